This design comes from an exercise in tuning for a short achievable clock period and few clock cycles on the open sky130 flow, not from production work. Only simulation tests tie the RTL to the original design; equivalence was not proved. Runs are listed by start time; runs that overlapped did not see each other's results, and the first one shown may already differ from the original design. Not every run is shown, and edits may drop behaviour that the tests do not exercise. Power and IR drop assume default switching activity.

--- flow/config.mk ---
export PLATFORM = sky130hd
export DESIGN_NAME = mips_cpu
export DESIGN_NICKNAME = mips_cpu
export VERILOG_FILES = /design/flow/design.v
export SDC_FILE = /design/flow/constraint.sdc
export NUM_CORES = 4
export LEC_CHECK = 0
export CAP_MARGIN = 20
export CORE_MARGIN = 2
export CORE_UTILIZATION = 45
export PLACE_DENSITY = 0.6
export SLEW_MARGIN = 20
--- flow/constraint.sdc ---
create_clock -name core_clock -period 10.0 [get_ports {clk}]
set_input_delay 2.0000 -clock core_clock [delete_from_list [all_inputs] [get_ports {clk}]]
set_output_delay 2.0000 -clock core_clock [all_outputs]
set_load 0.01 [all_outputs]
--- flow/design.v ---
`timescale 1ns / 1ps
module Alu(
  X, Y, S,
  Equal, Result
  );
  input [31:0] X, Y;
  input [3:0] S;
  output Equal;
  output reg [31:0] Result;
  assign  Equal = (X == Y) ? 1 : 0;
  always @ ( X or Y or S ) begin
    case (S)
    0 : Result = X << Y[4:0];
    1 : Result = $signed(X) >>> Y[4:0];
    2 : Result = X >> Y[4:0];
    3 : Result = 0; 
    4 : Result = 0; 
    5 : Result = X + Y;
    6 : Result = X - Y;
    7 : Result = X & Y;
    8 : Result = X | Y;
    9 : Result = X ^ Y;
    10 : Result = ~(X | Y);
    11 : Result = (($signed(X) < $signed(Y)) ? 1 : 0);
    12 : Result = (($unsigned(X) < $unsigned(Y)) ? 1 : 0);
    default : Result = 0;
    endcase
  end
endmodule
`timescale 1ns / 1ps
module AluSrc_mux(
R2, extend, shift_num,
AluSrc, shift, ComBranch, syscall,
Y
    );
    input [31:0] R2, extend, shift_num;
    input AluSrc, shift, ComBranch, syscall;
    output [31:0] Y;
    wire [31:0] a, b, c;
    assign a = (AluSrc) ? extend : R2;
    assign b = (shift) ? shift_num : a;
    assign c = (ComBranch) ? 0 : b;
    assign Y = (syscall) ? 10 : c;
endmodule
`timescale 1ns / 1ps
module branch_decoder(
beq, Equal, bne, true, ComBranch,
Branch
    );
    input beq, Equal, bne, true, ComBranch;
    output Branch;
    assign Branch = ((beq & Equal) | (~Equal & bne) | (~Equal & true & ComBranch));
endmodule
`timescale 1ns / 1ps
module control_unit_instruction_spliter(
	instruction,
	op, rs, rt, rd, shamt, func
);
	input [31:0] instruction;
	output [5:0] op;
	output [4:0] rs;
	output [4:0] rt;
	output [4:0] rd;
	output [4:0] shamt;
	output [5:0] func;
	assign op = instruction[31:26];
	assign rs = instruction[25:21];
	assign rt = instruction[20:16];
	assign rd = instruction[15:11];
	assign shamt = instruction[10:6];
	assign func = instruction[5:0];
endmodule
module Itype_decoder(
	op,
	_addi, _addiu, _andi, _ori, _xori, _lui, _lw, _sw, _beq, _bne, _slti, _sltiu
);
	input [5:0] op;
	output _addi, _addiu, _andi, _ori, _xori, _lui, _lw, _sw, _beq, _bne, _slti, _sltiu;
	assign _addi = ~op[5] & ~op[4] & op[3] & ~op[2] & ~op[1] & ~op[0];
	assign _addiu = ~op[5] & ~op[4] & op[3] & ~op[2] & ~op[1] & op[0];
	assign _andi = ~op[5] & ~op[4] & op[3] & op[2] & ~op[1] & ~op[0];
	assign _ori = ~op[5] & ~op[4] & op[3] & op[2] & ~op[1] & op[0];
	assign _xori = ~op[5] & ~op[4] & op[3] & op[2] & op[1] & ~op[0];
	assign _lui = ~op[5] & ~op[4] & op[3] & op[2] & op[1] & op[0];
	assign _lw = op[5] & ~op[4] & ~op[3] & ~op[2] & op[1] & op[0];
	assign _sw = op[5] & ~op[4] & op[3] & ~op[2] & op[1] & op[0];
	assign _beq = ~op[5] & ~op[4] & ~op[3] & op[2] & ~op[1] & ~op[0];
	assign _bne = ~op[5] & ~op[4] & ~op[3] & op[2] & ~op[1] & op[0];
	assign _slti = ~op[5] & ~op[4] & op[3] & ~op[2] & op[1] & ~op[0];
	assign _sltiu = ~op[5] & ~op[4] & op[3] & ~op[2] & op[1] & op[0];
endmodule
module Rtype_decoder(
	func, opiszero,
	_add, _addu, _sub, _subu, _and, _or, _xor, _nor, _slt, _sltu,
	_sll, _srl, _sra, _sllv, _srlv, _srav, _jr, _syscall
);
	input [5:0] func;
	input opiszero;
	output _add, _addu, _sub, _subu, _and, _or, _xor, _nor, _slt, _sltu, _sll, _srl;
	output _sra, _sllv, _srlv, _srav, _jr, _syscall;
	assign _add = func[5] & ~func[4] & ~func[3] & ~func[2] & ~func[1] & ~func[0] & opiszero;
	assign _addu = func[5] & ~func[4] & ~func[3] & ~func[2] & ~func[1] & func[0] & opiszero;
	assign _sub = func[5] & ~func[4] & ~func[3] & ~func[2] & func[1] & ~func[0] & opiszero;
	assign _subu = func[5] & ~func[4] & ~func[3] & ~func[2] & func[1] & func[0] & opiszero;
	assign _and = func[5] & ~func[4] & ~func[3] & func[2] & ~func[1] & ~func[0] & opiszero;
	assign _or = func[5] & ~func[4] & ~func[3] & func[2] & ~func[1] & func[0] & opiszero;
	assign _xor = func[5] & ~func[4] & ~func[3] & func[2] & func[1] & ~func[0] & opiszero;
	assign _nor = func[5] & ~func[4] & ~func[3] & func[2] & func[1] & func[0] & opiszero;
	assign _slt = func[5] & ~func[4] & func[3] & ~func[2] & func[1] & ~func[0] & opiszero;
	assign _sltu = func[5] & ~func[4] & func[3] & ~func[2] & func[1] & func[0] & opiszero;
	assign _sll = ~func[5] & ~func[4] & ~func[3] & ~func[2] & ~func[1] & ~func[0] & opiszero;
	assign _srl = ~func[5] & ~func[4] & ~func[3] & ~func[2] & func[1] & ~func[0] & opiszero;
	assign _sra = ~func[5] & ~func[4] & ~func[3] & ~func[2] & func[1] & func[0] & opiszero;
	assign _sllv = ~func[5] & ~func[4] & ~func[3] & func[2] & ~func[1] & ~func[0] & opiszero;
	assign _srlv = ~func[5] & ~func[4] & ~func[3] & func[2] & func[1] & ~func[0] & opiszero;
	assign _srav = ~func[5] & ~func[4] & ~func[3] & func[2] & func[1] & func[0] & opiszero;
	assign _jr = ~func[5] & ~func[4] & func[3] & ~func[2] & ~func[1] & ~func[0] & opiszero;
	assign _syscall = ~func[5] & ~func[4] & func[3] & func[2] & ~func[1] & ~func[0] & opiszero;
endmodule
module Jtype_decoder(
	op,
	j, jal
);
	input [5:0] op;
	output j, jal;
	assign j = ~op[5] & ~op[4] & ~op[3] & ~op[2] & op[1] & ~op[0];
	assign jal = ~op[5] & ~op[4] & ~op[3] & ~op[2] & op[1] & op[0];
endmodule
module control_unit(
	instruction,
	isCop, isCopread, jump, J_type, beq, bne, I_type, AluSrc,  R_type, RegDst,
    MemWrite, MemRead, MemtoReg, RegWrite, shift, syscall, Unsigned, jr, jal,
    isHalf, bltz, AluOp, _or
);
	input [31:0] instruction;
	output isCop, isCopread, jump, J_type, beq, bne, I_type, AluSrc,  R_type, RegDst,
	       MemWrite, MemRead, MemtoReg, RegWrite, shift, syscall, Unsigned, jr, jal,
	       isHalf, bltz, _or;
	output reg [3:0] AluOp;
	wire [5:0] op;
	wire [4:0] rs;
	wire [4:0] rt;
	wire [4:0] rd;
	wire [4:0] shamt;
	wire [5:0] func;
	wire _addi, _addiu, _andi, _ori, _xori, _lui, _lw, _sw, _beq, _bne, _slti, _sltiu;
	wire _j, _jal;
	wire _add, _addu, _sub, _subu, _and, _or, _xor, _nor, _slt, _sltu, _sll, _srl,
		_sra, _sllv, _srlv, _srav, _jr, _syscall;
	control_unit_instruction_spliter split(instruction, op, rs, rt, rd, shamt, func);
	Itype_decoder i_decode(op,
		_addi, _addiu, _andi, _ori, _xori, _lui, _lw, _sw, _beq, _bne, _slti, _sltiu);
	wire opiszero, shamt_is_0;
	assign opiszero = (op == 6'h0) ? 1 : 0;
	Jtype_decoder j_decode(op, _j, _jal);
	Rtype_decoder R_decode(func, opiszero,
		_add, _addu, _sub, _subu, _and, _or, _xor, _nor, _slt, _sltu, _sll, _srl,
		_sra, _sllv, _srlv, _srav, _jr, _syscall);
	assign shamt_is_0 = (shamt == 5'h0) ? 1 : 0;
	wire lh, lw, bltz, rs_is0, rt_is0, com_branch, isLoad;
	assign lh = (op == 6'b100001) ? 1 : 0;
	assign isLoad = _lw | lh;
	assign rs_is0 = (rs == 5'h0) ? 1 : 0;
	assign rt_is0 = (rt == 5'h0) ? 1 : 0;
	assign isCopread = rs_is0;
	assign isCop = (op == 6'b010000) ? 1 : 0;
	assign com_branch = (op == 6'b000001) ? 1 : 0;
	assign bltz = rt_is0 & com_branch;
	assign J_type = _j | _jal;
	assign jump = J_type;
	assign beq = _beq;
	assign bne = _bne;
	assign I_type = (~opiszero & ~_jal & ~_j);
	assign R_type = opiszero;
	assign RegDst = opiszero;
	assign MemWrite = _sw;
	assign MemRead = isLoad;
	assign MemtoReg = isLoad;
	assign AluSrc = (I_type & ~_beq & ~_bne);
	wire isAdd, isAnd, isSub, isOr, isXor, COM;
	assign isAdd = (_lw | _addu | _addiu | _addi | _add | _sw);
	assign isAnd = (_and | _andi);
	assign isSub = (_sub | _subu);
	assign COM = (_slt | bltz | _slti);
	assign isOr = (_ori | _or);
	assign isXor = (_xori | _xori);
	assign RegWrite = (_addi | _jal | _addiu | _andi | _ori | isLoad | _xori | _slti | (isCop & isCopread) | (opiszero & ~_jr & ~_syscall));
	assign shift = (_sll | _srl | _sra);
	assign syscall = _syscall;
	assign Unsigned = (_addiu | _addu | _subu | _sltu);
	assign jr = _jr;
	assign jal = _jal;
	assign isHalf = lh;
	always @ (*) begin
			if (_sra) begin
				AluOp = 4'h1;
			end
			else if (_srl) begin
				AluOp = 4'h2;
			end
			else if (isAdd) begin
				AluOp = 4'h5;
			end
			else if (isSub) begin
				AluOp = 4'h6;
			end
			else if (isAnd) begin
				AluOp = 4'h7;
			end
			else if (isOr) begin
				AluOp = 4'h8;
			end
			else if (isXor) begin
				AluOp = 4'h9;
			end
			else if (_nor) begin
				AluOp = 4'ha;
			end
			else if (COM) begin
				AluOp = 4'hb;
			end
			else if (_sltu) begin
				AluOp = 4'hc;
			end
			else
			    AluOp = 0;
	end
endmodule
`timescale 1ns / 1ps
module dst_mux(
  seq_dst, branch_dst, jump_dst, jr_dst,
  branch, jump, jr,
  PC_dst
    );
    input [31:0] seq_dst, branch_dst, jump_dst, jr_dst;
    input branch, jump, jr;
    output [31:0] PC_dst;
    wire [31:0] a, b;
    assign a = (branch) ? branch_dst : seq_dst;
    assign b = (jump) ? jump_dst : a;
    assign PC_dst = (jr) ? jr_dst : b;
endmodule
`timescale 1ns / 1ps
module mutex2_width32(
    sel,
    data0,
    data1,
    dataout
    );
    input sel;
    input [31:0] data0, data1;
    output [31:0] dataout;
    assign dataout = sel ? data1 : data0;
endmodule
module mutex4_width32(
    sel,
    data0, data1,
    data2, data3,
    dataout
    );
    input [1:0] sel;
    input [31:0] data0, data1, data2, data3;
    output [31:0] dataout;
    wire [31:0] dataout0, dataout1;
    mutex2_width32 mux0(sel[0], data0, data1, dataout0);
    mutex2_width32 mux1(sel[0], data2, data3, dataout1);
    assign dataout = sel[1] ? dataout1 : dataout0;
endmodule
module mutex8_width32(
    sel,
    data0, data1, data2, data3,
    data4, data5, data6, data7,
    dataout
    );
    input [2:0] sel;
    input [31:0] data0, data1, data2, data3;
    input [31:0] data4, data5, data6, data7;
    output [31:0] dataout;
    wire [31:0] dataout0, dataout1;
    mutex4_width32 mux0(sel[1:0], data0, data1, data2, data3, dataout0);
    mutex4_width32 mux1(sel[1:0], data4, data5, data6, data7, dataout1);
    assign dataout = sel[2] ? dataout1 : dataout0;
endmodule
module mutex16_width32(
    sel,
    data0, data1, data2, data3, data4, data5, data6, data7,
    data8, data9, data10, data11, data12, data13, data14, data15,
    dataout
    );
    input [3:0] sel;
    input [31:0] data0, data1, data2, data3, data4, data5, data6, data7;
    input [31:0] data8, data9, data10, data11, data12, data13, data14, data15;
    output [31:0] dataout;
    wire [31:0] dataout0, dataout1;
    mutex8_width32 mux0(sel[2:0], data0, data1, data2, data3, data4, data5, data6, data7, dataout0);
    mutex8_width32 mux1(sel[2:0], data8, data9, data10, data11, data12, data13, data14, data15, dataout1);
    assign dataout = sel[3] ? dataout1 : dataout0;
endmodule
module mutex32_width32(
    sel,
    data0, data1, data2, data3, data4, data5, data6, data7, data8, data9, data10, data11, data12, data13, data14, data15,
    data16, data17, data18, data19, data20, data21, data22, data23, data24, data25, data26, data27, data28, data29, data30, data31,
    dataout
    );
    input [4:0] sel;
    input [31:0] data0, data1, data2, data3, data4, data5, data6, data7, data8, data9, data10, data11, data12, data13, data14, data15;
    input [31:0] data16, data17, data18, data19, data20, data21, data22, data23, data24, data25, data26, data27, data28, data29, data30, data31;
    output [31:0] dataout;
    wire [31:0] dataout0, dataout1;
    mutex16_width32 mux0(sel[3:0], data0, data1, data2, data3, data4, data5, data6, data7, data8, data9, data10, data11, data12, data13, data14, data15, dataout0);
    mutex16_width32 mux1(sel[3:0], data16, data17, data18, data19, data20, data21, data22, data23, data24, data25, data26, data27, data28, data29, data30, data31, dataout1);
    assign dataout = sel[4] ? dataout1 : dataout0;
endmodule
module _regforMain (
  clk, ennable, reset, Din,
  dataout
  );
  input clk, ennable, reset;
  input [31:0] Din;
  output [31:0] dataout;
  reg [31:0] data;
  assign dataout = data;
  always @ ( posedge clk ) begin
    if (reset) begin
      data <= 0;
    end
    else if (ennable) begin
      data <= Din;
    end
  end
endmodule 
`timescale 1ns / 1ps
module _regforRegfile (
  clk, ennable, reset, Din,
  dataout
  );
  input clk, ennable, reset;
  input [31:0] Din;
  output [31:0] dataout;
  reg [31:0] data;
  assign dataout = data;
  always @ ( posedge clk ) begin
    if (reset) begin
      data <= 0;
    end
    else if (ennable) begin
      data <= Din;
    end
  end
endmodule 
module RegFile (
  R1_no, R2_no, RW_no, Din, WE, clk, reset,
  val_s0, val_s3, val_s2, val_ra, R1_val, R2_val
  );
  input [4:0] R1_no;
  input [4:0] R2_no;
  input [4:0] RW_no;
  input [31:0] Din;
  input WE, clk, reset;
  output [31:0] val_s0;
  output [31:0] val_s3;
  output [31:0] val_s2;
  output [31:0] val_ra;
  output [31:0] R1_val;
  output [31:0] R2_val;
  wire [31:0] R1_stored, R2_stored;
  assign R1_val = (WE && (RW_no == R1_no) && (R1_no != 0)) ? Din : R1_stored;
  assign R2_val = (WE && (RW_no == R2_no) && (R2_no != 0)) ? Din : R2_stored;
  wire [31:0] _reg0, _reg1, _reg2, _reg3, _reg4, _reg5, _reg6, _reg7,
       _reg8, _reg9, _reg10, _reg11, _reg12, _reg13, _reg14, _reg15,
       _reg16, _reg17, _reg18, _reg19, _reg20, _reg21, _reg22, _reg23,
       _reg24, _reg25, _reg26, _reg27, _reg28, _reg29, _reg30, _reg31;
  wire [31:0] we_n;
  assign we_n[0] = 0;
  assign we_n[1] = (RW_no == 1) ? (WE & 1) : 0;
  assign we_n[2] = (RW_no == 2) ? (WE & 1) : 0;
  assign we_n[3] = (RW_no == 3) ? (WE & 1) : 0;
  assign we_n[4] = (RW_no == 4) ? (WE & 1) : 0;
  assign we_n[5] = (RW_no == 5) ? (WE & 1) : 0;
  assign we_n[6] = (RW_no == 6) ? (WE & 1) : 0;
  assign we_n[7] = (RW_no == 7) ? (WE & 1) : 0;
  assign we_n[8] = (RW_no == 8) ? (WE & 1) : 0;
  assign we_n[9] = (RW_no == 9) ? (WE & 1) : 0;
  assign we_n[10] = (RW_no == 10) ? (WE & 1) : 0;
  assign we_n[11] = (RW_no == 11) ? (WE & 1) : 0;
  assign we_n[12] = (RW_no == 12) ? (WE & 1) : 0;
  assign we_n[13] = (RW_no == 13) ? (WE & 1) : 0;
  assign we_n[14] = (RW_no == 14) ? (WE & 1) : 0;
  assign we_n[15] = (RW_no == 15) ? (WE & 1) : 0;
  assign we_n[16] = (RW_no == 16) ? (WE & 1) : 0;
  assign we_n[17] = (RW_no == 17) ? (WE & 1) : 0;
  assign we_n[18] = (RW_no == 18) ? (WE & 1) : 0;
  assign we_n[19] = (RW_no == 19) ? (WE & 1) : 0;
  assign we_n[20] = (RW_no == 20) ? (WE & 1) : 0;
  assign we_n[21] = (RW_no == 21) ? (WE & 1) : 0;
  assign we_n[22] = (RW_no == 22) ? (WE & 1) : 0;
  assign we_n[23] = (RW_no == 23) ? (WE & 1) : 0;
  assign we_n[24] = (RW_no == 24) ? (WE & 1) : 0;
  assign we_n[25] = (RW_no == 25) ? (WE & 1) : 0;
  assign we_n[26] = (RW_no == 26) ? (WE & 1) : 0;
  assign we_n[27] = (RW_no == 27) ? (WE & 1) : 0;
  assign we_n[28] = (RW_no == 28) ? (WE & 1) : 0;
  assign we_n[29] = (RW_no == 29) ? (WE & 1) : 0;
  assign we_n[30] = (RW_no == 30) ? (WE & 1) : 0;
  assign we_n[31] = (RW_no == 31) ? (WE & 1) : 0;
  _regforRegfile r0(clk, we_n[0], reset, 0, _reg0);
  _regforRegfile r1(clk, we_n[1], reset, Din, _reg1);
  _regforRegfile r2(clk, we_n[2], reset, Din, _reg2);
  _regforRegfile r3(clk, we_n[3], reset, Din, _reg3);
  _regforRegfile r4(clk, we_n[4], reset, Din, _reg4);
  _regforRegfile r5(clk, we_n[5], reset, Din, _reg5);
  _regforRegfile r6(clk, we_n[6], reset, Din, _reg6);
  _regforRegfile r7(clk, we_n[7], reset, Din, _reg7);
  _regforRegfile r8(clk, we_n[8], reset, Din, _reg8);
  _regforRegfile r9(clk, we_n[9], reset, Din, _reg9);
  _regforRegfile r10(clk, we_n[10], reset, Din, _reg10);
  _regforRegfile r11(clk, we_n[11], reset, Din, _reg11);
  _regforRegfile r12(clk, we_n[12], reset, Din, _reg12);
  _regforRegfile r13(clk, we_n[13], reset, Din, _reg13);
  _regforRegfile r14(clk, we_n[14], reset, Din, _reg14);
  _regforRegfile r15(clk, we_n[15], reset, Din, _reg15);
  _regforRegfile r16(clk, we_n[16], reset, Din, _reg16);
  _regforRegfile r17(clk, we_n[17], reset, Din, _reg17);
  _regforRegfile r18(clk, we_n[18], reset, Din, _reg18);
  _regforRegfile r19(clk, we_n[19], reset, Din, _reg19);
  _regforRegfile r20(clk, we_n[20], reset, Din, _reg20);
  _regforRegfile r21(clk, we_n[21], reset, Din, _reg21);
  _regforRegfile r22(clk, we_n[22], reset, Din, _reg22);
  _regforRegfile r23(clk, we_n[23], reset, Din, _reg23);
  _regforRegfile r24(clk, we_n[24], reset, Din, _reg24);
  _regforRegfile r25(clk, we_n[25], reset, Din, _reg25);
  _regforRegfile r26(clk, we_n[26], reset, Din, _reg26);
  _regforRegfile r27(clk, we_n[27], reset, Din, _reg27);
  _regforRegfile r28(clk, we_n[28], reset, Din, _reg28);
  _regforRegfile r29(clk, we_n[29], reset, Din, _reg29);
  _regforRegfile r30(clk, we_n[30], reset, Din, _reg30);
  _regforRegfile r31(clk, we_n[31], reset, Din, _reg31);
  assign val_s0 = _reg16;
  assign val_s3 = _reg19;
  assign val_s2 = _reg18;
  assign val_ra = _reg31;
  mutex32_width32 choose_r1(R1_no,
    _reg0, _reg1, _reg2, _reg3, _reg4, _reg5, _reg6, _reg7,
    _reg8, _reg9, _reg10, _reg11, _reg12, _reg13, _reg14, _reg15,
    _reg16, _reg17, _reg18, _reg19, _reg20, _reg21, _reg22, _reg23,
    _reg24, _reg25, _reg26, _reg27, _reg28, _reg29, _reg30, _reg31,
    R1_stored);
    mutex32_width32 choose_r2(R2_no,
      _reg0, _reg1, _reg2, _reg3, _reg4, _reg5, _reg6, _reg7,
      _reg8, _reg9, _reg10, _reg11, _reg12, _reg13, _reg14, _reg15,
      _reg16, _reg17, _reg18, _reg19, _reg20, _reg21, _reg22, _reg23,
      _reg24, _reg25, _reg26, _reg27, _reg28, _reg29, _reg30, _reg31,
      R2_stored);
endmodule  
`timescale 1ns / 1ps
module IF_ID(
  reset, clk, PCdst, insert_nop,
  IRin, PC_add_4in, PCin,
  IRout, PC_add_4out, PCout
    );
    input reset;
    input clk, PCdst, insert_nop;
    input [31:0] IRin, PC_add_4in, PCin;
    wire [31:0] D_IR, D_PC_add_4, D_PC;
    output [31:0] IRout, PC_add_4out, PCout;
    assign D_IR = (PCdst) ? 0 : IRin;
    assign D_PC_add_4 = (PCdst) ? 0 : PC_add_4in;
    assign D_PC = (PCdst) ? 0 : PCin;
    _regforMain IR(clk, ~insert_nop, reset, D_IR, IRout);
    _regforMain PC_add_4(clk, ~insert_nop, reset, D_PC_add_4, PC_add_4out);
    _regforMain PC(clk, ~insert_nop, reset, D_PC, PCout);
endmodule
`timescale 1ns / 1ps
module ID_EX(
reset, clk, isNop, PC_dst, load_use, halt,
sig_in, PC_jmp_in, PC_add_4_in, R1_in, R2_in, shift_num_in, extend_in, IR_in, PC_in,
RD_in, src_reg_num_in,
sig_out, PC_jmp_out, PC_add_4_out, R1_out, R2_out, shift_num_out, extend_out, IR_out, PC_out,
RD_out, src_reg_num_out
    );
    input reset;
    input clk, isNop, PC_dst, load_use, halt;
    input [31:0] sig_in, PC_jmp_in, PC_add_4_in, R1_in, R2_in, shift_num_in, extend_in, IR_in, PC_in;
    input [4:0] RD_in;
    input [9:0] src_reg_num_in;
    output [31:0] sig_out, PC_jmp_out, PC_add_4_out, R1_out, R2_out, shift_num_out, extend_out, IR_out, PC_out;
    output [4:0] RD_out;
    output [9:0] src_reg_num_out;
    reg [4:0] RD;
    reg [9:0] src_reg_num;
    wire insert_nop;
    assign insert_nop = (PC_dst | load_use | halt);
    wire [31:0] D_sig, D_PC_jmp, D_PC_add_4, D_R1, D_R2, D_shift_num, D_extend, D_IR, D_PC, D_sig2;
    assign D_sig = (insert_nop) ? 0 : sig_in;
    assign D_PC_jmp = (insert_nop) ? 0 : PC_jmp_in;
    assign D_PC_add_4 = (insert_nop) ? 0 : PC_add_4_in;
    assign D_R1 = (insert_nop) ? 0 : R1_in;
    assign D_R2 = (insert_nop) ? 0 : R2_in;
    assign D_shift_num = (insert_nop) ? 0 : shift_num_in;
    assign D_extend = (insert_nop) ? 0 : extend_in;
    assign D_IR = (insert_nop) ? 0 : IR_in;
    assign D_PC = (insert_nop) ? 0 : PC_in;
    assign D_sig2 = (isNop) ? 0 : D_sig;
    _regforMain sig(clk, 1, reset, D_sig, sig_out);
    _regforMain PC_jmp(clk, 1, reset, D_PC_jmp, PC_jmp_out);
    _regforMain PC_add_4(clk, 1, reset, D_PC_add_4, PC_add_4_out);
    _regforMain R1(clk, 1, reset, D_R1, R1_out);
    _regforMain R2(clk, 1, reset, D_R2, R2_out);
    _regforMain shift_num(clk, 1, reset, D_shift_num, shift_num_out);
    _regforMain extend(clk, 1, reset, D_extend, extend_out);
    _regforMain IR(clk, 1, reset, D_IR, IR_out);
    _regforMain PC(clk, 1, reset, D_PC, PC_out);
    always @ ( posedge clk ) begin
      if(insert_nop | reset) begin
        RD <= 0;
        src_reg_num <= 0;
      end
      else begin
        RD <= RD_in;
        src_reg_num <= src_reg_num_in;
      end
    end
    assign src_reg_num_out = src_reg_num;
    assign RD_out = RD;
endmodule
`timescale 1ns / 1ps
module EX_MEM(
reset, clk,
sig_in, AluOut_in, R2_out_in, IR_in, PC_in,
RDdst_in, halt_in,
sig_out, AluOut_out, R2_out_out, IR_out, PC_out,
RDdst_out, halt_out
    );
    input reset;
    input clk, halt_in;
    input [31:0] sig_in, AluOut_in, R2_out_in, IR_in, PC_in;
    input [4:0] RDdst_in;
    reg [4:0] RDdst;
    reg halt;
    output [31:0] sig_out, AluOut_out, R2_out_out, IR_out, PC_out;
    output [4:0] RDdst_out;
    output halt_out;
    _regforMain sig(clk, 1, reset, sig_in, sig_out);
    _regforMain AluOut(clk, 1, reset, AluOut_in, AluOut_out);
    _regforMain R2_out(clk, 1, reset, R2_out_in, R2_out_out);
    _regforMain IR(clk, 1, reset, IR_in, IR_out);
    _regforMain PC(clk, 1, reset, PC_in, PC_out);
    always @ ( posedge clk ) begin
      if(reset) begin
      RDdst <= 0;
      halt <= 0;
      end
      else begin
      RDdst <= RDdst_in;
      halt <= halt_in;
      end
    end
    assign RDdst_out = RDdst;
    assign halt_out = halt;
endmodule
`timescale 1ns / 1ps
module MEM_WB(
reset, clk,
read_data_in, sig_in, AluOut_in, IR_in, PC_in,
RDdst_in, halt_in,
read_data_out, sig_out, AluOut_out, IR_out, PC_out,
RDdst_out, halt_out
    );
    input reset;
    input clk, halt_in;
    input [31:0] read_data_in, sig_in, AluOut_in, IR_in, PC_in;
    input [4:0] RDdst_in;
    output halt_out;
    output [31:0] read_data_out, sig_out, AluOut_out, IR_out, PC_out;
    output [4:0] RDdst_out;
    reg [4:0] RDdst;
    reg halt;
    _regforMain read_data(clk, 1, reset, read_data_in, read_data_out);
    _regforMain sig(clk, 1, reset, sig_in, sig_out);
    _regforMain AluOut(clk, 1, reset, AluOut_in, AluOut_out);
    _regforMain IR(clk, 1, reset, IR_in, IR_out);
    _regforMain PC(clk, 1, reset, PC_in, PC_out);
    always @ ( posedge clk ) begin
      if(reset) begin
      RDdst <= 0;
      halt <= 0;
      end
      else begin
      RDdst <= RDdst_in;
      halt <= halt_in;
      end
    end
    assign RDdst_out = RDdst;
    assign halt_out = halt;
endmodule
`timescale 1ns / 1ps
module mips_cpu(
  clk, reset,
  imem_addr, imem_rdata,
  dmem_addr, dmem_wdata, dmem_we, dmem_rdata,
  print_valid, print_data, halted
    );
    input clk;
    input reset;
    output [9:0] imem_addr;
    input [31:0] imem_rdata;
    output [9:0] dmem_addr;
    output [31:0] dmem_wdata;
    output dmem_we;
    input [31:0] dmem_rdata;
    output print_valid;
    output [31:0] print_data;
    output halted;
    wire PC_enable, load_use;
    wire _or;
    reg halt_end;
    wire Branch;
    wire [31:0] instruction, IRout_if_id, IR_out_id_ex, IR_out_ex_mem, IR_out_mem_wb, Branch_dst, PC_in, PC_out;
    assign PC_enable = ~(halt_end | load_use);
    wire PCdst;
    assign PC_in = (PCdst) ? Branch_dst : (PC_out + 4);
    _regforMain PC(clk, PC_enable, reset, PC_in, PC_out);
    assign imem_addr = PC_out[11:2];
    assign instruction = imem_rdata;
    wire [31:0] PC_add_4out_if_id, PC_out_if_id;
    IF_ID if_id(
      reset, clk, PCdst, load_use,
      instruction, PC_out + 4, PC_out,
      IRout_if_id, PC_add_4out_if_id, PC_out_if_id
      );
    wire [31:0] PC_jmp_id, PC_add_4out_id;
    assign PC_jmp_id = {PC_add_4out_if_id[31:28], IRout_if_id[25:0], 2'h0};
    assign PC_add_4out_id = PC_add_4out_if_id;
    wire isCop, rs_is_zero, Jump, J, beq, bne, I, ALUSrc,  R, RegDst,
      MemWrite, MemRead, MemtoReg, RegWrite, Shift, syscall, Unsigned, Jr, Jal,
      HalfWord, ComBranch;
    wire [3:0] ALUOp;
    control_unit c_u(
      IRout_if_id,
    	isCop, rs_is_zero, Jump, J, beq, bne, I, ALUSrc,  R, RegDst,
        MemWrite, MemRead, MemtoReg, RegWrite, Shift, syscall, Unsigned, Jr, Jal,
        HalfWord, ComBranch, ALUOp, _or
      );
    wire [4:0] rs_temp_id, rs;
    assign rs_temp_id = (syscall) ? 2 : IRout_if_id[25:21];
    assign rs = (Jr) ? 5'h1f : rs_temp_id;
    wire [4:0] rt;
    assign rt = (syscall) ? 4 : IRout_if_id[20:16];
    wire [4:0] rw_temp_id, Write_num;
    assign rw_temp_id = (RegDst) ? IRout_if_id[15:11] : IRout_if_id[20:16];
    assign Write_num = (Jal) ? 5'h1f : rw_temp_id;
    wire [1:0] selno;
    assign selno = IRout_if_id[12:11];
    wire [31:0] shift_num_id, unsigned_extend_id, signed_extend_id, extend_id;
    assign shift_num_id = {{27{1'b0}}, IRout_if_id[10:6]};
    assign unsigned_extend_id = {{16{1'b0}}, IRout_if_id[15:0]};
    assign signed_extend_id = {{16{IRout_if_id[15]}}, IRout_if_id[15:0]};
    assign extend_id = (Unsigned) ? unsigned_extend_id : signed_extend_id;
    wire [31:0] val_s0, val_s3, val_s2, val_ra, R1_val, R2_val;
    wire [31:0] DataToReg;
    wire [4:0] WB_RegWrite_num;
    wire WB_RegWrite;
    RegFile reg_file(
      rs, rt, WB_RegWrite_num, DataToReg, WB_RegWrite, clk, reset,
      val_s0, val_s3, val_s2, val_ra, R1_val, R2_val
      );
    wire if_id_isNop;
    assign if_id_isNop = (IRout_if_id == 0) ? 1 : 0;
    wire [31:0] id_sig;
    assign id_sig[31:30] = 0;
    assign id_sig[29] = RegWrite;
    assign id_sig[28] = Jal;
    assign id_sig[27:23] = rs;
    assign id_sig[22:21] = selno;
    assign id_sig[20] = R;
    assign id_sig[19] = I;
    assign id_sig[18] = J;
    assign id_sig[17] = rs_is_zero;
    assign id_sig[16] = HalfWord;
    assign id_sig[15] = isCop;
    assign id_sig[14] = MemRead;
    assign id_sig[13] = MemWrite;
    assign id_sig[12] = MemtoReg;
    assign id_sig[11] = syscall;
    assign id_sig[10:7] = ALUOp;
    assign id_sig[6] = ALUSrc;
    assign id_sig[5] = Shift;
    assign id_sig[4] = Jr;
    assign id_sig[3] = Jump;
    assign id_sig[2] = ComBranch;
    assign id_sig[1] = bne;
    assign id_sig[0] = beq;
    wire [31:0] sig_out_id_ex, PC_jmp_out_id_ex, PC_add_4_out_id_ex, R1_out_id_ex;
    wire [31:0] R2_out_id_ex, shift_num_out_id_ex, extend_out_id_ex, PC_out_id_ex;
    wire [4:0] RD_out_id_ex;
    wire [9:0] src_reg_num_out_id_ex;
    ID_EX id_ex(
      reset, clk, if_id_isNop, PCdst, load_use, halt_end,
      id_sig, PC_jmp_id, PC_add_4out_id, R1_val, R2_val, shift_num_id, extend_id, IRout_if_id, PC_out_if_id,
      Write_num, {rt, rs},
      sig_out_id_ex, PC_jmp_out_id_ex, PC_add_4_out_id_ex, R1_out_id_ex, R2_out_id_ex, shift_num_out_id_ex, extend_out_id_ex, IR_out_id_ex, PC_out_id_ex,
      RD_out_id_ex, src_reg_num_out_id_ex
      );
    wire [31:0] EX_rs_val, EX_rt_val;
    assign EX_rs_val = R1_out_id_ex;
    assign EX_rt_val = R2_out_id_ex;
    wire EX_beq, EX_bne, EX_ComBranch, EX_Jump, EX_Jr, EX_Shift, EX_ALUSrc, EX_syscall,
      EX_MemWrite, EX_MemRead, EX_isCop, EX_rs_iszero, EX_J, EX_I, EX_R, EX_RegWrite;
    wire [1:0] EX_selno;
    wire [3:0] EX_ALUOp;
    wire [4:0] EX_rs, EX_rt;
    assign EX_rs = src_reg_num_out_id_ex[4:0];
    assign EX_rt = src_reg_num_out_id_ex[9:5];
    assign EX_selno = sig_out_id_ex[22:21];
    assign EX_ALUOp = sig_out_id_ex[10:7];
    assign EX_beq = sig_out_id_ex[0];
    assign EX_bne = sig_out_id_ex[1];
    assign EX_ComBranch = sig_out_id_ex[2];
    assign EX_Jump = sig_out_id_ex[3];
    assign EX_Jr = sig_out_id_ex[4];
    assign EX_Shift = sig_out_id_ex[5];
    assign EX_ALUSrc = sig_out_id_ex[6];
    assign EX_syscall = sig_out_id_ex[11];
    assign EX_MemWrite = sig_out_id_ex[13];
    assign EX_MemRead = sig_out_id_ex[14];
    assign EX_isCop = sig_out_id_ex[15];
    assign EX_rs_iszero = sig_out_id_ex[17];
    assign EX_J = sig_out_id_ex[18];
    assign EX_I = sig_out_id_ex[19];
    assign EX_R = sig_out_id_ex[20];
    assign EX_RegWrite = sig_out_id_ex[29];
    wire [31:0] branch_dst;
    assign branch_dst = (extend_out_id_ex << 2) + PC_add_4_out_id_ex;
    wire [31:0] data2rs, data2rt;
    dst_mux d_m(
      PC_add_4_out_id_ex, branch_dst, PC_jmp_out_id_ex, data2rs,
      Branch, EX_Jump, EX_Jr,
      Branch_dst
      );
    wire [31:0] _Y, _X;
    assign _X = (EX_Shift) ? data2rt : data2rs;
    AluSrc_mux a_m(
      data2rt, extend_out_id_ex, shift_num_out_id_ex,
      EX_ALUSrc, EX_Shift, EX_ComBranch, EX_syscall,
      _Y
      );
    wire Equal, true;
    wire [31:0] EX_alures;
    assign true = EX_alures[0];
    Alu _alu(
        _X, _Y, EX_ALUOp,
        Equal, EX_alures
      );
    branch_decoder b_dec(
        EX_beq, Equal, EX_bne, true, EX_ComBranch,
        Branch
      );
    wire EX_halt;
    assign EX_halt = Equal & EX_syscall;
    wire [31:0] sig_out_ex_mem, AluOut_out_ex_mem, R2_out_out_ex_mem, PC_out_ex_mem;
    wire [4:0] RDdst_out_ex_mem;
    wire halt_out_ex_mem;
    EX_MEM ex_mem(
      reset, clk,
      sig_out_id_ex, EX_alures, data2rt, IR_out_id_ex, PC_out_id_ex,
      RD_out_id_ex, EX_halt,
      sig_out_ex_mem, AluOut_out_ex_mem, R2_out_out_ex_mem, IR_out_ex_mem, PC_out_ex_mem,
      RDdst_out_ex_mem, halt_out_ex_mem
      );
    wire MEM_MemWrite, MEM_MemRead, MEM_RegWrite;
    assign MEM_MemWrite = sig_out_ex_mem[13];
    assign MEM_MemRead = sig_out_ex_mem[14];
    assign MEM_RegWrite = sig_out_ex_mem[29];
    wire [31:0] data_from_ram;
    assign dmem_addr = AluOut_out_ex_mem[11:2];
    assign dmem_wdata = R2_out_out_ex_mem;
    assign dmem_we = MEM_MemWrite;
    assign data_from_ram = dmem_rdata;
    wire [31:0] read_data_out_mem_wb, sig_out_mem_wb, AluOut_out_mem_wb, PC_out_mem_wb;
    wire [4:0] RDdst_out_mem_wb;
    wire halt_out_mem_wb;
    MEM_WB mem_wb(
      reset, clk,
      data_from_ram, sig_out_ex_mem, AluOut_out_ex_mem, IR_out_ex_mem, PC_out_ex_mem,
      RDdst_out_ex_mem, halt_out_ex_mem,
      read_data_out_mem_wb, sig_out_mem_wb, AluOut_out_mem_wb, IR_out_mem_wb, PC_out_mem_wb,
      RDdst_out_mem_wb, halt_out_mem_wb
      );
    assign WB_RegWrite_num = RDdst_out_mem_wb;
    wire WB_Jal, WB_HalfWord, WB_MemtoReg;
    assign WB_RegWrite = sig_out_mem_wb[29];
    assign WB_Jal = sig_out_mem_wb[28];
    assign WB_HalfWord = sig_out_mem_wb[16];
    assign WB_MemtoReg = sig_out_mem_wb[12];
    wire [31:0] WB_data_from_Ram, WB_data_from_Ram_half;
    assign WB_data_from_Ram_half = {{16{read_data_out_mem_wb[15]}}, read_data_out_mem_wb[15:0]};
    assign WB_data_from_Ram = (WB_HalfWord) ?  WB_data_from_Ram_half : read_data_out_mem_wb;
    wire [31:0] WB_val_MemtoReg;
    assign WB_val_MemtoReg = (WB_MemtoReg) ? WB_data_from_Ram : AluOut_out_mem_wb;
    assign DataToReg = (WB_Jal) ? (PC_out_mem_wb + 4) : WB_val_MemtoReg;
    always @ ( posedge clk) begin
    if(reset)
      halt_end <= 0;
    else
      halt_end <= halt_end | halt_out_mem_wb;
    end
    assign halted = halt_end;
    wire rt_equ_EX_RegWrite, rs_equ_EX_RegWrite;
    wire load_usecheck_rs_rt, load_usecheck_rs, load_usecheck_rt;
    assign rt_equ_EX_RegWrite = (rt == RD_out_id_ex) ? 1 : 0;
    assign rs_equ_EX_RegWrite = (rs == RD_out_id_ex) ? 1 : 0;
    assign load_usecheck_rs = rs_equ_EX_RegWrite & EX_RegWrite;
    assign load_usecheck_rt = rt_equ_EX_RegWrite & EX_RegWrite;
    assign load_usecheck_rs_rt = load_usecheck_rs | load_usecheck_rt;
    wire id_ex_isNop = (IR_out_id_ex == 0) ? 1 : 0;
    wire load_use_relative;
    assign load_use_relative =
      (((MemWrite | MemRead | beq | bne | R) & load_usecheck_rs_rt)
      | ((I | syscall) & load_usecheck_rs)) & ~id_ex_isNop;
    assign PCdst = EX_Jr | Branch | EX_Jump;
    wire rt_Mem_relative, rs_Mem_relative, rt_Wb_relative, rs_Wb_relative;
    assign rt_Mem_relative = (EX_rt == RDdst_out_ex_mem) ? (MEM_RegWrite) : 0;
    assign rs_Mem_relative = (EX_rs == RDdst_out_ex_mem) ? (MEM_RegWrite) : 0;
    assign rt_Wb_relative = (EX_rt == RDdst_out_mem_wb) ? (WB_RegWrite) : 0;
    assign rs_Wb_relative = (EX_rs == RDdst_out_mem_wb) ? (WB_RegWrite) : 0;
    wire check_rs, check_rt, check_rs_rt;
    assign check_rs = rs_Mem_relative | rs_Wb_relative;
    assign check_rt = rt_Mem_relative | rt_Wb_relative;
    assign check_rs_rt = check_rs | check_rt;
    wire data_relative;
    wire check_2Reg, check_1Reg;
    assign check_2Reg = (EX_MemWrite | EX_MemRead | EX_beq | EX_bne | EX_R) & check_rs_rt;
    assign check_1Reg = (EX_I | EX_syscall) & check_rs;
    assign data_relative =  (check_2Reg | check_1Reg) & ~id_ex_isNop;
    assign load_use = EX_MemRead & load_use_relative;
    wire rt_Mem, rt_Wb, rs_Mem, rs_Wb;
    assign rt_Mem = data_relative & rt_Mem_relative;
    assign rt_Wb = data_relative & rt_Wb_relative;
    assign rs_Mem = data_relative & rs_Mem_relative;
    assign rs_Wb = data_relative & rs_Wb_relative;
    wire [31:0] data_from_mem, data_from_wb;
    assign data_from_mem = AluOut_out_ex_mem;
    assign data_from_wb = DataToReg;
    wire [31:0] rs_temp, rt_temp;
    assign rs_temp = (rs_Wb) ? data_from_wb : R1_out_id_ex;
    assign rt_temp = (rt_Wb) ? data_from_wb : R2_out_id_ex;
    assign data2rs = (rs_Mem) ? data_from_mem : rs_temp;
    assign data2rt = (rt_Mem) ? data_from_mem : rt_temp;
    reg [31:0] seg_num;
    reg print_valid_r;
    always @ ( posedge clk) begin
      if(EX_syscall)
        seg_num <= data2rt;
    end
    always @ ( posedge clk) begin
      if(reset)
        print_valid_r <= 0;
      else
        print_valid_r <= EX_syscall;
    end
    assign print_valid = print_valid_r;
    assign print_data = seg_num;
endmodule
--- flow/run.sh ---
#!/bin/bash
# synth_recipe.tcl (not shown) runs the flow's synth.tcl, then flattens the netlist and writes it again
# the make line also repeats each setting of config.mk as NAME=value (left out here)
make -C /OpenROAD-flow-scripts/flow DESIGN_CONFIG=/design/flow/config.mk WORK_HOME=/design/flow/orfs CLKGATE_MAP_FILE= SYNTH_SCRIPT=/design/flow/synth_recipe.tcl finish
==> impl_results.md, run 1 <==
- Run status: timing/DRC/antenna clean
- Synth Warn #: 27
- CTS clk-pin slew, worst paths: 0.06 ns
- Largest family of logic cells by synthesized area: simple AND/OR/NAND/NOR gates
- Synth top area share: 0.361
- Post_cts resized: 0
- Mean Syn Cell Area: 7.63 um^2
- Fillers: roughly 18000
- Root Driver: clkbuf_16
- Async S/R FF share, synth: 0
- Nets: 10806
- Area occupied by multi-input gates: 49300 um^2
- Grt ovf: 0
- Port buffer count: between 150 and 200
- Crit end category: flip-flop
- Post CTS Setup Buffer Count: 0
- Simple-gate area share of the yosys netlist: 0.236
- Routed Antenna Nets: 0
- CP max FO: 50
- Xor-xnor portion of the synthesized cell area: 0.0112
- Mux contribution to synthesized area: 0.0940
- Residual DRC: 0
- Main flop type after synthesis: dfxtp_1
- Worst-Margin Slew: 1.31 ns
- Post-DP HPWL: 241000 um
- Starting DRT DRC Count: around 12000
- TNS Setup: 0 ns
- Cell family with most CP delay: compound AO/OA/AOI/OAI gates
- Initial Utilization: 0.452
- Skew-Pair Late Insertion Delay: between 0.8 and 0.9 ns
- Final setup vio count: 0
- Pre-antenna DRT Iters: 7
- Syn Inst Count: 11093
- Vias per cell: 6.38
- Hold_buf cts: 0
- First-pass GRT wire length: between 500000 and 600000 um
- Cell repeated most along the worst path: a31oi_1
- Mapped Area: 84600 um^2
- CTS tree: built
- Unrepaired setup endpoints after global routing: no
- Pleak: 33.4 nW
- Die X-Extent: approximately 440 um
- Max Slew Vio Count: 0
- Die Y: 438 um
- Vias in the first global route: 77886
- Syn_nets: 11296
- Fin. Hold Viols: 0
- Critical Path AT: 9.53 ns
- Routed vias: approximately 85000
- FF+latch count, synth: about 1600
- Largest net degree at the start of global routing: 200
- Routed WL: 380000 um
- Top-count cell post-synth: nand2_1
- Clock Skew: 0.0538 ns
- Final min period: ~8.7 ns
- # H-tree levels: 4
- I/O Pins: 153
- Post-synth cell types: 104
- Sequential share of the synthesized area: 0.373
- Area contributors post-synth: dfxtp_1 36%, nand2_1 8.7%, a21oi_1 8.3%
- MaxCap Viol Count: 0
- Final period util: 0.874
- Critical Path Max Stage Delay: 0.71 ns
- CTS max path bufs: 3
- Setup CP Type: reg2reg
- GR Util All Layers: 0.383
- Relative slew slack: 0.128
- DIE AREA: 191000 um^2
- Post-DR wirelength/cell: 28.7 um
- Max Clk Rate: ~110 MHz
- Area Overhead vs Synth: 10.9%
- Class of the worst hold path: reg2reg
- Post-synth EDFFs: 32
- Area fraction in compound gates after synthesis: 0.212
- Share of layout cells above drive strength 1: 0.0939
- CTS sink cnt: 1558
- CP Data Required Time: 10.78 ns
- PwrDens: 170 nW/um^2
- Register area: 31500 um^2
- Slowest stage cell, crit path: nor2_1
- Core ar.: 187000 um^2
- Initial antenna violation count: 13
- Yosys top cell by area: dfxtp_1
- Hold WS: between 0.4 and 0.5 ns
- Post-synthesis adder-cell area fraction: 0.0205
- Num CTS Buffers: between 150 and 200
- Worst path buffer plus inverter count: 3
- GPL Wtd Cong: 0.974
- Top cells by count, synth: 1971 x nand2_1, 1681 x nor2_1, 1526 x dfxtp_1
- Rows: 159
- Worst Setup Start Kind: flip-flop
- Peak supply drop: 0.142 mV
==> final timing paths <==
kind	start	end	slack, ns	depth (start not counted)
setup / recovery	mem_wb.RDdst[3]	ex_mem.AluOut.data[30]	1.26	26
hold / removal	id_ex.PC.data[16]	ex_mem.PC.data[16]	0.43	1
setup reg to reg	mem_wb.RDdst[3]	ex_mem.AluOut.data[30]	1.26	26
hold reg to reg	id_ex.PC.data[16]	ex_mem.PC.data[16]	0.43	1
==> routing by layer <==
| layer | routed length (um) | vias to the layer above | part of all wire | track usage |
|---|---|---|---|---|
| met3 | 38800 | 1135 | 0.10 | 0.0714 |
| li1 | - | 37523 | - | - |
| met5 | 78 | - | 0.00021 | 0 |
| met2 | 163000 | 5225 | 0.43 | 0.578 |
| met4 | 28500 | 10 | 0.075 | 0.246 |
| met1 | 150000 | 40699 | 0.39 | 0.503 |
==> cells by family after synthesis <==
kind of cell,count (synthesis)
simple gates,4706
xor+xnor,108
flops,1558
buf+inv,1173
compound gates,2911
fa+ha+maj,137
mux,500
==> per-stage QoR <==
stage | instances | total power, mW | area (um^2) | utilization | worst slack (ns)
floorplan | 11093 | 8.05 | 84600 | - | 3.05
global placement | 12918 | 9.14 | 87700 | 0.469 | 1.73
detailed placement | 12919 | 9.13 | 87700 | 0.469 | 1.51
CTS | 13248 | 15.9 | 93800 | 0.501 | 1.48
global route | 13248 | 16.4 | 93800 | 0.501 | 0.771
finish | 13250 | 16.0 | 93800 | 0.501 | 1.26
==> placed cells by master (no fill, tap or decap), types with 66 or more instances in the layout <==
cell             synthesis  final
dfxtp_1               1526   1519
buf_4                   20    205
a21oi_1               1403   1393
o211ai_1                69     69
a211oi_1               308    307
clkdlybuf4s50_1          0    151
a311oi_1                81     81
nand2_1               1971   1930
a22oi_1                 89     89
o21ai_0                299    299
and2_1                 130    129
and3_1                  74     74
nor2b_1                276    274
mux2i_1                188    188
inv_1                  124    122
nand3_1                274    273
a2bb2oi_1               66     66
clkbuf_16                0    178
mux4_2                 225    225
ha_1                   134    134
nor3_1                  83     80
mux2_2                  83     83
nor2_1                1681   1644
a31oi_1                191    190
==> final cells by class <==
type | count | area share
multi-input combinational | 8362 | 0.525
sequential | 1558 | 0.336
clock buffer | 254 | 0.0552
timing repair buffer | 371 | 0.0356
tap | 2495 | 0.0333
clock inverter | 75 | 0.00964
inverter | 133 | 0.00532
antenna | 2 | 0.0000533
==> where the power goes <==
part / switching (mW) / internal (mW) / leakage (nW) / total, mW
Sequential: 0.158 / 6.34 / 12.7 / 6.50
Combinational: 1.89 / 0.722 / 17.8 / 2.61
Clock: 2.92 / 3.94 / 2.99 / 6.86
Total: 4.97 / 11.0 / 33.4 / 16.0
==> worst register-to-register path, stage by stage, from the launching register on <==
cell and delay, ns:
dfxtp_1 0.65, xnor2_1 0.22, nand4_1 0.21, nor2_1 0.71
nand2_1 0.60, o22a_1 0.34, o22ai_1 0.47, inv_1 0.19
a21oi_4 0.21, buf_4 0.53, inv_2 0.41, ha_1 0.38
a21oi_1 0.24, o21ai_0 0.15, o311ai_0 0.59, nand3_1 0.24
a31oi_1 0.42, o41ai_1 0.24, or4_1 0.51, a31oi_1 0.28
nor4_1 0.12, nor2_1 0.24, nor3_1 0.08, nor3_1 0.24
xnor2_1 0.14, nand2_1 0.07, a31oi_1 0.18
Testbench counts, summed over its fixed seeds: cycles 202,138.
==> run 2, diff against run 1 <==
==> flow/design.v (replaced) <==
`timescale 1ns / 1ps
module mips_cpu(
  clk, reset,
  imem_addr, imem_rdata,
  dmem_addr, dmem_wdata, dmem_we, dmem_rdata,
  print_valid, print_data, halted
    );
    input clk;
    input reset;
    output [9:0] imem_addr;
    input [31:0] imem_rdata;
    output [9:0] dmem_addr;
    output [31:0] dmem_wdata;
    output dmem_we;
    input [31:0] dmem_rdata;
    output print_valid;
    output [31:0] print_data;
    output halted;
    reg  [9:0]  fa;          
    reg         fix_v;       
    reg  [31:0] fix_pc;
    reg  [31:0] ra_pred;     
    reg         d_v;
    reg  [31:0] d_ir;
    reg  [31:0] d_pc;
    reg         d_isJ, d_isJr, d_pt;
    reg  [31:0] d_jrt;
    reg  [4:0]  d_rA, d_rB;
    reg         e_v;
    reg  [31:0] e_A, e_B, e_SD;
    reg         e_fwdA, e_fwdB, e_fwdSD;
    reg  [4:0]  e_rd;
    reg         e_wr, e_isLoad, e_isLh, e_isStore, e_isSys, e_isJal;
    reg         e_isBeq, e_isBne, e_isBltz, e_isJr, e_pt;
    reg  [31:0] e_btgt, e_pc4, e_jrt;
    reg         e_opAdd, e_opSub, e_opAnd, e_opOr, e_opXor, e_opNor;
    reg         e_opSlt, e_opSltu, e_opSll, e_opSrl, e_opSra;
    reg  [31:0] m_res, m_SD;
    reg  [4:0]  m_rd;
    reg         m_wr, m_isLoad, m_isLh, m_isStore;
    reg         halt_r;
    reg         pv_r;
    reg  [31:0] pd_r;
    reg  [31:0] rf [1:31];
    wire [31:0] ldata = m_isLh ? {{16{dmem_rdata[15]}}, dmem_rdata[15:0]} : dmem_rdata;
    wire [31:0] wb_data = m_isLoad ? ldata : m_res;
    assign dmem_addr  = m_res[11:2];
    assign dmem_wdata = m_SD;
    assign dmem_we    = m_isStore & ~halt_r;
    integer i;
    always @(posedge clk) begin
      if (reset) begin
        for (i = 1; i < 32; i = i + 1) rf[i] <= 32'd0;
      end else if (m_wr) begin
        rf[m_rd] <= wb_data;
      end
    end
    wire [31:0] A  = e_fwdA  ? m_res : e_A;
    wire [31:0] B  = e_fwdB  ? m_res : e_B;
    wire [31:0] SD = e_fwdSD ? m_res : e_SD;
    wire [31:0] sum  = A + B;
    wire [32:0] dif  = {1'b0, A} - {1'b0, B};
    wire        sltu = dif[32];
    wire        slt  = (A[31] ^ B[31]) ? A[31] : dif[31];
    wire [31:0] shl  = A << B[4:0];
    wire [31:0] shr  = A >> B[4:0];
    wire [31:0] sra  = $signed(A) >>> B[4:0];
    wire [31:0] res =
        ({32{e_opAdd}}  & sum)
      | ({32{e_opSub}}  & dif[31:0])
      | ({32{e_opAnd}}  & (A & B))
      | ({32{e_opOr}}   & (A | B))
      | ({32{e_opXor}}  & (A ^ B))
      | ({32{e_opNor}}  & ~(A | B))
      | {31'd0, (e_opSlt & slt) | (e_opSltu & sltu)}
      | ({32{e_opSll}}  & shl)
      | ({32{e_opSrl}}  & shr)
      | ({32{e_opSra}}  & sra);
    wire eq    = (A == B);
    wire taken = (e_isBeq & eq) | (e_isBne & ~eq) | (e_isBltz & A[31]);
    wire mis_br = (e_isBeq | e_isBne | e_isBltz) & (taken ^ e_pt);
    wire mis_jr = e_isJr & (A != e_jrt);
    wire redirect = e_v & (mis_br | mis_jr);
    wire [31:0] rtgt = e_isJr ? A : (taken ? e_btgt : e_pc4);
    wire halting = e_v & e_isSys & (A == 32'd10);
    always @(posedge clk) begin
      if (reset) begin
        halt_r <= 1'b0;
        pv_r   <= 1'b0;
      end else begin
        if (halting) halt_r <= 1'b1;
        pv_r <= e_v & e_isSys & ~halt_r;
      end
      if (e_v & e_isSys) pd_r <= SD;
    end
    assign halted = halt_r;
    assign print_valid = pv_r;
    assign print_data = pd_r;
    always @(posedge clk) begin
      if (reset) ra_pred <= 32'd0;
      else if (e_v & e_isJal) ra_pred <= e_A;
    end
    always @(posedge clk) begin
      if (reset) begin
        m_wr <= 1'b0;
        m_isLoad <= 1'b0;
        m_isStore <= 1'b0;
      end else begin
        m_wr <= e_v & e_wr;
        m_isLoad <= e_v & e_isLoad;
        m_isStore <= e_v & e_isStore;
      end
      m_res <= res;
      m_SD <= SD;
      m_rd <= e_rd;
      m_isLh <= e_isLh;
    end
    wire [5:0] op = d_ir[31:26];
    wire [4:0] rs = d_ir[25:21];
    wire [4:0] rt = d_ir[20:16];
    wire [4:0] rd = d_ir[15:11];
    wire [4:0] sh = d_ir[10:6];
    wire [5:0] fn = d_ir[5:0];
    wire [15:0] imm = d_ir[15:0];
    wire isR    = (op == 6'h00);
    wire r_sll  = isR & (fn == 6'h00);
    wire r_srl  = isR & (fn == 6'h02);
    wire r_sra  = isR & (fn == 6'h03);
    wire r_jr   = isR & (fn == 6'h08);
    wire r_sys  = isR & (fn == 6'h0c);
    wire r_add  = isR & ((fn == 6'h20) | (fn == 6'h21));
    wire r_sub  = isR & ((fn == 6'h22) | (fn == 6'h23));
    wire r_and  = isR & (fn == 6'h24);
    wire r_or   = isR & (fn == 6'h25);
    wire r_xor  = isR & (fn == 6'h26);
    wire r_nor  = isR & (fn == 6'h27);
    wire r_slt  = isR & (fn == 6'h2a);
    wire r_sltu = isR & (fn == 6'h2b);
    wire r_shi  = r_sll | r_srl | r_sra;
    wire r_other = isR & ~(r_shi | r_jr | r_sys | r_add | r_sub | r_and | r_or
                           | r_xor | r_nor | r_slt | r_sltu);    
    wire i_addi  = (op == 6'h08);
    wire i_addiu = (op == 6'h09);
    wire i_slti  = (op == 6'h0a);
    wire i_andi  = (op == 6'h0c);
    wire i_ori   = (op == 6'h0d);
    wire i_xori  = (op == 6'h0e);
    wire i_lw    = (op == 6'h23);
    wire i_lh    = (op == 6'h21);
    wire i_sw    = (op == 6'h2b);
    wire i_beq   = (op == 6'h04);
    wire i_bne   = (op == 6'h05);
    wire i_bltz  = (op == 6'h01) & (rt == 5'd0);
    wire i_jal   = (op == 6'h03);
    wire wr_rd = isR & ~r_jr & ~r_sys;
    wire wr_rt = i_addi | i_addiu | i_slti | i_andi | i_ori | i_xori | i_lw | i_lh;
    wire [4:0] dst = i_jal ? 5'd31 : (wr_rd ? rd : rt);
    wire d_wr = (wr_rd | wr_rt | i_jal) & (dst != 5'd0);
    wire usesA  = isR | i_addi | i_addiu | i_slti | i_andi | i_ori | i_xori
                | i_lw | i_lh | i_sw | i_beq | i_bne | i_bltz;
    wire usesB  = (isR & ~r_shi & ~r_jr & ~r_sys) | i_beq | i_bne;
    wire usesSD = i_sw | r_sys;
    wire useImm = ~usesB;
    wire [31:0] sext = {{16{imm[15]}}, imm};
    wire [31:0] immv = r_shi ? {27'd0, sh} : i_addiu ? {16'd0, imm} : i_jal ? 32'd0 : sext;
    wire [31:0] rfA = (d_rA == 5'd0) ? 32'd0 : rf[d_rA];
    wire [31:0] rfB = (d_rB == 5'd0) ? 32'd0 : rf[d_rB];
    wire hitA = m_wr & (m_rd == d_rA);
    wire hitB = m_wr & (m_rd == d_rB);
    wire [31:0] d_pc4 = d_pc + 32'd4;
    wire [31:0] valA = hitA ? wb_data : (i_jal ? d_pc4 : rfA);
    wire [31:0] valB = hitB ? wb_data : rfB;
    wire mA = e_v & e_wr & (e_rd == d_rA);
    wire mB = e_v & e_wr & (e_rd == d_rB);
    wire stall = d_v & e_isLoad & ((usesA & mA) | ((usesB | usesSD) & mB));
    wire [31:0] d_btgt = d_pc4 + {sext[29:0], 2'b00};
    wire [31:0] d_jtgt = {d_pc4[31:28], d_ir[25:0], 2'b00};
    always @(posedge clk) begin
      if (reset | redirect | stall | ~d_v) e_v <= 1'b0;
      else e_v <= 1'b1;
      e_A <= valA;
      e_B <= useImm ? immv : valB;
      e_SD <= valB;
      e_fwdA <= mA & ~i_jal;
      e_fwdB <= mB & ~useImm;
      e_fwdSD <= mB;
      e_rd <= dst;
      e_wr <= d_wr;
      e_isLoad <= i_lw | i_lh;
      e_isLh <= i_lh;
      e_isStore <= i_sw;
      e_isSys <= r_sys;
      e_isJal <= i_jal;
      e_isBeq <= i_beq;
      e_isBne <= i_bne;
      e_isBltz <= i_bltz;
      e_isJr <= r_jr;
      e_pt <= d_pt;
      e_btgt <= d_btgt;
      e_pc4 <= d_pc4;
      e_jrt <= d_jrt;
      e_opAdd <= r_add | i_addi | i_addiu | i_lw | i_sw;
      e_opSub <= r_sub;
      e_opAnd <= r_and | i_andi;
      e_opOr  <= r_or | i_ori | i_jal;
      e_opXor <= i_xori;
      e_opNor <= r_nor;
      e_opSlt <= r_slt | i_slti;
      e_opSltu <= r_sltu;
      e_opSll <= r_sll | r_xor | r_other | i_lh;    
      e_opSrl <= r_srl;
      e_opSra <= r_sra;
    end
    wire [31:0] fi = imem_rdata;
    wire [5:0]  f_op = fi[31:26];
    wire        f_isR  = (f_op == 6'h00);
    wire        f_isJ  = (f_op == 6'h02) | (f_op == 6'h03);
    wire        f_isJr = f_isR & (fi[5:0] == 6'h08);
    wire        f_sys  = f_isR & (fi[5:0] == 6'h0c);
    wire        f_shi  = f_isR & ((fi[5:0] == 6'h00) | (fi[5:0] == 6'h02) | (fi[5:0] == 6'h03));
    wire        f_isBr = (f_op == 6'h04) | (f_op == 6'h05) | ((f_op == 6'h01) & (fi[20:16] == 5'd0));
    wire        f_pt   = f_isBr & (fi[15] | (f_op == 6'h05));
    wire [4:0]  f_rA = f_isJr ? 5'd31 : f_sys ? 5'd2 : f_shi ? fi[20:16] :
                       (f_op == 6'h03) ? 5'd0 : fi[25:21];
    wire [4:0]  f_rB = f_sys ? 5'd4 : fi[20:16];
    wire [9:0]  fa1 = fa + 10'd1;
    wire [9:0]  fpred = f_isJ ? fi[9:0] : f_isJr ? ra_pred[11:2] :
                        f_pt ? (fa1 + fi[9:0]) : fa1;
    wire [31:0] d_tgt = d_isJ ? d_jtgt : d_isJr ? d_jrt : d_btgt;
    wire [31:0] pcF = fix_v ? fix_pc : ((d_isJ | d_isJr | d_pt) ? d_tgt : d_pc4);
    always @(posedge clk) begin
      if (reset) begin
        fa <= 10'd0;
        fix_v <= 1'b1;
        fix_pc <= 32'd0;
        d_v <= 1'b0;
      end else if (redirect) begin
        fa <= rtgt[11:2];
        fix_v <= 1'b1;
        fix_pc <= rtgt;
        d_v <= 1'b0;
      end else if (~stall) begin
        fa <= fpred;
        fix_v <= 1'b0;
        d_v <= 1'b1;
      end
      if (~stall) begin
        d_ir <= fi;
        d_pc <= pcF;
        d_isJ <= f_isJ;
        d_isJr <= f_isJr;
        d_pt <= f_pt;
        d_jrt <= ra_pred;
        d_rA <= f_rA;
        d_rB <= f_rB;
      end
    end
    assign imem_addr = fa;
endmodule
--- a/flow/config.mk
+++ b/flow/config.mk
@@ -6,7 +6,9 @@
 export NUM_CORES = 4
 export LEC_CHECK = 0
+export ABC_CLOCK_PERIOD_IN_PS = 4000
 export CAP_MARGIN = 20
 export CORE_MARGIN = 2
 export CORE_UTILIZATION = 45
 export PLACE_DENSITY = 0.6
+export SETUP_SLACK_MARGIN = 5
 export SLEW_MARGIN = 20
==> run 2 against run 1 <==
  * Clock power fell by 9.9%
  * Cell count decreased by 28%
  * Largest cell class is now sequential cells
  * Critical path depth down 10
  * Register-to-register slack improved by 3.8 ns
  * Non-clock buffer count is 11 higher
==> impl_results.md, run 2 <==
- Synth top area share: 0.426 (was 0.361)
- Post-route cell area: 92700 um^2 (was 93800 um^2)
- Sequential share of the synthesized area: 0.518 (was 0.373)
- Clock Skew: 0.0499 ns (was 0.0538 ns)
- GPL Wtd Cong: 1.07 (was 0.974)
- Top cells by count, synth: 1286 x nor2_1, 1165 x edfxtp_1, 474 x clkbuf_1 (was 1971 x nand2_1, 1681 x nor2_1, 1526 x dfxtp_1)
- CTS tree: built (unchanged)
- Relative slew slack: 0.234 (was 0.128)
- Placement Cell Area: 86300 um^2 (was 87700 um^2)
- Mapped Area: 82100 um^2 (was 84600 um^2)
- Hold path startpoint: e_isLh (was id_ex.PC.data[16])
- Post-synth EDFFs: 1165 (was 32)
- Async S/R FF share, synth: 0 (unchanged)
- Worst Setup Start Kind: flip-flop (unchanged)
- Vias in the first global route: 61207 (was 77886)
- Area Overhead vs Synth: 13.0% (was 10.9%)
- Pleak: 33.5 nW (was 33.4 nW)
- Largest reg by FF count: rf
- Most frequent cells in the layout: 1284 x nor2_1, 1165 x edfxtp_1, 451 x mux4_2 (was 1930 x nand2_1, 1644 x nor2_1, 1519 x dfxtp_1)
- Slowest stage cell, crit path: a2111oi_2 (was nor2_1)
- Port buffer count: 152 (unchanged)
- Fin. Hold Viols: 0 (unchanged)
- First-pass GRT wire length: 466000 um (was 548000 um)
- Worst-Margin Slew: 1.14 ns (was 1.31 ns)
- Pre-antenna DRT Iters: 7 (unchanged)
- Run status: timing/DRC/antenna clean (unchanged)
- Leading cell type in the layout, fill and taps excluded: nor2_1 (was nand2_1)
- Worst reg2reg endpoint: m_res[29] (was ex_mem.AluOut.data[30])
- Nets: 7214 (was 10806)
- Skew-Pair Late Insertion Delay: 0.83 ns (was 0.89 ns)
- Routed vias: 62899 (was 84592)
- Area occupied by multi-input gates: 37500 um^2 (was 49300 um^2)
- Post-DP HPWL: 221000 um (was 241000 um)
- Crit end category: flip-flop (unchanged)
- Routed WL: 334000 um (was 380000 um)
- Root Driver: clkbuf_16 (unchanged)
- Initial antenna violation count: 15 (was 13)
- Synth Warn #: 1 (was 27)
- Setup CP Type: reg2reg (unchanged)
- TNS Setup: 0 ns (unchanged)
- Max FFs per register: 1024
- Post-synth cell types: 94 (was 104)
- Register area: 42600 um^2 (was 31500 um^2)
- Critical Path Max Stage Delay: 0.50 ns (was 0.71 ns)
- FF+latch count, synth: 1542 (was 1558)
- Initial Utilization: 0.454 (was 0.452)
- Critical Path, Cell by Cell: buf_12 -> mux2i_4 -> buf_12 -> inv_1 -> buf_4 -> ha_1 -> a2111oi_0 -> o21ai_1 -> a21oi_2 -> o311ai_2 -> a31o_2 -> and3_1 -> a2111oi_2 -> o21bai_1 -> xnor2_1 -> a221o_1
- DIE AREA: 186000 um^2 (was 191000 um^2)
- # H-tree levels: 4 (unchanged)
- Worst R2R Setup Slack: 5.07 ns (was 1.26 ns)
- Share of layout cells above drive strength 1: 0.175 (was 0.0939)
- CP max FO: 26 (was 50)
- Die Y: 431 um (was 438 um)
- Vias per cell: 6.61 (was 6.38)
- Fillers: 15770 (was 18097)
- CTS max path bufs: 3 (unchanged)
- Hold Path Sink: m_isLh (was ex_mem.PC.data[16])
- Post-DR wirelength/cell: 35.2 um (was 28.7 um)
- Routed Antenna Nets: 0 (unchanged)
- Max Slew Vio Count: 0 (unchanged)
- Main flop type after synthesis: edfxtp_1 (was dfxtp_1)
- Peak supply drop: 0.162 mV (was 0.142 mV)
- Area contributors post-synth: edfxtp_1 43%, mux4_2 12%, dfxtp_1 9.2% (was dfxtp_1 36%, nand2_1 8.7%, a21oi_1 8.3%)
- Unrepaired setup endpoints after global routing: yes (was no)
- Residual DRC: 0 (unchanged)
- Final period util: 0.493 (was 0.874)
- Critical Path AT: 5.60 ns (was 9.53 ns)
- I/O Pins: 153 (unchanged)
- Die X-Extent: 431 um (was 438 um)
- Final min period: 4.93 ns (was 8.74 ns)
- MaxCap Viol Count: 0 (unchanged)
- FF-to-FF path depth: 16 (was 26)
- Core ar.: 181000 um^2 (was 187000 um^2)
- Final setup vio count: 0 (unchanged)
- Top-count cell post-synth: nor2_1 (was nand2_1)
- CP Data Required Time: 10.67 ns (was 10.78 ns)
- Class of the worst hold path: reg2reg (unchanged)
- Max Clk Rate: 203 MHz (was 114 MHz)
- Worst r2r src: e_fwdB (was mem_wb.RDdst[3])
- CTS sink cnt: 1542 (was 1558)
- Syn_nets: 7274 (was 11296)
- Num CTS Buffers: 169 (was 177)
- Mean Syn Cell Area: 11.6 um^2 (was 7.63 um^2)
- Grt ovf: 0 (unchanged)
- Yosys top cell by area: edfxtp_1 (was dfxtp_1)
- Largest net degree at the start of global routing: 109 (was 200)
- PwrDens: 179 nW/um^2 (was 170 nW/um^2)
- Rows: 156 (was 159)
- Starting DRT DRC Count: 8899 (was 11531)
- Syn Inst Count: 7057 (was 11093)
- Cell repeated most along the worst path: buf_12 (was a31oi_1)
- CTS clk-pin slew, worst paths: 0.06 ns (about the same)
- Worst Hold Depth: 0 (was 1)
- GR Util All Layers: 0.354 (was 0.383)
==> run 2: changes by cell type in the layout (fill, tap and decap cells not counted), moves of 116 or more <==
cell	previous run	this run
nand2_1	1930	400
dfxtp_1	1519	364
edfxtp_1	32	1165
a21oi_1	1393	428
nor2_1	1644	1284
a211oi_1	307	37
nor2b_1	274	17
mux2i_1	188	420
mux4_2	225	451
nand3_1	273	51
a31oi_1	190	20
and2_1	129	13
==> run 2: area by class of cell <==
| type | count | area share |
|---|---|---|
| tap | 2370 | 0.0320 |
| antenna | 5 | 0.000135 |
| multi-input combinational | 4721 | 0.404 |
| clock buffer | 221 | 0.0497 |
| clock inverter | 89 | 0.00850 |
| inverter | 181 | 0.00742 |
| timing repair buffer | 382 | 0.0389 |
| sequential | 1542 | 0.459 |
==> run 2: layer usage <==
metal	up-vias	GRT usage	wire length [um]	part of all wire
li1	26239	-	-	-
met1	31749	0.438	120000	0.36
met2	3936	0.557	154000	0.46
met3	963	0.0756	33300	0.10
met4	12	0.239	26800	0.080
met5	-	0	78	0.00023
==> run 2: logic make-up after synthesis <==
logic type,Yosys count,synth area share
fa+ha+maj,151,0.0235
xor+xnor,130,0.0139
simple gates,2078,0.106
mux,1023,0.196
buf+inv,794,0.0381
flops,1542,0.518
compound gates,1339,0.105
==> run 2: how the worst max path moves through the flow <==
stage                     startpoint   endpoint
after detailed placement      e_fwdA      fa[5]
after floorplan               e_fwdB  m_res[31]
after CTS                    d_pc[4]   d_pc[26]
after global placement        e_fwdA      fa[5]
after global routing          e_fwdB  m_res[31]
final                         e_fwdB  m_res[29]
==> run 2: what timing repair did <==
| action | in CTS | in global routing |
|---|---|---|
| pin swaps | 3 | 3 |
| buffers inserted | 17 | 10 |
| gates resized for setup | 71 | 43 |
| endpoints found under the setup margin | 66 | 57 |
| gates cloned | 2 | 4 |
| hold buffers | 0 | 0 |
==> run 2: per-stage QoR <==
step / hold slack [ns] / power, mW / std cells / utilization / setup slack [ns]
5_1_grt: 0.359 / 17.0 / 9506 / 0.512 / 4.92
4_1_cts: 0.346 / 16.5 / 9490 / 0.510 / 4.98
2_1_floorplan: 0.310 / 9.15 / 7057 / - / 5.04
6_report: 0.339 / 16.6 / 9511 / 0.512 / 5.07
3_5_place_dp: 0.317 / 10.4 / 9161 / 0.477 / 3.09
3_3_place_gp: 0.316 / 10.4 / 9160 / 0.477 / 3.25
==> run 2: critical path: cells and delay by family (launching register included) <==
family	cells	cell delay (ns)
simple gates	1	0.22
buf+inv	4	0.73
mux	1	0.38
xor+xnor	1	0.15
compound gates	8	2.50
flops	1	0.42
fa+ha+maj	1	0.34
==> run 2: power breakdown <==
group          total [mW]  leakage, nW  switching, mW  internal, mW
logic                3.03         15.6           2.02          1.01
clock network        6.18         2.64           2.69          3.49
registers            7.41         15.2          0.247          7.16
Testbench counts for the RTL of run 2, summed over its fixed seeds: cycles 168,706.
==> run 3, diff against run 2 <==
--- a/flow/design.v
+++ b/flow/design.v
@@ -29,5 +29,4 @@
     reg         e_v;
     reg  [31:0] e_A, e_B, e_SD;
-    reg         e_fwdA, e_fwdB, e_fwdSD;
     reg  [4:0]  e_rd;
     reg         e_wr, e_isLoad, e_isLh, e_isStore, e_isSys, e_isJal;
@@ -56,7 +55,7 @@
       end
     end
-    wire [31:0] A  = e_fwdA  ? m_res : e_A;
-    wire [31:0] B  = e_fwdB  ? m_res : e_B;
-    wire [31:0] SD = e_fwdSD ? m_res : e_SD;
+    wire [31:0] A  = e_A;
+    wire [31:0] B  = e_B;
+    wire [31:0] SD = e_SD;
     wire [31:0] sum  = A + B;
     wire [32:0] dif  = {1'b0, A} - {1'b0, B};
@@ -168,5 +167,5 @@
     wire hitA = m_wr & (m_rd == d_rA);
     wire hitB = m_wr & (m_rd == d_rB);
-    wire [31:0] d_pc4 = d_pc + 32'd4;
+    wire [31:0] d_pc4 = {d_pc[31:2] + 30'd1, d_pc[1:0]};
     wire [31:0] valA = hitA ? wb_data : (i_jal ? d_pc4 : rfA);
     wire [31:0] valB = hitB ? wb_data : rfB;
@@ -174,15 +173,13 @@
     wire mB = e_v & e_wr & (e_rd == d_rB);
     wire stall = d_v & e_isLoad & ((usesA & mA) | ((usesB | usesSD) & mB));
-    wire [31:0] d_btgt = d_pc4 + {sext[29:0], 2'b00};
+    wire [30:0] btsum = {d_pc[31:2], 1'b1} + {sext[29:0], 1'b1};
+    wire [31:0] d_btgt = {btsum[30:1], d_pc[1:0]};
     wire [31:0] d_jtgt = {d_pc4[31:28], d_ir[25:0], 2'b00};
     always @(posedge clk) begin
       if (reset | redirect | stall | ~d_v) e_v <= 1'b0;
       else e_v <= 1'b1;
-      e_A <= valA;
-      e_B <= useImm ? immv : valB;
-      e_SD <= valB;
-      e_fwdA <= mA & ~i_jal;
-      e_fwdB <= mB & ~useImm;
-      e_fwdSD <= mB;
+      e_A <= (mA & ~i_jal) ? res : valA;
+      e_B <= useImm ? immv : (mB ? res : valB);
+      e_SD <= mB ? res : valB;
       e_rd <= dst;
       e_wr <= d_wr;
==> flow/flow/run.sh (new file) <==
#!/bin/bash
# The standard layout (standard synthesis unchanged), with repair_timing aiming
# for extra setup slack so the layout is pushed below the design's 10 ns period.
set -o pipefail
bash standard.sh SETUP_SLACK_MARGIN=6.5 ABC_CLOCK_PERIOD_IN_PS=3000 finish > flow_make.log 2>&1
==> flow/standard.sh (new file) <==
#!/bin/bash
# synth_recipe.tcl (not shown) runs the flow's synth.tcl, then flattens the netlist and writes it again
# the make line also repeats each setting of config.mk as NAME=value (left out here)
make -C /OpenROAD-flow-scripts/flow DESIGN_CONFIG=/design/flow/config.mk WORK_HOME=/design/flow/orfs CLKGATE_MAP_FILE= SYNTH_SCRIPT=/design/flow/synth_recipe.tcl "${@:-finish}"
--- a/flow/config.mk
+++ b/flow/config.mk
@@ -6,9 +6,7 @@
 export NUM_CORES = 4
 export LEC_CHECK = 0
-export ABC_CLOCK_PERIOD_IN_PS = 4000
 export CAP_MARGIN = 20
 export CORE_MARGIN = 2
 export CORE_UTILIZATION = 45
 export PLACE_DENSITY = 0.6
-export SETUP_SLACK_MARGIN = 5
 export SLEW_MARGIN = 20
removed: flow/run.sh
==> run 3 against run 2 <==
  * Still clean
  * Non-clock buffer count grew 176
  * Largest power group unchanged
  * Largest cell class unchanged
  * Highest routed layer unchanged
  * Critical endpoint is now e_SD[31]
  * Synthesized cell count shrank 1.3%
  * Clock skew shrank 0.014 ns
  * Critical path type unchanged
  * First-iteration DRC count grew 7.3%
==> impl_results.md, run 3 <==
- Syn Inst Count: 6967 (was 7057)
- FF+latch count, synth: 1539 (was 1542)
- Max FFs per register: 1024 (unchanged)
- Clock Power Share: 0.354 (was 0.372)
- Crit end category: flip-flop (unchanged)
- Initial antenna violation count: 18 (was 15)
- Routed WL: 353000 um (was 334000 um)
- Final min period: 4.18 ns (was 4.93 ns)
- Class of the worst hold path: reg2reg (unchanged)
- Synth top area share: 0.424 (was 0.426)
- Root Driver: clkbuf_16 (unchanged)
- Top-count cell post-synth: nor2_1 (unchanged)
- # H-tree levels: 4 (unchanged)
- Sw frac: 0.311 (was 0.299)
- Post-route cell area: 97800 um^2 (was 92700 um^2)
- Share of layout cells above drive strength 1: 0.251 (was 0.175)
- Leading cell type in the layout, fill and taps excluded: nor2_1 (unchanged)
- CP Data Required Time: 10.70 ns (was 10.67 ns)
- P_sw: 5.37 mW (was 4.96 mW)
- Nets: 7304 (was 7214)
- Clock Skew: 0.0362 ns (was 0.0499 ns)
- Peak supply drop: 0.181 mV (was 0.162 mV)
- Post-synth EDFFs: 1165 (unchanged)
- Final period util: 0.418 (was 0.493)
- Vias per cell: 6.84 (was 6.61)
- Placement Cell Area: 86600 um^2 (was 86300 um^2)
- Fin. Hold Viols: 0 (unchanged)
- Power share of the combinational group: 0.217 (was 0.182)
- CP max FO: 3 (was 26)
- Post-DP HPWL: 219000 um (was 221000 um)
- Grt ovf: 0 (unchanged)
- Pleak: 35.9 nW (was 33.5 nW)
- Area occupied by multi-input gates: 39800 um^2 (was 37500 um^2)
- CTS clk-pin slew, worst paths: 0.06 ns (about the same)
- Vias in the first global route: 62013 (was 61207)
- Worst Hold Depth: 0 (unchanged)
- CTS sink cnt: 1539 (was 1542)
- Post-DR wirelength/cell: 36.7 um (was 35.2 um)
- Yosys top cell by area: edfxtp_1 (unchanged)
- Largest family of logic cells by synthesized area: multiplexers (unchanged)
- Syn_nets: 7184 (was 7274)
- Mux contribution to synthesized area: 0.200 (was 0.196)
- Unrepaired setup endpoints after global routing: yes (unchanged)
- Main flop type after synthesis: edfxtp_1 (unchanged)
- Critical Path AT: 4.87 ns (was 5.60 ns)
- Fillers: 15457 (was 15770)
- GR Util All Layers: 0.370 (was 0.354)
- Worst Setup Start Kind: flip-flop (unchanged)
- Area Overhead vs Synth: 18.5% (was 13.0%)
- Mean Syn Cell Area: 11.8 um^2 (was 11.6 um^2)
- GPL Wtd Cong: 0.994 (was 1.07)
- Async S/R FF share, synth: 0 (unchanged)
- MaxCap Viol Count: 0 (unchanged)
- Max Slew Vio Count: 0 (unchanged)
- CTS tree: built (unchanged)
- TNS Setup: 0 ns (unchanged)
- Top cells by count, synth: 1285 x nor2_1, 1165 x edfxtp_1, 537 x mux4_2 (was 1286 x nor2_1, 1165 x edfxtp_1, 474 x clkbuf_1)
- Max Clk Rate: 240 MHz (was 203 MHz)
- Rows: 157 (was 156)
- Register area: 42700 um^2 (was 42600 um^2)
- Finished Layout Cells: 9620 (was 9511)
- Worst-Margin Slew: 1.35 ns (was 1.14 ns)
- Routed Antenna Nets: 0 (unchanged)
- Synth Warn #: 1 (unchanged)
- Area contributors post-synth: edfxtp_1 42%, mux4_2 15%, dfxtp_1 9.1% (was edfxtp_1 43%, mux4_2 12%, dfxtp_1 9.2%)
- Post-synthesis adder-cell area fraction: 0.0233 (was 0.0235)
- Final setup vio count: 0 (unchanged)
- Post-synth cell types: 88 (was 94)
- Skew-Pair Late Insertion Delay: 0.86 ns (was 0.83 ns)
- CTS max path bufs: 3 (unchanged)
- Placed insts: 9018 (was 9161)
- Largest reg by FF count: rf (unchanged)
- Xor-xnor portion of the synthesized cell area: 0.0136 (was 0.0139)
- Core ar.: 183000 um^2 (was 181000 um^2)
- Setup CP Type: reg2reg (unchanged)
- Die X-Extent: 432 um (was 431 um)
- FF-to-FF path depth: 17 (was 16)
- Most frequent cells in the layout: 1262 x nor2_1, 1165 x edfxtp_1, 537 x mux4_2 (was 1284 x nor2_1, 1165 x edfxtp_1, 451 x mux4_2)
- Largest net degree at the start of global routing: 76 (was 109)
- Area fraction in compound gates after synthesis: 0.0990 (was 0.105)
- Reg power frac: 0.429 (was 0.446)
- Relative slew slack: 0.0958 (was 0.234)
- Starting DRT DRC Count: 9545 (was 8899)
- I/O Pins: 153 (unchanged)
- Simple-gate area share of the yosys netlist: 0.109 (was 0.106)
- Mapped Area: 82500 um^2 (was 82100 um^2)
- Sequential share of the synthesized area: 0.515 (was 0.518)
- Routed vias: 65768 (was 62899)
- Die Y: 432 um (was 431 um)
- Num CTS Buffers: 170 (was 169)
- PwrDens: 177 nW/um^2 (was 179 nW/um^2)
- Residual DRC: 0 (unchanged)
- Initial Utilization: 0.452 (was 0.454)
- Port buffer count: 152 (unchanged)
- Run status: timing/DRC/antenna clean (unchanged)
- DIE AREA: 187000 um^2 (was 186000 um^2)
- Pre-antenna DRT Iters: 8 (was 7)
- First-pass GRT wire length: 486000 um (was 466000 um)
- Cell internal pwr: 11.9 mW (was 11.7 mW)
## run 3: cell types whose count changed after synthesis, moves of 52 or more
cell     before  now
a21oi_1     430  329
mux4_2      451  537
o21ai_0     246  165
mux2_2      104   32
mux2i_1     459  400
nor3_1       41   93
## run 3: routing by layer
layer | global-route usage | wire, um | part of all wire
met1 | 0.472 | 126000 | 0.36
met2 | 0.568 | 158000 | 0.45
met3 | 0.0899 | 41700 | 0.12
met4 | 0.233 | 27200 | 0.077
met5 | 0 | 201 | 0.00057
## run 3: stage by stage
| stage | setup slack, ns | hold slack (ns) | power (mW) | utilization |
|---|---|---|---|---|
| floorplan | 6.08 | 0.310 | 9.32 | - |
| global placement | 4.41 | 0.321 | 10.6 | 0.474 |
| detailed placement | 4.39 | 0.322 | 10.6 | 0.474 |
| CTS | 5.92 | 0.347 | 17.0 | 0.527 |
| global route | 5.74 | 0.354 | 17.7 | 0.535 |
| finish | 5.82 | 0.341 | 17.3 | 0.535 |
## run 3: layout make-up
| class | count | area share |
|---|---|---|
| Multi-Input combinational cell | 4608 | 0.407 |
| Sequential cell | 1539 | 0.436 |
| Timing Repair Buffer | 558 | 0.0623 |
| Clock buffer | 219 | 0.0464 |
| Antenna cell | 10 | 0.000256 |
| Clock inverter | 91 | 0.00756 |
| Inverter | 210 | 0.00909 |
| Tap cell | 2385 | 0.0305 |
## run 3: worst max-delay path, stage by stage (launching register included)
cell,delay (ns)
dfxtp_2,0.34
inv_2,0.07
ha_4,0.27
nor3_4,0.20
or4b_4,0.50
or2_4,0.25
o211a_4,0.17
o21ai_2,0.14
a21oi_2,0.06
o21bai_1,0.21
a21oi_2,0.09
fa_2,0.52
o21ai_1,0.05
a221oi_1,0.22
nand4_1,0.19
a211oi_4,0.36
a21boi_4,0.30
a21oi_1,0.08
## run 3: worst paths after layout
kind / endpoint / startpoint / slack [ns]
max: e_SD[31] / e_B[20] / 5.82
min: m_isLh / e_isLh / 0.34
max reg2reg: e_SD[31] / e_B[20] / 5.82
min reg2reg: m_isLh / e_isLh / 0.34
## run 3: timing repair
item	4_1_cts	5_1_grt
endpoints found under the setup margin	2097	842
pin swaps	82	75
gates resized for setup	735	182
setup buffers	170	61
cloned	41	6
hold buffers	0	0
## run 3: logic make-up (layout without fill, tap and decap cells)
group | after synthesis | count (layout)
flops | 1539 | 1539
buf+inv | 847 | 1078
compound gates | 1205 | 1207
other cells | 0 | 10
simple gates | 2127 | 2152
fa+ha+maj | 151 | 151
mux | 970 | 970
xor+xnor | 128 | 128
## run 3: power by group through the flow
stage          registers, mW  clock network, mW  logic [mW]
2_1_floorplan           7.42                  0        1.90
3_3_place_gp            7.57                  0        3.00
3_5_place_dp            7.59                  0        3.00
4_1_cts                 7.40               6.14        3.50
5_1_grt                 7.43               6.37        3.85
6_report                7.41               6.13        3.75
Testbench counts for the RTL of run 3, summed over its fixed seeds: cycles 168,706.
==> run 4, diff against run 3 <==
--- a/flow/design.v
+++ b/flow/design.v
@@ -1,2 +1,21 @@
+module ks_add32(a, b, cin, s, cout);
+  input [31:0] a, b;
+  input cin;
+  output [31:0] s;
+  output cout;
+  wire [31:0] p0 = a ^ b;
+  wire [31:0] g0 = (a & b) | {31'd0, p0[0] & cin};    
+  wire [31:0] g1 = g0 | (p0 & {g0[30:0], 1'b0});
+  wire [31:0] p1 = p0 & {p0[30:0], 1'b0};
+  wire [31:0] g2 = g1 | (p1 & {g1[29:0], 2'b0});
+  wire [31:0] p2 = p1 & {p1[29:0], 2'b0};
+  wire [31:0] g3 = g2 | (p2 & {g2[27:0], 4'b0});
+  wire [31:0] p3 = p2 & {p2[27:0], 4'b0};
+  wire [31:0] g4 = g3 | (p3 & {g3[23:0], 8'b0});
+  wire [31:0] p4 = p3 & {p3[23:0], 8'b0};
+  wire [31:0] c  = g4 | (p4 & {g4[15:0], 16'b0});    
+  assign s = p0 ^ {c[30:0], cin};
+  assign cout = c[31];
+endmodule
 `timescale 1ns / 1ps
 module mips_cpu(
@@ -58,8 +77,10 @@
     wire [31:0] B  = e_B;
     wire [31:0] SD = e_SD;
-    wire [31:0] sum  = A + B;
-    wire [32:0] dif  = {1'b0, A} - {1'b0, B};
-    wire        sltu = dif[32];
-    wire        slt  = (A[31] ^ B[31]) ? A[31] : dif[31];
+    wire [31:0] sum, dif;
+    wire        sum_co, dif_co;
+    ks_add32 u_add(.a(A), .b(B), .cin(1'b0), .s(sum), .cout(sum_co));
+    ks_add32 u_sub(.a(A), .b(~B), .cin(1'b1), .s(dif), .cout(dif_co));
+    wire        sltu = ~dif_co;
+    wire        slt  = A[31] ^ ~B[31] ^ dif_co;
     wire [31:0] shl  = A << B[4:0];
     wire [31:0] shr  = A >> B[4:0];
@@ -67,5 +88,5 @@
     wire [31:0] res =
         ({32{e_opAdd}}  & sum)
-      | ({32{e_opSub}}  & dif[31:0])
+      | ({32{e_opSub}}  & dif)
       | ({32{e_opAnd}}  & (A & B))
       | ({32{e_opOr}}   & (A | B))
@@ -217,5 +238,8 @@
     wire        f_shi  = f_isR & ((fi[5:0] == 6'h00) | (fi[5:0] == 6'h02) | (fi[5:0] == 6'h03));
     wire        f_isBr = (f_op == 6'h04) | (f_op == 6'h05) | ((f_op == 6'h01) & (fi[20:16] == 5'd0));
-    wire        f_pt   = f_isBr & (fi[15] | (f_op == 6'h05));
+    wire        f_same = (fi[25:21] == fi[20:16]);
+    wire        f_pt   = ((f_op == 6'h04) & (f_same | fi[15]))
+                       | ((f_op == 6'h05) & ~f_same)
+                       | ((f_op == 6'h01) & (fi[20:16] == 5'd0) & fi[15] & (fi[25:21] != 5'd0));
     wire [4:0]  f_rA = f_isJr ? 5'd31 : f_sys ? 5'd2 : f_shi ? fi[20:16] :
                        (f_op == 6'h03) ? 5'd0 : fi[25:21];
==> run 4 against run 3 <==
  * Largest cell class unchanged
  * Sequential cell count is the same
  * Die area is 1.1% higher
  * Synthesized cell count rose by 0.92%
  * Non-clock buffer count rose by 56
  * Maximum frequency is 17% higher
  * Final area rose by 1.8%
  * Hold slack got worse by 0.0083 ns
  * Register-to-register slack improved by 0.59 ns
  * Sequential power about the same
==> impl_results.md, run 4 <==
- Max FFs per register: 1024 (unchanged)
- CTS sink cnt: 1539 (unchanged)
- Vias per cell: 6.79 (was 6.84)
- GPL Wtd Cong: 1.01 (was 0.994)
- Critical Path, Cell by Cell: buf_16 -> or2_4 -> buf_16 -> o221ai_1 -> o22ai_1 -> nor3_2 -> o21ai_0 -> o211ai_1 -> o211ai_1 -> o21ai_2 (was inv_2 -> ha_4 -> nor3_4 -> or4b_4 -> or2_4 -> o211a_4 -> o21ai_2 -> a21oi_2 -> o21bai_1 -> a21oi_2 -> fa_2 -> o21ai_1 -> a221oi_1 -> nand4_1 -> a211oi_4 -> a21boi_4 -> a21oi_1)
- Run status: timing/DRC/antenna clean (unchanged)
- Post-synth cell types: 97 (was 88)
- Critical Path Max Stage Delay: 0.62 ns (was 0.52 ns)
- Max Clk Rate: 279 MHz (was 240 MHz)
- Slowest stage cell, crit path: nor3_2 (was fa_2)
- Async S/R FF share, synth: 0 (unchanged)
- Synth top area share: 0.419 (was 0.424)
- Routed vias: 66750 (was 65768)
- Final period util: 0.358 (was 0.418)
- Largest net degree at the start of global routing: 100 (was 76)
- Vias in the first global route: 62870 (was 62013)
- Critical Path AT: 4.26 ns (was 4.87 ns)
- Peak supply drop: 0.139 mV (was 0.181 mV)
- Unrepaired setup endpoints after global routing: yes (unchanged)
- Pre-antenna DRT Iters: 9 (was 8)
- Sequential share of the synthesized area: 0.509 (was 0.515)
- TNS Setup: 0 ns (unchanged)
- Register area: 42600 um^2 (was 42700 um^2)
- Area Overhead vs Synth: 19.4% (was 18.5%)
- Worst Setup Start Kind: flip-flop (unchanged)
- CTS tree: built (unchanged)
- Top cells by count, synth: 1252 x nor2_1, 1165 x edfxtp_1, 549 x mux4_2 (was 1285 x nor2_1, 1165 x edfxtp_1, 537 x mux4_2)
- Yosys top cell by area: edfxtp_1 (unchanged)
- Grt ovf: 0 (unchanged)
- Syn_nets: 7238 (was 7184)
- PwrDens: 177 nW/um^2 (about the same)
- CTS max path bufs: 3 (unchanged)
- Setup CP Type: reg2reg (unchanged)
- Area occupied by multi-input gates: 40500 um^2 (was 39800 um^2)
- Root Driver: clkbuf_16 (unchanged)
- MaxCap Viol Count: 0 (unchanged)
- Initial antenna violation count: 24 (was 18)
- Share of layout cells above drive strength 1: 0.254 (was 0.251)
- Final min period: 3.58 ns (was 4.18 ns)
- Post-DP HPWL: 217000 um (was 219000 um)
- Relative slew slack: 0.174 (was 0.0958)
- Largest reg by FF count: rf (unchanged)
- I/O Pins: 153 (unchanged)
- Die X-Extent: 435 um (was 432 um)
- Final setup vio count: 0 (unchanged)
- Fillers: 15507 (was 15457)
- Die Y: 435 um (was 432 um)
- Post-DR wirelength/cell: 35.5 um (was 36.7 um)
- Top-count cell post-synth: nor2_1 (unchanged)
- Rows: 158 (was 157)
- Syn Inst Count: 7031 (was 6967)
- Nets: 7405 (was 7304)
- CTS clk-pin slew, worst paths: 0.07 ns (was 0.06 ns)
- Max Slew Vio Count: 0 (unchanged)
- Mean Syn Cell Area: 11.9 um^2 (was 11.8 um^2)
- Port buffer count: 152 (unchanged)
- Fin. Hold Viols: 0 (unchanged)
- Area contributors post-synth: edfxtp_1 42%, mux4_2 15%, dfxtp_1 9.0% (was edfxtp_1 42%, mux4_2 15%, dfxtp_1 9.1%)
- Routed WL: 349000 um (was 353000 um)
- Starting DRT DRC Count: 10225 (was 9545)
- Residual DRC: 0 (unchanged)
- Clock Skew: 0.0622 ns (was 0.0362 ns)
- First-pass GRT wire length: 480000 um (was 486000 um)
- Num CTS Buffers: 168 (was 170)
- Core ar.: 185000 um^2 (was 183000 um^2)
- FF+latch count, synth: 1539 (unchanged)
- Class of the worst hold path: reg2reg (unchanged)
- Pleak: 36.7 nW (was 35.9 nW)
- # H-tree levels: 4 (unchanged)
- GR Util All Layers: 0.359 (was 0.370)
- Mapped Area: 83400 um^2 (was 82500 um^2)
- Worst-Margin Slew: 1.24 ns (was 1.35 ns)
- Routed Antenna Nets: 0 (unchanged)
- CP max FO: 73 (was 3)
- Synth Warn #: 1 (unchanged)
- Initial Utilization: 0.451 (was 0.452)
- CP Data Required Time: 10.68 ns (was 10.70 ns)
- Most frequent cells in the layout: 1241 x nor2_1, 1165 x edfxtp_1, 558 x mux4_2 (was 1262 x nor2_1, 1165 x edfxtp_1, 537 x mux4_2)
- Post-synth EDFFs: 1165 (unchanged)
- Main flop type after synthesis: edfxtp_1 (unchanged)
- Skew-Pair Late Insertion Delay: 0.85 ns (was 0.86 ns)
- Leading cell type in the layout, fill and taps excluded: nor2_1 (unchanged)
- DIE AREA: 189000 um^2 (was 187000 um^2)
- Hold WS: 0.333 ns (was 0.341 ns)
- Crit end category: flip-flop (unchanged)
==> run 4: critical path: cells and delay by family, from the launching register on <==
family	cells	cell delay (ns)
buffers and inverters	2	0.47
and+or+nand+nor	2	0.97
DFF	1	0.45
AOI/OAI and AO/OA	6	1.34
==> run 4: metrics by stage <==
| stage | cells | total power [mW] | worst slack [ns] | utilization | cell area [um^2] |
|---|---|---|---|---|---|
| 4_1_cts | 9669 | 17.2 | 6.40 | 0.525 | 97100 |
| 6_report | 9831 | 17.6 | 6.42 | 0.539 | 99600 |
| 3_3_place_gp | 9183 | 10.6 | 4.07 | 0.473 | 87400 |
| 5_1_grt | 9819 | 17.9 | 6.36 | 0.538 | 99500 |
| 3_5_place_dp | 9186 | 10.6 | 4.35 | 0.473 | 87500 |
| 2_1_floorplan | 7031 | 9.33 | 6.15 | - | 83800 |
==> run 4: worst paths after layout <==
check            end  depth (start not counted)    start  slack [ns]
max          e_A[31]                         10  d_rA[1]        6.42
max reg2reg  e_A[31]                         10  d_rA[1]        6.42
min reg2reg   m_isLh                          0   e_isLh        0.33
min           m_isLh                          0   e_isLh        0.33
==> run 4: power by group <==
group | internal [mW] | switching (mW) | leakage (nW)
Clock | 3.49 | 2.79 | 2.65
Sequential | 7.16 | 0.221 | 15.2
Combinational | 1.45 | 2.46 | 18.9
==> run 4: cell families (layout without fill, tap and decap cells) <==
logic type | after synthesis | in the layout | share of synthesized area
other | 0 | 12 | 0
xor gates and xnor gates | 130 | 130 | 0.0137
DFF | 1539 | 1539 | 0.509
and+or+nand+nor | 2172 | 2199 | 0.112
AOI/OAI and AO/OA | 1216 | 1216 | 0.0989
muxes | 969 | 969 | 0.203
buffers and inverters | 864 | 1145 | 0.0426
adders and majority gates | 141 | 141 | 0.0214
==> run 4: routing by layer <==
metal  track usage  vias to the layer above  part of all wire
li1              -                    26956                 -
met1         0.454                    33651              0.35
met2         0.553                     5005              0.45
met3        0.0954                     1128              0.12
met4         0.219                       10             0.076
met5             0                        -           0.00017
==> run 4: final cells by class <==
type,instances,share of cell area
Sequential cell,1539,0.428
Multi-Input combinational cell,4655,0.407
Timing Repair Buffer,614,0.0699
Clock buffer,201,0.0439
Tap cell,2480,0.0312
Clock inverter,110,0.0112
Inverter,220,0.00910
Antenna cell,12,0.000302
==> run 4: repair_timing <==
action | in CTS | in global routing
resized for setup | 670 | 218
hold buffers | 0 | 0
cloned | 42 | 15
pin swaps | 35 | 68
buffers inserted | 130 | 133
setup endpoints to repair | 1376 | 800
Testbench counts for the RTL of run 4, summed over its fixed seeds: cycles 167,082.
==> run 5, diff against run 4 <==
==> flow/flow/run.sh (replaced) <==
#!/bin/bash
# The standard layout (standard synthesis unchanged), with repair_timing aiming
# for extra setup slack so the layout is pushed below the design's 10 ns period.
set -o pipefail
bash standard.sh SETUP_SLACK_MARGIN=7.5 ABC_CLOCK_PERIOD_IN_PS=2000 finish > flow_make.log 2>&1
==> run 5 against run 4 <==
  * The flow now stops in global routing (5_1_grt)
  * Synthesized cell count stayed put
  * Area after synthesis unchanged
==> impl_results.md, run 5 <==
- GR Util All Layers: 0.607
- Largest net degree at the start of global routing: 59
- Mapped Area: 83400 um^2 (unchanged)
- Area contributors post-synth: edfxtp_1 42%, mux4_2 15%, dfxtp_1 9.0% (unchanged)
- Async S/R FF share, synth: 0 (unchanged)
- Syn_nets: 7238 (unchanged)
- Post-DP HPWL: 224000 um (was 217000 um)
- I/O Pins: 153 (unchanged)
- Placement Cell Area: 88700 um^2 (was 87500 um^2)
- Placed insts: 9185 (was 9186)
- CTS sink cnt: 1539 (unchanged)
- Yosys top cell by area: edfxtp_1 (unchanged)
- Mux contribution to synthesized area: 0.203 (unchanged)
- Die Y: 435 um (unchanged)
- Initial Utilization: 0.451 (unchanged)
- Run status: did not finish (was timing/DRC/antenna clean)
- Last stage: global routing (5_1_grt)
- Area fraction in compound gates after synthesis: 0.0989 (unchanged)
- Synth top area share: 0.419 (unchanged)
- Xor-xnor portion of the synthesized cell area: 0.0137 (unchanged)
- Syn Inst Count: 7031 (unchanged)
- Top cells by count, synth: 1252 x nor2_1, 1165 x edfxtp_1, 549 x mux4_2 (unchanged)
- Simple-gate area share of the yosys netlist: 0.112 (unchanged)
- Synth Warn #: 1 (unchanged)
- Num CTS Buffers: 168 (unchanged)
- Sequential share of the synthesized area: 0.509 (unchanged)
- Die X-Extent: 435 um (unchanged)
- Rows: 158 (unchanged)
- Root Driver: clkbuf_16 (unchanged)
- Mean Syn Cell Area: 11.9 um^2 (unchanged)
- Hold_buf cts: 0 (unchanged)
- Post-synth EDFFs: 1165 (unchanged)
- Tool error: [ERROR GRT-0232] Routing congestion too high. Check the congestion heatmap in the GUI.
- Top-count cell post-synth: nor2_1 (unchanged)
- Grt ovf: 3
- FF+latch count, synth: 1539 (unchanged)
- Largest family of logic cells by synthesized area: multiplexers (unchanged)
- Main flop type after synthesis: edfxtp_1 (unchanged)
- CTS max path bufs: 3 (unchanged)
- GPL Wtd Cong: 0.969 (was 1.01)
- # H-tree levels: 4 (unchanged)
- Post-synthesis adder-cell area fraction: 0.0214 (unchanged)
- Port buffer count: 152 (unchanged)
- Post-synth cell types: 97 (unchanged)
run 5: cell counts after synthesis:
Identical to the previous run, type by type.
run 5: power groups by stage:
stage | Clock (mW) | Combinational, mW | Sequential [mW]
2_1_floorplan | 0 | 2.16 | 7.43
3_3_place_gp | 0 | 3.21 | 7.56
3_5_place_dp | 0 | 3.24 | 7.57
4_1_cts | 6.17 | 4.96 | 7.39
run 5: cells by family after synthesis:
kind of cell,count (synthesis)
mux,969
simple gates,2172
flops,1539
fa+ha+maj,141
compound gates,1216
xor+xnor,130
buf+inv,864
run 5: how the worst max path moves through the flow:
| stage | startpoint | to | cells past startpoint |
|---|---|---|---|
| 2_1_floorplan | imem_rdata[22] | fa[6] | 10 |
| 3_3_place_gp | e_A[6] | fix_v | 13 |
| 3_5_place_dp | e_A[6] | fa[6] | 12 |
| 4_1_cts | halt_r | dmem_we | 2 |
run 5: per-stage QoR:
step / worst slack [ns] / hold WS [ns]
floorplan: 6.15 / 0.310
global placement: 4.82 / 0.322
detailed placement: 4.80 / 0.330
CTS: 6.50 / 0.340
run 5: repair_timing:
item	CTS
endpoints found under the setup margin	2509
resized for setup	2677
buffers inserted	831
pin swaps	559
cloned	289
run 5: routing by layer:
layer / track usage / GRT overflow
met1: 0.612 / 0
met2: 0.762 / 0
met3: 0.457 / 0
met4: 0.576 / 3
met5: 0.291 / 0
==> run 6, diff against run 5 <==
--- a/flow/design.v
+++ b/flow/design.v
@@ -66,10 +66,21 @@
     assign dmem_wdata = m_SD;
     assign dmem_we    = m_isStore & ~halt_r;
+    reg  [31:0] w_data;
+    reg  [4:0]  w_rd;
+    reg         w_wr;
+    always @(posedge clk) begin
+      if (reset) w_wr <= 1'b0;
+      else w_wr <= m_wr;
+      w_data <= wb_data;
+      w_rd <= m_rd;
+    end
+    reg rst_q;
+    always @(posedge clk) rst_q <= reset;
     integer i;
     always @(posedge clk) begin
-      if (reset) begin
+      if (rst_q) begin
         for (i = 1; i < 32; i = i + 1) rf[i] <= 32'd0;
-      end else if (m_wr) begin
-        rf[m_rd] <= wb_data;
+      end else if (w_wr) begin
+        rf[w_rd] <= w_data;
       end
     end
@@ -118,6 +129,5 @@
     assign print_data = pd_r;
     always @(posedge clk) begin
-      if (reset) ra_pred <= 32'd0;
-      else if (e_v & e_isJal) ra_pred <= e_A;
+      if (e_v & e_isJal) ra_pred <= e_A;
     end
     always @(posedge clk) begin
@@ -188,7 +198,9 @@
     wire hitA = m_wr & (m_rd == d_rA);
     wire hitB = m_wr & (m_rd == d_rB);
+    wire hwA = w_wr & (w_rd == d_rA);
+    wire hwB = w_wr & (w_rd == d_rB);
     wire [31:0] d_pc4 = {d_pc[31:2] + 30'd1, d_pc[1:0]};
-    wire [31:0] valA = hitA ? wb_data : (i_jal ? d_pc4 : rfA);
-    wire [31:0] valB = hitB ? wb_data : rfB;
+    wire [31:0] valA = hitA ? wb_data : hwA ? w_data : (i_jal ? d_pc4 : rfA);
+    wire [31:0] valB = hitB ? wb_data : hwB ? w_data : rfB;
     wire mA = e_v & e_wr & (e_rd == d_rA);
     wire mB = e_v & e_wr & (e_rd == d_rB);
==> flow/flow/run.sh (replaced) <==
#!/bin/bash
# The standard layout (standard synthesis unchanged), with repair_timing aiming
# for extra setup slack so the layout is pushed below the design's 10 ns period.
set -o pipefail
bash standard.sh SETUP_SLACK_MARGIN=6.5 ABC_CLOCK_PERIOD_IN_PS=3000 finish > flow_make.log 2>&1
==> run 6 against run 5 <==
  * Now clean on timing, DRC and antenna
  * Synthesized cell count fell by 0.82%
  * Area after synthesis rose by 3.3%
==> impl_results.md, run 6 <==
- Final min period: 4.00 ns
- Vias per cell: 6.65
- Die X-Extent: 442 um (was 435 um)
- Routed Antenna Nets: 0
- Num CTS Buffers: 175 (was 168)
- Initial Utilization: 0.453 (was 0.451)
- Post-DR wirelength/cell: about 36 um
- Main flop type after synthesis: edfxtp_1 (unchanged)
- Most frequent cells in the layout: 1197 x edfxtp_1, 1006 x and2_1, 536 x mux4_2
- GR Util All Layers: 0.345
- Crit end category: flip-flop
- Crit. Startpoint: d_ir[0]
- Max Clk Rate: 250 MHz
- Syn_nets: 7180 (was 7238)
- Core ar.: about 190000 um^2
- Critical Path, Cell by Cell: inv_2 -> ha_4 -> inv_2 -> fa_2 -> a211oi_4 -> o21ai_2 -> a221o_1 -> a211o_1 -> o211a_1 -> o311a_4 -> o41ai_4 -> mux2i_1 -> nand2_1
- Yosys top cell by area: edfxtp_1 (unchanged)
- MaxCap Viol Count: 0
- Hold_buf cts: 0 (unchanged)
- PwrDens: 172 nW/um^2
- Synth Warn #: 1 (unchanged)
- Worst slack, placed: 4.78 ns (was 4.80 ns)
- Area Overhead vs Synth: 16.7%
- CTS clk-pin slew, worst paths: ~0.06 ns
- Critical Path AT: between 4 and 5 ns
- Cell family with most CP delay: compound AO/OA/AOI/OAI gates
- Post-synth EDFFs: 1197 (was 1165)
- Synth top area share: 0.417 (was 0.419)
- First-pass GRT wire length: 481000 um
- Fin. Hold Viols: 0
- Run status: timing/DRC/antenna clean (was did not finish)
- Leading cell type in the layout, fill and taps excluded: edfxtp_1
- I/O Pins: 153 (unchanged)
- Async S/R FF share, synth: 0 (unchanged)
- Worst-Margin Slew: 1.16 ns
- Peak supply drop: 0.146 mV
- CP max FO: 2
- CTS tree: built
- Worst setup margin: 6.00 ns
- Grt ovf: 0
- DIE AREA: 195000 um^2
- Worst r2r src: d_ir[0]
- Nets: 7269
- Initial antenna violation count: 19
- Routed WL: 346000 um
- Critical Path Max Stage Delay: 0.49 ns
- Sequential share of the synthesized area: 0.506 (was 0.509)
- Vias in the first global route: ~63000
- Relative slew slack: 0.225
- FF+latch count, synth: 1578 (was 1539)
- Setup CP Type: reg2reg
- Skew-Pair Late Insertion Delay: roughly 0.86 ns
- Top-count cell post-synth: edfxtp_1 (was nor2_1)
- Worst R2R Setup Slack: 6.00 ns
- Die Y: 442 um (was 435 um)
- Power Total: 17.3 mW
- Port buffer count: 152 (unchanged)
- Post-synth cell types: 90 (was 97)
- Worst path buffer plus inverter count: 2
- Mapped Area: 86200 um^2 (was 83400 um^2)
- Post-DP HPWL: 210000 um (was 224000 um)
- TNS Setup: 0 ns
- Rows: 160 (was 158)
- Largest reg by FF count: rf
- # H-tree levels: 4 (unchanged)
- Slowest stage cell, crit path: edfxtp_1
- Worst Setup Start Kind: flip-flop
- CP Data Required Time: 10.61 ns
- Cell repeated most along the worst path: inv_2
- Class of the worst hold path: reg2reg
- Final period util: 0.400
- Mean Syn Cell Area: 12.4 um^2 (was 11.9 um^2)
- GPL Wtd Cong: 0.988 (was 0.969)
- Area contributors post-synth: edfxtp_1 42%, mux4_2 14%, dfxtp_1 8.8% (was edfxtp_1 42%, mux4_2 15%, dfxtp_1 9.0%)
- Hold path startpoint: e_isLh
- Root Driver: clkbuf_16 (unchanged)
- Routed vias: 64661
- Syn Inst Count: 6973 (was 7031)
- CTS max path bufs: 3 (unchanged)
- Max Slew Vio Count: 0
- Final setup vio count: 0
- Starting DRT DRC Count: 8378
- Top cells by count, synth: 1197 x edfxtp_1, 1008 x and2_1, 536 x mux4_2 (was 1252 x nor2_1, 1165 x edfxtp_1, 549 x mux4_2)
- CTS sink cnt: 1578 (was 1539)
- Unrepaired setup endpoints after global routing: yes
- Residual DRC: 0
- Max FFs per register: 1024
- Pre-antenna DRT Iters: 6
- Share of layout cells above drive strength 1: 0.243
- Clock Skew: 0.0731 ns
- Pleak: 37.2 nW
- Largest net degree at the start of global routing: 65
-- run 6: changes by cell type after synthesis, sizes merged, moves of 26 or more --
cell / change
and2: +984
buf: -29
clkbuf: +27
edfxtp: +32
inv: -42
mux2i: +34
mux4: -30
nand2: -140
nand2b: -40
nor2: -950
o221ai: +30
or2: +26
xor2: +40
-- run 6: worst paths after layout --
| path | cells past startpoint | endpoint |
|---|---|---|
| hold / removal | 0 | m_isLh |
| hold reg to reg | 0 | m_isLh |
| setup / recovery | 13 | d_pc[30] |
| setup reg to reg | 13 | d_pc[30] |
-- run 6: final cells by class --
type / count / area [um^2]
flip-flops and latches: 1578 / 43700
diodes: 10 / 25.0
clock inverters: 89 / 767
fillers: 16123 / 89600
repair buffers: 547 / 5680
multi-input cells: 4582 / 41800
inverters: 178 / 701
well taps: 2511 / 3140
clock buffers: 230 / 4780
-- run 6: per-stage QoR --
step / std cells / area [um^2] / hold WS (ns) / util
2_1_floorplan: 6973 / 86600 / 0.310 / -
3_3_place_gp: 9191 / 90400 / 0.315 / 0.475
3_5_place_dp: 9191 / 90400 / 0.317 / 0.475
4_1_cts: 9650 / 98900 / 0.328 / 0.520
5_1_grt: 9716 / 101000 / 0.342 / 0.529
6_report: 9725 / 101000 / 0.326 / 0.529
-- run 6: routing by layer --
metal,routed length (um),up-vias,GRT usage,part of all wire
li1,-,26647,-,-
met1,127000,32933,0.437,0.37
met2,160000,4053,0.550,0.46
met3,36400,1006,0.0816,0.11
met4,21800,22,0.182,0.063
met5,152,-,0,0.00044
-- run 6: cells by family (layout without fill, tap and decap cells) --
logic type / after synthesis / after routing / synth area share
AOI/OAI and AO/OA: 1270 / 1270 / 0.0986
and+or+nand+nor: 2032 / 2039 / 0.129
buffers and inverters: 820 / 1044 / 0.0379
adders and majority gates: 141 / 141 / 0.0207
xor gates and xnor gates: 147 / 147 / 0.0152
DFF: 1578 / 1578 / 0.506
other: 0 / 10 / 0
muxes: 985 / 985 / 0.193
-- run 6: repair_timing --
item	in CTS	in global routing
gates resized for setup	548	283
endpoints found under the hold margin	0	0
pin swaps	46	86
setup endpoints to repair	494	293
cloned	18	7
buffers inserted	122	57
-- run 6: report_power, final --
group | leakage, nW | internal (mW) | switching, mW
combinational | 19.0 | 1.25 | 2.00
sequential | 15.5 | 7.36 | 0.378
clock | 2.70 | 3.52 | 2.83
-- run 6: worst register-to-register path: cells and delay by family, from the launching register on --
family,cells,cell delay (ns)
mux,1,0.24
flops,1,0.49
compound gates,7,2.25
buf+inv,2,0.17
fa+ha+maj,2,0.54
simple gates,1,0.07
Testbench counts for the RTL of run 6, summed over its fixed seeds: cycles 167,082.
==> run 7, diff against run 6 <==
==> flow/flow/run.sh (replaced) <==
#!/bin/bash
# The standard layout (standard synthesis unchanged), with repair_timing aiming
# for extra setup slack so the layout is pushed below the design's 10 ns period.
set -o pipefail
bash standard.sh SETUP_SLACK_MARGIN=7.5 ABC_CLOCK_PERIOD_IN_PS=2000 finish > flow_make.log 2>&1
--- a/flow/config.mk
+++ b/flow/config.mk
@@ -8,5 +8,5 @@
 export CAP_MARGIN = 20
 export CORE_MARGIN = 2
-export CORE_UTILIZATION = 45
-export PLACE_DENSITY = 0.6
+export CORE_UTILIZATION = 35
+export PLACE_DENSITY = 0.5
 export SLEW_MARGIN = 20
==> run 7 against run 6 <==
  * Cell count up 13%
  * Utilization down 6.6 points
  * Final area increased by 13%
  * Critical path depth increased by 2
  * Via count is 6.1% higher
  * Setup slack improved by 0.19 ns
  * Synthesized cell count unchanged
  * Wire length rose by 20%
  * Die area up 28%
  * Sequential power is 0.9% lower
  * Largest cell class is now multi-input combinational cells
==> impl_results.md, run 7 <==
- Vias per cell: 6.24 (was 6.65)
- TNS Setup: 0 ns (unchanged)
- Fillers: 21724 (was 16123)
- Critical Path AT: 4.37 ns (was 4.61 ns)
- Placement Cell Area: 92000 um^2 (was 90400 um^2)
- FF+latch count, synth: 1578 (unchanged)
- Routed vias: 68608 (was 64661)
- Nets: 7816 (was 7269)
- Pre-antenna DRT Iters: 6 (unchanged)
- Worst r2r src: d_ir[0] (unchanged)
- Routed WL: 413000 um (was 346000 um)
- Largest reg by FF count: rf (unchanged)
- Initial antenna violation count: 20 (was 19)
- Largest net degree at the start of global routing: 65 (unchanged)
- Post-synth EDFFs: 1197 (unchanged)
- DIE AREA: 250000 um^2 (was 195000 um^2)
- # H-tree levels: 4 (unchanged)
- Mux contribution to synthesized area: 0.193 (unchanged)
- Max Clk Rate: 263 MHz (was 250 MHz)
- Class of the worst hold path: reg2reg (unchanged)
- Hold Path Sink: m_isLh (unchanged)
- Mapped Area: 86200 um^2 (unchanged)
- Synth Warn #: 1 (unchanged)
- Top-count cell post-synth: edfxtp_1 (unchanged)
- Main flop type after synthesis: edfxtp_1 (unchanged)
- Worst reg2reg endpoint: d_pc[28] (was d_pc[30])
- Worst path buffer plus inverter count: 4 (was 2)
- Worst Hold Depth: 0 (unchanged)
- Syn_nets: 7180 (unchanged)
- Setup CP Type: reg2reg (unchanged)
- Area Overhead vs Synth: 31.9% (was 16.7%)
- Unrepaired setup endpoints after global routing: yes (unchanged)
- GPL Wtd Cong: 0.959 (was 0.988)
- CTS clk-pin slew, worst paths: 0.06 ns (about the same)
- Placed insts: 9881 (was 9191)
- GR Util All Layers: 0.318 (was 0.345)
- Final min period: 3.81 ns (was 4.00 ns)
- Mean Syn Cell Area: 12.4 um^2 (unchanged)
- Worst-Margin Slew: 1.21 ns (was 1.16 ns)
- Post-route cell area: 114000 um^2 (was 101000 um^2)
- CTS tree: built (unchanged)
- Clock Skew: 0.0430 ns (was 0.0731 ns)
- Finished Layout Cells: 10997 (was 9725)
- Yosys top cell by area: edfxtp_1 (unchanged)
- CTS sink cnt: 1578 (unchanged)
- CP max FO: 2 (unchanged)
- Sequential share of the synthesized area: 0.506 (unchanged)
- Fin. Hold Viols: 0 (unchanged)
- Root Driver: clkbuf_16 (unchanged)
- Rows: 182 (was 160)
- Die Y: 500 um (was 442 um)
- Xor-xnor portion of the synthesized cell area: 0.0152 (unchanged)
- Worst Setup Start Kind: flip-flop (unchanged)
- Final period util: 0.381 (was 0.400)
- Max FFs per register: 1024 (unchanged)
- Simple-gate area share of the yosys netlist: 0.129 (unchanged)
- Pleak: 42.4 nW (was 37.2 nW)
- Skew-Pair Late Insertion Delay: 0.87 ns (was 0.86 ns)
- CTS max path bufs: 3 (unchanged)
- Post-synth cell types: 90 (unchanged)
- Slowest stage cell, crit path: a221o_2 (was edfxtp_1)
- CP Data Required Time: 10.57 ns (was 10.61 ns)
- Vias in the first global route: 65955 (was 62833)
- FF-to-FF path depth: 15 (was 13)
- MaxCap Viol Count: 0 (unchanged)
- First-pass GRT wire length: 554000 um (was 481000 um)
- Num CTS Buffers: 180 (was 175)
- Hold path startpoint: e_isLh (unchanged)
- Relative slew slack: 0.191 (was 0.225)
- Leading cell type in the layout, fill and taps excluded: edfxtp_1 (unchanged)
- Die X-Extent: 500 um (was 442 um)
- Async S/R FF share, synth: 0 (unchanged)
- PwrDens: 165 nW/um^2 (was 172 nW/um^2)
- I/O Pins: 153 (unchanged)
- Share of layout cells above drive strength 1: 0.369 (was 0.243)
- Initial Utilization: 0.351 (was 0.453)
- Post-DP HPWL: 223000 um (was 210000 um)
- Routed Antenna Nets: 0 (unchanged)
- Critical Path Max Stage Delay: 0.44 ns (was 0.49 ns)
- Cell family with most CP delay: compound AO/OA/AOI/OAI gates (unchanged)
- Area fraction in compound gates after synthesis: 0.0986 (unchanged)
- Post-DR wirelength/cell: 37.6 um (was 35.6 um)
- Syn Inst Count: 6973 (unchanged)
- Area contributors post-synth: edfxtp_1 42%, mux4_2 14%, dfxtp_1 8.8% (unchanged)
- Starting DRT DRC Count: 9228 (was 8378)
- Residual DRC: 0 (unchanged)
- Port buffer count: 152 (unchanged)
- Run status: timing/DRC/antenna clean (unchanged)
- Largest family of logic cells by synthesized area: multiplexers (unchanged)
- Max Slew Vio Count: 0 (unchanged)
- Final setup vio count: 0 (unchanged)
- Post-synthesis adder-cell area fraction: 0.0207 (unchanged)
- Critical Path, Cell by Cell: buf_8 -> inv_8 -> ha_4 -> inv_2 -> fa_2 -> a211oi_2 -> o21ai_2 -> a221o_2 -> a211o_1 -> o211a_1 -> o311a_4 -> buf_6 -> mux2i_4 -> o21ai_1 -> o21ai_1 (was inv_2 -> ha_4 -> inv_2 -> fa_2 -> a211oi_4 -> o21ai_2 -> a221o_1 -> a211o_1 -> o211a_1 -> o311a_4 -> o41ai_4 -> mux2i_1 -> nand2_1)
- Worst R2R Setup Slack: 6.19 ns (was 6.00 ns)
- Cell repeated most along the worst path: o21ai_1 (was inv_2)
- Core ar.: 245000 um^2 (was 190000 um^2)
- Most frequent cells in the layout: 1197 x edfxtp_1, 1003 x and2_1, 536 x mux4_2 (was 1197 x edfxtp_1, 1006 x and2_1, 536 x mux4_2)
- Grt ovf: 0 (unchanged)
- Peak supply drop: 0.163 mV (was 0.146 mV)
- Top cells by count, synth: 1197 x edfxtp_1, 1008 x and2_1, 536 x mux4_2 (unchanged)
- Crit end category: flip-flop (unchanged)
- Synth top area share: 0.417 (unchanged)
- Hold_buf cts: 0 (unchanged)
-- run 7: cell counts after synthesis --
Identical to the previous run, type by type.
-- run 7: timing repair --
action                      CTS  global route
gates resized for setup    1596           477
gates cloned                112            16
setup endpoints to repair  1643           948
buffers inserted            469           169
pin swaps                   214           225
-- run 7: worst register-to-register path, cell delays in order, from the launching register on --
cell and delay (ns):
edfxtp_1 0.43, buf_8 0.17, inv_8 0.07, ha_4 0.13, inv_2 0.03, fa_2 0.35
a211oi_2 0.25, o21ai_2 0.10, a221o_2 0.44, a211o_1 0.35, o211a_1 0.31, o311a_4 0.35
buf_6 0.13, mux2i_4 0.18, o21ai_1 0.14, o21ai_1 0.10
-- run 7: how the worst max path moves through the flow --
stage | depth (start not counted) | slack (ns) | from | endpoint
floorplan | 11 | 5.89 | imem_rdata[0] | fa[8]
global placement | 11 | 4.64 | imem_rdata[31] | fa[5]
detailed placement | 11 | 4.64 | imem_rdata[31] | fa[5]
CTS | 13 | 6.15 | e_B[17] | fix_pc[7]
global route | 12 | 6.16 | imem_rdata[0] | fa[8]
finish | 15 | 6.19 | d_ir[0] | d_pc[28]
-- run 7: stage by stage --
step	util	worst slack [ns]	hold slack, ns	total power [mW]
detailed placement	0.375	4.64	0.325	10.8
finish	0.463	6.19	0.331	18.8
global placement	0.375	4.64	0.319	10.7
floorplan	-	5.89	0.310	9.52
CTS	0.447	6.15	0.333	18.4
global route	0.463	6.16	0.331	19.2
-- run 7: logic make-up (layout without fill, tap and decap cells) --
logic type      after synthesis  after routing
compound gates             1270           1271
xor+xnor                    147            147
fa+ha+maj                   141            141
buf+inv                     820           1586
flops                      1578           1578
mux                         985            985
other cells                   0             11
simple gates               2032           2058
-- run 7: per-layer routing --
metal  track usage  up-vias  routed length [um]
li1              -    27827                   -
met1         0.406    35397              155000
met2         0.504     4283              188000
met3        0.0695     1093               41500
met4         0.169        8               28000
met5             0        -                  51
-- run 7: power breakdown --
part / switching [mW] / total [mW] / internal (mW)
clock: 2.92 / 6.77 / 3.85
sequential: 0.310 / 7.67 / 7.36
combinational: 2.54 / 4.34 / 1.80
-- run 7: final cells by class --
class / instances / area, um^2 / area share
multi-input combinational: 4602 / 45400 / 0.400
tap: 3220 / 4030 / 0.0354
sequential: 1578 / 43800 / 0.385
timing repair inverter: 3 / 26.3 / 0.000231
timing repair buffer: 1066 / 13700 / 0.121
inverter: 178 / 785 / 0.00690
clock buffer: 247 / 4960 / 0.0436
antenna: 11 / 27.5 / 0.000242
clock inverter: 92 / 958 / 0.00843
==> run 8, diff against run 7 <==
--- a/flow/design.v
+++ b/flow/design.v
@@ -97,15 +97,24 @@
     wire [31:0] shr  = A >> B[4:0];
     wire [31:0] sra  = $signed(A) >>> B[4:0];
-    wire [31:0] res =
-        ({32{e_opAdd}}  & sum)
-      | ({32{e_opSub}}  & dif)
-      | ({32{e_opAnd}}  & (A & B))
-      | ({32{e_opOr}}   & (A | B))
-      | ({32{e_opXor}}  & (A ^ B))
-      | ({32{e_opNor}}  & ~(A | B))
-      | {31'd0, (e_opSlt & slt) | (e_opSltu & sltu)}
-      | ({32{e_opSll}}  & shl)
-      | ({32{e_opSrl}}  & shr)
-      | ({32{e_opSra}}  & sra);
+    function [31:0] pick;
+      input [10:0] sel;    
+      input [31:0] sum, dif, a, b, shl, shr, sra;
+      input slt, sltu;
+      begin
+        pick = ({32{sel[10]}} & sum)
+             | ({32{sel[9]}}  & dif)
+             | ({32{sel[8]}}  & (a & b))
+             | ({32{sel[7]}}  & (a | b))
+             | ({32{sel[6]}}  & (a ^ b))
+             | ({32{sel[5]}}  & ~(a | b))
+             | {31'd0, (sel[4] & slt) | (sel[3] & sltu)}
+             | ({32{sel[2]}}  & shl)
+             | ({32{sel[1]}}  & shr)
+             | ({32{sel[0]}}  & sra);
+      end
+    endfunction
+    wire [10:0] e_ops = {e_opAdd, e_opSub, e_opAnd, e_opOr, e_opXor, e_opNor,
+                         e_opSlt, e_opSltu, e_opSll, e_opSrl, e_opSra};
+    wire [31:0] res = pick(e_ops, sum, dif, A, B, shl, shr, sra, slt, sltu);
     wire eq    = (A == B);
     wire taken = (e_isBeq & eq) | (e_isBne & ~eq) | (e_isBltz & A[31]);
@@ -200,19 +209,29 @@
     wire hwA = w_wr & (w_rd == d_rA);
     wire hwB = w_wr & (w_rd == d_rB);
-    wire [31:0] d_pc4 = {d_pc[31:2] + 30'd1, d_pc[1:0]};
+    wire [31:0] pc4sum;
+    wire        pc4co;
+    ks_add32 u_pc4(.a({2'b00, d_pc[31:2]}), .b(32'd0), .cin(1'b1), .s(pc4sum), .cout(pc4co));
+    wire [31:0] d_pc4 = {pc4sum[29:0], d_pc[1:0]};
     wire [31:0] valA = hitA ? wb_data : hwA ? w_data : (i_jal ? d_pc4 : rfA);
     wire [31:0] valB = hitB ? wb_data : hwB ? w_data : rfB;
     wire mA = e_v & e_wr & (e_rd == d_rA);
     wire mB = e_v & e_wr & (e_rd == d_rB);
+    wire fA = mA & ~i_jal;        
+    wire fB = mB & ~useImm;
     wire stall = d_v & e_isLoad & ((usesA & mA) | ((usesB | usesSD) & mB));
-    wire [30:0] btsum = {d_pc[31:2], 1'b1} + {sext[29:0], 1'b1};
-    wire [31:0] d_btgt = {btsum[30:1], d_pc[1:0]};
+    wire [31:0] btsum;
+    wire        btco;
+    ks_add32 u_bt(.a({2'b00, d_pc[31:2]}), .b({2'b00, sext[29:0]}), .cin(1'b1), .s(btsum), .cout(btco));
+    wire [31:0] d_btgt = {btsum[29:0], d_pc[1:0]};
     wire [31:0] d_jtgt = {d_pc4[31:28], d_ir[25:0], 2'b00};
     always @(posedge clk) begin
       if (reset | redirect | stall | ~d_v) e_v <= 1'b0;
       else e_v <= 1'b1;
-      e_A <= (mA & ~i_jal) ? res : valA;
-      e_B <= useImm ? immv : (mB ? res : valB);
-      e_SD <= mB ? res : valB;
+      e_A  <= pick(e_ops & {11{fA}}, sum, dif, A, B, shl, shr, sra, slt, sltu)
+            | ({32{~fA}} & valA);
+      e_B  <= pick(e_ops & {11{fB}}, sum, dif, A, B, shl, shr, sra, slt, sltu)
+            | ({32{~fB & ~useImm}} & valB) | ({32{useImm}} & immv);
+      e_SD <= pick(e_ops & {11{mB}}, sum, dif, A, B, shl, shr, sra, slt, sltu)
+            | ({32{~mB}} & valB);
       e_rd <= dst;
       e_wr <= d_wr;
@@ -257,7 +276,11 @@
                        (f_op == 6'h03) ? 5'd0 : fi[25:21];
     wire [4:0]  f_rB = f_sys ? 5'd4 : fi[20:16];
-    wire [9:0]  fa1 = fa + 10'd1;
+    wire [31:0] fa1s, fbts;
+    wire        fa1co, fbtco;
+    ks_add32 u_fa1(.a({22'd0, fa}), .b(32'd0), .cin(1'b1), .s(fa1s), .cout(fa1co));
+    ks_add32 u_fbt(.a({22'd0, fa}), .b({22'd0, fi[9:0]}), .cin(1'b1), .s(fbts), .cout(fbtco));
+    wire [9:0]  fa1 = fa1s[9:0];
     wire [9:0]  fpred = f_isJ ? fi[9:0] : f_isJr ? ra_pred[11:2] :
-                        f_pt ? (fa1 + fi[9:0]) : fa1;
+                        f_pt ? fbts[9:0] : fa1;
     wire [31:0] d_tgt = d_isJ ? d_jtgt : d_isJr ? d_jrt : d_btgt;
     wire [31:0] pcF = fix_v ? fix_pc : ((d_isJ | d_isJr | d_pt) ? d_tgt : d_pc4);
@@ -266,10 +289,8 @@
         fa <= 10'd0;
         fix_v <= 1'b1;
-        fix_pc <= 32'd0;
         d_v <= 1'b0;
       end else if (redirect) begin
         fa <= rtgt[11:2];
         fix_v <= 1'b1;
-        fix_pc <= rtgt;
         d_v <= 1'b0;
       end else if (~stall) begin
@@ -278,4 +299,5 @@
         d_v <= 1'b1;
       end
+      fix_pc <= reset ? 32'd0 : rtgt;
       if (~stall) begin
         d_ir <= fi;
==> run 8 against run 7 <==
  * Still clean on timing, DRC and antenna
  * Total power rose by 0.40%
  * Wire length decreased by 1.1%
  * Area after synthesis is 1.0% lower
  * Register-to-register slack better by 0.17 ns
  * Die area fell by 1.0%
  * Non-clock buffer count rose by 38
  * Clock power down 2%
  * Critical path type unchanged
  * Largest cell class unchanged
  * Largest power group unchanged
==> impl_results.md, run 8 <==
- Mapped Area: 85300 um^2 (was 86200 um^2)
- Worst setup margin: 6.36 ns (was 6.19 ns)
- Clock Skew: 0.0654 ns (was 0.0430 ns)
- Final min period: 3.64 ns (was 3.81 ns)
- Initial Utilization: 0.351 (about the same)
- P_sw: 5.82 mW (was 5.77 mW)
- Synth Warn #: 1 (unchanged)
- CTS max path bufs: 3 (unchanged)
- Worst-Margin Slew: 1.14 ns (was 1.21 ns)
- Vias per cell: 6.21 (was 6.24)
- Post-layout util: 0.466 (was 0.463)
- Top cells by count, synth: 1197 x edfxtp_1, 1007 x and2_1, 670 x mux4_2 (was 1197 x edfxtp_1, 1008 x and2_1, 536 x mux4_2)
- Post-synth EDFFs: 1197 (unchanged)
- # H-tree levels: 4 (unchanged)
- I/O Pins: 153 (unchanged)
- Routed vias: 66377 (was 68608)
- Area fraction in compound gates after synthesis: 0.0829 (was 0.0986)
- Initial antenna violation count: 57 (was 20)
- Relative slew slack: 0.237 (was 0.191)
- Crit end category: flip-flop (unchanged)
- Syn_nets: 6835 (was 7180)
- Grt ovf: 0 (unchanged)
- Pleak: 41.8 nW (was 42.4 nW)
- Area Overhead vs Synth: 32.5% (was 31.9%)
- Hold_buf cts: 0 (unchanged)
- Finished Layout Cells: 10686 (was 10997)
- CTS tree: built (unchanged)
- Post-DP HPWL: 221000 um (was 223000 um)
- Reg power frac: 0.409 (about the same)
- Post-synthesis adder-cell area fraction: 0.0210 (was 0.0207)
- GR Util All Layers: 0.319 (was 0.318)
- Cell internal pwr: 13.0 mW (about the same)
- Fin. Hold Viols: 0 (unchanged)
- Root Driver: clkbuf_16 (unchanged)
- TNS Setup: 0 ns (unchanged)
- Core ar.: 243000 um^2 (was 245000 um^2)
- Largest net degree at the start of global routing: 65 (unchanged)
- Peak supply drop: 0.192 mV (was 0.163 mV)
- Sw frac: 0.308 (was 0.307)
- FF+latch count, synth: 1578 (unchanged)
- Largest family of logic cells by synthesized area: multiplexers (unchanged)
- Post-DR wirelength/cell: 38.3 um (was 37.6 um)
- Die Y: 498 um (was 500 um)
- Critical Path AT: 4.40 ns (was 4.37 ns)
- Placed insts: 9561 (was 9881)
- Starting DRT DRC Count: 10014 (was 9228)
- Port buffer count: 152 (unchanged)
- GPL Wtd Cong: 0.947 (was 0.959)
- MaxCap Viol Count: 0 (unchanged)
- Simple-gate area share of the yosys netlist: 0.125 (was 0.129)
- CTS sink cnt: 1578 (unchanged)
- Setup CP Type: reg2reg (unchanged)
- Xor-xnor portion of the synthesized cell area: 0.0175 (was 0.0152)
- Skew-Pair Late Insertion Delay: 0.88 ns (was 0.87 ns)
- Leading cell type in the layout, fill and taps excluded: edfxtp_1 (unchanged)
- CP Data Required Time: 10.76 ns (was 10.57 ns)
- Die X-Extent: 498 um (was 500 um)
- Worst Setup Start Kind: flip-flop (unchanged)
- Nets: 7524 (was 7816)
- CP max FO: 5 (was 2)
- Num CTS Buffers: 180 (unchanged)
- Residual DRC: 0 (unchanged)
- Yosys top cell by area: edfxtp_1 (unchanged)
- PwrDens: 167 nW/um^2 (was 165 nW/um^2)
- Worst slack, placed: 4.70 ns (was 4.64 ns)
- DIE AREA: 248000 um^2 (was 250000 um^2)
- Syn Inst Count: 6628 (was 6973)
- Largest reg by FF count: rf (unchanged)
- Main flop type after synthesis: edfxtp_1 (unchanged)
- Share of layout cells above drive strength 1: 0.397 (was 0.369)
- Mean Syn Cell Area: 12.9 um^2 (was 12.4 um^2)
- Max FFs per register: 1024 (unchanged)
- Power share of the combinational group: 0.239 (was 0.231)
- Routed Antenna Nets: 0 (unchanged)
- Unrepaired setup endpoints after global routing: yes (unchanged)
- Rows: 181 (was 182)
- First-pass GRT wire length: 546000 um (was 554000 um)
- Clock Power Share: 0.352 (was 0.360)
- Vias in the first global route: 63381 (was 65955)
- CTS clk-pin slew, worst paths: 0.06 ns (about the same)
- Top-count cell post-synth: edfxtp_1 (unchanged)
- Power Total: 18.9 mW (was 18.8 mW)
- Final period util: 0.364 (was 0.381)
- Routed WL: 409000 um (was 413000 um)
- Post-synth cell types: 83 (was 90)
- Synth top area share: 0.421 (was 0.417)
- Sequential share of the synthesized area: 0.511 (was 0.506)
- Mux contribution to synthesized area: 0.207 (was 0.193)
- Pre-antenna DRT Iters: 8 (was 6)
- Area contributors post-synth: edfxtp_1 42%, mux4_2 18%, dfxtp_1 8.9% (was edfxtp_1 42%, mux4_2 14%, dfxtp_1 8.8%)
- Async S/R FF share, synth: 0 (unchanged)
- Class of the worst hold path: reg2reg (unchanged)
- Most frequent cells in the layout: 1197 x edfxtp_1, 1003 x and2_1, 670 x mux4_2 (was 1197 x edfxtp_1, 1003 x and2_1, 536 x mux4_2)
- Max Clk Rate: 275 MHz (was 263 MHz)
- Final setup vio count: 0 (unchanged)
- Run status: timing/DRC/antenna clean (unchanged)
- Max Slew Vio Count: 0 (unchanged)
## run 8: changes by cell type after synthesis, sizes merged, moves of 31 or more
cell / delta
nand2: -31
clkbuf: -34
o22ai: -57
nor2: +38
mux2i: -215
nor3: -55
o221ai: -114
nand3: -35
mux4: +134
## run 8: power groups by stage
stage	clock [mW]	sequential (mW)	combinational, mW
floorplan	0	7.69	2.02
global placement	0	7.90	3.04
detailed placement	0	7.91	3.04
CTS	6.68	7.70	4.05
global route	6.97	7.74	4.64
finish	6.64	7.71	4.50
## run 8: kinds of logic after synthesis
| kind of cell | count (synthesis) |
|---|---|
| AO/OA/AOI/OAI | 1077 |
| buffers and inverters | 801 |
| AND/OR/NAND/NOR | 1946 |
| XOR/XNOR | 170 |
| multiplexers | 915 |
| flip-flops | 1578 |
| adder cells (fa/ha/maj) | 141 |
## run 8: final timing paths
check / start / end / slack (ns) / cells after the start
max: e_A[2] / fa[8] / 6.36 / 15
min: e_isLh / m_isLh / 0.34 / 0
max reg2reg: e_A[2] / fa[8] / 6.36 / 15
min reg2reg: e_isLh / m_isLh / 0.34 / 0
## run 8: critical path, stage by stage, from the launching register on
cell and delay [ns]:
dfxtp_2 0.35, buf_12 0.12, clkinvlp_4 0.13, ha_4 0.30
nor4_4 0.37, nand4_1 0.23, nor4_4 0.54, mux2i_1 0.28
nand2_2 0.16, xor2_2 0.21, o31ai_4 0.11, a21boi_4 0.26
buf_6 0.15, clkbuf_16 0.14, a211oi_1 0.04, a211oi_1 0.15
## run 8: what timing repair did
| action | in CTS | in global routing |
|---|---|---|
| setup endpoints to repair | 2483 | 597 |
| pin swaps | 227 | 221 |
| cloned | 99 | 12 |
| setup buffers | 440 | 225 |
| resized for setup | 1733 | 416 |
## run 8: area by class of cell
| cell class | instances | area [um^2] |
|---|---|---|
| diodes | 23 | 57.6 |
| multi-input cells | 4251 | 44100 |
| well taps | 3202 | 4010 |
| clock buffers | 244 | 4920 |
| fillers | 21239 | 130000 |
| clock inverters | 82 | 905 |
| repair inverters | 5 | 56.3 |
| flip-flops and latches | 1578 | 43800 |
| repair buffers | 1104 | 14300 |
| inverters | 197 | 867 |
## run 8: stage by stage
stage / hold WS [ns] / instance area, um^2
3_3_place_gp: 0.325 / 91300
6_report: 0.336 / 113000
5_1_grt: 0.350 / 113000
2_1_floorplan: 0.310 / 87000
3_5_place_dp: 0.328 / 91300
4_1_cts: 0.343 / 109000
## run 8: layer usage
layer  vias up  part of all wire  global-route usage
met5         -           0.00039                   0
met4        24             0.071               0.189
met3      1107              0.11              0.0772
met2      4449              0.46               0.501
met1     34264              0.36               0.401
li1      26533                 -                   -
Testbench counts for the RTL of run 8, summed over its fixed seeds: cycles 167,082.
==> run 9, diff against run 8 <==
--- a/flow/design.v
+++ b/flow/design.v
@@ -48,8 +48,12 @@
     reg         e_v;
     reg  [31:0] e_A, e_B, e_SD;
+    reg  [31:0] e_sA, e_cA, e_cB;
+    reg  [4:0]  e_sB;
+    reg         stall_r;
     reg  [4:0]  e_rd;
     reg         e_wr, e_isLoad, e_isLh, e_isStore, e_isSys, e_isJal;
-    reg         e_isBeq, e_isBne, e_isBltz, e_isJr, e_pt;
-    reg  [31:0] e_btgt, e_pc4, e_jrt;
+    reg         e_isJr;
+    reg         e_rEq, e_rNe, e_rNeg, e_rPos, e_rJr;
+    reg  [31:0] e_alt, e_jrt;
     reg         e_opAdd, e_opSub, e_opAnd, e_opOr, e_opXor, e_opNor;
     reg         e_opSlt, e_opSltu, e_opSll, e_opSrl, e_opSra;
@@ -94,7 +98,7 @@
     wire        sltu = ~dif_co;
     wire        slt  = A[31] ^ ~B[31] ^ dif_co;
-    wire [31:0] shl  = A << B[4:0];
-    wire [31:0] shr  = A >> B[4:0];
-    wire [31:0] sra  = $signed(A) >>> B[4:0];
+    wire [31:0] shl  = e_sA << e_sB;
+    wire [31:0] shr  = e_sA >> e_sB;
+    wire [31:0] sra  = $signed(e_sA) >>> e_sB;
     function [31:0] pick;
       input [10:0] sel;    
@@ -117,10 +121,8 @@
                          e_opSlt, e_opSltu, e_opSll, e_opSrl, e_opSra};
     wire [31:0] res = pick(e_ops, sum, dif, A, B, shl, shr, sra, slt, sltu);
-    wire eq    = (A == B);
-    wire taken = (e_isBeq & eq) | (e_isBne & ~eq) | (e_isBltz & A[31]);
-    wire mis_br = (e_isBeq | e_isBne | e_isBltz) & (taken ^ e_pt);
-    wire mis_jr = e_isJr & (A != e_jrt);
-    wire redirect = e_v & (mis_br | mis_jr);
-    wire [31:0] rtgt = e_isJr ? A : (taken ? e_btgt : e_pc4);
+    wire eq    = (e_cA == e_cB);
+    wire redirect = (eq & e_rEq) | (~eq & e_rNe) | (e_cA[31] & e_rNeg) | (~e_cA[31] & e_rPos)
+                  | (e_rJr & (e_cA != e_jrt));
+    wire [31:0] rtgt = e_isJr ? e_cA : e_alt;
     wire halting = e_v & e_isSys & (A == 32'd10);
     always @(posedge clk) begin
@@ -219,5 +221,5 @@
     wire fA = mA & ~i_jal;        
     wire fB = mB & ~useImm;
-    wire stall = d_v & e_isLoad & ((usesA & mA) | ((usesB | usesSD) & mB));
+    wire stall = stall_r;
     wire [31:0] btsum;
     wire        btco;
@@ -225,13 +227,23 @@
     wire [31:0] d_btgt = {btsum[29:0], d_pc[1:0]};
     wire [31:0] d_jtgt = {d_pc4[31:28], d_ir[25:0], 2'b00};
+    wire [31:0] nA  = pick(e_ops & {11{fA}}, sum, dif, A, B, shl, shr, sra, slt, sltu)
+                    | ({32{~fA}} & valA);
+    wire [31:0] nB  = pick(e_ops & {11{fB}}, sum, dif, A, B, shl, shr, sra, slt, sltu)
+                    | ({32{~fB & ~useImm}} & valB) | ({32{useImm}} & immv);
+    wire [31:0] nSD = pick(e_ops & {11{mB}}, sum, dif, A, B, shl, shr, sra, slt, sltu)
+                    | ({32{~mB}} & valB);
+    wire isShOp  = r_sll | r_srl | r_sra | r_xor | r_other | i_lh;
+    wire isCmpA  = i_beq | i_bne | i_bltz | r_jr;
+    wire isCmpB  = i_beq | i_bne;
+    wire vnext = d_v & ~stall & ~redirect & ~reset;    
     always @(posedge clk) begin
-      if (reset | redirect | stall | ~d_v) e_v <= 1'b0;
-      else e_v <= 1'b1;
-      e_A  <= pick(e_ops & {11{fA}}, sum, dif, A, B, shl, shr, sra, slt, sltu)
-            | ({32{~fA}} & valA);
-      e_B  <= pick(e_ops & {11{fB}}, sum, dif, A, B, shl, shr, sra, slt, sltu)
-            | ({32{~fB & ~useImm}} & valB) | ({32{useImm}} & immv);
-      e_SD <= pick(e_ops & {11{mB}}, sum, dif, A, B, shl, shr, sra, slt, sltu)
-            | ({32{~mB}} & valB);
+      e_v <= vnext;
+      e_A  <= nA;
+      e_B  <= nB;
+      e_SD <= nSD;
+      e_sA <= {32{isShOp}} & nA;
+      e_sB <= {5{isShOp}} & nB[4:0];
+      e_cA <= {32{isCmpA}} & nA;
+      e_cB <= {32{isCmpB}} & nB;
       e_rd <= dst;
       e_wr <= d_wr;
@@ -241,11 +253,11 @@
       e_isSys <= r_sys;
       e_isJal <= i_jal;
-      e_isBeq <= i_beq;
-      e_isBne <= i_bne;
-      e_isBltz <= i_bltz;
       e_isJr <= r_jr;
-      e_pt <= d_pt;
-      e_btgt <= d_btgt;
-      e_pc4 <= d_pc4;
+      e_rEq  <= vnext & ((i_beq & ~d_pt) | (i_bne & d_pt));
+      e_rNe  <= vnext & ((i_beq & d_pt) | (i_bne & ~d_pt));
+      e_rNeg <= vnext & i_bltz & ~d_pt;
+      e_rPos <= vnext & i_bltz & d_pt;
+      e_rJr  <= vnext & r_jr;
+      e_alt <= d_pt ? d_pc4 : d_btgt;
       e_jrt <= d_jrt;
       e_opAdd <= r_add | i_addi | i_addiu | i_lw | i_sw;
@@ -276,4 +288,13 @@
                        (f_op == 6'h03) ? 5'd0 : fi[25:21];
     wire [4:0]  f_rB = f_sys ? 5'd4 : fi[20:16];
+    wire        f_rt0  = (fi[20:16] == 5'd0);
+    wire        f_usesA = f_isR | (f_op == 6'h08) | (f_op == 6'h09) | (f_op == 6'h0a)
+                        | (f_op == 6'h0c) | (f_op == 6'h0d) | (f_op == 6'h0e)
+                        | (f_op == 6'h23) | (f_op == 6'h21) | (f_op == 6'h2b)
+                        | (f_op == 6'h04) | (f_op == 6'h05) | ((f_op == 6'h01) & f_rt0);
+    wire        f_usesB = (f_isR & ~f_shi & ~f_isJr) | (f_op == 6'h04) | (f_op == 6'h05)
+                        | (f_op == 6'h2b);
+    wire        f_ldhit = d_v & (i_lw | i_lh) & d_wr
+                        & ((f_usesA & (f_rA == dst)) | (f_usesB & (f_rB == dst)));
     wire [31:0] fa1s, fbts;
     wire        fa1co, fbtco;
@@ -300,4 +321,5 @@
       end
       fix_pc <= reset ? 32'd0 : rtgt;
+      stall_r <= ~reset & ~stall & ~redirect & f_ldhit;
       if (~stall) begin
         d_ir <= fi;
==> run 9 against run 8 <==
  * Sequential share of layout area rose by 0.40 points
  * Count of clock-buffer cells in the layout increased by 16
  * First-iteration DRC count decreased by 18%
  * Critical path type is now reg2out
  * Wire length fell by 1.0%
  * Hold slack worse by 0.0040 ns
  * Clock skew shrank 0.012 ns
==> impl_results.md, run 9 <==
- Pre-antenna DRT Iters: 7 (was 8)
- Synth Warn #: 1 (unchanged)
- Sequential share of the synthesized area: 0.507 (was 0.511)
- Max Clk Rate: 278 MHz (was 275 MHz)
- Power Total: 19.3 mW (was 18.9 mW)
- Routed vias: 67391 (was 66377)
- Max Slew Vio Count: 0 (unchanged)
- Critical Path Max Stage Delay: 0.53 ns (was 0.54 ns)
- Largest reg by FF count: rf (unchanged)
- Post-synth cell types: 97 (was 83)
- Critical Path Stages: 1 (was 15)
- Power share of the combinational group: 0.213 (was 0.239)
- Max FFs per register: 1024 (unchanged)
- Post-synth EDFFs: 1197 (unchanged)
- Die Y: 508 um (was 498 um)
- First-pass GRT wire length: 549000 um (was 546000 um)
- Num CTS Buffers: 191 (was 180)
- Post-DR wirelength/cell: 36.4 um (was 38.3 um)
- Area contributors post-synth: edfxtp_1 40%, mux4_2 17%, dfxtp_1 10% (was edfxtp_1 42%, mux4_2 18%, dfxtp_1 8.9%)
- Fin. Hold Viols: 0 (unchanged)
- DIE AREA: 258000 um^2 (was 248000 um^2)
- Placement Cell Area: 94700 um^2 (was 91300 um^2)
- TNS Setup: 0 ns (unchanged)
- Most frequent cells in the layout: 1197 x edfxtp_1, 1021 x and2_1, 690 x mux4_2 (was 1197 x edfxtp_1, 1003 x and2_1, 670 x mux4_2)
- Worst path buffer plus inverter count: 1 (was 4)
- Async S/R FF share, synth: 0 (unchanged)
- MaxCap Viol Count: 0 (unchanged)
- Area Overhead vs Synth: 30.4% (was 32.5%)
- Run status: timing/DRC/antenna clean (unchanged)
- Worst-Margin Slew: 1.21 ns (was 1.14 ns)
- Routed WL: 405000 um (was 409000 um)
- Syn Inst Count: 6956 (was 6628)
- Class of the worst hold path: reg2reg (unchanged)
- Port buffer count: 152 (unchanged)
- Worst R2R Setup Slack: 6.51 ns (was 6.36 ns)
- # H-tree levels: 4 (unchanged)
- GPL Wtd Cong: 0.967 (was 0.947)
- Worst Hold Depth: 0 (unchanged)
- Vias in the first global route: 66389 (was 63381)
- Clock Power Share: 0.364 (was 0.352)
- Initial antenna violation count: 17 (was 57)
- CTS tree: built (unchanged)
- Worst reg2reg endpoint: d_pc[29] (was fa[8])
- Largest net degree at the start of global routing: 57 (was 65)
- GR Util All Layers: 0.306 (was 0.319)
- Sw frac: 0.298 (was 0.308)
- Post-layout util: 0.458 (was 0.466)
- CTS clk-pin slew, worst paths: 0.06 ns (about the same)
- Starting DRT DRC Count: 8193 (was 10014)
- CTS sink cnt: 1656 (was 1578)
- Rows: 185 (was 181)
- Hold path startpoint: e_isLh (unchanged)
- P_sw: 5.76 mW (was 5.82 mW)
- CP Data Required Time: 8.00 ns (was 10.76 ns)
- Unrepaired setup endpoints after global routing: yes (unchanged)
- Peak supply drop: 0.195 mV (was 0.192 mV)
- Root Driver: clkbuf_16 (unchanged)
- Setup CP Type: reg2out (was reg2reg)
- CP max FO: 1 (was 5)
- Mean Syn Cell Area: 12.8 um^2 (was 12.9 um^2)
- Initial Utilization: 0.351 (about the same)
- Grt ovf: 0 (unchanged)
- Share of layout cells above drive strength 1: 0.392 (was 0.397)
- Post-DP HPWL: 233000 um (was 221000 um)
- Routed Antenna Nets: 0 (unchanged)
- Final min period: 3.59 ns (was 3.64 ns)
- Syn_nets: 7162 (was 6835)
- Main flop type after synthesis: edfxtp_1 (unchanged)
- Critical Path, Cell by Cell: buf_2 (was buf_12 -> clkinvlp_4 -> ha_4 -> nor4_4 -> nand4_1 -> nor4_4 -> mux2i_1 -> nand2_2 -> xor2_2 -> o31ai_4 -> a21boi_4 -> buf_6 -> clkbuf_16 -> a211oi_1 -> a211oi_1)
- Nets: 7796 (was 7524)
- Cell family with most CP delay: flip-flops (was simple AND/OR/NAND/NOR gates)
- Worst Setup Start Kind: flip-flop (unchanged)
- Worst r2r src: d_ir[9] (was e_A[2])
- Skew-Pair Late Insertion Delay: 0.88 ns (about the same)
- Clock Skew: 0.0536 ns (was 0.0654 ns)
- Final setup vio count: 0 (unchanged)
- Slowest stage cell, crit path: edfxtp_1 (was nor4_4)
- Hold Path Sink: m_isLh (unchanged)
- Post-route cell area: 116000 um^2 (was 113000 um^2)
- Core ar.: 253000 um^2 (was 243000 um^2)
- Pleak: 42.8 nW (was 41.8 nW)
- FF+latch count, synth: 1656 (was 1578)
- Relative slew slack: 0.196 (was 0.237)
- Final period util: 0.359 (was 0.364)
- FF-to-FF path depth: 10 (was 15)
- PwrDens: 166 nW/um^2 (was 167 nW/um^2)
- Synth top area share: 0.404 (was 0.421)
- I/O Pins: 153 (unchanged)
- CTS max path bufs: 3 (unchanged)
- Yosys top cell by area: edfxtp_1 (unchanged)
- Critical Path AT: 1.59 ns (was 4.40 ns)
- Top-count cell post-synth: edfxtp_1 (unchanged)
- Die X-Extent: 508 um (was 498 um)
- Reg power frac: 0.423 (was 0.409)
- Cell internal pwr: 13.5 mW (was 13.0 mW)
- Crit end category: output port (was flip-flop)
- Leading cell type in the layout, fill and taps excluded: edfxtp_1 (unchanged)
- Residual DRC: 0 (unchanged)
- Hold WS: 0.332 ns (was 0.336 ns)
- Top cells by count, synth: 1197 x edfxtp_1, 1029 x and2_1, 690 x mux4_2 (was 1197 x edfxtp_1, 1007 x and2_1, 670 x mux4_2)
- Mapped Area: 89000 um^2 (was 85300 um^2)
- Vias per cell: 6.06 (was 6.21)
run 9: worst reg2reg max path: cells and delay by family (launching register included):
kind | cells | cell delay, ns
adders and majority gates | 1 | 0.31
muxes | 1 | 0.31
DFF | 1 | 0.54
AOI/OAI and AO/OA | 6 | 1.91
and+or+nand+nor | 2 | 0.16
run 9: worst max-delay path by stage:
| stage | slack (ns) | to | startpoint |
|---|---|---|---|
| after global routing | 6.36 | print_data[16] | pd_r[16] |
| final | 6.41 | print_data[16] | pd_r[16] |
| after global placement | 4.99 | e_B[8] | flip-flop |
| after detailed placement | 5.00 | fa[0] | imem_rdata[18] |
| after floorplan | 5.95 | fa[5] | imem_rdata[21] |
| after CTS | 6.37 | print_data[16] | pd_r[16] |
run 9: metrics by stage:
step / cells / setup WS (ns)
3_3_place_gp: 10028 / 4.99
3_5_place_dp: 10028 / 5.00
5_1_grt: 11125 / 6.36
4_1_cts: 10947 / 6.37
2_1_floorplan: 6956 / 5.95
6_report: 11128 / 6.41
run 9: cell families after synthesis:
group / Yosys count / synth area share
xor gates and xnor gates: 215 / 0.0212
DFF: 1656 / 0.507
AOI/OAI and AO/OA: 1083 / 0.0807
adders and majority gates: 140 / 0.0200
buffers and inverters: 792 / 0.0355
muxes: 953 / 0.205
and+or+nand+nor: 2117 / 0.130
run 9: layout make-up:
class                      count  area, um^2
fill                       22443      137000
multi-input combinational   4537       46700
sequential                  1656       45400
timing repair buffer        1001       12700
clock buffer                 260        5330
tap                         3366        4210
inverter                     203         848
clock inverter                94         817
antenna                       11        27.5
run 9: per-layer routing:
layer,vias to the layer above,GRT usage,routed length (um)
met5,-,0,31
met4,4,0.169,27700
met3,955,0.0581,35600
met2,3787,0.503,192000
met1,35069,0.379,149000
li1,27576,-,-
run 9: power by group through the flow:
stage | registers, mW | clock network, mW | logic, mW
finish | 8.17 | 7.02 | 4.11
global route | 8.20 | 7.34 | 4.26
CTS | 8.15 | 7.08 | 3.75
detailed placement | 8.33 | 0 | 2.88
global placement | 8.32 | 0 | 2.88
floorplan | 8.06 | 0 | 1.96
run 9: what timing repair did:
item,4_1_cts,5_1_grt
hold buffers,0,0
gates resized for setup,1691,389
endpoints found under the setup margin,2445,759
buffers inserted,474,165
cloned,91,5
pin swaps,321,236
Testbench counts for the RTL of run 9, summed over its fixed seeds: cycles 167,082.
==> run 10, diff against run 9 <==
--- a/flow/design.v
+++ b/flow/design.v
@@ -49,4 +49,5 @@
     reg  [31:0] e_A, e_B, e_SD;
     reg  [31:0] e_sA, e_cA, e_cB;
+    reg  [31:0] e_xA, e_xB, e_lA, e_lB;    
     reg  [4:0]  e_sB;
     reg         stall_r;
@@ -60,5 +61,6 @@
     reg  [31:0] m_res, m_SD;
     reg  [4:0]  m_rd;
-    reg         m_wr, m_isLoad, m_isLh, m_isStore;
+    reg         m_wr, m_isLoad, m_isLh, m_we;
+    reg  [9:0]  m_addr;       
     reg         halt_r;
     reg         pv_r;
@@ -67,7 +69,7 @@
     wire [31:0] ldata = m_isLh ? {{16{dmem_rdata[15]}}, dmem_rdata[15:0]} : dmem_rdata;
     wire [31:0] wb_data = m_isLoad ? ldata : m_res;
-    assign dmem_addr  = m_res[11:2];
+    assign dmem_addr  = m_addr;
     assign dmem_wdata = m_SD;
-    assign dmem_we    = m_isStore & ~halt_r;
+    assign dmem_we    = m_we;
     reg  [31:0] w_data;
     reg  [4:0]  w_rd;
@@ -95,7 +97,7 @@
     wire        sum_co, dif_co;
     ks_add32 u_add(.a(A), .b(B), .cin(1'b0), .s(sum), .cout(sum_co));
-    ks_add32 u_sub(.a(A), .b(~B), .cin(1'b1), .s(dif), .cout(dif_co));
+    ks_add32 u_sub(.a(e_xA), .b(~e_xB), .cin(1'b1), .s(dif), .cout(dif_co));
     wire        sltu = ~dif_co;
-    wire        slt  = A[31] ^ ~B[31] ^ dif_co;
+    wire        slt  = e_xA[31] ^ ~e_xB[31] ^ dif_co;
     wire [31:0] shl  = e_sA << e_sB;
     wire [31:0] shr  = e_sA >> e_sB;
@@ -120,5 +122,5 @@
     wire [10:0] e_ops = {e_opAdd, e_opSub, e_opAnd, e_opOr, e_opXor, e_opNor,
                          e_opSlt, e_opSltu, e_opSll, e_opSrl, e_opSra};
-    wire [31:0] res = pick(e_ops, sum, dif, A, B, shl, shr, sra, slt, sltu);
+    wire [31:0] res = pick(e_ops, sum, dif, e_lA, e_lB, shl, shr, sra, slt, sltu);
     wire eq    = (e_cA == e_cB);
     wire redirect = (eq & e_rEq) | (~eq & e_rNe) | (e_cA[31] & e_rNeg) | (~e_cA[31] & e_rPos)
@@ -134,5 +136,5 @@
         pv_r <= e_v & e_isSys & ~halt_r;
       end
-      if (e_v & e_isSys) pd_r <= SD;
+      pd_r <= {32{e_v & e_isSys}} & SD;    
     end
     assign halted = halt_r;
@@ -146,11 +148,12 @@
         m_wr <= 1'b0;
         m_isLoad <= 1'b0;
-        m_isStore <= 1'b0;
+        m_we <= 1'b0;
       end else begin
         m_wr <= e_v & e_wr;
         m_isLoad <= e_v & e_isLoad;
-        m_isStore <= e_v & e_isStore;
+        m_we <= e_v & e_isStore & ~halt_r & ~halting;    
       end
       m_res <= res;
+      m_addr <= {10{e_v & (e_isLoad | e_isStore)}} & res[11:2];
       m_SD <= SD;
       m_rd <= e_rd;
@@ -227,13 +230,15 @@
     wire [31:0] d_btgt = {btsum[29:0], d_pc[1:0]};
     wire [31:0] d_jtgt = {d_pc4[31:28], d_ir[25:0], 2'b00};
-    wire [31:0] nA  = pick(e_ops & {11{fA}}, sum, dif, A, B, shl, shr, sra, slt, sltu)
+    wire [31:0] nA  = pick(e_ops & {11{fA}}, sum, dif, e_lA, e_lB, shl, shr, sra, slt, sltu)
                     | ({32{~fA}} & valA);
-    wire [31:0] nB  = pick(e_ops & {11{fB}}, sum, dif, A, B, shl, shr, sra, slt, sltu)
+    wire [31:0] nB  = pick(e_ops & {11{fB}}, sum, dif, e_lA, e_lB, shl, shr, sra, slt, sltu)
                     | ({32{~fB & ~useImm}} & valB) | ({32{useImm}} & immv);
-    wire [31:0] nSD = pick(e_ops & {11{mB}}, sum, dif, A, B, shl, shr, sra, slt, sltu)
+    wire [31:0] nSD = pick(e_ops & {11{mB}}, sum, dif, e_lA, e_lB, shl, shr, sra, slt, sltu)
                     | ({32{~mB}} & valB);
     wire isShOp  = r_sll | r_srl | r_sra | r_xor | r_other | i_lh;
     wire isCmpA  = i_beq | i_bne | i_bltz | r_jr;
     wire isCmpB  = i_beq | i_bne;
+    wire isSubOp = r_sub | r_slt | i_slti | r_sltu;
+    wire isLogOp = r_and | i_andi | r_or | i_ori | i_jal | i_xori | r_nor;
     wire vnext = d_v & ~stall & ~redirect & ~reset;    
     always @(posedge clk) begin
@@ -246,4 +251,8 @@
       e_cA <= {32{isCmpA}} & nA;
       e_cB <= {32{isCmpB}} & nB;
+      e_xA <= {32{isSubOp}} & nA;
+      e_xB <= {32{isSubOp}} & nB;
+      e_lA <= {32{isLogOp}} & nA;
+      e_lB <= {32{isLogOp}} & nB;
       e_rd <= dst;
       e_wr <= d_wr;
==> flow/flow/run.sh (replaced) <==
#!/bin/bash
# The standard layout (standard synthesis unchanged), with repair_timing aiming
# for extra setup slack so the layout is pushed below the design's 10 ns period.
set -o pipefail
bash standard.sh SETUP_SLACK_MARGIN=7.5 ABC_CLOCK_PERIOD_IN_PS=1000 finish > flow_make.log 2>&1
==> run 10 against run 9 <==
  * Still clean
  * Setup slack better by 0.13 ns
  * Critical path depth increased by 12
  * Sequential cell count rose by 138
  * Final area up 6.2%
  * Non-clock buffer count up 123
  * Critical path type is now reg2reg
  * Critical endpoint is now e_lB[1]
==> impl_results.md, run 10 <==
- P_sw: 5.93 mW (was 5.76 mW)
- First-pass GRT wire length: 587000 um (was 549000 um)
- Vias per cell: 6.07 (was 6.06)
- Unrepaired setup endpoints after global routing: yes (unchanged)
- Class of the worst hold path: reg2reg (unchanged)
- Initial antenna violation count: 37 (was 17)
- Residual DRC: 0 (unchanged)
- Fin. Hold Viols: 0 (unchanged)
- FF-to-FF path depth: 13 (was 10)
- Sequential share of the synthesized area: 0.511 (was 0.507)
- Die X-Extent: 520 um (was 508 um)
- Worst setup margin: 6.54 ns (was 6.41 ns)
- Post-synthesis adder-cell area fraction: 0.0233 (was 0.0200)
- Finished Layout Cells: 11878 (was 11128)
- Power share of the combinational group: 0.200 (was 0.213)
- Post-synth EDFFs: 1165 (was 1197)
- Nets: 8398 (was 7796)
- Pre-antenna DRT Iters: 7 (unchanged)
- Post-DR wirelength/cell: 36.4 um (about the same)
- Simple-gate area share of the yosys netlist: 0.136 (was 0.130)
- Worst Hold Depth: 0 (unchanged)
- Xor-xnor portion of the synthesized cell area: 0.0190 (was 0.0212)
- Largest net degree at the start of global routing: 65 (was 57)
- Relative slew slack: 0.164 (was 0.196)
- Vias in the first global route: 70225 (was 66389)
- MaxCap Viol Count: 0 (unchanged)
- CP Data Required Time: 10.71 ns (was 8.00 ns)
- Pleak: 45.9 nW (was 42.8 nW)
- Worst-Margin Slew: 1.25 ns (was 1.21 ns)
- Mean Syn Cell Area: 12.6 um^2 (was 12.8 um^2)
- Async S/R FF share, synth: 0 (unchanged)
- Initial Utilization: 0.352 (was 0.351)
- Top-count cell post-synth: edfxtp_1 (unchanged)
- Synth Warn #: 1 (unchanged)
- Clock Power Share: 0.377 (was 0.364)
- Worst slack, placed: 4.86 ns (was 5.00 ns)
- Routed WL: 433000 um (was 405000 um)
- Syn Inst Count: 7406 (was 6956)
- Max Clk Rate: 289 MHz (was 278 MHz)
- GR Util All Layers: 0.312 (was 0.306)
- PwrDens: 165 nW/um^2 (was 166 nW/um^2)
- Post-DP HPWL: 260000 um (was 233000 um)
- Most frequent cells in the layout: 1165 x edfxtp_1, 1017 x and2_1, 697 x mux4_2 (was 1197 x edfxtp_1, 1021 x and2_1, 690 x mux4_2)
- Peak supply drop: 0.179 mV (was 0.195 mV)
- Power Total: 20.4 mW (was 19.3 mW)
- # H-tree levels: 4 (unchanged)
- Final min period: 3.46 ns (was 3.59 ns)
- Core ar.: 265000 um^2 (was 253000 um^2)
- Sw frac: 0.291 (was 0.298)
- Mapped Area: 93200 um^2 (was 89000 um^2)
- Starting DRT DRC Count: 8948 (was 8193)
- I/O Pins: 153 (unchanged)
- Hold_buf cts: 0 (unchanged)
- Rows: 189 (was 185)
- Final setup vio count: 0 (unchanged)
- Mux contribution to synthesized area: 0.193 (was 0.205)
- FF+latch count, synth: 1794 (was 1656)
- DIE AREA: 270000 um^2 (was 258000 um^2)
- Final period util: 0.346 (was 0.359)
- Crit end category: flip-flop (was output port)
- Max FFs per register: 1024 (unchanged)
- Worst reg2reg endpoint: e_lB[1] (was d_pc[29])
- Post-synth cell types: 109 (was 97)
- Area contributors post-synth: edfxtp_1 38%, mux4_2 17%, dfxtp_1 14% (was edfxtp_1 40%, mux4_2 17%, dfxtp_1 10%)
- GPL Wtd Cong: 1.02 (was 0.967)
- Top cells by count, synth: 1165 x edfxtp_1, 1027 x and2_1, 697 x mux4_2 (was 1197 x edfxtp_1, 1029 x and2_1, 690 x mux4_2)
- CTS clk-pin slew, worst paths: 0.07 ns (was 0.06 ns)
- CP max FO: 5 (was 1)
- Reg power frac: 0.423 (about the same)
- Cell internal pwr: 14.4 mW (was 13.5 mW)
- Max Slew Vio Count: 0 (unchanged)
- CTS max path bufs: 3 (unchanged)
- Root Driver: clkbuf_16 (unchanged)
- Clock Skew: 0.0590 ns (was 0.0536 ns)
- Worst R2R Setup Slack: 6.54 ns (was 6.51 ns)
- Placed insts: 10683 (was 10028)
- CTS tree: built (unchanged)
- Skew-Pair Late Insertion Delay: 0.90 ns (was 0.88 ns)
- Hold Path Sink: m_isLh (unchanged)
- Area fraction in compound gates after synthesis: 0.0827 (was 0.0807)
- Largest reg by FF count: rf (unchanged)
- Worst Setup Start Kind: flip-flop (unchanged)
- Area Overhead vs Synth: 32.2% (was 30.4%)
- Critical Path AT: 4.17 ns (was 1.59 ns)
- Routed Antenna Nets: 0 (unchanged)
- Num CTS Buffers: 202 (was 191)
- Die Y: 520 um (was 508 um)
- Routed vias: 72085 (was 67391)
- Setup CP Type: reg2reg (was reg2out)
- Yosys top cell by area: edfxtp_1 (unchanged)
- Main flop type after synthesis: edfxtp_1 (unchanged)
- Grt ovf: 0 (unchanged)
- Synth top area share: 0.375 (was 0.404)
- Hold path startpoint: e_isLh (unchanged)
- CTS sink cnt: 1794 (was 1656)
- Largest family of logic cells by synthesized area: multiplexers (unchanged)
- TNS Setup: 0 ns (unchanged)
- Share of layout cells above drive strength 1: 0.394 (was 0.392)
- Port buffer count: 152 (unchanged)
- Run status: timing/DRC/antenna clean (unchanged)
- Syn_nets: 7643 (was 7162)
- Leading cell type in the layout, fill and taps excluded: edfxtp_1 (unchanged)
==> run 10: cell count changes after synthesis, sizes merged, moves of 16 or more <==
cell | previous run | this run
buf | 159 | 138
nand2 | 302 | 328
dfxtp | 459 | 629
edfxtp | 1197 | 1165
nor2 | 361 | 513
o21a | 17 | 37
and3 | 18 | 63
mux2i | 190 | 156
inv | 193 | 238
clkbuf | 430 | 452
o221ai | 39 | 23
ha | 136 | 167
==> run 10: layer usage <==
layer  up-vias  share of wire  global-route usage
li1      29397              -                   -
met1     37395           0.38               0.397
met2      4285           0.46               0.497
met3       998          0.097              0.0688
met4        10          0.063               0.163
met5         -        0.00025                   0
==> run 10: logic make-up (layout without fill, tap and decap cells) <==
logic type               count (synthesis)  in the layout
other                                    0             13
XOR/XNOR                               202            202
buffers and inverters                  830           1739
AND/OR/NAND/NOR                       2359           2375
multiplexers                           917            917
flip-flops                            1794           1794
adder cells (fa/ha/maj)                171            171
AO/OA/AOI/OAI                         1133           1134
==> run 10: power by group through the flow <==
stage / sequential (mW) / clock [mW] / combinational [mW]
2_1_floorplan: 8.58 / 0 / 1.67
3_3_place_gp: 8.77 / 0 / 2.69
3_5_place_dp: 8.78 / 0 / 2.70
4_1_cts: 8.60 / 7.73 / 3.70
5_1_grt: 8.64 / 8.04 / 4.20
6_report: 8.61 / 7.68 / 4.08
==> run 10: worst max path at each step <==
stage                   startpoint        to  slack [ns]  cells after the start
floorplan           imem_rdata[21]     fa[1]        6.04                      9
global placement    imem_rdata[17]     fa[1]        4.65                     10
detailed placement  imem_rdata[17]     fa[1]        4.86                     10
CTS                         halt_r    halted        6.59                      1
global route               d_ir[0]  d_pc[28]        6.53                     13
finish                   flip-flop   e_lB[1]        6.54                     13
==> run 10: what timing repair did <==
action / in CTS / in global routing
buffers inserted: 558 / 149
gates cloned: 92 / 8
setup endpoints to repair: 2411 / 1194
gates resized for setup: 1915 / 448
pin swaps: 337 / 197
==> run 10: per-stage QoR <==
stage               utilization  cell area, um^2  hold slack (ns)
global placement          0.375            99400            0.324
finish                    0.465           123000            0.340
detailed placement        0.375            99400            0.320
CTS                       0.453           120000            0.339
floorplan                     -            94200            0.310
global route              0.465           123000            0.343
==> run 10: worst max-delay path, cell delays in order, from the launching register on <==
cell      delay [ns]
dfxtp_4         0.43
buf_12          0.17
buf_12          0.11
buf_16          0.15
buf_12          0.11
mux4_2          0.51
mux4_2          0.56
mux2i_4         0.25
nor2_4          0.11
o22a_1          0.25
a222oi_1        0.25
buf_4           0.20
buf_6           0.12
nor2_2          0.03
==> run 10: final cells by class <==
type,instances,area [um^2]
fillers,23543,142000
multi-input cells,4799,49000
flip-flops and latches,1794,47800
repair buffers,1124,14200
clock buffers,258,5520
well taps,3533,4420
clock inverters,117,1190
inverters,240,955
diodes,13,32.5
Testbench counts for the RTL of run 10, summed over its fixed seeds: cycles 167,082.
==> run 11, diff against run 10 <==
==> flow/flow/run.sh (replaced) <==
#!/bin/bash
# The standard layout (standard synthesis unchanged), with repair_timing aiming
# for extra setup slack so the layout is pushed below the design's 10 ns period.
set -o pipefail
bash standard.sh SETUP_SLACK_MARGIN=7.5 ABC_CLOCK_PERIOD_IN_PS=2000 finish > flow_make.log 2>&1
==> run 11 against run 10 <==
  * Utilization did not move
  * Area after synthesis did not move
  * Hold slack did not move
  * Cell count did not move
  * Die area did not move
  * Global-route usage did not move
  * Clock skew did not move
  * Final area did not move
  * Non-clock buffer count did not move
  * Via count did not move
==> impl_results.md, run 11 <==
- Power share of the combinational group: 0.200 (about the same)
- Area fraction in compound gates after synthesis: 0.0827 (unchanged)
- Initial Utilization: 0.352 (unchanged)
- Final setup vio count: 0 (unchanged)
- Mean Syn Cell Area: 12.6 um^2 (unchanged)
- Most frequent cells in the layout: 1165 x edfxtp_1, 1017 x and2_1, 697 x mux4_2 (unchanged)
- Routed Antenna Nets: 0 (unchanged)
- Register area: 47800 um^2 (unchanged)
- DIE AREA: 270000 um^2 (unchanged)
- Mapped Area: 93200 um^2 (unchanged)
- Pre-antenna DRT Iters: 7 (unchanged)
- Worst Hold Depth: 0 (unchanged)
- Main flop type after synthesis: edfxtp_1 (unchanged)
- Skew-Pair Late Insertion Delay: 0.90 ns (about the same)
- Top-count cell post-synth: edfxtp_1 (unchanged)
- Post-DP HPWL: 260000 um (unchanged)
- Critical Path AT: 4.17 ns (about the same)
- Synth top area share: 0.375 (unchanged)
- Synth Warn #: 1 (unchanged)
- CP Data Required Time: 10.71 ns (about the same)
- CTS clk-pin slew, worst paths: 0.07 ns (about the same)
- Fin. Hold Viols: 0 (unchanged)
- Starting DRT DRC Count: 8948 (unchanged)
- CTS tree: built (unchanged)
- Max Clk Rate: 289 MHz (unchanged)
- Rows: 189 (unchanged)
- Grt ovf: 0 (unchanged)
- Share of layout cells above drive strength 1: 0.394 (unchanged)
- Fillers: 23543 (unchanged)
- Setup CP Type: reg2reg (unchanged)
- Routed WL: 433000 um (unchanged)
- First-pass GRT wire length: 587000 um (unchanged)
- Reg power frac: 0.423 (about the same)
- Xor-xnor portion of the synthesized cell area: 0.0190 (unchanged)
- Max FFs per register: 1024 (unchanged)
- Syn Inst Count: 7406 (unchanged)
- Final period util: 0.346 (unchanged)
- Vias in the first global route: 70225 (unchanged)
- GPL Wtd Cong: 1.02 (unchanged)
- Routed vias: 72085 (unchanged)
- FF-to-FF path depth: 13 (unchanged)
- MaxCap Viol Count: 0 (unchanged)
- FF+latch count, synth: 1794 (unchanged)
- Worst Setup Start Kind: flip-flop (unchanged)
- I/O Pins: 153 (unchanged)
- CTS sink cnt: 1794 (unchanged)
- Worst-Margin Slew: 1.25 ns (unchanged)
- Relative slew slack: 0.164 (unchanged)
- Yosys top cell by area: edfxtp_1 (unchanged)
- Residual DRC: 0 (unchanged)
- Mux contribution to synthesized area: 0.193 (unchanged)
- Class of the worst hold path: reg2reg (unchanged)
- Sequential share of the synthesized area: 0.511 (unchanged)
- P_sw: 5.93 mW (unchanged)
- Async S/R FF share, synth: 0 (unchanged)
- Sw frac: 0.291 (unchanged)
- Crit end category: flip-flop (unchanged)
- CP max FO: 5 (unchanged)
- Area occupied by multi-input gates: 49000 um^2 (unchanged)
- Root Driver: clkbuf_16 (unchanged)
- Largest net degree at the start of global routing: 65 (unchanged)
- GR Util All Layers: 0.312 (unchanged)
- Area contributors post-synth: edfxtp_1 38%, mux4_2 17%, dfxtp_1 14% (unchanged)
- Nets: 8398 (unchanged)
- Pleak: 45.9 nW (unchanged)
- Post-synth cell types: 109 (unchanged)
- Hold_buf cts: 0 (unchanged)
- Die X-Extent: 520 um (unchanged)
- # H-tree levels: 4 (unchanged)
- Initial antenna violation count: 37 (unchanged)
- Port buffer count: 152 (unchanged)
- Clock Skew: 0.0590 ns (unchanged)
- Syn_nets: 7643 (unchanged)
- Die Y: 520 um (unchanged)
- Num CTS Buffers: 202 (unchanged)
- PwrDens: 165 nW/um^2 (unchanged)
- Finished Layout Cells: 11878 (unchanged)
- Run status: timing/DRC/antenna clean (unchanged)
- Peak supply drop: 0.179 mV (unchanged)
- Simple-gate area share of the yosys netlist: 0.136 (unchanged)
- Post-DR wirelength/cell: 36.4 um (unchanged)
- Final min period: 3.46 ns (unchanged)
- Post-synth EDFFs: 1165 (unchanged)
- Cell internal pwr: 14.4 mW (unchanged)
- Unrepaired setup endpoints after global routing: yes (unchanged)
- Leading cell type in the layout, fill and taps excluded: edfxtp_1 (unchanged)
- Max Slew Vio Count: 0 (unchanged)
- Clock Power Share: 0.377 (about the same)
- Largest reg by FF count: rf (unchanged)
- Placed insts: 10683 (unchanged)
- TNS Setup: 0 ns (unchanged)
- Top cells by count, synth: 1165 x edfxtp_1, 1027 x and2_1, 697 x mux4_2 (unchanged)
- Largest family of logic cells by synthesized area: multiplexers (unchanged)
- Post-synthesis adder-cell area fraction: 0.0233 (unchanged)
- Core ar.: 265000 um^2 (unchanged)
- Hold WS: 0.340 ns (unchanged)
- Vias per cell: 6.07 (unchanged)
- CTS max path bufs: 3 (unchanged)
- Area Overhead vs Synth: 32.2% (unchanged)
run 11: cell counts in the layout (fill, tap and decap cells not counted):
Identical to the previous run, type by type.
run 11: what timing repair did:
action / 4_1_cts / 5_1_grt
gates cloned: 92 / 8
pin swaps: 337 / 197
resized for setup: 1915 / 448
setup buffers: 558 / 149
endpoints found under the setup margin: 2411 / 1194
run 11: per-layer routing:
metal  part of all wire  global-route usage  wire, um  vias to the layer above
met5            0.00025                   0       107                        -
met4              0.063               0.163     27400                       10
met3              0.097              0.0688     41900                      998
met2               0.46               0.497    200000                     4285
met1               0.38               0.397    163000                    37395
li1                   -                   -         -                    29397
run 11: worst paths after layout:
kind,from,endpoint,slack (ns)
hold / removal,e_isLh,m_isLh,0.34
setup reg to reg,flip-flop,e_lB[1],6.54
setup / recovery,flip-flop,e_lB[1],6.54
hold reg to reg,e_isLh,m_isLh,0.34
run 11: critical path, cell delays in order, from the launching register on:
cell	delay [ns]
dfxtp_4	0.43
buf_12	0.17
buf_12	0.11
buf_16	0.15
buf_12	0.11
mux4_2	0.51
mux4_2	0.56
mux2i_4	0.25
nor2_4	0.11
o22a_1	0.25
a222oi_1	0.25
buf_4	0.20
buf_6	0.12
nor2_2	0.03
run 11: cell type report:
class	instances	area share
Tap cell	3533	0.0359
Multi-Input combinational cell	4799	0.398
Clock inverter	117	0.00970
Inverter	240	0.00775
Clock buffer	258	0.0448
Sequential cell	1794	0.388
Antenna cell	13	0.000264
Timing Repair Buffer	1124	0.115
run 11: power groups by stage:
stage / clock, mW / combinational, mW / sequential, mW
2_1_floorplan: 0 / 1.67 / 8.58
3_3_place_gp: 0 / 2.69 / 8.77
3_5_place_dp: 0 / 2.70 / 8.78
4_1_cts: 7.73 / 3.70 / 8.60
5_1_grt: 8.04 / 4.20 / 8.64
6_report: 7.68 / 4.08 / 8.61
run 11: cells by family (layout without fill, tap and decap cells):
| logic type | after synthesis | in the layout |
|---|---|---|
| buffers and inverters | 830 | 1739 |
| DFF | 1794 | 1794 |
| AOI/OAI and AO/OA | 1133 | 1134 |
| xor gates and xnor gates | 202 | 202 |
| other | 0 | 13 |
| muxes | 917 | 917 |
| and+or+nand+nor | 2359 | 2375 |
| adders and majority gates | 171 | 171 |
run 11: stage by stage:
stage               power, mW  setup slack (ns)   util  cell area (um^2)
floorplan                10.3              6.04      -             94200
global placement         11.5              4.65  0.375             99400
detailed placement       11.5              4.86  0.375             99400
CTS                      20.0              6.59  0.453            120000
global route             20.9              6.53  0.465            123000
finish                   20.4              6.54  0.465            123000
==> run 12, diff against run 11 <==
--- a/flow/design.v
+++ b/flow/design.v
@@ -48,7 +48,10 @@
     reg         e_v;
     reg  [31:0] e_A, e_B, e_SD;
-    reg  [31:0] e_sA, e_cA, e_cB;
+    reg  [31:0] e_cA, e_cB;
+    reg  [31:0] e_lsA, e_rsA;
+    reg         e_rfill;
+    reg  [3:0]  e_hl1, e_hl2, e_hr1, e_hr2;
+    reg  [1:0]  e_hl3, e_hr3;
     reg  [31:0] e_xA, e_xB, e_lA, e_lB;    
-    reg  [4:0]  e_sB;
     reg         stall_r;
     reg  [4:0]  e_rd;
@@ -100,7 +103,54 @@
     wire        sltu = ~dif_co;
     wire        slt  = e_xA[31] ^ ~e_xB[31] ^ dif_co;
-    wire [31:0] shl  = e_sA << e_sB;
-    wire [31:0] shr  = e_sA >> e_sB;
-    wire [31:0] sra  = $signed(e_sA) >>> e_sB;
+    function [31:0] lsh;
+      input [31:0] x;
+      input [3:0] h1, h2;
+      input [1:0] h3;
+      reg [34:0] xe;
+      reg [31:0] t1, t2;
+      reg [43:0] t1e;
+      reg [47:0] t2e;
+      integer i;
+      begin
+        xe = {x, 3'b000};
+        for (i = 0; i < 32; i = i + 1)
+          t1[i] = (h1[0] & xe[i+3]) | (h1[1] & xe[i+2]) | (h1[2] & xe[i+1]) | (h1[3] & xe[i]);
+        t1e = {t1, 12'd0};
+        for (i = 0; i < 32; i = i + 1)
+          t2[i] = (h2[0] & t1e[i+12]) | (h2[1] & t1e[i+8]) | (h2[2] & t1e[i+4]) | (h2[3] & t1e[i]);
+        t2e = {t2, 16'd0};
+        for (i = 0; i < 32; i = i + 1)
+          lsh[i] = (h3[0] & t2e[i+16]) | (h3[1] & t2e[i]);
+      end
+    endfunction
+    function [31:0] rsh;
+      input [31:0] x;
+      input f;
+      input [3:0] h1, h2;
+      input [1:0] h3;
+      reg [34:0] xe;
+      reg [31:0] t1, t2;
+      reg [43:0] t1e;
+      reg [47:0] t2e;
+      integer i;
+      begin
+        xe = {{3{f}}, x};
+        for (i = 0; i < 32; i = i + 1)
+          t1[i] = (h1[0] & xe[i]) | (h1[1] & xe[i+1]) | (h1[2] & xe[i+2]) | (h1[3] & xe[i+3]);
+        t1e = {{12{f}}, t1};
+        for (i = 0; i < 32; i = i + 1)
+          t2[i] = (h2[0] & t1e[i]) | (h2[1] & t1e[i+4]) | (h2[2] & t1e[i+8]) | (h2[3] & t1e[i+12]);
+        t2e = {{16{f}}, t2};
+        for (i = 0; i < 32; i = i + 1)
+          rsh[i] = (h3[0] & t2e[i]) | (h3[1] & t2e[i+16]);
+      end
+    endfunction
+    function [3:0] dec2;
+      input [1:0] v;
+      dec2 = {v == 2'd3, v == 2'd2, v == 2'd1, v == 2'd0};
+    endfunction
+    wire [31:0] shl  = lsh(e_lsA, e_hl1, e_hl2, e_hl3);
+    wire [31:0] shr  = rsh(e_rsA, e_rfill, e_hr1, e_hr2, e_hr3);    
+    wire [31:0] sra  = shr;
     function [31:0] pick;
       input [10:0] sel;    
@@ -236,5 +286,6 @@
     wire [31:0] nSD = pick(e_ops & {11{mB}}, sum, dif, e_lA, e_lB, shl, shr, sra, slt, sltu)
                     | ({32{~mB}} & valB);
-    wire isShOp  = r_sll | r_srl | r_sra | r_xor | r_other | i_lh;
+    wire isShL   = r_sll | r_xor | r_other | i_lh;
+    wire isShR   = r_srl | r_sra;
     wire isCmpA  = i_beq | i_bne | i_bltz | r_jr;
     wire isCmpB  = i_beq | i_bne;
@@ -247,6 +298,13 @@
       e_B  <= nB;
       e_SD <= nSD;
-      e_sA <= {32{isShOp}} & nA;
-      e_sB <= {5{isShOp}} & nB[4:0];
+      e_lsA <= {32{isShL}} & nA;
+      e_rsA <= {32{isShR}} & nA;
+      e_rfill <= r_sra & nA[31];
+      e_hl1 <= {4{isShL}} & dec2(nB[1:0]);
+      e_hl2 <= {4{isShL}} & dec2(nB[3:2]);
+      e_hl3 <= {2{isShL}} & {nB[4], ~nB[4]};
+      e_hr1 <= {4{isShR}} & dec2(nB[1:0]);
+      e_hr2 <= {4{isShR}} & dec2(nB[3:2]);
+      e_hr3 <= {2{isShR}} & {nB[4], ~nB[4]};
       e_cA <= {32{isCmpA}} & nA;
       e_cB <= {32{isCmpB}} & nB;
==> flow/flow/run.sh (replaced) <==
#!/bin/bash
# The standard layout (standard synthesis unchanged), with repair_timing aiming
# for extra setup slack so the layout is pushed below the design's 10 ns period.
set -o pipefail
bash standard.sh SETUP_SLACK_MARGIN=7.5 ABC_CLOCK_PERIOD_IN_PS=1000 finish > flow_make.log 2>&1
==> run 12 against run 11 <==
  * Synthesized cell count up 1.2%
  * Via count down 1.8%
  * Register-to-register slack worse by 0.06 ns
  * Area after synthesis about the same
  * Final area down 0.26%
  * Die area about the same
  * Wire length down 6.3%
  * Still clean
  * Largest power group unchanged
==> impl_results.md, run 12 <==
- TNS Setup: 0 ns (unchanged)
- FF-to-FF path depth: 17 (was 13)
- FF+latch count, synth: 1842 (was 1794)
- Placed insts: 10786 (was 10683)
- Port buffer count: 152 (unchanged)
- Syn_nets: 7731 (was 7643)
- Largest family of logic cells by synthesized area: multiplexers (unchanged)
- Post-DR wirelength/cell: 34.0 um (was 36.4 um)
- Max FFs per register: 1024 (unchanged)
- CTS clk-pin slew, worst paths: 0.06 ns (was 0.07 ns)
- Class of the worst hold path: reg2reg (unchanged)
- Post-synth cell types: 88 (was 109)
- Routed WL: 405000 um (was 433000 um)
- PwrDens: 170 nW/um^2 (was 165 nW/um^2)
- Run status: timing/DRC/antenna clean (unchanged)
- MaxCap Viol Count: 0 (unchanged)
- Syn Inst Count: 7494 (was 7406)
- Area fraction in compound gates after synthesis: 0.0928 (was 0.0827)
- Area Overhead vs Synth: 32.0% (was 32.2%)
- Power Total: 20.9 mW (was 20.4 mW)
- Largest reg by FF count: rf (unchanged)
- Mux contribution to synthesized area: 0.172 (was 0.193)
- Fillers: 23564 (was 23543)
- Crit end category: flip-flop (unchanged)
- DIE AREA: 270000 um^2 (about the same)
- Share of layout cells above drive strength 1: 0.378 (was 0.394)
- GPL Wtd Cong: 0.953 (was 1.02)
- Post-layout util: 0.464 (was 0.465)
- Pre-antenna DRT Iters: 6 (was 7)
- Core ar.: 265000 um^2 (unchanged)
- Routed vias: 70807 (was 72085)
- Vias per cell: 5.95 (was 6.07)
- Async S/R FF share, synth: 0 (unchanged)
- Most frequent cells in the layout: 1165 x edfxtp_1, 1025 x and2_1, 633 x mux4_2 (was 1165 x edfxtp_1, 1017 x and2_1, 697 x mux4_2)
- Top cells by count, synth: 1165 x edfxtp_1, 1046 x and2_1, 677 x dfxtp_1 (was 1165 x edfxtp_1, 1027 x and2_1, 697 x mux4_2)
- Routed Antenna Nets: 0 (unchanged)
- # H-tree levels: 4 (unchanged)
- Initial Utilization: 0.352 (about the same)
- Finished Layout Cells: 11905 (was 11878)
- Synth top area share: 0.376 (was 0.375)
- Leading cell type in the layout, fill and taps excluded: edfxtp_1 (unchanged)
- Largest net degree at the start of global routing: 65 (unchanged)
- Initial antenna violation count: 26 (was 37)
- Synth Warn #: 1 (unchanged)
- Top-count cell post-synth: edfxtp_1 (unchanged)
- Mean Syn Cell Area: 12.4 um^2 (was 12.6 um^2)
- Worst Hold Depth: 0 (unchanged)
- Main flop type after synthesis: edfxtp_1 (unchanged)
- CP max FO: 6 (was 5)
- Post-DP HPWL: 249000 um (was 260000 um)
- Post-synthesis adder-cell area fraction: 0.0234 (was 0.0233)
- Vias in the first global route: 68816 (was 70225)
- Critical Path AT: 4.36 ns (was 4.17 ns)
- Final period util: 0.360 (was 0.346)
- Residual DRC: 0 (unchanged)
- Simple-gate area share of the yosys netlist: 0.135 (was 0.136)
- Num CTS Buffers: 216 (was 202)
- First-pass GRT wire length: 554000 um (was 587000 um)
- Yosys top cell by area: edfxtp_1 (unchanged)
- CTS sink cnt: 1842 (was 1794)
- Area contributors post-synth: edfxtp_1 38%, mux4_2 15%, dfxtp_1 15% (was edfxtp_1 38%, mux4_2 17%, dfxtp_1 14%)
- Peak supply drop: 0.156 mV (was 0.179 mV)
- Post-synth EDFFs: 1165 (unchanged)
- CTS max path bufs: 4 (was 3)
- Pleak: 45.8 nW (was 45.9 nW)
- Max Clk Rate: 278 MHz (was 289 MHz)
- Sequential share of the synthesized area: 0.521 (was 0.511)
- Xor-xnor portion of the synthesized cell area: 0.0198 (was 0.0190)
- Nets: 8427 (was 8398)
- CTS tree: built (unchanged)
- Mapped Area: 93100 um^2 (was 93200 um^2)
- Final setup vio count: 0 (unchanged)
- CP Data Required Time: 10.76 ns (was 10.71 ns)
- Grt ovf: 0 (unchanged)
- Starting DRT DRC Count: 7955 (was 8948)
- Unrepaired setup endpoints after global routing: yes (unchanged)
- Die X-Extent: 520 um (about the same)
- Worst-Margin Slew: 1.08 ns (was 1.25 ns)
- Setup CP Type: in2reg (was reg2reg)
- Final min period: 3.60 ns (was 3.46 ns)
- Worst Setup Start Kind: input port (was flip-flop)
- I/O Pins: 153 (unchanged)
- Max Slew Vio Count: 0 (unchanged)
- Root Driver: clkbuf_16 (unchanged)
- Die Y: 520 um (about the same)
- Clock Skew: 0.0709 ns (was 0.0590 ns)
- Relative slew slack: 0.276 (was 0.164)
- Hold_buf cts: 0 (unchanged)
- Rows: 189 (unchanged)
- GR Util All Layers: 0.289 (was 0.312)
- Skew-Pair Late Insertion Delay: 0.92 ns (was 0.90 ns)
- Fin. Hold Viols: 0 (unchanged)
-- run 12: cell count changes in the layout (fill, tap and decap cells not counted), sizes merged, moves of 24 or more --
cell,delta
nor2,-82
and3,+26
clkbuf,+45
a22o,+58
mux4,-64
o21ai,+46
mux2i,-29
nand2,+72
buf,-57
a221oi,+24
dfxtp,+48
a22oi,+91
-- run 12: kinds of logic after synthesis --
| group | Yosys count |
|---|---|
| AO/OA/AOI/OAI | 1271 |
| flip-flops | 1842 |
| adder cells (fa/ha/maj) | 172 |
| multiplexers | 807 |
| buffers and inverters | 836 |
| AND/OR/NAND/NOR | 2355 |
| XOR/XNOR | 211 |
-- run 12: where the power goes --
group          leakage, nW  total, mW  switching, mW  internal, mW
Combinational         24.8       4.04           2.20          1.84
Clock                 3.40       8.02           3.36          4.65
Sequential            17.6       8.81          0.344          8.47
-- run 12: worst paths after layout --
check / slack [ns] / endpoint / startpoint
worst max-delay path: 6.40 / fa[0] / imem_rdata[24]
worst min-delay path: 0.34 / m_isLh / e_isLh
worst max register to register: 6.48 / e_rsA[12] / e_xA[0]
worst min register to register: 0.34 / m_isLh / e_isLh
-- run 12: repair_timing --
item | in CTS | in global routing
resized for setup | 1748 | 704
endpoints found under the setup margin | 2371 | 828
setup buffers | 426 | 216
endpoints found under the hold margin | 0 | 0
pin swaps | 276 | 277
gates cloned | 66 | 11
-- run 12: stage by stage --
stage	instance area (um^2)	setup slack (ns)	hold slack (ns)
2_1_floorplan	94400	5.90	0.310
3_3_place_gp	99400	4.77	0.322
3_5_place_dp	99500	4.78	0.331
4_1_cts	118000	6.46	0.341
5_1_grt	123000	6.30	0.346
6_report	123000	6.40	0.339
-- run 12: layout make-up --
cell class	count	area, um^2	area share
sequential	1842	48800	0.397
timing repair buffer	1068	13400	0.109
tap	3533	4420	0.0360
multi-input combinational	4824	48300	0.393
antenna	18	45.0	0.000367
inverter	237	958	0.00780
timing repair inverter	1	5.00	0.0000407
clock buffer	295	6060	0.0493
clock inverter	87	907	0.00738
-- run 12: layer usage --
metal | up-vias | GRT usage | share of wire
met5 | - | 0 | 0.00028
met4 | 18 | 0.127 | 0.053
met3 | 798 | 0.0438 | 0.078
met2 | 3493 | 0.483 | 0.48
met1 | 36927 | 0.372 | 0.39
li1 | 29571 | - | -
-- run 12: worst max-delay path, stage by stage --
cell and delay (ns):
clkdlybuf4s15_2 0.26, or4_4 0.56, nor2_2 0.12, o21ai_2 0.09
a211oi_4 0.25, buf_4 0.16, buf_12 0.12, mux2_2 0.34
o21ai_1 0.15, a221oi_1 0.09, a211oi_1 0.20
Testbench counts for the RTL of run 12, summed over its fixed seeds: cycles 167,082.
==> run 13, diff against run 12 <==
==> flow/flow/run.sh (replaced) <==
#!/bin/bash
# The standard layout (standard synthesis unchanged), with repair_timing aiming
# for extra setup slack so the layout is pushed below the design's 10 ns period.
set -o pipefail
bash standard.sh SETUP_SLACK_MARGIN=8 ABC_CLOCK_PERIOD_IN_PS=1000 finish > flow_make.log 2>&1
--- a/flow/config.mk
+++ b/flow/config.mk
@@ -8,5 +8,5 @@
 export CAP_MARGIN = 20
 export CORE_MARGIN = 2
-export CORE_UTILIZATION = 35
-export PLACE_DENSITY = 0.5
+export CORE_UTILIZATION = 30
+export PLACE_DENSITY = 0.45
 export SLEW_MARGIN = 20
==> run 13 against run 12 <==
  * Global-route usage is 1.4 points lower
  * Total power rose by 1.4%
  * Register-to-register slack got worse by 0.11 ns
  * Still clean on timing, DRC and antenna
  * Via count rose by 3.1%
  * Critical endpoint is now e_hr2[1]
  * Maximum frequency fell by 1.1%
  * Critical path depth down 1
  * Largest power group unchanged
  * Non-clock buffer count up 262
  * Count of clock-buffer cells in the layout fell by 14
  * Clock skew rose by 0.0068 ns
==> impl_results.md, run 13 <==
- Placed insts: 11357 (was 10786)
- MaxCap Viol Count: 0 (unchanged)
- Peak supply drop: 0.132 mV (was 0.156 mV)
- Syn Inst Count: 7494 (unchanged)
- Routed vias: 72978 (was 70807)
- CP Data Required Time: 10.79 ns (was 10.76 ns)
- Unrepaired setup endpoints after global routing: yes (unchanged)
- Worst Setup Start Kind: flip-flop (was input port)
- Post-route cell area: 129000 um^2 (was 123000 um^2)
- Cell repeated most along the worst path: mux4_2
- Pre-antenna DRT Iters: 8 (was 6)
- Max Clk Rate: 275 MHz (was 278 MHz)
- Class of the worst hold path: reg2reg (unchanged)
- GPL Wtd Cong: 0.912 (was 0.953)
- Clock Skew: 0.0778 ns (was 0.0709 ns)
- PwrDens: 163 nW/um^2 (was 170 nW/um^2)
- CTS clk-pin slew, worst paths: 0.06 ns (about the same)
- Post-synth cell types: 88 (unchanged)
- CTS sink cnt: 1842 (unchanged)
- Power Total: 21.2 mW (was 20.9 mW)
- Core ar.: 309000 um^2 (was 265000 um^2)
- Worst R2R Setup Slack: 6.37 ns (was 6.48 ns)
- Routed Antenna Nets: 0 (unchanged)
- TNS Setup: 0 ns (unchanged)
- Leading cell type in the layout, fill and taps excluded: edfxtp_1 (unchanged)
- Fillers: 28116 (was 23564)
- Largest reg by FF count: rf (unchanged)
- Mean Syn Cell Area: 12.4 um^2 (unchanged)
- Critical Path Max Stage Delay: 0.65 ns (was 0.56 ns)
- Finished Layout Cells: 12780 (was 11905)
- Worst-Margin Slew: 1.16 ns (was 1.08 ns)
- Fin. Hold Viols: 0 (unchanged)
- Root Driver: clkbuf_16 (unchanged)
- Crit end category: flip-flop (unchanged)
- Crit path to: e_hr2[1] (was fa[0])
- First-pass GRT wire length: 600000 um (was 554000 um)
- Relative slew slack: 0.229 (was 0.276)
- GR Util All Layers: 0.275 (was 0.289)
- Post-DR wirelength/cell: 35.8 um (was 34.0 um)
- Top cells by count, synth: 1165 x edfxtp_1, 1046 x and2_1, 677 x dfxtp_1 (unchanged)
- Max FFs per register: 1024 (unchanged)
- Die Y: 561 um (was 520 um)
- Yosys top cell by area: edfxtp_1 (unchanged)
- Num CTS Buffers: 220 (was 216)
- Worst setup margin: 6.37 ns (was 6.40 ns)
- Critical Path Stages: 10 (was 11)
- Post-synth EDFFs: 1165 (unchanged)
- Final period util: 0.363 (was 0.360)
- Setup CP Type: reg2reg (was in2reg)
- FF+latch count, synth: 1842 (unchanged)
- Vias per cell: 5.71 (was 5.95)
- Area contributors post-synth: edfxtp_1 38%, mux4_2 15%, dfxtp_1 15% (unchanged)
- Starting DRT DRC Count: 8711 (was 7955)
- Synth top area share: 0.376 (unchanged)
- Critical Path AT: 4.43 ns (was 4.36 ns)
- Sequential share of the synthesized area: 0.521 (unchanged)
- Routed WL: 457000 um (was 405000 um)
- I/O Pins: 153 (unchanged)
- Largest net degree at the start of global routing: 63 (was 65)
- Pleak: 48.6 nW (was 45.8 nW)
- Worst reg2reg endpoint: e_hr2[1] (was e_rsA[12])
- Residual DRC: 0 (unchanged)
- Grt ovf: 0 (unchanged)
- Synth Warn #: 1 (unchanged)
- Top-count cell post-synth: edfxtp_1 (unchanged)
- Slowest stage cell, crit path: a222oi_1 (was or4_4)
- Final min period: 3.63 ns (was 3.60 ns)
- CTS max path bufs: 4 (unchanged)
- Skew-Pair Late Insertion Delay: 0.92 ns (about the same)
- Rows: 204 (was 189)
- Async S/R FF share, synth: 0 (unchanged)
- Cell family with most CP delay: multiplexers (was compound AO/OA/AOI/OAI gates)
- DIE AREA: 315000 um^2 (was 270000 um^2)
- Most frequent cells in the layout: 1165 x edfxtp_1, 920 x and2_1, 633 x mux4_2 (was 1165 x edfxtp_1, 1025 x and2_1, 633 x mux4_2)
- Mapped Area: 93100 um^2 (unchanged)
- FF-to-FF path depth: 10 (was 17)
- Critical Path, Cell by Cell: buf_16 -> mux4_2 -> mux4_2 -> nand2_2 -> nand2_4 -> a222oi_1 -> mux2i_4 -> a221oi_4 -> buf_12 -> and3_1 (was clkdlybuf4s15_2 -> or4_4 -> nor2_2 -> o21ai_2 -> a211oi_4 -> buf_4 -> buf_12 -> mux2_2 -> o21ai_1 -> a221oi_1 -> a211oi_1)
- CTS tree: built (unchanged)
- Run status: timing/DRC/antenna clean (unchanged)
- CP max FO: 12 (was 6)
- Area Overhead vs Synth: 39.0% (was 32.0%)
- Vias in the first global route: 70052 (was 68816)
- Port buffer count: 152 (unchanged)
- # H-tree levels: 4 (unchanged)
- Hold_buf cts: 0 (unchanged)
- Placement Cell Area: 101000 um^2 (was 99500 um^2)
- Main flop type after synthesis: edfxtp_1 (unchanged)
- Syn_nets: 7731 (unchanged)
- Post-layout util: 0.419 (was 0.464)
- Nets: 8709 (was 8427)
- Initial Utilization: 0.302 (was 0.352)
- Final setup vio count: 0 (unchanged)
- Worst path buffer plus inverter count: 2 (was 3)
- Max Slew Vio Count: 0 (unchanged)
- Worst slack, placed: 4.17 ns (was 4.78 ns)
- Hold WS: 0.342 ns (was 0.339 ns)
- Initial antenna violation count: 36 (was 26)
- Share of layout cells above drive strength 1: 0.411 (was 0.378)
- Die X-Extent: 561 um (was 520 um)
- Post-DP HPWL: 259000 um (was 249000 um)
-- run 13: changes by cell type in the layout (fill, tap and decap cells not counted), moves of 22 or more --
cell       delta
buf_6       +106
dfxtp_2      +49
and2_1      -105
and2_4      +104
buf_2        -41
nor2_2       -22
nor2_4       -37
or2_4        +26
dfxtp_1      -56
buf_12       +72
clkbuf_16    +31
buf_16       +62
nor2_1       +59
-- run 13: layout make-up --
cell class | count | area [um^2] | area share
Timing Repair inverter | 1 | 5.00 | 0.0000387
Clock buffer | 281 | 6070 | 0.0469
Clock inverter | 112 | 1050 | 0.00808
Multi-Input combinational cell | 4840 | 48500 | 0.374
Tap cell | 4120 | 5150 | 0.0398
Inverter | 237 | 963 | 0.00744
Timing Repair Buffer | 1330 | 18900 | 0.146
Sequential cell | 1842 | 48800 | 0.377
Antenna cell | 17 | 42.5 | 0.000329
-- run 13: report_power, final --
group	switching (mW)	internal (mW)
combinational	2.24	1.90
sequential	0.383	8.47
clock	3.44	4.72
total	6.06	15.1
-- run 13: metal layers --
| metal | vias up | global-route usage | wire [um] |
|---|---|---|---|
| met4 | 2 | 0.139 | 31700 |
| met1 | 37714 | 0.342 | 173000 |
| met3 | 1060 | 0.0492 | 37100 |
| met5 | - | 0 | 13 |
| met2 | 4034 | 0.456 | 216000 |
| li1 | 30168 | - | - |
-- run 13: worst min-delay path by stage --
| stage | from | endpoint | slack (ns) | cells past startpoint |
|---|---|---|---|---|
| finish | e_SD[22] | m_SD[22] | 0.34 | 0 |
| detailed placement | e_SD[28] | m_SD[28] | 0.34 | 0 |
| CTS | e_SD[28] | m_SD[28] | 0.35 | 0 |
| global route | e_SD[22] | m_SD[22] | 0.35 | 0 |
| floorplan | e_isLh | m_isLh | 0.31 | 0 |
| global placement | e_SD[6] | m_SD[6] | 0.34 | 0 |
-- run 13: timing repair --
action                                  in CTS  in global routing
pin swaps                                  294                321
cloned                                     145                 36
endpoints found under the setup margin    2720               1956
resized for setup                         1878                778
buffers inserted                           581                251
-- run 13: kinds of logic (layout without fill, tap and decap cells) --
family,count (synthesis),after routing,share of synthesized area
buf+inv,836,1961,0.0349
fa+ha+maj,172,172,0.0234
simple gates,2355,2378,0.135
xor+xnor,211,211,0.0198
other cells,0,17,0
flops,1842,1842,0.521
mux,807,807,0.172
compound gates,1271,1272,0.0928
==> run 14, diff against run 13 <==
--- a/flow/design.v
+++ b/flow/design.v
@@ -38,5 +38,6 @@
     reg  [9:0]  fa;          
     reg         fix_v;       
-    reg  [31:0] fix_pc;
+    reg         fix_e;       
+    reg  [31:0] fix_pe, fix_pd;
     reg  [31:0] ra_pred;     
     reg         d_v;
@@ -372,4 +373,5 @@
                         f_pt ? fbts[9:0] : fa1;
     wire [31:0] d_tgt = d_isJ ? d_jtgt : d_isJr ? d_jrt : d_btgt;
+    wire [31:0] fix_pc = fix_e ? fix_pe : fix_pd;
     wire [31:0] pcF = fix_v ? fix_pc : ((d_isJ | d_isJr | d_pt) ? d_tgt : d_pc4);
     always @(posedge clk) begin
@@ -382,21 +384,25 @@
         fix_v <= 1'b1;
         d_v <= 1'b0;
-      end else if (~stall) begin
+      end else if (stall) begin
+        fa <= d_pc[11:2];
+        fix_v <= 1'b1;
+        d_v <= 1'b0;
+      end else begin
         fa <= fpred;
         fix_v <= 1'b0;
         d_v <= 1'b1;
       end
-      fix_pc <= reset ? 32'd0 : rtgt;
+      fix_e <= redirect & ~reset;
+      fix_pe <= rtgt;
+      fix_pd <= reset ? 32'd0 : d_pc;
       stall_r <= ~reset & ~stall & ~redirect & f_ldhit;
-      if (~stall) begin
-        d_ir <= fi;
-        d_pc <= pcF;
-        d_isJ <= f_isJ;
-        d_isJr <= f_isJr;
-        d_pt <= f_pt;
-        d_jrt <= ra_pred;
-        d_rA <= f_rA;
-        d_rB <= f_rB;
-      end
+      d_ir <= fi;
+      d_pc <= pcF;
+      d_isJ <= f_isJ;
+      d_isJr <= f_isJr;
+      d_pt <= f_pt;
+      d_jrt <= ra_pred;
+      d_rA <= f_rA;
+      d_rB <= f_rB;
     end
     assign imem_addr = fa;
==> flow/flow/run.sh (replaced) <==
#!/bin/bash
# The standard layout (standard synthesis unchanged), with repair_timing aiming
# for extra setup slack so the layout is pushed below the design's 10 ns period.
set -o pipefail
bash standard.sh SETUP_SLACK_MARGIN=7.5 ABC_CLOCK_PERIOD_IN_PS=1000 finish > flow_make.log 2>&1
--- a/flow/config.mk
+++ b/flow/config.mk
@@ -8,5 +8,5 @@
 export CAP_MARGIN = 20
 export CORE_MARGIN = 2
-export CORE_UTILIZATION = 30
-export PLACE_DENSITY = 0.45
+export CORE_UTILIZATION = 35
+export PLACE_DENSITY = 0.5
 export SLEW_MARGIN = 20
==> run 14 against run 13 <==
  * Still clean on timing, DRC and antenna
  * Area after synthesis decreased by 0.17%
  * Critical path depth rose by 2
  * Final area shrank 6.2%
  * Count of clock-buffer cells in the layout down 19
  * Sequential share of layout area increased by 2.1 points
  * Non-clock buffer count decreased by 336
  * Clock power fell by 1%
  * Via count is 0.82% lower
  * Wire length is 5.4% lower
==> impl_results.md, run 14 <==
- Most frequent cells in the layout: 1058 x edfxtp_1, 1015 x and2_1, 634 x dfxtp_1 (was 1165 x edfxtp_1, 920 x and2_1, 633 x mux4_2)
- Leading cell type in the layout, fill and taps excluded: edfxtp_1 (unchanged)
- Clock Power Share: 0.400 (was 0.386)
- Rows: 189 (was 204)
- Sequential share of the synthesized area: 0.516 (was 0.521)
- Starting DRT DRC Count: 9525 (was 8711)
- Largest net degree at the start of global routing: 60 (was 63)
- Final period util: 0.354 (was 0.363)
- Vias per cell: 6.08 (was 5.71)
- Grt ovf: 0 (unchanged)
- PwrDens: 166 nW/um^2 (was 163 nW/um^2)
- Finished Layout Cells: 11898 (was 12780)
- Sw frac: 0.279 (was 0.287)
- Post-synth cell types: 91 (was 88)
- Fin. Hold Viols: 0 (unchanged)
- Area occupied by multi-input gates: 48500 um^2 (about the same)
- Core ar.: 265000 um^2 (was 309000 um^2)
- Root Driver: clkbuf_16 (unchanged)
- P_sw: 5.62 mW (was 6.06 mW)
- TNS Setup: 0 ns (unchanged)
- Synth Warn #: 1 (unchanged)
- Num CTS Buffers: 208 (was 220)
- Register area: 48300 um^2 (was 48800 um^2)
- Initial Utilization: 0.351 (was 0.302)
- I/O Pins: 153 (unchanged)
- Class of the worst hold path: reg2reg (unchanged)
- Worst Setup Start Kind: flip-flop (unchanged)
- Share of layout cells above drive strength 1: 0.381 (was 0.411)
- CTS max path bufs: 3 (was 4)
- Top-count cell post-synth: edfxtp_1 (unchanged)
- Port buffer count: 152 (unchanged)
- Max Clk Rate: 282 MHz (was 275 MHz)
- Routed WL: 432000 um (was 457000 um)
- Die X-Extent: 519 um (was 561 um)
- CP max FO: 6 (was 12)
- Unrepaired setup endpoints after global routing: yes (unchanged)
- Area Overhead vs Synth: 30.6% (was 39.0%)
- First-pass GRT wire length: 583000 um (was 600000 um)
- CTS sink cnt: 1865 (was 1842)
- Run status: timing/DRC/antenna clean (unchanged)
- Peak supply drop: 0.169 mV (was 0.132 mV)
- Mapped Area: 93000 um^2 (was 93100 um^2)
- CTS clk-pin slew, worst paths: 0.06 ns (about the same)
- Post-DR wirelength/cell: 36.3 um (was 35.8 um)
- Synth top area share: 0.342 (was 0.376)
- Top cells by count, synth: 1058 x edfxtp_1, 1026 x and2_1, 807 x dfxtp_1 (was 1165 x edfxtp_1, 1046 x and2_1, 677 x dfxtp_1)
- Syn Inst Count: 7560 (was 7494)
- # H-tree levels: 4 (unchanged)
- Cell internal pwr: 14.5 mW (was 15.1 mW)
- GR Util All Layers: 0.309 (was 0.275)
- Skew-Pair Late Insertion Delay: 0.91 ns (was 0.92 ns)
- Die Y: 519 um (was 561 um)
- Residual DRC: 0 (unchanged)
- Post-synth EDFFs: 1058 (was 1165)
- Final setup vio count: 0 (unchanged)
- Initial antenna violation count: 47 (was 36)
- MaxCap Viol Count: 0 (unchanged)
- Relative slew slack: 0.225 (was 0.229)
- Reg power frac: 0.434 (was 0.418)
- Fillers: 23563 (was 28116)
- Routed vias: 72377 (was 72978)
- Max FFs per register: 1024 (unchanged)
- Power share of the combinational group: 0.166 (was 0.196)
- Power Total: 20.2 mW (was 21.2 mW)
- Worst R2R Setup Slack: 6.46 ns (was 6.37 ns)
- Mean Syn Cell Area: 12.3 um^2 (was 12.4 um^2)
- CP Data Required Time: 10.81 ns (was 10.79 ns)
- Setup CP Type: reg2reg (unchanged)
- Clock Skew: 0.0613 ns (was 0.0778 ns)
- Crit end category: flip-flop (unchanged)
- Final min period: 3.54 ns (was 3.63 ns)
- Critical Path AT: 4.35 ns (was 4.43 ns)
- Async S/R FF share, synth: 0 (unchanged)
- Post-layout util: 0.459 (was 0.419)
- Hold WS: 0.341 ns (was 0.342 ns)
- Placed insts: 10827 (was 11357)
- Routed Antenna Nets: 0 (unchanged)
- Worst-Margin Slew: 1.16 ns (about the same)
- Nets: 8417 (was 8709)
- FF+latch count, synth: 1865 (was 1842)
- Main flop type after synthesis: edfxtp_1 (unchanged)
- Max Slew Vio Count: 0 (unchanged)
- Syn_nets: 7797 (was 7731)
- GPL Wtd Cong: 0.958 (was 0.912)
- Vias in the first global route: 69812 (was 70052)
- Post-DP HPWL: 257000 um (was 259000 um)
- Yosys top cell by area: edfxtp_1 (unchanged)
- Largest reg by FF count: rf (unchanged)
- CTS tree: built (unchanged)
- Area contributors post-synth: edfxtp_1 34%, dfxtp_1 17%, mux4_2 15% (was edfxtp_1 38%, mux4_2 15%, dfxtp_1 15%)
- Pleak: 45.2 nW (was 48.6 nW)
- DIE AREA: 270000 um^2 (was 315000 um^2)
- Pre-antenna DRT Iters: 6 (was 8)
==> run 14: changes by cell type after synthesis, sizes merged, moves of 20 or more <==
cell,previous run,this run
a21oi,255,303
a211oi,34,66
xor2,135,103
a22oi,146,171
edfxtp,1165,1058
xnor2,76,105
and2,1047,1027
nor2b,27,60
dfxtp,677,807
nand2,400,327
==> run 14: critical path: stages (launching register included) <==
cell and delay (ns):
dfxtp_4 0.37, buf_12 0.15, buf_12 0.15, buf_16 0.13
mux4_2 0.50, mux4_2 0.53, a22oi_2 0.47, nand3_2 0.14
o211a_4 0.21, a222oi_1 0.24, buf_4 0.22, buf_8 0.16
nor3b_2 0.16
==> run 14: power groups by stage <==
stage	clock network [mW]	logic [mW]	registers, mW
floorplan	0	1.43	8.73
global placement	0	2.27	8.91
detailed placement	0	2.28	8.92
CTS	8.12	3.00	8.73
global route	8.42	3.43	8.77
finish	8.07	3.34	8.74
==> run 14: worst paths after layout <==
| path | start | to | cells after the start |
|---|---|---|---|
| worst min-delay path | ra_pred[25] | d_jrt[25] | 0 |
| worst min register to register | ra_pred[25] | d_jrt[25] | 0 |
| worst max-delay path | d_rB[0] | e_hr1[1] | 12 |
| worst max register to register | d_rB[0] | e_hr1[1] | 12 |
==> run 14: cell families after synthesis <==
kind of cell / after synthesis / synth area share
adders and majority gates: 171 / 0.0233
muxes: 822 / 0.173
DFF: 1865 / 0.516
xor gates and xnor gates: 208 / 0.0196
and+or+nand+nor: 2268 / 0.132
buffers and inverters: 855 / 0.0366
AOI/OAI and AO/OA: 1371 / 0.0997
==> run 14: final cells by class <==
class | count | share of cell area
antenna | 12 | 0.000247
multi-input combinational | 4862 | 0.400
inverter | 249 | 0.00816
clock inverter | 121 | 0.0119
timing repair buffer | 994 | 0.0996
tap | 3533 | 0.0364
clock buffer | 262 | 0.0461
sequential | 1865 | 0.398
==> run 14: metrics by stage <==
step	worst slack (ns)	area, um^2
2_1_floorplan	5.94	94000
3_5_place_dp	4.87	99200
3_3_place_gp	4.86	99200
6_report	6.46	121000
5_1_grt	6.45	121000
4_1_cts	6.58	117000
==> run 14: metal layers <==
| layer | up-vias | GRT usage | wire length, um |
|---|---|---|---|
| li1 | 29564 | - | - |
| met1 | 37423 | 0.397 | 164000 |
| met2 | 4340 | 0.489 | 197000 |
| met3 | 1040 | 0.0616 | 41000 |
| met4 | 10 | 0.174 | 30100 |
| met5 | - | 0 | 60 |
==> run 14: timing repair <==
action,CTS,global route
pin swaps,281,256
gates resized for setup,1712,583
cloned,77,17
setup buffers,389,193
setup endpoints to repair,2229,1120
hold buffers,0,0
Testbench counts for the RTL of run 14, summed over its fixed seeds: cycles 168,341.

separate check: timing with driven ports:
In the flow no input, the clock included, has a driving cell. The finished layouts below were timed again as built, in two steps.
Step 1, drivers: a clkbuf_16 drives clk and a buf_2 each remaining input, both assumed.
Step 2 adds t to the input delays and takes it off the output delays; t is the mean of the earliest and latest rising clock arrival at the registers after step 1. Input paths then give back, and output paths get back, about the clock's delay inside the block.
Three values: no drivers, after step 1, after step 2; two values: the first two.
run	t (ns)	setup slack, ns	hold slack, ns	worst register clock-pin slew, ns	worst slew at a driven data input, ns
run 1	0.953	1.259 / 1.259 / 1.259	0.434 / 0.434 / 0.434	0.07 / 0.07	0.06
run 2	0.897	5.069 / 5.069 / 4.273	0.339 / 0.339 / 0.339	0.08 / 0.08	0.11
run 3	0.927	5.825 / 5.825 / 5.497	0.341 / 0.341 / 0.341	0.07 / 0.07	0.07
run 4	0.913	6.419 / 6.419 / 5.598	0.333 / 0.333 / 0.333	0.08 / 0.08	0.07
run 6	0.910	6.003 / 6.003 / 5.562	0.326 / 0.326 / 0.326	0.07 / 0.07	0.11
run 7	0.945	6.195 / 6.195 / 5.327	0.331 / 0.331 / 0.331	0.07 / 0.07	0.13
run 8	0.946	6.361 / 6.361 / 5.507	0.336 / 0.336 / 0.336	0.07 / 0.07	0.19
run 9	0.943	6.405 / 6.313 / 5.658	0.332 / 0.332 / 0.332	0.07 / 0.07	0.20
run 10	0.965	6.539 / 6.524 / 5.732	0.340 / 0.340 / 0.340	0.07 / 0.07	0.07
run 11	0.965	6.539 / 6.524 / 5.732	0.340 / 0.340 / 0.340	0.07 / 0.07	0.07
run 12	0.983	6.405 / 6.412 / 5.429	0.339 / 0.339 / 0.339	0.07 / 0.07	0.15
run 13	0.978	6.365 / 6.365 / 5.558	0.342 / 0.342 / 0.342	0.07 / 0.07	0.11
run 14	0.982	6.455 / 6.455 / 5.645	0.341 / 0.341 / 0.341	0.07 / 0.07	0.11
After both steps setup and hold are still met in every run listed. The setup slack of run 12, which loses most, moves by +0.007 ns with the drivers and by -0.976 ns with both steps.
